What follows belongs to an exercise in optimizing a design on an open flow for a short achievable clock period and few clock cycles; a production flow would make more cautious choices. In this exercise RTL edits were held to simulation tests only and were not proved equivalent to the original. Runs are listed by start time; runs that overlapped did not see each other's results, and the first one shown may already differ from the original design. Not every run is shown, and edits may drop behaviour that the tests do not exercise. Power figures rest on the tool's default switching activity, not on a simulated workload.

===== flow/run.sh =====
#!/bin/bash
# synth_recipe.tcl (not shown) runs the flow's synth.tcl, then flattens the netlist and writes it again
# the make line also repeats each setting of config.mk as NAME=value (left out here)
make -C /OpenROAD-flow-scripts/flow DESIGN_CONFIG=/design/flow/config.mk WORK_HOME=/design/flow/orfs CLKGATE_MAP_FILE= SYNTH_SCRIPT=/design/flow/synth_recipe.tcl finish

===== flow/config.mk =====
export PLATFORM = sky130hd
export DESIGN_NAME = cpu_add
export DESIGN_NICKNAME = cpu_add
export VERILOG_FILES = /design/flow/design.v
export SDC_FILE = /design/flow/constraint.sdc
export NUM_CORES = 8
export LEC_CHECK = 0
export CAP_MARGIN = 20
export CORE_MARGIN = 2
export CORE_UTILIZATION = 40
export SLEW_MARGIN = 20

===== flow/constraint.sdc =====
create_clock -name core_clock -period 18.0 [get_ports {clk}]
set_input_delay 3.6000 -clock core_clock [delete_from_list [all_inputs] [get_ports {clk}]]
set_output_delay 3.6000 -clock core_clock [all_outputs]
set_load 0.01 [all_outputs]

===== flow/design.v =====
module Banco_reg(
    input  wire        Clk,
    input  wire        Reset,
    input  wire        RegWrite,
    input  wire [4:0]  ReadReg1,
    input  wire [4:0]  ReadReg2,
    input  wire [4:0]  WriteReg,
    input  wire [31:0] WriteData,
    output wire [31:0] ReadData1,
    output wire [31:0] ReadData2
);
    reg [31:0] Cluster [0:31];
    integer i;
    assign ReadData1 = Cluster[ReadReg1];
    assign ReadData2 = Cluster[ReadReg2];
    always @(posedge Clk or posedge Reset) begin
        if (Reset) begin
            for (i = 0; i < 32; i = i + 1)
                Cluster[i] <= 32'd0;
        end else if (RegWrite) begin
            Cluster[WriteReg] <= WriteData;
        end
    end
endmodule
module Instr_Reg(
    input  wire        Clk,
    input  wire        Reset,
    input  wire        Load_ir,
    input  wire [31:0] Entrada,
    output reg  [5:0]  Instr31_26,
    output reg  [4:0]  Instr25_21,
    output reg  [4:0]  Instr20_16,
    output reg  [15:0] Instr15_0
);
    always @(posedge Clk or posedge Reset) begin
        if (Reset) begin
            Instr31_26 <= 6'd0;
            Instr25_21 <= 5'd0;
            Instr20_16 <= 5'd0;
            Instr15_0  <= 16'd0;
        end else if (Load_ir) begin
            Instr31_26 <= Entrada[31:26];
            Instr25_21 <= Entrada[25:21];
            Instr20_16 <= Entrada[20:16];
            Instr15_0  <= Entrada[15:0];
        end
    end
endmodule
module LoadSize(
    input  wire [1:0] LoadSize_Ctrl,
    input  wire [31:0] data_in,
    output reg [31:0] write_data  
);
    always @(*) begin
        case(LoadSize_Ctrl)
            2'b00: write_data = data_in;  
            2'b01: write_data = {16'd0, data_in[15:0]};  
            2'b10: write_data = {24'd0, data_in[7:0]};  
            default: write_data = 32'd0;  
        endcase
    end
endmodule
module Registrador(
    input  wire        Clk,
    input  wire        Reset,
    input  wire        Load,
    input  wire [31:0] Entrada,
    output reg  [31:0] Saida
);
    always @(posedge Clk or posedge Reset) begin
        if (Reset)
            Saida <= 32'd0;
        else if (Load)
            Saida <= Entrada;
    end
endmodule
module StoreSize(
    input  wire [1:0]  StoreSize_Ctrl,
    input  wire [31:0] data_in,
    input  wire [31:0] B,
    output reg [31:0] write_data
);
    always @(*) begin
        case(StoreSize_Ctrl)
            2'b00: write_data = B;  
            2'b01: write_data = {data_in[31:16], B[15:0]};  
            2'b10: write_data = {data_in[31:8], B[7:0]};  
            default: write_data = 32'd0;  
        endcase
    end
endmodule 
module ctrl_unit(
    input wire clk,
    input wire reset,
    input wire Gt,
    input wire Eq,
    input wire Lt,
    input wire Ng,
    input wire Zr,
    input wire Ofw,
    input wire DIVQ,  
    input wire [5:0] OPCODE,
    input wire [5:0] Funct,
    output reg PCWrite,
    output reg PCWriteCond,
    output reg [1:0] ExcptCtrl,
    output reg [2:0] IorD,
    output reg [1:0] SSCtrl,
    output reg mult_ctrl,
    output reg DIVASelect,
    output reg DIVBSelect,
    output reg div_ctrl,
    output reg MDSelect,
    output reg MEM_write_or_read,
    output reg HiCtrl,
    output reg LoCtrl,
    output reg DivQuotCtrl,
    output reg DivRemCtrl,
    output reg MDRCtrl,
    output reg IR_Write,
    output reg [1:0] LSCtrl,
    output reg [1:0] RegDst,
    output reg RegWrite,
    output reg AB_Write,
    output reg [1:0] ALUSrcA,
    output reg [1:0] ALUSrcB,
    output reg [2:0] ALUCtrl,
    output reg ALUOutCtrl,
    output reg EPCCtrl,
    output reg [2:0] PCSource,
    output reg [3:0] DataSrc,
    output reg ShiftSrc,
    output reg ShiftAmt,
    output reg [2:0] ShiftCtrl,
    output reg [1:0] Branch_Ctrl,
    output reg reset_out
);
    reg [5:0] COUNTER;
    reg [5:0] STATE;
    parameter ST_COMMON = 6'd0;
    parameter ST_ADD = 6'd1;
    parameter ST_ADDI = 6'd2;
    parameter ST_RESET = 6'd3;
    parameter ST_AND = 6'd4;
    parameter ST_SUB = 6'd5;
    parameter ST_MULT = 6'd6;
    parameter ST_DIV = 6'd7;
    parameter ST_DIVM = 6'd8;
    parameter ST_MFHI = 6'd9;
    parameter ST_MFLO = 6'd10;
    parameter ST_JR = 6'd11;
    parameter ST_SRL = 6'd12;
    parameter ST_SLL = 6'd13;
    parameter ST_SRA = 6'd14;
    parameter ST_SLLV = 6'd15;
    parameter ST_SRAV = 6'd16;
    parameter ST_SLT = 6'd17;
    parameter ST_RTE = 6'd18;
    parameter ST_ADDIU = 6'd19;
    parameter ST_BEQ = 6'd20;
    parameter ST_BNE = 6'd21;
    parameter ST_BLE = 6'd22;
    parameter ST_BGT = 6'd23;
    parameter ST_LUI = 6'd24;
    parameter ST_ADDM = 6'd25;
    parameter ST_SLTI = 6'd26;
    parameter ST_J = 6'd27;
    parameter ST_JAL = 6'd28;
    parameter ST_BREAK = 6'd29;
    parameter ST_LW = 6'd30;
    parameter ST_LH = 6'd31;
    parameter ST_LB = 6'd32;
    parameter ST_SW = 6'd33;
    parameter ST_SH = 6'd34;
    parameter ST_SB = 6'd35;
    parameter ST_EXCP_OPCODE_INEXISTS = 6'd36;
    parameter ST_EXCP_OVERFLOW = 6'd37;
    parameter ST_EXCP_DIVZERO = 6'd38;
    parameter R_TYPE = 6'b000000;
    parameter RESET = 6'b111111;
    parameter ADDI = 6'h8;
    parameter ADDIU = 6'h9;
    parameter BEQ = 6'h4;
    parameter BNE = 6'h5;
    parameter BLE = 6'h6;
    parameter BGT = 6'h7;
    parameter ADDM = 6'h1;  
    parameter LB = 6'h20;
    parameter LH = 6'h21;
    parameter LUI = 6'hf;
    parameter LW = 6'h23;
    parameter SB = 6'h28;
    parameter SH = 6'h29;
    parameter SLTI = 6'ha;
    parameter SW = 6'h2b;
    parameter J = 6'h2;
    parameter JAL = 6'h3;
    parameter ADD = 6'h20;
    parameter AND = 6'h24;
    parameter DIV = 6'h1a;
    parameter MULT = 6'h18;
    parameter JR = 6'h8;
    parameter MFHI = 6'h10;
    parameter MFLO = 6'h12;
    parameter SLL = 6'h0;
    parameter SLLV = 6'h4;
    parameter SLT = 6'h2a;
    parameter SRA = 6'h3;
    parameter SRAV = 6'h7;
    parameter SRL = 6'h2;
    parameter SUB = 6'h22;
    parameter BREAK = 6'hd;
    parameter RTE = 6'h13;
    parameter DIVM = 6'h5;  
    reg [1:0] exceptionCtrl;
    reg [1:0] branchCtrl;
    reg [1:0] lsCtrl;
    reg [1:0] ssCtrl;
    always @(posedge clk) begin
        if (reset == 1'b1) begin
            if (STATE != ST_RESET) begin
                STATE <= ST_RESET;
                PCWrite <= 1'b0;
                PCWriteCond <= 1'b0;
                ExcptCtrl <= 2'b00;
                IorD <= 3'b000;
                SSCtrl <= 2'b00;
                mult_ctrl <= 1'b0;
                DIVASelect <= 1'b0;
                DIVBSelect <= 1'b0;
                div_ctrl <= 1'b0;
                MDSelect <= 1'b0;
                MEM_write_or_read <= 1'b0;
                HiCtrl <= 1'b0;
                LoCtrl <= 1'b0;
                DivQuotCtrl <= 1'b0;
                DivRemCtrl <= 1'b0;
                MDRCtrl <= 1'b0;
                IR_Write <= 1'b0;
                LSCtrl <= 2'b00;
                RegDst <= 2'b00;
                RegWrite <= 1'b0;
                AB_Write <= 1'b0;
                ALUSrcA <= 2'b00;
                ALUSrcB <= 2'b00;
                ALUCtrl <= 3'b000;
                ALUOutCtrl <= 1'b0;
                EPCCtrl <= 1'b0;
                PCSource <= 3'b000;
                DataSrc <= 4'b0000;
                ShiftSrc <= 1'b0;
                ShiftAmt <= 1'b0;
                ShiftCtrl <= 3'b000;
                Branch_Ctrl <= 2'b00;
                reset_out <= 1'b1;
                COUNTER <= 6'b000000;
            end
            else begin
                STATE <= ST_COMMON;
                PCWrite <= 1'b0;
                PCWriteCond <= 1'b0;
                ExcptCtrl <= 2'b00;
                IorD <= 3'b000;
                SSCtrl <= 2'b00;
                mult_ctrl <= 1'b0;
                DIVASelect <= 1'b0;
                DIVBSelect <= 1'b0;
                div_ctrl <= 1'b0;
                MDSelect <= 1'b0;
                MEM_write_or_read <= 1'b0;
                HiCtrl <= 1'b0;
                LoCtrl <= 1'b0;
                DivQuotCtrl <= 1'b0;
                DivRemCtrl <= 1'b0;
                MDRCtrl <= 1'b0;
                IR_Write <= 1'b0;
                LSCtrl <= 2'b00;
                RegDst <= 2'b10;   
                RegWrite <= 1'b1;  
                AB_Write <= 1'b0;
                ALUSrcA <= 2'b00;
                ALUSrcB <= 2'b00;
                ALUCtrl <= 3'b000;
                ALUOutCtrl <= 1'b0;
                EPCCtrl <= 1'b0;
                PCSource <= 3'b000;
                DataSrc <= 4'b1000;  
                ShiftSrc <= 1'b0;
                ShiftAmt <= 1'b0;
                ShiftCtrl <= 3'b000;
                Branch_Ctrl <= 2'b00;
                reset_out <= 1'b0;  
                COUNTER <= 6'b000000;
            end
        end
        else begin
            case (STATE)
                ST_COMMON: begin
                    if (COUNTER == 6'b000000 || COUNTER == 6'b000001 || COUNTER == 6'b000010) begin
                        STATE <= ST_COMMON;
                        PCWrite <= 1'b0;
                        PCWriteCond <= 1'b0;
                        ExcptCtrl <= 2'b00;
                        IorD <= 3'b000;
                        SSCtrl <= 2'b00;
                        mult_ctrl <= 1'b0;
                        DIVASelect <= 1'b0;
                        DIVBSelect <= 1'b0;
                        div_ctrl <= 1'b0;
                        MDSelect <= 1'b0;
                        MEM_write_or_read <= 1'b0;
                        HiCtrl <= 1'b0;
                        LoCtrl <= 1'b0;
                        DivQuotCtrl <= 1'b0;
                        DivRemCtrl <= 1'b0;
                        MDRCtrl <= 1'b0;
                        IR_Write <= 1'b0;
                        LSCtrl <= 2'b00;
                        RegDst <= 2'b00;
                        RegWrite <= 1'b0;
                        AB_Write <= 1'b0;
                        ALUSrcA <= 2'b00;  
                        ALUSrcB <= 2'b01;  
                        ALUCtrl <= 3'b001;  
                        ALUOutCtrl <= 1'b0;
                        EPCCtrl <= 1'b0;
                        PCSource <= 3'b000;
                        DataSrc <= 4'b0000;
                        ShiftSrc <= 1'b0;
                        ShiftAmt <= 1'b0;
                        ShiftCtrl <= 3'b000;
                        Branch_Ctrl <= 2'b00;
                        reset_out <= 1'b0;
                        COUNTER <= COUNTER + 1;
                    end
                    else if (COUNTER == 6'b000011) begin
                        STATE <= ST_COMMON;
                        PCWrite <= 1'b1;  
                        PCWriteCond <= 1'b0;
                        ExcptCtrl <= 2'b00;
                        IorD <= 3'b000;
                        SSCtrl <= 2'b00;
                        mult_ctrl <= 1'b0;
                        DIVASelect <= 1'b0;
                        DIVBSelect <= 1'b0;
                        div_ctrl <= 1'b0;
                        MDSelect <= 1'b0;
                        MEM_write_or_read <= 1'b0; 
                        HiCtrl <= 1'b0;
                        LoCtrl <= 1'b0;
                        DivQuotCtrl <= 1'b0;
                        DivRemCtrl <= 1'b0;
                        MDRCtrl <= 1'b0;
                        IR_Write <= 1'b1; 
                        LSCtrl <= 2'b00;
                        RegDst <= 2'b00;
                        RegWrite <= 1'b0;
                        AB_Write <= 1'b0;
                        ALUSrcA <= 2'b00;
                        ALUSrcB <= 2'b01; 
                        ALUCtrl <= 3'b001;  
                        ALUOutCtrl <= 1'b1;  
                        EPCCtrl <= 1'b0;
                        PCSource <= 3'b000;
                        DataSrc <= 4'b0000;
                        ShiftSrc <= 1'b0;
                        ShiftAmt <= 1'b0;
                        ShiftCtrl <= 3'b000;
                        Branch_Ctrl <= 2'b00;
                        reset_out <= 1'b0;
                        COUNTER <= COUNTER + 1;
                    end
                    else if (COUNTER == 6'b000100) begin
                        STATE <= ST_COMMON;
                        PCWrite <= 1'b0;
                        PCWriteCond <= 1'b0;
                        ExcptCtrl <= 2'b00;
                        IorD <= 3'b000;
                        SSCtrl <= 2'b00;
                        mult_ctrl <= 1'b0;
                        DIVASelect <= 1'b0;
                        DIVBSelect <= 1'b0;
                        div_ctrl <= 1'b0;
                        MDSelect <= 1'b0;
                        MEM_write_or_read <= 1'b0;
                        HiCtrl <= 1'b0;
                        LoCtrl <= 1'b0;
                        DivQuotCtrl <= 1'b0;
                        DivRemCtrl <= 1'b0;
                        MDRCtrl <= 1'b0;
                        IR_Write <= 1'b0;
                        LSCtrl <= 2'b00;
                        RegDst <= 2'b00;
                        RegWrite <= 1'b0;
                        AB_Write <= 1'b1;  
                        ALUSrcA <= 2'b00;
                        ALUSrcB <= 2'b00;
                        ALUCtrl <= 3'b000;
                        ALUOutCtrl <= 1'b0;
                        EPCCtrl <= 1'b0;
                        PCSource <= 3'b000;
                        DataSrc <= 4'b0000;
                        ShiftSrc <= 1'b0;
                        ShiftAmt <= 1'b0;
                        ShiftCtrl <= 3'b000;
                        Branch_Ctrl <= 2'b00;
                        reset_out <= 1'b0;
                        COUNTER <= COUNTER + 1;
                    end
                    else if (COUNTER == 6'b000101) begin
                        case (OPCODE)
                            R_TYPE: begin
                                case(Funct)
                                ADD: begin
                                    STATE <= ST_ADD;
                                end
                                AND: begin
                                    STATE <= ST_AND;
                                end
                                SUB: begin
                                    STATE <= ST_SUB;
                                end
                                MULT: begin
                                    STATE <= ST_MULT;
                                end
                                DIV: begin
                                    STATE <= ST_DIV;
                                end
                                DIVM: begin
                                    STATE <= ST_DIVM;
                                end
                                MFHI: begin
                                    STATE <= ST_MFHI;
                                end
                                MFLO: begin
                                    STATE <= ST_MFLO;
                                end
                                SRL: begin
                                    STATE <= ST_SRL;
                                end
                                SLL: begin
                                    STATE <= ST_SLL;
                                end
                                SRA: begin
                                    STATE <= ST_SRA;
                                end
                                SLLV: begin
                                    STATE <= ST_SLLV;
                                end
                                SRAV: begin
                                    STATE <= ST_SRAV;
                                end
                                SLT: begin
                                    STATE <= ST_SLT;
                                end
                                JR: begin
                                    STATE <= ST_JR;
                                end
                                RTE: begin
                                    STATE <= ST_RTE;
                                end
                                BREAK:begin
                                    STATE <= ST_BREAK;
                                end
                            endcase
                            end
                            ADDI: begin
                                STATE <= ST_ADDI;
                            end
                            ADDIU: begin
                                STATE <= ST_ADDIU;
                            end
                            BEQ: begin
                                STATE <= ST_BEQ;
                            end
                            BNE: begin
                                STATE <= ST_BNE;
                            end
                            BLE: begin
                                STATE <= ST_BLE;
                            end
                            BGT: begin
                                STATE <= ST_BGT;
                            end
                            ADDM: begin
                                STATE <= ST_ADDM;
                            end
                            LB: begin
                                STATE <= ST_LB;
                            end
                            LH: begin
                                STATE <= ST_LH;
                            end
                            LW: begin
                                STATE <= ST_LW;
                            end
                            LUI: begin
                                STATE <= ST_LUI;
                            end
                            SB: begin
                                STATE <= ST_SB;
                            end
                            SH: begin
                                STATE <= ST_SH;
                            end
                            SW: begin
                                STATE <= ST_SW;
                            end
                            SLTI: begin
                                STATE <= ST_SLTI;
                            end
                            J: begin
                                STATE <= ST_J;
                            end
                            JAL: begin
                                STATE <= ST_JAL;
                            end
                            default: begin
                                STATE <= ST_EXCP_OPCODE_INEXISTS;
                            end
                        endcase
                        PCWrite <= 1'b0;
                        PCWriteCond <= 1'b0;
                        ExcptCtrl <= 2'b00;
                        IorD <= 3'b000;
                        SSCtrl <= 2'b00;
                        mult_ctrl <= 1'b0;
                        DIVASelect <= 1'b0;
                        DIVBSelect <= 1'b0;
                        div_ctrl <= 1'b0;
                        MDSelect <= 1'b0;
                        MEM_write_or_read <= 1'b0;
                        HiCtrl <= 1'b0;
                        LoCtrl <= 1'b0;
                        DivQuotCtrl <= 1'b0;
                        DivRemCtrl <= 1'b0;
                        MDRCtrl <= 1'b0;
                        IR_Write <= 1'b0;
                        LSCtrl <= 2'b00;
                        RegDst <= 2'b00;
                        RegWrite <= 1'b0;
                        AB_Write <= 1'b0;
                        ALUSrcA <= 2'b00;
                        ALUSrcB <= 2'b00;
                        ALUCtrl <= 3'b000;
                        ALUOutCtrl <= 1'b0;
                        EPCCtrl <= 1'b0;
                        PCSource <= 3'b000;
                        DataSrc <= 4'b0000;
                        ShiftSrc <= 1'b0;
                        ShiftAmt <= 1'b0;
                        ShiftCtrl <= 3'b000;
                        Branch_Ctrl <= 2'b00;
                        reset_out <= 1'b0;
                        COUNTER <= 6'b000000;
                    end
                end
                ST_ADD: begin
                    if (COUNTER == 6'b000000) begin
                        STATE <= ST_ADD;
                        PCWrite <= 1'b0;
                        PCWriteCond <= 1'b0;
                        ExcptCtrl <= 2'b00;
                        IorD <= 3'b000;
                        SSCtrl <= 2'b00;
                        mult_ctrl <= 1'b0;
                        DIVASelect <= 1'b0;
                        DIVBSelect <= 1'b0;
                        div_ctrl <= 1'b0;
                        MDSelect <= 1'b0;
                        MEM_write_or_read <= 1'b0;
                        HiCtrl <= 1'b0;
                        LoCtrl <= 1'b0;
                        DivQuotCtrl <= 1'b0;
                        DivRemCtrl <= 1'b0;
                        MDRCtrl <= 1'b0;
                        IR_Write <= 1'b0;
                        LSCtrl <= 2'b00;
                        RegDst <= 2'b00;
                        RegWrite <= 1'b0;
                        AB_Write <= 1'b0;
                        ALUSrcA <= 2'b01;  
                        ALUSrcB <= 2'b00;  
                        ALUCtrl <= 3'b001;  
                        ALUOutCtrl <= 1'b1;  
                        EPCCtrl <= 1'b0;
                        PCSource <= 3'b000;
                        DataSrc <= 4'b0000;
                        ShiftSrc <= 1'b0;
                        ShiftAmt <= 1'b0;
                        ShiftCtrl <= 3'b000;
                        Branch_Ctrl <= 2'b00;
                        reset_out <= 1'b0;
                        COUNTER <= COUNTER + 1;
                    end
                    else if (COUNTER == 6'b000001) begin
                        STATE <= ST_ADD;
                        PCWrite <= 1'b0;
                        PCWriteCond <= 1'b0;
                        ExcptCtrl <= 2'b00;
                        IorD <= 3'b000;
                        SSCtrl <= 2'b00;
                        mult_ctrl <= 1'b0;
                        DIVASelect <= 1'b0;
                        DIVBSelect <= 1'b0;
                        div_ctrl <= 1'b0;
                        MDSelect <= 1'b0;
                        MEM_write_or_read <= 1'b0;
                        HiCtrl <= 1'b0;
                        LoCtrl <= 1'b0;
                        DivQuotCtrl <= 1'b0;
                        DivRemCtrl <= 1'b0;
                        MDRCtrl <= 1'b0;
                        IR_Write <= 1'b0;
                        LSCtrl <= 2'b00;
                        RegDst <= 2'b01;  
                        RegWrite <= 1'b1;  
                        AB_Write <= 1'b0;
                        ALUSrcA <= 2'b01;  
                        ALUSrcB <= 2'b00;  
                        ALUCtrl <= 3'b001;  
                        ALUOutCtrl <= 1'b0;
                        EPCCtrl <= 1'b0;
                        PCSource <= 3'b000;
                        DataSrc <= 4'b0000;  
                        ShiftSrc <= 1'b0;
                        ShiftAmt <= 1'b0;
                        ShiftCtrl <= 3'b000;
                        Branch_Ctrl <= 2'b00;
                        reset_out <= 1'b0;
                        COUNTER <= COUNTER + 1;
                        if (Ofw == 1'b1) 
                        begin
                            RegDst <= 2'b00;  
                            RegWrite <= 1'b0;  
                            ALUSrcA <= 2'b00;  
                            ALUCtrl <= 3'b000;  
                            STATE <= ST_EXCP_OVERFLOW;
                            COUNTER <= 6'b000000;
                        end
                    end
                    else if (COUNTER == 6'b000010) begin
                        PCWrite <= 1'b0;
                        PCWriteCond <= 1'b0;
                        ExcptCtrl <= 2'b00;
                        IorD <= 3'b000;
                        SSCtrl <= 2'b00;
                        mult_ctrl <= 1'b0;
                        DIVASelect <= 1'b0;
                        DIVBSelect <= 1'b0;
                        div_ctrl <= 1'b0;
                        MDSelect <= 1'b0;
                        MEM_write_or_read <= 1'b0;
                        HiCtrl <= 1'b0;
                        LoCtrl <= 1'b0;
                        DivQuotCtrl <= 1'b0;
                        DivRemCtrl <= 1'b0;
                        MDRCtrl <= 1'b0;
                        IR_Write <= 1'b0;
                        LSCtrl <= 2'b00;
                        RegDst <= 2'b01;  
                        RegWrite <= 1'b0;  
                        AB_Write <= 1'b0;
                        ALUSrcA <= 2'b01;  
                        ALUSrcB <= 2'b00;  
                        ALUCtrl <= 3'b001;  
                        ALUOutCtrl <= 1'b0;
                        EPCCtrl <= 1'b0;
                        PCSource <= 3'b000;
                        DataSrc <= 4'b0000; 
                        ShiftSrc <= 1'b0;
                        ShiftAmt <= 1'b0;
                        ShiftCtrl <= 3'b000;
                        Branch_Ctrl <= 2'b00;
                        reset_out <= 1'b0;
                        STATE <= ST_COMMON;
                        COUNTER <= 6'b000000;
                    end
                end
                ST_ADDI: begin
                    if (COUNTER == 6'b000000) begin
                        STATE <= ST_ADDI;
                        PCWrite <= 1'b0;
                        PCWriteCond <= 1'b0;
                        ExcptCtrl <= 2'b00;
                        IorD <= 3'b000;
                        SSCtrl <= 2'b00;
                        mult_ctrl <= 1'b0;
                        DIVASelect <= 1'b0;
                        DIVBSelect <= 1'b0;
                        div_ctrl <= 1'b0;
                        MDSelect <= 1'b0;
                        MEM_write_or_read <= 1'b0;
                        HiCtrl <= 1'b0;
                        LoCtrl <= 1'b0;
                        DivQuotCtrl <= 1'b0;
                        DivRemCtrl <= 1'b0;
                        MDRCtrl <= 1'b0;
                        IR_Write <= 1'b0;
                        LSCtrl <= 2'b00;
                        RegDst <= 2'b00;  
                        RegWrite <= 1'b0;
                        AB_Write <= 1'b0;
                        ALUSrcA <= 2'b01;  
                        ALUSrcB <= 2'b10;  
                        ALUCtrl <= 3'b001;  
                        ALUOutCtrl <= 1'b1;  
                        EPCCtrl <= 1'b0;
                        PCSource <= 3'b000;
                        DataSrc <= 4'b0000;
                        ShiftSrc <= 1'b0;
                        ShiftAmt <= 1'b0;
                        ShiftCtrl <= 3'b000;
                        Branch_Ctrl <= 2'b00;
                        reset_out <= 1'b0;
                        COUNTER <= COUNTER + 1;
                    end
                    else if (COUNTER == 6'b000001) begin
                        STATE <= ST_ADDI;
                        PCWrite <= 1'b0;
                        PCWriteCond <= 1'b0;
                        ExcptCtrl <= 2'b00;
                        IorD <= 3'b000;
                        SSCtrl <= 2'b00;
                        mult_ctrl <= 1'b0;
                        DIVASelect <= 1'b0;
                        DIVBSelect <= 1'b0;
                        div_ctrl <= 1'b0;
                        MDSelect <= 1'b0;
                        MEM_write_or_read <= 1'b0;
                        HiCtrl <= 1'b0;
                        LoCtrl <= 1'b0;
                        DivQuotCtrl <= 1'b0;
                        DivRemCtrl <= 1'b0;
                        MDRCtrl <= 1'b0;
                        IR_Write <= 1'b0;
                        LSCtrl <= 2'b00;
                        RegDst <= 2'b00;
                        RegWrite <= 1'b1;  
                        AB_Write <= 1'b0;
                        ALUSrcA <= 2'b01;  
                        ALUSrcB <= 2'b10;  
                        ALUCtrl <= 3'b001;  
                        ALUOutCtrl <= 1'b1;  
                        EPCCtrl <= 1'b0;
                        PCSource <= 3'b000;
                        DataSrc <= 4'b0000;
                        ShiftSrc <= 1'b0;
                        ShiftAmt <= 1'b0;
                        ShiftCtrl <= 3'b000;
                        Branch_Ctrl <= 2'b00;
                        reset_out <= 1'b0;
                        COUNTER <= COUNTER + 1;
                        if (Ofw == 1'b1) 
                        begin
                            RegDst <= 2'b00;  
                            RegWrite <= 1'b0;  
                            ALUSrcA <= 2'b00;  
                            ALUCtrl <= 3'b000;  
                            ALUSrcB <= 2'b00;
                            ALUOutCtrl <= 1'b0;
                            STATE <= ST_EXCP_OVERFLOW;
                            COUNTER <= 6'b000000;
                        end
                    end
                    else if (COUNTER == 6'b000010) begin
                        PCWrite <= 1'b0;
                        PCWriteCond <= 1'b0;
                        ExcptCtrl <= 2'b00;
                        IorD <= 3'b000;
                        SSCtrl <= 2'b00;
                        mult_ctrl <= 1'b0;
                        DIVASelect <= 1'b0;
                        DIVBSelect <= 1'b0;
                        div_ctrl <= 1'b0;
                        MDSelect <= 1'b0;
                        MEM_write_or_read <= 1'b0;
                        HiCtrl <= 1'b0;
                        LoCtrl <= 1'b0;
                        DivQuotCtrl <= 1'b0;
                        DivRemCtrl <= 1'b0;
                        MDRCtrl <= 1'b0;
                        IR_Write <= 1'b0;
                        LSCtrl <= 2'b00;
                        RegDst <= 2'b00;
                        RegWrite <= 1'b0;
                        AB_Write <= 1'b0;
                        ALUSrcA <= 2'b00;
                        ALUSrcB <= 2'b00;
                        ALUCtrl <= 3'b000;
                        ALUOutCtrl <= 1'b0;
                        EPCCtrl <= 1'b0;
                        PCSource <= 3'b000;
                        DataSrc <= 4'b0000;
                        ShiftSrc <= 1'b0;
                        ShiftAmt <= 1'b0;
                        ShiftCtrl <= 3'b000;
                        Branch_Ctrl <= 2'b00;
                        reset_out <= 1'b0;
                        STATE <= ST_COMMON;
                        COUNTER <= 6'b000000;
                    end
                end
                ST_ADDIU: begin
                    if (COUNTER == 6'b000000) begin
                        STATE <= ST_ADDIU;
                        PCWrite <= 1'b0;
                        PCWriteCond <= 1'b0;
                        ExcptCtrl <= 2'b00;
                        IorD <= 3'b000;
                        SSCtrl <= 2'b00;
                        mult_ctrl <= 1'b0;
                        DIVASelect <= 1'b0;
                        DIVBSelect <= 1'b0;
                        div_ctrl <= 1'b0;
                        MDSelect <= 1'b0;
                        MEM_write_or_read <= 1'b0;
                        HiCtrl <= 1'b0;
                        LoCtrl <= 1'b0;
                        DivQuotCtrl <= 1'b0;
                        DivRemCtrl <= 1'b0;
                        MDRCtrl <= 1'b0;
                        IR_Write <= 1'b0;
                        LSCtrl <= 2'b00;
                        RegDst <= 2'b00;  
                        RegWrite <= 1'b0;
                        AB_Write <= 1'b0;
                        ALUSrcA <= 2'b01;  
                        ALUSrcB <= 2'b10;  
                        ALUCtrl <= 3'b001;  
                        ALUOutCtrl <= 1'b1;  
                        EPCCtrl <= 1'b0;
                        PCSource <= 3'b000;
                        DataSrc <= 4'b0000;
                        ShiftSrc <= 1'b0;
                        ShiftAmt <= 1'b0;
                        ShiftCtrl <= 3'b000;
                        Branch_Ctrl <= 2'b00;
                        reset_out <= 1'b0;
                        COUNTER <= COUNTER + 1;
                    end
                    else if (COUNTER == 6'b000001) begin
                        STATE <= ST_ADDIU;
                        PCWrite <= 1'b0;
                        PCWriteCond <= 1'b0;
                        ExcptCtrl <= 2'b00;
                        IorD <= 3'b000;
                        SSCtrl <= 2'b00;
                        mult_ctrl <= 1'b0;
                        DIVASelect <= 1'b0;
                        DIVBSelect <= 1'b0;
                        div_ctrl <= 1'b0;
                        MDSelect <= 1'b0;
                        MEM_write_or_read <= 1'b0;
                        HiCtrl <= 1'b0;
                        LoCtrl <= 1'b0;
                        DivQuotCtrl <= 1'b0;
                        DivRemCtrl <= 1'b0;
                        MDRCtrl <= 1'b0;
                        IR_Write <= 1'b0;
                        LSCtrl <= 2'b00;
                        RegDst <= 2'b00;
                        RegWrite <= 1'b1;  
                        AB_Write <= 1'b0;
                        ALUSrcA <= 2'b01;  
                        ALUSrcB <= 2'b10;  
                        ALUCtrl <= 3'b001;  
                        ALUOutCtrl <= 1'b1;  
                        EPCCtrl <= 1'b0;
                        PCSource <= 3'b000;
                        DataSrc <= 4'b0000;
                        ShiftSrc <= 1'b0;
                        ShiftAmt <= 1'b0;
                        ShiftCtrl <= 3'b000;
                        Branch_Ctrl <= 2'b00;
                        reset_out <= 1'b0;
                        COUNTER <= COUNTER + 1;
                    end
                    else if (COUNTER == 6'b000010) begin
                        PCWrite <= 1'b0;
                        PCWriteCond <= 1'b0;
                        ExcptCtrl <= 2'b00;
                        IorD <= 3'b000;
                        SSCtrl <= 2'b00;
                        mult_ctrl <= 1'b0;
                        DIVASelect <= 1'b0;
                        DIVBSelect <= 1'b0;
                        div_ctrl <= 1'b0;
                        MDSelect <= 1'b0;
                        MEM_write_or_read <= 1'b0;
                        HiCtrl <= 1'b0;
                        LoCtrl <= 1'b0;
                        DivQuotCtrl <= 1'b0;
                        DivRemCtrl <= 1'b0;
                        MDRCtrl <= 1'b0;
                        IR_Write <= 1'b0;
                        LSCtrl <= 2'b00;
                        RegDst <= 2'b00;
                        RegWrite <= 1'b0;
                        AB_Write <= 1'b0;
                        ALUSrcA <= 2'b00;
                        ALUSrcB <= 2'b00;
                        ALUCtrl <= 3'b000;
                        ALUOutCtrl <= 1'b0;
                        EPCCtrl <= 1'b0;
                        PCSource <= 3'b000;
                        DataSrc <= 4'b0000;
                        ShiftSrc <= 1'b0;
                        ShiftAmt <= 1'b0;
                        ShiftCtrl <= 3'b000;
                        Branch_Ctrl <= 2'b00;
                        reset_out <= 1'b0;
                        STATE <= ST_COMMON;
                        COUNTER <= 6'b000000;
                    end
                end
                ST_RESET: begin
                    if (COUNTER == 6'b000000) begin
                        STATE <= ST_RESET;
                        PCWrite <= 1'b0;
                        PCWriteCond <= 1'b0;
                        ExcptCtrl <= 2'b00;
                        IorD <= 3'b000;
                        SSCtrl <= 2'b00;
                        mult_ctrl <= 1'b0;
                        DIVASelect <= 1'b0;
                        DIVBSelect <= 1'b0;
                        div_ctrl <= 1'b0;
                        MDSelect <= 1'b0;
                        MEM_write_or_read <= 1'b0;
                        HiCtrl <= 1'b0;
                        LoCtrl <= 1'b0;
                        DivQuotCtrl <= 1'b0;
                        DivRemCtrl <= 1'b0;
                        MDRCtrl <= 1'b0;
                        IR_Write <= 1'b0;
                        LSCtrl <= 2'b00;
                        RegDst <= 2'b00;
                        RegWrite <= 1'b0;
                        AB_Write <= 1'b0;
                        ALUSrcA <= 2'b00;
                        ALUSrcB <= 2'b00;
                        ALUCtrl <= 3'b000;
                        ALUOutCtrl <= 1'b0;
                        EPCCtrl <= 1'b0;
                        PCSource <= 3'b000;
                        DataSrc <= 4'b0000;
                        ShiftSrc <= 1'b0;
                        ShiftAmt <= 1'b0;
                        ShiftCtrl <= 3'b000;
                        Branch_Ctrl <= 2'b00;
                        reset_out <= 1'b1;
                        COUNTER <= 6'b000000;
                    end
            	end
                ST_AND: begin
                    if (COUNTER == 6'b000000) begin
                        STATE <= ST_AND;
                        PCWrite <= 1'b0;
                        PCWriteCond <= 1'b0;
                        ExcptCtrl <= 2'b00;
                        IorD <= 3'b000;
                        SSCtrl <= 2'b00;
                        mult_ctrl <= 1'b0;
                        DIVASelect <= 1'b0;
                        DIVBSelect <= 1'b0;
                        div_ctrl <= 1'b0;
                        MDSelect <= 1'b0;
                        MEM_write_or_read <= 1'b0;
                        HiCtrl <= 1'b0;
                        LoCtrl <= 1'b0;
                        DivQuotCtrl <= 1'b0;
                        DivRemCtrl <= 1'b0;
                        MDRCtrl <= 1'b0;
                        IR_Write <= 1'b0;
                        LSCtrl <= 2'b00;
                        RegDst <= 2'b00;
                        RegWrite <= 1'b0;
                        AB_Write <= 1'b0;
                        ALUSrcA <= 2'b01;
                        ALUSrcB <= 2'b00;
                        ALUCtrl <= 3'b011;
                        ALUOutCtrl <= 1'b1;
                        EPCCtrl <= 1'b0;
                        PCSource <= 3'b000;
                        DataSrc <= 4'b0000;
                        ShiftSrc <= 1'b0;
                        ShiftAmt <= 1'b0;
                        ShiftCtrl <= 3'b000;
                        Branch_Ctrl <= 2'b00;
                        reset_out <= 1'b0;
                        COUNTER <= COUNTER + 1;
                    end
                    else if (COUNTER == 6'b000001) begin
                        STATE <= ST_AND;
                        PCWrite <= 1'b0;
                        PCWriteCond <= 1'b0;
                        ExcptCtrl <= 2'b00;
                        IorD <= 3'b000;
                        SSCtrl <= 2'b00;
                        mult_ctrl <= 1'b0;
                        DIVASelect <= 1'b0;
                        DIVBSelect <= 1'b0;
                        div_ctrl <= 1'b0;
                        MDSelect <= 1'b0;
                        MEM_write_or_read <= 1'b0;
                        HiCtrl <= 1'b0;
                        LoCtrl <= 1'b0;
                        DivQuotCtrl <= 1'b0;
                        DivRemCtrl <= 1'b0;
                        MDRCtrl <= 1'b0;
                        IR_Write <= 1'b0;
                        LSCtrl <= 2'b00;
                        RegDst <= 2'b01;  
                        RegWrite <= 1'b1;  
                        AB_Write <= 1'b0;
                        ALUSrcA <= 2'b01;  
                        ALUSrcB <= 2'b00;
                        ALUCtrl <= 3'b011;  
                        ALUOutCtrl <= 1'b0;
                        EPCCtrl <= 1'b0;
                        PCSource <= 3'b000;
                        DataSrc <= 4'b0000;
                        ShiftSrc <= 1'b0;
                        ShiftAmt <= 1'b0;
                        ShiftCtrl <= 3'b000;
                        Branch_Ctrl <= 2'b00;
                        reset_out <= 1'b0;
                        COUNTER <= COUNTER + 1;
                    end
                    else if (COUNTER == 6'b000010) begin
                        PCWrite <= 1'b0;
                        PCWriteCond <= 1'b0;
                        ExcptCtrl <= 2'b00;
                        IorD <= 3'b000;
                        SSCtrl <= 2'b00;
                        mult_ctrl <= 1'b0;
                        DIVASelect <= 1'b0;
                        DIVBSelect <= 1'b0;
                        div_ctrl <= 1'b0;
                        MDSelect <= 1'b0;
                        MEM_write_or_read <= 1'b0;
                        HiCtrl <= 1'b0;
                        LoCtrl <= 1'b0;
                        DivQuotCtrl <= 1'b0;
                        DivRemCtrl <= 1'b0;
                        MDRCtrl <= 1'b0;
                        IR_Write <= 1'b0;
                        LSCtrl <= 2'b00;
                        RegDst <= 2'b01;  
                        RegWrite <= 1'b0;
                        AB_Write <= 1'b0;
                        ALUSrcA <= 2'b01;
                        ALUSrcB <= 2'b00;
                        ALUCtrl <= 3'b011;
                        ALUOutCtrl <= 1'b0;
                        EPCCtrl <= 1'b0;
                        PCSource <= 3'b000;
                        DataSrc <= 4'b0000;
                        ShiftSrc <= 1'b0;
                        ShiftAmt <= 1'b0;
                        ShiftCtrl <= 3'b000;
                        Branch_Ctrl <= 2'b00;
                        reset_out <= 1'b0;
                        STATE <= ST_COMMON;
                        COUNTER <= 6'b000000;
                    end
                end
                ST_SUB: begin
                    if (COUNTER == 6'b000000) begin
                        STATE <= ST_SUB;
                        PCWrite <= 1'b0;
                        PCWriteCond <= 1'b0;
                        ExcptCtrl <= 2'b00;
                        IorD <= 3'b000;
                        SSCtrl <= 2'b00;
                        mult_ctrl <= 1'b0;
                        DIVASelect <= 1'b0;
                        DIVBSelect <= 1'b0;
                        div_ctrl <= 1'b0;
                        MDSelect <= 1'b0;
                        MEM_write_or_read <= 1'b0;
                        HiCtrl <= 1'b0;
                        LoCtrl <= 1'b0;
                        DivQuotCtrl <= 1'b0;
                        DivRemCtrl <= 1'b0;
                        MDRCtrl <= 1'b0;
                        IR_Write <= 1'b0;
                        LSCtrl <= 2'b00;
                        RegDst <= 2'b00;
                        RegWrite <= 1'b0;
                        AB_Write <= 1'b0;
                        ALUSrcA <= 2'b01;  
                        ALUSrcB <= 2'b00;  
                        ALUCtrl <= 3'b010;  
                        ALUOutCtrl <= 1'b1;
                        EPCCtrl <= 1'b0;
                        PCSource <= 3'b000;
                        DataSrc <= 4'b0000;
                        ShiftSrc <= 1'b0;
                        ShiftAmt <= 1'b0;
                        ShiftCtrl <= 3'b000;
                        Branch_Ctrl <= 2'b00;
                        reset_out <= 1'b0;
                        COUNTER <= COUNTER + 1;
                    end
                    else if (COUNTER == 6'b000001) begin
                        STATE <= ST_SUB;
                        PCWrite <= 1'b0;
                        PCWriteCond <= 1'b0;
                        ExcptCtrl <= 2'b00;
                        IorD <= 3'b000;
                        SSCtrl <= 2'b00;
                        mult_ctrl <= 1'b0;
                        DIVASelect <= 1'b0;
                        DIVBSelect <= 1'b0;
                        div_ctrl <= 1'b0;
                        MDSelect <= 1'b0;
                        MEM_write_or_read <= 1'b0;
                        HiCtrl <= 1'b0;
                        LoCtrl <= 1'b0;
                        DivQuotCtrl <= 1'b0;
                        DivRemCtrl <= 1'b0;
                        MDRCtrl <= 1'b0;
                        IR_Write <= 1'b0;
                        LSCtrl <= 2'b00;
                        RegDst <= 2'b01;  
                        RegWrite <= 1'b1;  
                        AB_Write <= 1'b0;
                        ALUSrcA <= 2'b01;  
                        ALUSrcB <= 2'b00;  
                        ALUCtrl <= 3'b010;  
                        ALUOutCtrl <= 1'b0;
                        EPCCtrl <= 1'b0;
                        PCSource <= 3'b000;
                        DataSrc <= 4'b0000;
                        ShiftSrc <= 1'b0;
                        ShiftAmt <= 1'b0;
                        ShiftCtrl <= 3'b000;
                        Branch_Ctrl <= 2'b00;
                        reset_out <= 1'b0;
                        COUNTER <= COUNTER + 1;
                        if (Ofw == 1'b1) 
                        begin
                            RegDst <= 2'b00;  
                            RegWrite <= 1'b0;  
                            ALUSrcA <= 2'b00;  
                            ALUCtrl <= 3'b000;  
                            STATE <= ST_EXCP_OVERFLOW;
                            COUNTER <= 6'b000000;
                        end
                    end
                    else if (COUNTER == 6'b000010) begin
                        PCWrite <= 1'b0;
                        PCWriteCond <= 1'b0;
                        ExcptCtrl <= 2'b00;
                        IorD <= 3'b000;
                        SSCtrl <= 2'b00;
                        mult_ctrl <= 1'b0;
                        DIVASelect <= 1'b0;
                        DIVBSelect <= 1'b0;
                        div_ctrl <= 1'b0;
                        MDSelect <= 1'b0;
                        MEM_write_or_read <= 1'b0;
                        HiCtrl <= 1'b0;
                        LoCtrl <= 1'b0;
                        DivQuotCtrl <= 1'b0;
                        DivRemCtrl <= 1'b0;
                        MDRCtrl <= 1'b0;
                        IR_Write <= 1'b0;
                        LSCtrl <= 2'b00;
                        RegDst <= 2'b01;  
                        RegWrite <= 1'b0;
                        AB_Write <= 1'b0;
                        ALUSrcA <= 2'b01;  
                        ALUSrcB <= 2'b00;
                        ALUCtrl <= 3'b010;
                        ALUOutCtrl <= 1'b0;
                        EPCCtrl <= 1'b0;
                        PCSource <= 3'b000;
                        DataSrc <= 4'b0000;
                        ShiftSrc <= 1'b0;
                        ShiftAmt <= 1'b0;
                        ShiftCtrl <= 3'b000;
                        Branch_Ctrl <= 2'b00;
                        reset_out <= 1'b0;
                        STATE <= ST_COMMON;
                        COUNTER <= 6'b000000;
                    end
                end
                ST_MULT:begin
                    if(COUNTER == 6'b100001) begin  
                        PCWrite <= 1'b0;
                        PCWriteCond <= 1'b0;
                        ExcptCtrl <= 2'b00;
                        IorD <= 3'b000;
                        SSCtrl <= 2'b00;
                        mult_ctrl <= 1'b1;
                        DIVASelect <= 1'b0;
                        DIVBSelect <= 1'b0;
                        div_ctrl <= 1'b0;
                        MDSelect <= 1'b1;
                        MEM_write_or_read <= 1'b0;
                        HiCtrl <= 1'b1;
                        LoCtrl <= 1'b1;
                        DivQuotCtrl <= 1'b0;
                        DivRemCtrl <= 1'b0;
                        MDRCtrl <= 1'b0;
                        IR_Write <= 1'b0;
                        LSCtrl <= 2'b00;
                        RegDst <= 2'b00;
                        RegWrite <= 1'b0;
                        AB_Write <= 1'b0;
                        ALUSrcA <= 2'b00;
                        ALUSrcB <= 2'b00;
                        ALUCtrl <= 3'b000;
                        ALUOutCtrl <= 1'b0;
                        EPCCtrl <= 1'b0;
                        PCSource <= 3'b000;
                        DataSrc <= 4'b0000;
                        ShiftSrc <= 1'b0;
                        ShiftAmt <= 1'b0;
                        ShiftCtrl <= 3'b000;
                        Branch_Ctrl <= 2'b00;
                        reset_out <= 1'b0;
                        COUNTER <= 6'b000000;
                        STATE <= ST_COMMON;
                    end
                    else if(COUNTER < 6'b100001) begin  
                        STATE <= ST_MULT;
                        PCWrite <= 1'b0;
                        PCWriteCond <= 1'b0;
                        ExcptCtrl <= 2'b00;
                        IorD <= 3'b000;
                        SSCtrl <= 2'b00;
                        mult_ctrl <= 1'b1;
                        DIVASelect <= 1'b0;
                        DIVBSelect <= 1'b0;
                        div_ctrl <= 1'b0;
                        MDSelect <= 1'b0;
                        MEM_write_or_read <= 1'b0;
                        HiCtrl <= 1'b0;
                        LoCtrl <= 1'b0;
                        DivQuotCtrl <= 1'b0;
                        DivRemCtrl <= 1'b0;
                        MDRCtrl <= 1'b0;
                        IR_Write <= 1'b0;
                        LSCtrl <= 2'b00;
                        RegDst <= 2'b00;
                        RegWrite <= 1'b0;
                        AB_Write <= 1'b0;
                        ALUSrcA <= 2'b00;
                        ALUSrcB <= 2'b00;
                        ALUCtrl <= 3'b000;
                        ALUOutCtrl <= 1'b0;
                        EPCCtrl <= 1'b0;
                        PCSource <= 3'b000;
                        DataSrc <= 4'b0000;
                        ShiftSrc <= 1'b0;
                        ShiftAmt <= 1'b0;
                        ShiftCtrl <= 3'b000;
                        Branch_Ctrl <= 2'b00;
                        reset_out <= 1'b0;
                        COUNTER <= COUNTER + 1;
                    end
                end
                ST_DIV: begin
                    if(COUNTER == 6'b100001) begin      
                        STATE <= ST_COMMON;
                        PCWrite <= 1'b0;
                        PCWriteCond <= 1'b0;
                        ExcptCtrl <= 2'b00;
                        IorD <= 3'b000;
                        SSCtrl <= 2'b00;
                        mult_ctrl <= 1'b0;
                        DIVASelect <= 1'b0;
                        DIVBSelect <= 1'b0;
                        div_ctrl <= 1'b1;    
                        MDSelect <= 1'b0;
                        MEM_write_or_read <= 1'b0;
                        HiCtrl <= 1'b1; 
                        LoCtrl <= 1'b1; 
                        DivQuotCtrl <= 1'b0;
                        DivRemCtrl <= 1'b0;
                        MDRCtrl <= 1'b0;
                        IR_Write <= 1'b0;
                        LSCtrl <= 2'b00;
                        RegDst <= 2'b00;
                        RegWrite <= 1'b0;
                        AB_Write <= 1'b0;
                        ALUSrcA <= 2'b00;
                        ALUSrcB <= 2'b00;
                        ALUCtrl <= 3'b000;
                        ALUOutCtrl <= 1'b0;
                        EPCCtrl <= 1'b0;
                        PCSource <= 3'b000;
                        DataSrc <= 4'b0000;
                        ShiftSrc <= 1'b0;
                        ShiftAmt <= 1'b0;
                        ShiftCtrl <= 3'b000;
                        Branch_Ctrl <= 2'b00;
                        reset_out <= 1'b0;
                        COUNTER <= 6'b000000;
                        STATE <= ST_COMMON;
                    end
                    else begin       
                        STATE <= ST_DIV;
                        PCWrite <= 1'b0;
                        PCWriteCond <= 1'b0;
                        ExcptCtrl <= 2'b00;
                        IorD <= 3'b000;
                        SSCtrl <= 2'b00;
                        mult_ctrl <= 1'b0;
                        DIVASelect <= 1'b0;
                        DIVBSelect <= 1'b0;
                        div_ctrl <= 1'b1;  
                        MDSelect <= 1'b0;
                        MEM_write_or_read <= 1'b0;
                        HiCtrl <= 1'b0;  
                        LoCtrl <= 1'b0;  
                        DivQuotCtrl <= 1'b0;
                        DivRemCtrl <= 1'b0;
                        MDRCtrl <= 1'b0;
                        IR_Write <= 1'b0;
                        LSCtrl <= 2'b00;
                        RegDst <= 2'b00;
                        RegWrite <= 1'b0;
                        AB_Write <= 1'b0;
                        ALUSrcA <= 2'b00;
                        ALUSrcB <= 2'b00;
                        ALUCtrl <= 3'b000;
                        ALUOutCtrl <= 1'b0;
                        EPCCtrl <= 1'b0;
                        PCSource <= 3'b000;
                        DataSrc <= 4'b0000;
                        ShiftSrc <= 1'b0;
                        ShiftAmt <= 1'b0;
                        ShiftCtrl <= 3'b000;
                        Branch_Ctrl <= 2'b00;
                        reset_out <= 1'b0;
                        COUNTER <= COUNTER + 1;
                        if(DIVQ)begin
                            div_ctrl <= 1'b0;
                            RegDst <= 2'b00;  
                            RegWrite <= 1'b0;  
                            ALUSrcA <= 2'b00;  
                            ALUCtrl <= 3'b000;  
                            ALUSrcB <= 2'b00;
                            ALUOutCtrl <= 1'b0;
                            STATE <= ST_EXCP_DIVZERO;
                            COUNTER <= 6'b000000; 
                        end
                    end
                end    
                ST_EXCP_OPCODE_INEXISTS, ST_EXCP_OVERFLOW, ST_EXCP_DIVZERO: begin
                    if (COUNTER == 6'b000000) begin
                        case (STATE)
                        ST_EXCP_OPCODE_INEXISTS: exceptionCtrl = 2'b00;
                        ST_EXCP_OVERFLOW: exceptionCtrl = 2'b01;
                        ST_EXCP_DIVZERO: exceptionCtrl = 2'b10;
                        endcase
                        PCWrite <= 1'b0;
                        PCWriteCond <= 1'b0;
                        ExcptCtrl <= exceptionCtrl;  
                        IorD <= 3'b011;  
                        SSCtrl <= 2'b00;
                        mult_ctrl <= 1'b0;
                        DIVASelect <= 1'b0;
                        DIVBSelect <= 1'b0;
                        div_ctrl <= 1'b0;
                        MDSelect <= 1'b0;
                        MEM_write_or_read <= 1'b0;  
                        HiCtrl <= 1'b0;
                        LoCtrl <= 1'b0;
                        DivQuotCtrl <= 1'b0;
                        DivRemCtrl <= 1'b0;
                        MDRCtrl <= 1'b0;
                        IR_Write <= 1'b0;
                        LSCtrl <= 2'b00;
                        RegDst <= 2'b00;
                        RegWrite <= 1'b0;
                        AB_Write <= 1'b0;
                        ALUSrcA <= 2'b00;  
                        ALUSrcB <= 2'b01;  
                        ALUCtrl <= 3'b010;  
                        ALUOutCtrl <= 1'b0;
                        EPCCtrl <= 1'b1;  
                        PCSource <= 3'b000;
                        DataSrc <= 4'b0000;
                        ShiftSrc <= 1'b0;
                        ShiftAmt <= 1'b0;
                        ShiftCtrl <= 3'b000;
                        Branch_Ctrl <= 2'b00;
                        COUNTER <= COUNTER + 1;
                    end
                    else if (COUNTER == 6'b000001 || COUNTER == 6'b000010) begin
                        case (STATE)
                        ST_EXCP_OPCODE_INEXISTS: exceptionCtrl = 2'b00;
                        ST_EXCP_OVERFLOW: exceptionCtrl = 2'b01;
                        ST_EXCP_DIVZERO: exceptionCtrl = 2'b10;
                        endcase
                        PCWrite <= 1'b0;
                        PCWriteCond <= 1'b0;
                        ExcptCtrl <= exceptionCtrl;  
                        IorD <= 3'b011;  
                        SSCtrl <= 2'b00;
                        mult_ctrl <= 1'b0;
                        DIVASelect <= 1'b0;
                        DIVBSelect <= 1'b0;
                        div_ctrl <= 1'b0;
                        MDSelect <= 1'b0;
                        MEM_write_or_read <= 1'b0;  
                        HiCtrl <= 1'b0;
                        LoCtrl <= 1'b0;
                        DivQuotCtrl <= 1'b0;
                        DivRemCtrl <= 1'b0;
                        MDRCtrl <= 1'b1;  
                        IR_Write <= 1'b0;
                        LSCtrl <= 2'b00;
                        RegDst <= 2'b00;
                        RegWrite <= 1'b0;
                        AB_Write <= 1'b0;
                        ALUSrcA <= 2'b00;  
                        ALUSrcB <= 2'b00;  
                        ALUCtrl <= 3'b000;  
                        ALUOutCtrl <= 1'b0;
                        EPCCtrl <= 1'b0;  
                        PCSource <= 3'b000;
                        DataSrc <= 4'b0000;
                        ShiftSrc <= 1'b0;
                        ShiftAmt <= 1'b0;
                        ShiftCtrl <= 3'b000;
                        Branch_Ctrl <= 2'b00;
                        COUNTER <= COUNTER + 1;
                    end
                    else if (COUNTER == 6'd3) begin
                        PCWrite <= 1'b1;  
                        PCWriteCond <= 1'b0;
                        ExcptCtrl <= 1'b0;  
                        IorD <= 3'b000;  
                        SSCtrl <= 2'b00;
                        mult_ctrl <= 1'b0;
                        DIVASelect <= 1'b0;
                        DIVBSelect <= 1'b0;
                        div_ctrl <= 1'b0;
                        MDSelect <= 1'b0;
                        MEM_write_or_read <= 1'b0;  
                        HiCtrl <= 1'b0;
                        LoCtrl <= 1'b0;
                        DivQuotCtrl <= 1'b0;
                        DivRemCtrl <= 1'b0;
                        MDRCtrl <= 1'b0;  
                        IR_Write <= 1'b0;
                        LSCtrl <= 2'b00;
                        RegDst <= 2'b00;
                        RegWrite <= 1'b0;
                        AB_Write <= 1'b0;
                        ALUSrcA <= 2'b00;  
                        ALUSrcB <= 2'b00;  
                        ALUCtrl <= 3'b000;  
                        ALUOutCtrl <= 1'b0;
                        EPCCtrl <= 1'b0;  
                        PCSource <= 3'b011;  
                        DataSrc <= 4'b0000;
                        ShiftSrc <= 1'b0;
                        ShiftAmt <= 1'b0;
                        ShiftCtrl <= 3'b000;
                        Branch_Ctrl <= 2'b00;
                        COUNTER <= COUNTER + 1;
                    end
                    else if (COUNTER == 6'd4) begin
                        STATE <= ST_COMMON;
                        COUNTER <= 6'b000000;
                    end
                end
                ST_MFHI: begin
                    if(COUNTER == 6'b000000) begin
                        STATE <= ST_MFHI;
                        PCWrite <= 1'b0;
                        PCWriteCond <= 1'b0;
                        ExcptCtrl <= 2'b00;
                        IorD <= 3'b000;
                        SSCtrl <= 2'b00;
                        mult_ctrl <= 1'b0;
                        DIVASelect <= 1'b0;
                        DIVBSelect <= 1'b0;
                        div_ctrl <= 1'b0;
                        MDSelect <= 1'b0;
                        MEM_write_or_read <= 1'b0;
                        HiCtrl <= 1'b1;
                        LoCtrl <= 1'b0;
                        DivQuotCtrl <= 1'b0;
                        DivRemCtrl <= 1'b0;
                        MDRCtrl <= 1'b0;
                        IR_Write <= 1'b0;
                        LSCtrl <= 2'b00;
                        RegDst <= 2'b01;
                        RegWrite <= 1'b1;
                        AB_Write <= 1'b0;
                        ALUSrcA <= 2'b00;
                        ALUSrcB <= 2'b00;
                        ALUCtrl <= 3'b000;
                        ALUOutCtrl <= 1'b0;
                        EPCCtrl <= 1'b0;
                        PCSource <= 3'b000;
                        DataSrc <= 4'b0010;
                        ShiftSrc <= 1'b0;
                        ShiftAmt <= 1'b0;
                        ShiftCtrl <= 3'b000;
                        Branch_Ctrl <= 2'b00;
                        reset_out <= 1'b0;
                        COUNTER <= COUNTER + 1;
                    end
                    else if(COUNTER == 6'b000001)begin
                        PCWrite <= 1'b0;
                        PCWriteCond <= 1'b0;
                        ExcptCtrl <= 2'b00;
                        IorD <= 3'b000;
                        SSCtrl <= 2'b00;
                        mult_ctrl <= 1'b0;
                        DIVASelect <= 1'b0;
                        DIVBSelect <= 1'b0;
                        div_ctrl <= 1'b0;
                        MDSelect <= 1'b0;
                        MEM_write_or_read <= 1'b0;
                        HiCtrl <= 1'b0;
                        LoCtrl <= 1'b0;
                        DivQuotCtrl <= 1'b0;
                        DivRemCtrl <= 1'b0;
                        MDRCtrl <= 1'b0;
                        IR_Write <= 1'b0;
                        LSCtrl <= 2'b00;
                        RegDst <= 2'b01;
                        RegWrite <= 1'b0;
                        AB_Write <= 1'b0;
                        ALUSrcA <= 2'b00;
                        ALUSrcB <= 2'b00;
                        ALUCtrl <= 3'b000;
                        ALUOutCtrl <= 1'b0;
                        EPCCtrl <= 1'b0;
                        PCSource <= 3'b000;
                        DataSrc <= 4'b0010;
                        ShiftSrc <= 1'b0;
                        ShiftAmt <= 1'b0;
                        ShiftCtrl <= 3'b000;
                        Branch_Ctrl <= 2'b00;
                        reset_out <= 1'b0;
                        STATE <= ST_COMMON;
                        COUNTER <= 6'b000000;
                    end
                end
                ST_MFLO: begin
                    if(COUNTER == 6'b000000) begin
                        STATE <= ST_MFLO;
                        PCWrite <= 1'b0;
                        PCWriteCond <= 1'b0;
                        ExcptCtrl <= 2'b00;
                        IorD <= 3'b000;
                        SSCtrl <= 2'b00;
                        mult_ctrl <= 1'b0;
                        DIVASelect <= 1'b0;
                        DIVBSelect <= 1'b0;
                        div_ctrl <= 1'b0;
                        MDSelect <= 1'b0;
                        MEM_write_or_read <= 1'b0;
                        HiCtrl <= 1'b0;
                        LoCtrl <= 1'b1;
                        DivQuotCtrl <= 1'b0;
                        DivRemCtrl <= 1'b0;
                        MDRCtrl <= 1'b0;
                        IR_Write <= 1'b0;
                        LSCtrl <= 2'b00;
                        RegDst <= 2'b01;
                        RegWrite <= 1'b1;
                        AB_Write <= 1'b0;
                        ALUSrcA <= 2'b00;
                        ALUSrcB <= 2'b00;
                        ALUCtrl <= 3'b000;
                        ALUOutCtrl <= 1'b0;
                        EPCCtrl <= 1'b0;
                        PCSource <= 3'b000;
                        DataSrc <= 4'b0011;
                        ShiftSrc <= 1'b0;
                        ShiftAmt <= 1'b0;
                        ShiftCtrl <= 3'b000;
                        Branch_Ctrl <= 2'b00;
                        reset_out <= 1'b0;
                        COUNTER <= COUNTER + 1;
                    end
                    else if(COUNTER == 6'b000001)begin
                        PCWrite <= 1'b0;
                        PCWriteCond <= 1'b0;
                        ExcptCtrl <= 2'b00;
                        IorD <= 3'b000;
                        SSCtrl <= 2'b00;
                        mult_ctrl <= 1'b0;
                        DIVASelect <= 1'b0;
                        DIVBSelect <= 1'b0;
                        div_ctrl <= 1'b0;
                        MDSelect <= 1'b0;
                        MEM_write_or_read <= 1'b0;
                        HiCtrl <= 1'b0;
                        LoCtrl <= 1'b0;
                        DivQuotCtrl <= 1'b0;
                        DivRemCtrl <= 1'b0;
                        MDRCtrl <= 1'b0;
                        IR_Write <= 1'b0;
                        LSCtrl <= 2'b00;
                        RegDst <= 2'b01;
                        RegWrite <= 1'b0;
                        AB_Write <= 1'b0;
                        ALUSrcA <= 2'b00;
                        ALUSrcB <= 2'b00;
                        ALUCtrl <= 3'b000;
                        ALUOutCtrl <= 1'b0;
                        EPCCtrl <= 1'b0;
                        PCSource <= 3'b000;
                        DataSrc <= 4'b0011;
                        ShiftSrc <= 1'b0;
                        ShiftAmt <= 1'b0;
                        ShiftCtrl <= 3'b000;
                        Branch_Ctrl <= 2'b00;
                        reset_out <= 1'b0;
                        STATE <= ST_COMMON;
                        COUNTER <= 6'b000000;
                    end
                end
                ST_BEQ, ST_BNE, ST_BLE, ST_BGT: begin
                    if (COUNTER == 6'd0) begin
                        PCWrite <= 1'b0;
                        PCWriteCond <= 1'b0;
                        ExcptCtrl <= 2'b00;
                        IorD <= 3'b000;
                        SSCtrl <= 2'b00;
                        mult_ctrl <= 1'b0;
                        DIVASelect <= 1'b0;
                        DIVBSelect <= 1'b0;
                        div_ctrl <= 1'b0;
                        MDSelect <= 1'b0;
                        MEM_write_or_read <= 1'b0;
                        HiCtrl <= 1'b0;
                        LoCtrl <= 1'b0;
                        DivQuotCtrl <= 1'b0;
                        DivRemCtrl <= 1'b0;
                        MDRCtrl <= 1'b0;
                        IR_Write <= 1'b0;
                        LSCtrl <= 2'b00;
                        RegDst <= 2'b00;
                        RegWrite <= 1'b0;
                        AB_Write <= 1'b0;
                        ALUSrcA <= 2'b00;  
                        ALUSrcB <= 2'b11;  
                        ALUCtrl <= 3'b001;  
                        ALUOutCtrl <= 1'b1;  
                        EPCCtrl <= 1'b0;
                        PCSource <= 3'b000;
                        DataSrc <= 4'b0000;
                        ShiftSrc <= 1'b0;
                        ShiftAmt <= 1'b0;
                        ShiftCtrl <= 3'b000;
                        Branch_Ctrl <= 2'b00;
                        reset_out <= 1'b0;
                        COUNTER <= COUNTER +1;
                    end
                    else if (COUNTER == 6'd1) begin
                        case (STATE)
                        ST_BEQ: branchCtrl = 2'b00;
                        ST_BNE: branchCtrl = 2'b01;
                        ST_BLE: branchCtrl = 2'b10;
                        ST_BGT: branchCtrl = 2'b11;
                        endcase
                        PCWrite <= 1'b0;
                        PCWriteCond <= 1'b1;  
                        ExcptCtrl <= 2'b00;
                        IorD <= 3'b000;
                        SSCtrl <= 2'b00;
                        mult_ctrl <= 1'b0;
                        DIVASelect <= 1'b0;
                        DIVBSelect <= 1'b0;
                        div_ctrl <= 1'b0;
                        MDSelect <= 1'b0;
                        MEM_write_or_read <= 1'b0;
                        HiCtrl <= 1'b0;
                        LoCtrl <= 1'b0;
                        DivQuotCtrl <= 1'b0;
                        DivRemCtrl <= 1'b0;
                        MDRCtrl <= 1'b0;
                        IR_Write <= 1'b0;
                        LSCtrl <= 2'b00;
                        RegDst <= 2'b00;
                        RegWrite <= 1'b0;
                        AB_Write <= 1'b0;
                        ALUSrcA <= 2'b01;  
                        ALUSrcB <= 2'b00;  
                        ALUCtrl <= 3'b111;  
                        ALUOutCtrl <= 1'b0;  
                        EPCCtrl <= 1'b0;
                        PCSource <= 3'b001;  
                        DataSrc <= 4'b0000;
                        ShiftSrc <= 1'b0;
                        ShiftAmt <= 1'b0;
                        ShiftCtrl <= 3'b000;
                        Branch_Ctrl <= branchCtrl;
                        reset_out <= 1'b0;
                        COUNTER <= 6'd0;
                        STATE <= ST_COMMON;
                    end
                end
                ST_JR: begin
                    if(COUNTER == 6'b000000) begin
                        STATE <= ST_JR;
                        PCWrite <= 1'b1;
                        PCWriteCond <= 1'b0;
                        ExcptCtrl <= 2'b00;
                        IorD <= 3'b000;
                        SSCtrl <= 2'b00;
                        mult_ctrl <= 1'b0;
                        DIVASelect <= 1'b0;
                        DIVBSelect <= 1'b0;
                        div_ctrl <= 1'b0;
                        MDSelect <= 1'b0;
                        MEM_write_or_read <= 1'b0;
                        HiCtrl <= 1'b0;
                        LoCtrl <= 1'b0;
                        DivQuotCtrl <= 1'b0;
                        DivRemCtrl <= 1'b0;
                        MDRCtrl <= 1'b0;
                        IR_Write <= 1'b0;
                        LSCtrl <= 2'b00;
                        RegDst <= 2'b00;
                        RegWrite <= 1'b0;
                        AB_Write <= 1'b0;
                        ALUSrcA <= 2'b01;
                        ALUSrcB <= 2'b00;
                        ALUCtrl <= 3'b000;
                        ALUOutCtrl <= 1'b0;
                        EPCCtrl <= 1'b0;
                        PCSource <= 3'b000;
                        DataSrc <= 4'b0000;
                        ShiftSrc <= 1'b0;
                        ShiftAmt <= 1'b0;
                        ShiftCtrl <= 3'b000;
                        Branch_Ctrl <= 2'b00;
                        reset_out <= 1'b0;
                        COUNTER <= COUNTER + 1;
                    end
                    else if(COUNTER == 6'b000001) begin
                        STATE <= ST_JR;
                        PCWrite <= 1'b1;
                        PCWriteCond <= 1'b0;
                        ExcptCtrl <= 2'b00;
                        IorD <= 3'b000;
                        SSCtrl <= 2'b00;
                        mult_ctrl <= 1'b0;
                        DIVASelect <= 1'b0;
                        DIVBSelect <= 1'b0;
                        div_ctrl <= 1'b0;
                        MDSelect <= 1'b0;
                        MEM_write_or_read <= 1'b0;
                        HiCtrl <= 1'b0;
                        LoCtrl <= 1'b0;
                        DivQuotCtrl <= 1'b0;
                        DivRemCtrl <= 1'b0;
                        MDRCtrl <= 1'b0;
                        IR_Write <= 1'b0;
                        LSCtrl <= 2'b00;
                        RegDst <= 2'b00;
                        RegWrite <= 1'b0;
                        AB_Write <= 1'b0;
                        ALUSrcA <= 2'b01;
                        ALUSrcB <= 2'b00;
                        ALUCtrl <= 3'b000;
                        ALUOutCtrl <= 1'b0;
                        EPCCtrl <= 1'b0;
                        PCSource <= 3'b000;
                        DataSrc <= 4'b0000;
                        ShiftSrc <= 1'b0;
                        ShiftAmt <= 1'b0;
                        ShiftCtrl <= 3'b000;
                        Branch_Ctrl <= 2'b00;
                        reset_out <= 1'b0;
                        STATE <= ST_COMMON;
                        COUNTER <= 6'b000000;
                    end
                end
                ST_J: begin
                    if (COUNTER == 6'd0) begin
                        PCWrite <= 1'b1;  
                        PCWriteCond <= 1'b0;
                        ExcptCtrl <= 2'b00;
                        IorD <= 3'b000;
                        SSCtrl <= 2'b00;
                        mult_ctrl <= 1'b0;
                        DIVASelect <= 1'b0;
                        DIVBSelect <= 1'b0;
                        div_ctrl <= 1'b0;
                        MDSelect <= 1'b0;
                        MEM_write_or_read <= 1'b0;
                        HiCtrl <= 1'b0;
                        LoCtrl <= 1'b0;
                        DivQuotCtrl <= 1'b0;
                        DivRemCtrl <= 1'b0;
                        MDRCtrl <= 1'b0;
                        IR_Write <= 1'b0;
                        LSCtrl <= 2'b00;
                        RegDst <= 2'b00;
                        RegWrite <= 1'b0;
                        AB_Write <= 1'b0;
                        ALUSrcA <= 2'b00;
                        ALUSrcB <= 2'b00;
                        ALUCtrl <= 3'b000;
                        ALUOutCtrl <= 1'b0;
                        EPCCtrl <= 1'b0;
                        PCSource <= 3'b010;  
                        DataSrc <= 4'b0000;
                        ShiftSrc <= 1'b0;
                        ShiftAmt <= 1'b0;
                        ShiftCtrl <= 3'b000;
                        Branch_Ctrl <= 2'b00;
                        reset_out <= 1'b0;
                        COUNTER <= 6'd0;
                        STATE <= ST_COMMON;
                    end
                end
                ST_SRL: begin
                    if(COUNTER == 6'b000000) begin
                        STATE <= ST_SRL;
                        PCWrite <= 1'b0;
                        PCWriteCond <= 1'b0;
                        ExcptCtrl <= 2'b00;
                        IorD <= 3'b000;
                        SSCtrl <= 2'b00;
                        mult_ctrl <= 1'b0;
                        DIVASelect <= 1'b0;
                        DIVBSelect <= 1'b0;
                        div_ctrl <= 1'b0;
                        MDSelect <= 1'b0;
                        MEM_write_or_read <= 1'b0;
                        HiCtrl <= 1'b0;
                        LoCtrl <= 1'b0;
                        DivQuotCtrl <= 1'b0;
                        DivRemCtrl <= 1'b0;
                        MDRCtrl <= 1'b0;
                        IR_Write <= 1'b0;
                        LSCtrl <= 2'b00;
                        RegDst <= 2'b00;
                        RegWrite <= 1'b0;
                        AB_Write <= 1'b0;
                        ALUSrcA <= 2'b00;
                        ALUSrcB <= 2'b00;
                        ALUCtrl <= 3'b000;
                        ALUOutCtrl <= 1'b0;
                        EPCCtrl <= 1'b0;
                        PCSource <= 3'b000;
                        DataSrc <= 4'b0000;
                        ShiftSrc <= 1'b1; 
                        ShiftAmt <= 1'b1; 
                        ShiftCtrl <= 3'b001; 
                        Branch_Ctrl <= 2'b00;
                        reset_out <= 1'b0;
                        COUNTER <= COUNTER + 1;
                    end
                    else if(COUNTER == 6'b000001) begin
                        STATE <= ST_SRL;
                        PCWrite <= 1'b0;
                        PCWriteCond <= 1'b0;
                        ExcptCtrl <= 2'b00;
                        IorD <= 3'b000;
                        SSCtrl <= 2'b00;
                        mult_ctrl <= 1'b0;
                        DIVASelect <= 1'b0;
                        DIVBSelect <= 1'b0;
                        div_ctrl <= 1'b0;
                        MDSelect <= 1'b0;
                        MEM_write_or_read <= 1'b0;
                        HiCtrl <= 1'b0;
                        LoCtrl <= 1'b0;
                        DivQuotCtrl <= 1'b0;
                        DivRemCtrl <= 1'b0;
                        MDRCtrl <= 1'b0;
                        IR_Write <= 1'b0;
                        LSCtrl <= 2'b00;
                        RegDst <= 2'b00;
                        RegWrite <= 1'b0; 
                        AB_Write <= 1'b0;
                        ALUSrcA <= 2'b00;
                        ALUSrcB <= 2'b00;
                        ALUCtrl <= 3'b000;
                        ALUOutCtrl <= 1'b0;
                        EPCCtrl <= 1'b0;
                        PCSource <= 3'b000;
                        DataSrc <= 4'b0000;
                        ShiftSrc <= 1'b1; 
                        ShiftAmt <= 1'b1; 
                        ShiftCtrl <= 3'b011; 
                        Branch_Ctrl <= 2'b00;
                        reset_out <= 1'b0;
                        COUNTER <= COUNTER + 1;
                    end
                    else if(COUNTER == 6'b000010) begin
                        STATE <= ST_SRL;
                        PCWrite <= 1'b0;
                        PCWriteCond <= 1'b0;
                        ExcptCtrl <= 2'b00;
                        IorD <= 3'b000;
                        SSCtrl <= 2'b00;
                        mult_ctrl <= 1'b0;
                        DIVASelect <= 1'b0;
                        DIVBSelect <= 1'b0;
                        div_ctrl <= 1'b0;
                        MDSelect <= 1'b0;
                        MEM_write_or_read <= 1'b0;
                        HiCtrl <= 1'b0;
                        LoCtrl <= 1'b0;
                        DivQuotCtrl <= 1'b0;
                        DivRemCtrl <= 1'b0;
                        MDRCtrl <= 1'b0;
                        IR_Write <= 1'b0;
                        LSCtrl <= 2'b00;
                        RegDst <= 2'b01;
                        RegWrite <= 1'b1; 
                        AB_Write <= 1'b0;
                        ALUSrcA <= 2'b00;
                        ALUSrcB <= 2'b00;
                        ALUCtrl <= 3'b000;
                        ALUOutCtrl <= 1'b0;
                        EPCCtrl <= 1'b0;
                        PCSource <= 3'b000;
                        DataSrc <= 4'b0111; 
                        ShiftSrc <= 1'b1; 
                        ShiftAmt <= 1'b1; 
                        ShiftCtrl <= 3'b011; 
                        Branch_Ctrl <= 2'b00;
                        reset_out <= 1'b0;
                        COUNTER <= 6'd0;
                        STATE <= ST_COMMON;
                    end
                end
                ST_SLL: begin
                    if(COUNTER == 6'b000000) begin
                        STATE <= ST_SLL;
                        PCWrite <= 1'b0;
                        PCWriteCond <= 1'b0;
                        ExcptCtrl <= 2'b00;
                        IorD <= 3'b000;
                        SSCtrl <= 2'b00;
                        mult_ctrl <= 1'b0;
                        DIVASelect <= 1'b0;
                        DIVBSelect <= 1'b0;
                        div_ctrl <= 1'b0;
                        MDSelect <= 1'b0;
                        MEM_write_or_read <= 1'b0;
                        HiCtrl <= 1'b0;
                        LoCtrl <= 1'b0;
                        DivQuotCtrl <= 1'b0;
                        DivRemCtrl <= 1'b0;
                        MDRCtrl <= 1'b0;
                        IR_Write <= 1'b0;
                        LSCtrl <= 2'b00;
                        RegDst <= 2'b00;
                        RegWrite <= 1'b0; 
                        AB_Write <= 1'b0;
                        ALUSrcA <= 2'b00;
                        ALUSrcB <= 2'b00;
                        ALUCtrl <= 3'b000;
                        ALUOutCtrl <= 1'b0;
                        EPCCtrl <= 1'b0;
                        PCSource <= 3'b000;
                        DataSrc <= 4'b0000;
                        ShiftSrc <= 1'b1; 
                        ShiftAmt <= 1'b1; 
                        ShiftCtrl <= 3'b001; 
                        Branch_Ctrl <= 2'b00;
                        reset_out <= 1'b0;
                        COUNTER <= COUNTER + 1;
                    end
                    else if(COUNTER == 6'b000001) begin
                        STATE <= ST_SLL;
                        PCWrite <= 1'b0;
                        PCWriteCond <= 1'b0;
                        ExcptCtrl <= 2'b00;
                        IorD <= 3'b000;
                        SSCtrl <= 2'b00;
                        mult_ctrl <= 1'b0;
                        DIVASelect <= 1'b0;
                        DIVBSelect <= 1'b0;
                        div_ctrl <= 1'b0;
                        MDSelect <= 1'b0;
                        MEM_write_or_read <= 1'b0;
                        HiCtrl <= 1'b0;
                        LoCtrl <= 1'b0;
                        DivQuotCtrl <= 1'b0;
                        DivRemCtrl <= 1'b0;
                        MDRCtrl <= 1'b0;
                        IR_Write <= 1'b0;
                        LSCtrl <= 2'b00;
                        RegDst <= 2'b00;
                        RegWrite <= 1'b0; 
                        AB_Write <= 1'b0;
                        ALUSrcA <= 2'b00;
                        ALUSrcB <= 2'b00;
                        ALUCtrl <= 3'b000;
                        ALUOutCtrl <= 1'b0;
                        EPCCtrl <= 1'b0;
                        PCSource <= 3'b000;
                        DataSrc <= 4'b0000;
                        ShiftSrc <= 1'b1; 
                        ShiftAmt <= 1'b1; 
                        ShiftCtrl <= 3'b010;
                        Branch_Ctrl <= 2'b00;
                        reset_out <= 1'b0;
                        COUNTER <= COUNTER + 1;
                    end
                    else if(COUNTER == 6'b000010) begin
                        STATE <= ST_SLL;
                        PCWrite <= 1'b0;
                        PCWriteCond <= 1'b0;
                        ExcptCtrl <= 2'b00;
                        IorD <= 3'b000;
                        SSCtrl <= 2'b00;
                        mult_ctrl <= 1'b0;
                        DIVASelect <= 1'b0;
                        DIVBSelect <= 1'b0;
                        div_ctrl <= 1'b0;
                        MDSelect <= 1'b0;
                        MEM_write_or_read <= 1'b0;
                        HiCtrl <= 1'b0;
                        LoCtrl <= 1'b0;
                        DivQuotCtrl <= 1'b0;
                        DivRemCtrl <= 1'b0;
                        MDRCtrl <= 1'b0;
                        IR_Write <= 1'b0;
                        LSCtrl <= 2'b00;
                        RegDst <= 2'b01; 
                        RegWrite <= 1'b1;
                        AB_Write <= 1'b1;
                        ALUSrcA <= 2'b00;
                        ALUSrcB <= 2'b00;
                        ALUCtrl <= 3'b000;
                        ALUOutCtrl <= 1'b0;
                        EPCCtrl <= 1'b0;
                        PCSource <= 3'b000;
                        DataSrc <= 4'b0111; 
                        ShiftSrc <= 1'b1;
                        ShiftAmt <= 1'b1;
                        ShiftCtrl <= 3'b010;
                        Branch_Ctrl <= 2'b00;
                        reset_out <= 1'b0;
                        STATE <= ST_COMMON;
                        COUNTER <= 6'b000000;
                    end
                end
                ST_SRA: begin
                    if(COUNTER == 6'b000000) begin
                        STATE <= ST_SRA;
                        PCWrite <= 1'b0;
                        PCWriteCond <= 1'b0;
                        ExcptCtrl <= 2'b00;
                        IorD <= 3'b000;
                        SSCtrl <= 2'b00;
                        mult_ctrl <= 1'b0;
                        DIVASelect <= 1'b0;
                        DIVBSelect <= 1'b0;
                        div_ctrl <= 1'b0;
                        MDSelect <= 1'b0;
                        MEM_write_or_read <= 1'b0;
                        HiCtrl <= 1'b0;
                        LoCtrl <= 1'b0;
                        DivQuotCtrl <= 1'b0;
                        DivRemCtrl <= 1'b0;
                        MDRCtrl <= 1'b0;
                        IR_Write <= 1'b0;
                        LSCtrl <= 2'b00;
                        RegDst <= 2'b00;
                        RegWrite <= 1'b0;
                        AB_Write <= 1'b0;
                        ALUSrcA <= 2'b00;
                        ALUSrcB <= 2'b00;
                        ALUCtrl <= 3'b000;
                        ALUOutCtrl <= 1'b0;
                        EPCCtrl <= 1'b0;
                        PCSource <= 3'b000;
                        DataSrc <= 4'b0000;
                        ShiftSrc <= 1'b1; 
                        ShiftAmt <= 1'b1; 
                        ShiftCtrl <= 3'b001; 
                        Branch_Ctrl <= 2'b00;
                        reset_out <= 1'b0;
                        COUNTER <= COUNTER + 1;
                    end
                    else if(COUNTER == 6'b000001) begin
                        STATE <= ST_SRA;
                        PCWrite <= 1'b0;
                        PCWriteCond <= 1'b0;
                        ExcptCtrl <= 2'b00;
                        IorD <= 3'b000;
                        SSCtrl <= 2'b00;
                        mult_ctrl <= 1'b0;
                        DIVASelect <= 1'b0;
                        DIVBSelect <= 1'b0;
                        div_ctrl <= 1'b0;
                        MDSelect <= 1'b0;
                        MEM_write_or_read <= 1'b0;
                        HiCtrl <= 1'b0;
                        LoCtrl <= 1'b0;
                        DivQuotCtrl <= 1'b0;
                        DivRemCtrl <= 1'b0;
                        MDRCtrl <= 1'b0;
                        IR_Write <= 1'b0;
                        LSCtrl <= 2'b00;
                        RegDst <= 2'b00;
                        RegWrite <= 1'b0;
                        AB_Write <= 1'b0;
                        ALUSrcA <= 2'b00;
                        ALUSrcB <= 2'b00;
                        ALUCtrl <= 3'b000;
                        ALUOutCtrl <= 1'b0;
                        EPCCtrl <= 1'b0;
                        PCSource <= 3'b000;
                        DataSrc <= 4'b0000;
                        ShiftSrc <= 1'b1; 
                        ShiftAmt <= 1'b1; 
                        ShiftCtrl <= 3'b100; 
                        Branch_Ctrl <= 2'b00;
                        reset_out <= 1'b0;
                        COUNTER <= COUNTER + 1;
                    end
                    else if(COUNTER == 6'b000010) begin
                        STATE <= ST_SRA;
                        PCWrite <= 1'b0;
                        PCWriteCond <= 1'b0;
                        ExcptCtrl <= 2'b00;
                        IorD <= 3'b000;
                        SSCtrl <= 2'b00;
                        mult_ctrl <= 1'b0;
                        DIVASelect <= 1'b0;
                        DIVBSelect <= 1'b0;
                        div_ctrl <= 1'b0;
                        MDSelect <= 1'b0;
                        MEM_write_or_read <= 1'b0;
                        HiCtrl <= 1'b0;
                        LoCtrl <= 1'b0;
                        DivQuotCtrl <= 1'b0;
                        DivRemCtrl <= 1'b0;
                        MDRCtrl <= 1'b0;
                        IR_Write <= 1'b0;
                        LSCtrl <= 2'b00;
                        RegDst <= 2'b01;
                        RegWrite <= 1'b1; 
                        AB_Write <= 1'b0;
                        ALUSrcA <= 2'b00;
                        ALUSrcB <= 2'b00;
                        ALUCtrl <= 3'b000;
                        ALUOutCtrl <= 1'b0;
                        EPCCtrl <= 1'b0;
                        PCSource <= 3'b000;
                        DataSrc <= 4'b0111; 
                        ShiftSrc <= 1'b1; 
                        ShiftAmt <= 1'b1; 
                        ShiftCtrl <= 3'b100; 
                        Branch_Ctrl <= 2'b00;
                        reset_out <= 1'b0;
                        COUNTER <= 6'd0;
                        STATE <= ST_COMMON;
                    end
                end              
                ST_SLLV: begin
                    if(COUNTER == 6'b000000) begin
                        STATE <= ST_SLLV;
                        PCWrite <= 1'b0;
                        PCWriteCond <= 1'b0;
                        ExcptCtrl <= 2'b00;
                        IorD <= 3'b000;
                        SSCtrl <= 2'b00;
                        mult_ctrl <= 1'b0;
                        DIVASelect <= 1'b0;
                        DIVBSelect <= 1'b0;
                        div_ctrl <= 1'b0;
                        MDSelect <= 1'b0;
                        MEM_write_or_read <= 1'b0;
                        HiCtrl <= 1'b0;
                        LoCtrl <= 1'b0;
                        DivQuotCtrl <= 1'b0;
                        DivRemCtrl <= 1'b0;
                        MDRCtrl <= 1'b0;
                        IR_Write <= 1'b0;
                        LSCtrl <= 2'b00;
                        RegDst <= 2'b00;
                        RegWrite <= 1'b0;
                        AB_Write <= 1'b0;
                        ALUSrcA <= 2'b00;
                        ALUSrcB <= 2'b00;
                        ALUCtrl <= 3'b000;
                        ALUOutCtrl <= 1'b0;
                        EPCCtrl <= 1'b0;
                        PCSource <= 3'b000;
                        DataSrc <= 4'b0000;
                        ShiftSrc <= 1'b0; 
                        ShiftAmt <= 1'b0; 
                        ShiftCtrl <= 3'b001; 
                        Branch_Ctrl <= 2'b00;
                        reset_out <= 1'b0;
                        COUNTER <= COUNTER + 1;
                    end
                    else if(COUNTER == 6'b000001) begin
                        STATE <= ST_SLLV;
                        PCWrite <= 1'b0;
                        PCWriteCond <= 1'b0;
                        ExcptCtrl <= 2'b00;
                        IorD <= 3'b000;
                        SSCtrl <= 2'b00;
                        mult_ctrl <= 1'b0;
                        DIVASelect <= 1'b0;
                        DIVBSelect <= 1'b0;
                        div_ctrl <= 1'b0;
                        MDSelect <= 1'b0;
                        MEM_write_or_read <= 1'b0;
                        HiCtrl <= 1'b0;
                        LoCtrl <= 1'b0;
                        DivQuotCtrl <= 1'b0;
                        DivRemCtrl <= 1'b0;
                        MDRCtrl <= 1'b0;
                        IR_Write <= 1'b0;
                        LSCtrl <= 2'b00;
                        RegDst <= 2'b00;
                        RegWrite <= 1'b0;
                        AB_Write <= 1'b0;
                        ALUSrcA <= 2'b00;
                        ALUSrcB <= 2'b00;
                        ALUCtrl <= 3'b000;
                        ALUOutCtrl <= 1'b0;
                        EPCCtrl <= 1'b0;
                        PCSource <= 3'b000;
                        DataSrc <= 4'b0000;
                        ShiftSrc <= 1'b0; 
                        ShiftAmt <= 1'b0; 
                        ShiftCtrl <= 3'b010; 
                        Branch_Ctrl <= 2'b00;
                        reset_out <= 1'b0;
                        COUNTER <= COUNTER + 1;
                    end
                    else if(COUNTER == 6'b000010) begin
                        STATE <= ST_SLLV;
                        PCWrite <= 1'b0;
                        PCWriteCond <= 1'b0;
                        ExcptCtrl <= 2'b00;
                        IorD <= 3'b000;
                        SSCtrl <= 2'b00;
                        mult_ctrl <= 1'b0;
                        DIVASelect <= 1'b0;
                        DIVBSelect <= 1'b0;
                        div_ctrl <= 1'b0;
                        MDSelect <= 1'b0;
                        MEM_write_or_read <= 1'b0;
                        HiCtrl <= 1'b0;
                        LoCtrl <= 1'b0;
                        DivQuotCtrl <= 1'b0;
                        DivRemCtrl <= 1'b0;
                        MDRCtrl <= 1'b0;
                        IR_Write <= 1'b0;
                        LSCtrl <= 2'b00;
                        RegDst <= 2'b01;
                        RegWrite <= 1'b1; 
                        AB_Write <= 1'b0;
                        ALUSrcA <= 2'b00;
                        ALUSrcB <= 2'b00;
                        ALUCtrl <= 3'b000;
                        ALUOutCtrl <= 1'b0;
                        EPCCtrl <= 1'b0;
                        PCSource <= 3'b000;
                        DataSrc <= 4'b0111; 
                        ShiftSrc <= 1'b0; 
                        ShiftAmt <= 1'b0; 
                        ShiftCtrl <= 3'b010; 
                        Branch_Ctrl <= 2'b00;
                        reset_out <= 1'b0;
                        COUNTER <= 6'd0;
                        STATE <= ST_COMMON;
                    end
                end
                ST_SRAV: begin
                    if(COUNTER == 6'b000000) begin
                        STATE <= ST_SRAV;
                        PCWrite <= 1'b0;
                        PCWriteCond <= 1'b0;
                        ExcptCtrl <= 2'b00;
                        IorD <= 3'b000;
                        SSCtrl <= 2'b00;
                        mult_ctrl <= 1'b0;
                        DIVASelect <= 1'b0;
                        DIVBSelect <= 1'b0;
                        div_ctrl <= 1'b0;
                        MDSelect <= 1'b0;
                        MEM_write_or_read <= 1'b0;
                        HiCtrl <= 1'b0;
                        LoCtrl <= 1'b0;
                        DivQuotCtrl <= 1'b0;
                        DivRemCtrl <= 1'b0;
                        MDRCtrl <= 1'b0;
                        IR_Write <= 1'b0;
                        LSCtrl <= 2'b00;
                        RegDst <= 2'b00;
                        RegWrite <= 1'b0;
                        AB_Write <= 1'b0;
                        ALUSrcA <= 2'b00;
                        ALUSrcB <= 2'b00;
                        ALUCtrl <= 3'b000;
                        ALUOutCtrl <= 1'b0;
                        EPCCtrl <= 1'b0;
                        PCSource <= 3'b000;
                        DataSrc <= 4'b0000;
                        ShiftSrc <= 1'b0; 
                        ShiftAmt <= 1'b0; 
                        ShiftCtrl <= 3'b001; 
                        Branch_Ctrl <= 2'b00;
                        reset_out <= 1'b0;
                        COUNTER <= COUNTER + 1;
                    end
                    else if(COUNTER == 6'b000001) begin
                        STATE <= ST_SRAV;
                        PCWrite <= 1'b0;
                        PCWriteCond <= 1'b0;
                        ExcptCtrl <= 2'b00;
                        IorD <= 3'b000;
                        SSCtrl <= 2'b00;
                        mult_ctrl <= 1'b0;
                        DIVASelect <= 1'b0;
                        DIVBSelect <= 1'b0;
                        div_ctrl <= 1'b0;
                        MDSelect <= 1'b0;
                        MEM_write_or_read <= 1'b0;
                        HiCtrl <= 1'b0;
                        LoCtrl <= 1'b0;
                        DivQuotCtrl <= 1'b0;
                        DivRemCtrl <= 1'b0;
                        MDRCtrl <= 1'b0;
                        IR_Write <= 1'b0;
                        LSCtrl <= 2'b00;
                        RegDst <= 2'b00;
                        RegWrite <= 1'b0; 
                        AB_Write <= 1'b0;
                        ALUSrcA <= 2'b00;
                        ALUSrcB <= 2'b00;
                        ALUCtrl <= 3'b000;
                        ALUOutCtrl <= 1'b0;
                        EPCCtrl <= 1'b0;
                        PCSource <= 3'b000;
                        DataSrc <= 4'b0000; 
                        ShiftSrc <= 1'b0; 
                        ShiftAmt <= 1'b0; 
                        ShiftCtrl <= 3'b100; 
                        Branch_Ctrl <= 2'b00;
                        reset_out <= 1'b0;
                        COUNTER <= COUNTER + 1;
                    end
                    else if(COUNTER == 6'b000010) begin
                        STATE <= ST_SRAV;
                        PCWrite <= 1'b0;
                        PCWriteCond <= 1'b0;
                        ExcptCtrl <= 2'b00;
                        IorD <= 3'b000;
                        SSCtrl <= 2'b00;
                        mult_ctrl <= 1'b0;
                        DIVASelect <= 1'b0;
                        DIVBSelect <= 1'b0;
                        div_ctrl <= 1'b0;
                        MDSelect <= 1'b0;
                        MEM_write_or_read <= 1'b0;
                        HiCtrl <= 1'b0;
                        LoCtrl <= 1'b0;
                        DivQuotCtrl <= 1'b0;
                        DivRemCtrl <= 1'b0;
                        MDRCtrl <= 1'b0;
                        IR_Write <= 1'b0;
                        LSCtrl <= 2'b00;
                        RegDst <= 2'b01; 
                        RegWrite <= 1'b1; 
                        AB_Write <= 1'b0; 
                        ALUSrcA <= 2'b00;
                        ALUSrcB <= 2'b00;
                        ALUCtrl <= 3'b000;
                        ALUOutCtrl <= 1'b0;
                        EPCCtrl <= 1'b0;
                        PCSource <= 3'b000;
                        DataSrc <= 4'b0111; 
                        ShiftSrc <= 1'b0; 
                        ShiftAmt <= 1'b0; 
                        ShiftCtrl <= 3'b100; 
                        Branch_Ctrl <= 2'b00;
                        reset_out <= 1'b0;
                        COUNTER <= 6'd0;
                        STATE <= ST_COMMON;
                    end
                end
                ST_SLT: begin
                    if(COUNTER == 6'b000000)begin
                        STATE <= ST_SLT;
                        PCWrite <= 1'b0;
                        PCWriteCond <= 1'b0;
                        ExcptCtrl <= 2'b00;
                        IorD <= 3'b000;
                        SSCtrl <= 2'b00;
                        mult_ctrl <= 1'b0;
                        DIVASelect <= 1'b0;
                        DIVBSelect <= 1'b0;
                        div_ctrl <= 1'b0;
                        MDSelect <= 1'b0;
                        MEM_write_or_read <= 1'b0;
                        HiCtrl <= 1'b0;
                        LoCtrl <= 1'b0;
                        DivQuotCtrl <= 1'b0;
                        DivRemCtrl <= 1'b0;
                        MDRCtrl <= 1'b0;
                        IR_Write <= 1'b0;
                        LSCtrl <= 2'b00;
                        RegDst <= 2'b01;
                        RegWrite <= 1'b1;
                        AB_Write <= 1'b1;
                        ALUSrcA <= 2'b01;
                        ALUSrcB <= 2'b00;
                        ALUCtrl <= 3'b111;
                        ALUOutCtrl <= 1'b0;
                        EPCCtrl <= 1'b0;
                        PCSource <= 3'b000;
                        DataSrc <= 4'b0100;
                        ShiftSrc <= 1'b0;
                        ShiftAmt <= 1'b0;
                        ShiftCtrl <= 3'b000;
                        Branch_Ctrl <= 2'b00;
                        reset_out <= 1'b0;
                        COUNTER <= COUNTER + 1;
                    end
                    else if(COUNTER == 6'b000001) begin
                        STATE <= ST_SLT;
                        PCWrite <= 1'b0;
                        PCWriteCond <= 1'b0;
                        ExcptCtrl <= 2'b00;
                        IorD <= 3'b000;
                        SSCtrl <= 2'b00;
                        mult_ctrl <= 1'b0;
                        DIVASelect <= 1'b0;
                        DIVBSelect <= 1'b0;
                        div_ctrl <= 1'b0;
                        MDSelect <= 1'b0;
                        MEM_write_or_read <= 1'b0;
                        HiCtrl <= 1'b0;
                        LoCtrl <= 1'b0;
                        DivQuotCtrl <= 1'b0;
                        DivRemCtrl <= 1'b0;
                        MDRCtrl <= 1'b0;
                        IR_Write <= 1'b0;
                        LSCtrl <= 2'b00;
                        RegDst <= 2'b01;
                        RegWrite <= 1'b1;
                        AB_Write <= 1'b1;
                        ALUSrcA <= 2'b01;
                        ALUSrcB <= 2'b00;
                        ALUCtrl <= 3'b111;
                        ALUOutCtrl <= 1'b0;
                        EPCCtrl <= 1'b0;
                        PCSource <= 3'b000;
                        DataSrc <= 4'b0100;
                        ShiftSrc <= 1'b0;
                        ShiftAmt <= 1'b0;
                        ShiftCtrl <= 3'b000;
                        Branch_Ctrl <= 2'b00;
                        reset_out <= 1'b0;
                        COUNTER <= COUNTER + 1;
                    end
                    else if(COUNTER == 6'b000010) begin
                        STATE <= ST_SLT;
                        PCWrite <= 1'b0;
                        PCWriteCond <= 1'b0;
                        ExcptCtrl <= 2'b00;
                        IorD <= 3'b000;
                        SSCtrl <= 2'b00;
                        mult_ctrl <= 1'b0;
                        DIVASelect <= 1'b0;
                        DIVBSelect <= 1'b0;
                        div_ctrl <= 1'b0;
                        MDSelect <= 1'b0;
                        MEM_write_or_read <= 1'b0;
                        HiCtrl <= 1'b0;
                        LoCtrl <= 1'b0;
                        DivQuotCtrl <= 1'b0;
                        DivRemCtrl <= 1'b0;
                        MDRCtrl <= 1'b0;
                        IR_Write <= 1'b0;
                        LSCtrl <= 2'b00;
                        RegDst <= 2'b01;
                        RegWrite <= 1'b1;
                        AB_Write <= 1'b1;
                        ALUSrcA <= 2'b01;
                        ALUSrcB <= 2'b00;
                        ALUCtrl <= 3'b111;
                        ALUOutCtrl <= 1'b0;
                        EPCCtrl <= 1'b0;
                        PCSource <= 3'b000;
                        DataSrc <= 4'b0100;
                        ShiftSrc <= 1'b0;
                        ShiftAmt <= 1'b0;
                        ShiftCtrl <= 3'b000;
                        Branch_Ctrl <= 2'b00;
                        reset_out <= 1'b0;
                        STATE <= ST_COMMON;
                        COUNTER <= 6'b000000;
                    end     
                end
                ST_SLTI: begin
                    if(COUNTER == 6'b000000)begin
                        STATE <= ST_SLTI;
                        PCWrite <= 1'b0;
                        PCWriteCond <= 1'b0;
                        ExcptCtrl <= 2'b00;
                        IorD <= 3'b000;
                        SSCtrl <= 2'b00;
                        mult_ctrl <= 1'b0;
                        DIVASelect <= 1'b0;
                        DIVBSelect <= 1'b0;
                        div_ctrl <= 1'b0;
                        MDSelect <= 1'b0;
                        MEM_write_or_read <= 1'b0;
                        HiCtrl <= 1'b0;
                        LoCtrl <= 1'b0;
                        DivQuotCtrl <= 1'b0;
                        DivRemCtrl <= 1'b0;
                        MDRCtrl <= 1'b0;
                        IR_Write <= 1'b0;
                        LSCtrl <= 2'b00;
                        RegDst <= 2'b00;
                        RegWrite <= 1'b1;
                        AB_Write <= 1'b1;
                        ALUSrcA <= 2'b01;
                        ALUSrcB <= 2'b10;
                        ALUCtrl <= 3'b111;
                        ALUOutCtrl <= 1'b0;
                        EPCCtrl <= 1'b0;
                        PCSource <= 3'b000;
                        DataSrc <= 4'b0100;
                        ShiftSrc <= 1'b0;
                        ShiftAmt <= 1'b0;
                        ShiftCtrl <= 3'b000;
                        Branch_Ctrl <= 2'b00;
                        reset_out <= 1'b0;
                        COUNTER <= COUNTER + 1;
                    end
                    else if(COUNTER == 6'b000001) begin
                        STATE <= ST_SLTI;
                        PCWrite <= 1'b0;
                        PCWriteCond <= 1'b0;
                        ExcptCtrl <= 2'b00;
                        IorD <= 3'b000;
                        SSCtrl <= 2'b00;
                        mult_ctrl <= 1'b0;
                        DIVASelect <= 1'b0;
                        DIVBSelect <= 1'b0;
                        div_ctrl <= 1'b0;
                        MDSelect <= 1'b0;
                        MEM_write_or_read <= 1'b0;
                        HiCtrl <= 1'b0;
                        LoCtrl <= 1'b0;
                        DivQuotCtrl <= 1'b0;
                        DivRemCtrl <= 1'b0;
                        MDRCtrl <= 1'b0;
                        IR_Write <= 1'b0;
                        LSCtrl <= 2'b00;
                        RegDst <= 2'b00;
                        RegWrite <= 1'b1;
                        AB_Write <= 1'b1;
                        ALUSrcA <= 2'b01;
                        ALUSrcB <= 2'b10;
                        ALUCtrl <= 3'b111;
                        ALUOutCtrl <= 1'b0;
                        EPCCtrl <= 1'b0;
                        PCSource <= 3'b000;
                        DataSrc <= 4'b0100;
                        ShiftSrc <= 1'b0;
                        ShiftAmt <= 1'b0;
                        ShiftCtrl <= 3'b000;
                        Branch_Ctrl <= 2'b00;
                        reset_out <= 1'b0;
                        COUNTER <= COUNTER + 1;
                    end
                    else if(COUNTER == 6'b000010) begin
                        STATE <= ST_SLTI;
                        PCWrite <= 1'b0;
                        PCWriteCond <= 1'b0;
                        ExcptCtrl <= 2'b00;
                        IorD <= 3'b000;
                        SSCtrl <= 2'b00;
                        mult_ctrl <= 1'b0;
                        DIVASelect <= 1'b0;
                        DIVBSelect <= 1'b0;
                        div_ctrl <= 1'b0;
                        MDSelect <= 1'b0;
                        MEM_write_or_read <= 1'b0;
                        HiCtrl <= 1'b0;
                        LoCtrl <= 1'b0;
                        DivQuotCtrl <= 1'b0;
                        DivRemCtrl <= 1'b0;
                        MDRCtrl <= 1'b0;
                        IR_Write <= 1'b0;
                        LSCtrl <= 2'b00;
                        RegDst <= 2'b00;
                        RegWrite <= 1'b1;
                        AB_Write <= 1'b1;
                        ALUSrcA <= 2'b01;
                        ALUSrcB <= 2'b10;
                        ALUCtrl <= 3'b111;
                        ALUOutCtrl <= 1'b0;
                        EPCCtrl <= 1'b0;
                        PCSource <= 3'b000;
                        DataSrc <= 4'b0100;
                        ShiftSrc <= 1'b0;
                        ShiftAmt <= 1'b0;
                        ShiftCtrl <= 3'b000;
                        Branch_Ctrl <= 2'b00;
                        reset_out <= 1'b0;
                        STATE <= ST_COMMON;
                        COUNTER <= 6'b000000;
                    end  
                end
                ST_RTE: begin
                    STATE <= ST_RTE;
                    PCWrite <= 1'b1;
                    PCWriteCond <= 1'b0;
                    ExcptCtrl <= 2'b00;
                    IorD <= 3'b000;
                    SSCtrl <= 2'b00;
                    mult_ctrl <= 1'b0;
                    DIVASelect <= 1'b0;
                    DIVBSelect <= 1'b0;
                    div_ctrl <= 1'b0;
                    MDSelect <= 1'b0;
                    MEM_write_or_read <= 1'b0;
                    HiCtrl <= 1'b0;
                    LoCtrl <= 1'b0;
                    DivQuotCtrl <= 1'b0;
                    DivRemCtrl <= 1'b0;
                    MDRCtrl <= 1'b0;
                    IR_Write <= 1'b0;
                    LSCtrl <= 2'b00;
                    RegDst <= 2'b00;
                    RegWrite <= 1'b0;
                    AB_Write <= 1'b0;
                    ALUSrcA <= 2'b00;
                    ALUSrcB <= 2'b00;
                    ALUCtrl <= 3'b000;
                    ALUOutCtrl <= 1'b0;
                    EPCCtrl <= 1'b0;
                    PCSource <= 3'b101;
                    DataSrc <= 4'b0000;
                    ShiftSrc <= 1'b0;
                    ShiftAmt <= 1'b0;
                    ShiftCtrl <= 3'b000;
                    Branch_Ctrl <= 2'b00;
                    reset_out <= 1'b0;
                    STATE <= ST_COMMON;
                    COUNTER <= 6'b000000;
                end 
                ST_LUI: begin
                   if(COUNTER == 6'b000000) begin
                        STATE <= ST_LUI;
                        PCWrite <= 1'b0;
                        PCWriteCond <= 1'b0;
                        ExcptCtrl <= 2'b00;
                        IorD <= 3'b000;
                        SSCtrl <= 2'b00;
                        mult_ctrl <= 1'b0;
                        DIVASelect <= 1'b0;
                        DIVBSelect <= 1'b0;
                        div_ctrl <= 1'b0;
                        MDSelect <= 1'b0;
                        MEM_write_or_read <= 1'b0;
                        HiCtrl <= 1'b0;
                        LoCtrl <= 1'b0;
                        DivQuotCtrl <= 1'b0;
                        DivRemCtrl <= 1'b0;
                        MDRCtrl <= 1'b0;
                        IR_Write <= 1'b0;
                        LSCtrl <= 2'b00;
                        RegDst <= 2'b00;
                        RegWrite <= 1'b1;
                        AB_Write <= 1'b0;
                        ALUSrcA <= 2'b00;
                        ALUSrcB <= 2'b00;
                        ALUCtrl <= 3'b000;
                        ALUOutCtrl <= 1'b0;
                        EPCCtrl <= 1'b0;
                        PCSource <= 3'b000;
                        DataSrc <= 4'b0110;
                        ShiftSrc <= 1'b0;
                        ShiftAmt <= 1'b0;
                        ShiftCtrl <= 3'b000;
                        Branch_Ctrl <= 2'b00;
                        reset_out <= 1'b0;
                        COUNTER <= 6'd0;
                        STATE <= ST_COMMON; 
                   end
                end
                ST_ADDM: begin
                    if(COUNTER == 6'b000000) begin
                        STATE <= ST_ADDM;
                        PCWrite <= 1'b0;
                        PCWriteCond <= 1'b0;
                        ExcptCtrl <= 2'b00;
                        IorD <= 3'b000;
                        SSCtrl <= 2'b00;
                        mult_ctrl <= 1'b0;
                        DIVASelect <= 1'b0;
                        DIVBSelect <= 1'b0;
                        div_ctrl <= 1'b0;
                        MDSelect <= 1'b0;
                        MEM_write_or_read <= 1'b0;
                        HiCtrl <= 1'b0;
                        LoCtrl <= 1'b0;
                        MDRCtrl <= 1'b0;
                        IR_Write <= 1'b0;
                        LSCtrl <= 2'b00;
                        RegDst <= 2'b00;
                        RegWrite <= 1'b0;
                        AB_Write <= 1'b0;
                        ALUSrcA <= 2'b01;
                        ALUSrcB <= 2'b10;
                        ALUCtrl <= 3'b001;
                        ALUOutCtrl <= 1'b1;
                        EPCCtrl <= 1'b0;
                        PCSource <= 3'b000;
                        DataSrc <= 4'b0000;
                        ShiftSrc <= 1'b0;
                        ShiftAmt <= 1'b0;
                        ShiftCtrl <= 3'b000;
                        Branch_Ctrl <= 2'b00;
                        reset_out <= 1'b0;
                        COUNTER <= COUNTER + 1;
                    end
                    else if(COUNTER == 6'b000001) begin
                        STATE <= ST_ADDM;
                        PCWrite <= 1'b0;
                        PCWriteCond <= 1'b0;
                        ExcptCtrl <= 2'b00;
                        IorD <= 3'b010;
                        SSCtrl <= 2'b00;
                        mult_ctrl <= 1'b0;
                        DIVASelect <= 1'b0;
                        DIVBSelect <= 1'b0;
                        div_ctrl <= 1'b0;
                        MDSelect <= 1'b0;
                        MEM_write_or_read <= 1'b0;
                        HiCtrl <= 1'b0;
                        LoCtrl <= 1'b0;
                        MDRCtrl <= 1'b1;
                        IR_Write <= 1'b0;
                        LSCtrl <= 2'b00;
                        RegDst <= 2'b00;
                        RegWrite <= 1'b0;
                        AB_Write <= 1'b0;
                        ALUSrcA <= 2'b01;
                        ALUSrcB <= 2'b10;
                        ALUCtrl <= 3'b001;
                        ALUOutCtrl <= 1'b0;
                        EPCCtrl <= 1'b0;
                        PCSource <= 3'b000;
                        DataSrc <= 4'b0000;
                        ShiftSrc <= 1'b0;
                        ShiftAmt <= 1'b0;
                        ShiftCtrl <= 3'b000;
                        Branch_Ctrl <= 2'b00;
                        reset_out <= 1'b0;
                        COUNTER <= COUNTER + 1;
                    end
                    else if(COUNTER == 6'b000010) begin
                        STATE <= ST_ADDM;
                        PCWrite <= 1'b0;
                        PCWriteCond <= 1'b0;
                        ExcptCtrl <= 2'b00;
                        IorD <= 3'b010;
                        SSCtrl <= 2'b00;
                        mult_ctrl <= 1'b0;
                        DIVASelect <= 1'b0;
                        DIVBSelect <= 1'b0;
                        div_ctrl <= 1'b0;
                        MDSelect <= 1'b0;
                        MEM_write_or_read <= 1'b0;
                        HiCtrl <= 1'b0;
                        LoCtrl <= 1'b0;
                        MDRCtrl <= 1'b1;
                        IR_Write <= 1'b0;
                        LSCtrl <= 2'b00;
                        RegDst <= 2'b00;
                        RegWrite <= 1'b0;
                        AB_Write <= 1'b0;
                        ALUSrcA <= 2'b10;
                        ALUSrcB <= 2'b00;
                        ALUCtrl <= 3'b001;
                        ALUOutCtrl <= 1'b1;
                        EPCCtrl <= 1'b0;
                        PCSource <= 3'b000;
                        DataSrc <= 4'b0000;
                        ShiftSrc <= 1'b0;
                        ShiftAmt <= 1'b0;
                        ShiftCtrl <= 3'b000;
                        Branch_Ctrl <= 2'b00;
                        reset_out <= 1'b0;
                        COUNTER <= COUNTER + 1;
                    end
                    else if(COUNTER == 6'b000011) begin
                        STATE <= ST_ADDM;
                        PCWrite <= 1'b0;
                        PCWriteCond <= 1'b0;
                        ExcptCtrl <= 2'b00;
                        IorD <= 3'b010;
                        SSCtrl <= 2'b00;
                        mult_ctrl <= 1'b0;
                        DIVASelect <= 1'b0;
                        DIVBSelect <= 1'b0;
                        div_ctrl <= 1'b0;
                        MDSelect <= 1'b0;
                        MEM_write_or_read <= 1'b0;
                        HiCtrl <= 1'b0;
                        LoCtrl <= 1'b0;
                        MDRCtrl <= 1'b1;
                        IR_Write <= 1'b0;
                        LSCtrl <= 2'b00;
                        RegDst <= 2'b00;
                        RegWrite <= 1'b1;
                        AB_Write <= 1'b0;
                        ALUSrcA <= 2'b01;
                        ALUSrcB <= 2'b10;
                        ALUCtrl <= 3'b001;
                        ALUOutCtrl <= 1'b0;
                        EPCCtrl <= 1'b0;
                        PCSource <= 3'b000;
                        DataSrc <= 4'b0000;
                        ShiftSrc <= 1'b0;
                        ShiftAmt <= 1'b0;
                        ShiftCtrl <= 3'b000;
                        Branch_Ctrl <= 2'b00;
                        reset_out <= 1'b0;
                        COUNTER <= COUNTER + 1;
                    end
                    else if(COUNTER == 6'b000100) begin
                        STATE <= ST_ADDM;
                        PCWrite <= 1'b0;
                        PCWriteCond <= 1'b0;
                        ExcptCtrl <= 2'b00;
                        IorD <= 3'b010;
                        SSCtrl <= 2'b00;
                        mult_ctrl <= 1'b0;
                        DIVASelect <= 1'b0;
                        DIVBSelect <= 1'b0;
                        div_ctrl <= 1'b0;
                        MDSelect <= 1'b0;
                        MEM_write_or_read <= 1'b0;
                        HiCtrl <= 1'b0;
                        LoCtrl <= 1'b0;
                        MDRCtrl <= 1'b1;
                        IR_Write <= 1'b0;
                        LSCtrl <= 2'b00;
                        RegDst <= 2'b00;
                        RegWrite <= 1'b0;
                        AB_Write <= 1'b0;
                        ALUSrcA <= 2'b10;
                        ALUSrcB <= 2'b00;
                        ALUCtrl <= 3'b001;
                        ALUOutCtrl <= 1'b0;
                        EPCCtrl <= 1'b0;
                        PCSource <= 3'b000;
                        DataSrc <= 4'b0000;
                        ShiftSrc <= 1'b0;
                        ShiftAmt <= 1'b0;
                        ShiftCtrl <= 3'b000;
                        Branch_Ctrl <= 2'b00;
                        reset_out <= 1'b0;
                        COUNTER <= COUNTER + 1;
                    end
                    else if(COUNTER == 6'b000101)begin
                        STATE <= ST_ADDM;
                        PCWrite <= 1'b0;
                        PCWriteCond <= 1'b0;
                        ExcptCtrl <= 2'b00;
                        IorD <= 3'b010;
                        SSCtrl <= 2'b00;
                        mult_ctrl <= 1'b0;
                        DIVASelect <= 1'b0;
                        DIVBSelect <= 1'b0;
                        div_ctrl <= 1'b0;
                        MDSelect <= 1'b0;
                        MEM_write_or_read <= 1'b0;
                        HiCtrl <= 1'b0;
                        LoCtrl <= 1'b0;
                        MDRCtrl <= 1'b0;
                        IR_Write <= 1'b0;
                        LSCtrl <= 2'b00;
                        RegDst <= 2'b00;
                        RegWrite <= 1'b0;
                        AB_Write <= 1'b0;
                        ALUSrcA <= 2'b10;
                        ALUSrcB <= 2'b00;
                        ALUCtrl <= 3'b001;
                        ALUOutCtrl <= 1'b1;
                        EPCCtrl <= 1'b0;
                        PCSource <= 3'b000;
                        DataSrc <= 4'b0000;
                        ShiftSrc <= 1'b0;
                        ShiftAmt <= 1'b0;
                        ShiftCtrl <= 3'b000;
                        Branch_Ctrl <= 2'b00;
                        reset_out <= 1'b0;
                        COUNTER <= COUNTER + 1;
                    end
                    else if(COUNTER == 6'b000110) begin
                        STATE <= ST_ADDM;
                        PCWrite <= 1'b0;
                        PCWriteCond <= 1'b0;
                        ExcptCtrl <= 2'b00;
                        IorD <= 3'b010;
                        SSCtrl <= 2'b00;
                        mult_ctrl <= 1'b0;
                        DIVASelect <= 1'b0;
                        DIVBSelect <= 1'b0;
                        div_ctrl <= 1'b0;
                        MDSelect <= 1'b0;
                        MEM_write_or_read <= 1'b0;
                        HiCtrl <= 1'b0;
                        LoCtrl <= 1'b0;
                        MDRCtrl <= 1'b0;
                        IR_Write <= 1'b0;
                        LSCtrl <= 2'b00;
                        RegDst <= 2'b00;
                        RegWrite <= 1'b0;
                        AB_Write <= 1'b0;
                        ALUSrcA <= 2'b10;
                        ALUSrcB <= 2'b00;
                        ALUCtrl <= 3'b001;
                        ALUOutCtrl <= 1'b1;
                        EPCCtrl <= 1'b0;
                        PCSource <= 3'b000;
                        DataSrc <= 4'b0000;
                        ShiftSrc <= 1'b0;
                        ShiftAmt <= 1'b0;
                        ShiftCtrl <= 3'b000;
                        Branch_Ctrl <= 2'b00;
                        reset_out <= 1'b0;
                        COUNTER <= COUNTER + 1;
                    end
                    else if(COUNTER == 6'b000111) begin
                        STATE <= ST_ADDM;
                        PCWrite <= 1'b0;
                        PCWriteCond <= 1'b0;
                        ExcptCtrl <= 2'b00;
                        IorD <= 3'b010;
                        SSCtrl <= 2'b00;
                        mult_ctrl <= 1'b0;
                        DIVASelect <= 1'b0;
                        DIVBSelect <= 1'b0;
                        div_ctrl <= 1'b0;
                        MDSelect <= 1'b0;
                        MEM_write_or_read <= 1'b0;
                        HiCtrl <= 1'b0;
                        LoCtrl <= 1'b0;
                        MDRCtrl <= 1'b0;
                        IR_Write <= 1'b0;
                        LSCtrl <= 2'b00;
                        RegDst <= 2'b00;
                        RegWrite <= 1'b1;
                        AB_Write <= 1'b0;
                        ALUSrcA <= 2'b10;
                        ALUSrcB <= 2'b00;
                        ALUCtrl <= 3'b001;
                        ALUOutCtrl <= 1'b0;
                        EPCCtrl <= 1'b0;
                        PCSource <= 3'b000;
                        DataSrc <= 4'b0000;
                        ShiftSrc <= 1'b0;
                        ShiftAmt <= 1'b0;
                        ShiftCtrl <= 3'b000;
                        Branch_Ctrl <= 2'b00;
                        reset_out <= 1'b0;
                        COUNTER <= COUNTER + 1;
                    end
                    else if(COUNTER == 6'b001000) begin
                        STATE <= ST_ADDM;
                        PCWrite <= 1'b0;
                        PCWriteCond <= 1'b0;
                        ExcptCtrl <= 2'b00;
                        IorD <= 3'b010;
                        SSCtrl <= 2'b00;
                        mult_ctrl <= 1'b0;
                        DIVASelect <= 1'b0;
                        DIVBSelect <= 1'b0;
                        div_ctrl <= 1'b0;
                        MDSelect <= 1'b0;
                        MEM_write_or_read <= 1'b0;
                        HiCtrl <= 1'b0;
                        LoCtrl <= 1'b0;
                        MDRCtrl <= 1'b0;
                        IR_Write <= 1'b0;
                        LSCtrl <= 2'b00;
                        RegDst <= 2'b00;
                        RegWrite <= 1'b1;
                        AB_Write <= 1'b0;
                        ALUSrcA <= 2'b10;
                        ALUSrcB <= 2'b00;
                        ALUCtrl <= 3'b001;
                        ALUOutCtrl <= 1'b0;
                        EPCCtrl <= 1'b0;
                        PCSource <= 3'b000;
                        DataSrc <= 4'b0000;
                        ShiftSrc <= 1'b0;
                        ShiftAmt <= 1'b0;
                        ShiftCtrl <= 3'b000;
                        Branch_Ctrl <= 2'b00;
                        reset_out <= 1'b0;
                        STATE <= ST_COMMON;
                        COUNTER <= 6'b000000;
                    end   
                end
                ST_JAL: begin
                    if (COUNTER == 6'd0) begin
                        STATE <= ST_JAL;
                        PCWrite <= 1'b0;
                        PCWriteCond <= 1'b0;
                        ExcptCtrl <= 2'b00;
                        IorD <= 3'b000;
                        SSCtrl <= 2'b00;
                        mult_ctrl <= 1'b0;
                        DIVASelect <= 1'b0;
                        DIVBSelect <= 1'b0;
                        div_ctrl <= 1'b0;
                        MDSelect <= 1'b0;
                        MEM_write_or_read <= 1'b0;
                        HiCtrl <= 1'b0;
                        LoCtrl <= 1'b0;
                        DivQuotCtrl <= 1'b0;
                        DivRemCtrl <= 1'b0;
                        MDRCtrl <= 1'b0;
                        IR_Write <= 1'b0;
                        LSCtrl <= 2'b00;
                        RegDst <= 2'b00;
                        RegWrite <= 1'b0;
                        AB_Write <= 1'b0;
                        ALUSrcA <= 2'b00;  
                        ALUSrcB <= 2'b00;
                        ALUCtrl <= 3'b000;  
                        ALUOutCtrl <= 1'b1;  
                        EPCCtrl <= 1'b0;
                        PCSource <= 3'b000;
                        DataSrc <= 4'b0000;
                        ShiftSrc <= 1'b0;
                        ShiftAmt <= 1'b0;
                        ShiftCtrl <= 3'b000;
                        Branch_Ctrl <= 2'b00;
                        reset_out <= 1'b0;
                        COUNTER <= COUNTER +1;
                    end
                    else if (COUNTER == 6'd1) begin
                        PCWrite <= 1'b1;  
                        PCWriteCond <= 1'b0;
                        ExcptCtrl <= 2'b00;
                        IorD <= 3'b000;
                        SSCtrl <= 2'b00;
                        mult_ctrl <= 1'b0;
                        DIVASelect <= 1'b0;
                        DIVBSelect <= 1'b0;
                        div_ctrl <= 1'b0;
                        MDSelect <= 1'b0;
                        MEM_write_or_read <= 1'b0;
                        HiCtrl <= 1'b0;
                        LoCtrl <= 1'b0;
                        DivQuotCtrl <= 1'b0;
                        DivRemCtrl <= 1'b0;
                        MDRCtrl <= 1'b0;
                        IR_Write <= 1'b0;
                        LSCtrl <= 2'b00;
                        RegDst <= 2'b11;  
                        RegWrite <= 1'b1;  
                        AB_Write <= 1'b0;
                        ALUSrcA <= 2'b00;
                        ALUSrcB <= 2'b00;
                        ALUCtrl <= 3'b000;
                        ALUOutCtrl <= 1'b0;  
                        EPCCtrl <= 1'b0;
                        PCSource <= 3'b010;  
                        DataSrc <= 4'b0000;  
                        ShiftSrc <= 1'b0;
                        ShiftAmt <= 1'b0;
                        ShiftCtrl <= 3'b000;
                        Branch_Ctrl <= 2'b00;
                        reset_out <= 1'b0;
                        COUNTER <= 6'd0;
                        STATE <= ST_COMMON;
                    end
                end
                ST_BREAK:begin
                    STATE <= ST_COMMON;
                    COUNTER <= 6'd0;
                    PCWrite <= 1'b1;
                    PCWriteCond <= 1'b0;
                    ExcptCtrl <= 2'b00;
                    IorD <= 3'b000; 
                    SSCtrl <= 2'b00;
                    mult_ctrl <= 1'b0;
                    DIVASelect <= 1'b0;
                    DIVBSelect <= 1'b0;
                    div_ctrl <= 1'b0;
                    MDSelect <= 1'b0;
                    MEM_write_or_read <= 1'b0; 
                    HiCtrl <= 1'b0;
                    LoCtrl <= 1'b0;
                    MDRCtrl <= 1'b0;
                    IR_Write <= 1'b0;
                    LSCtrl <= 2'b00;
                    RegDst <= 2'b00;
                    RegWrite <= 1'b0;
                    AB_Write <= 1'b0;
                    ALUSrcA <= 2'b00; 
                    ALUSrcB <= 2'b01; 
                    ALUCtrl <= 3'b010; 
                    ALUOutCtrl <= 1'b0; 
                    EPCCtrl <= 1'b0;
                    PCSource <= 3'b000;
                    DataSrc <= 4'b0000;
                    ShiftSrc <= 1'b0;
                    ShiftAmt <= 1'b0;
                    ShiftCtrl <= 3'b000;
                    Branch_Ctrl <= 2'b00;
                    reset_out <= 1'b0;
                end
                ST_LW, ST_LH, ST_LB, ST_SW, ST_SH, ST_SB: begin
                    if (COUNTER == 6'd0) begin  
                        PCWrite <= 1'b0;
                        PCWriteCond <= 1'b0;
                        ExcptCtrl <= 2'b00;
                        IorD <= 3'b001;  
                        SSCtrl <= 2'b00;
                        mult_ctrl <= 1'b0;
                        DIVASelect <= 1'b0;
                        DIVBSelect <= 1'b0;
                        div_ctrl <= 1'b0;
                        MDSelect <= 1'b0;
                        MEM_write_or_read <= 1'b0;  
                        HiCtrl <= 1'b0;
                        LoCtrl <= 1'b0;
                        MDRCtrl <= 1'b0;
                        IR_Write <= 1'b0;
                        LSCtrl <= 2'b00;
                        RegDst <= 2'b00;
                        RegWrite <= 1'b0;
                        AB_Write <= 1'b0;
                        ALUSrcA <= 2'b01;  
                        ALUSrcB <= 2'b10;  
                        ALUCtrl <= 3'b001;  
                        ALUOutCtrl <= 1'b1;  
                        EPCCtrl <= 1'b0;
                        PCSource <= 3'b000;
                        DataSrc <= 4'b0000;
                        ShiftSrc <= 1'b0;
                        ShiftAmt <= 1'b0;
                        ShiftCtrl <= 3'b000;
                        Branch_Ctrl <= 2'b00;
                        reset_out <= 1'b0;
                        COUNTER <= COUNTER +1;
                    end
                    else if (COUNTER == 6'd1) begin  
                        PCWrite <= 1'b0;
                        PCWriteCond <= 1'b0;
                        ExcptCtrl <= 2'b00;
                        IorD <= 3'b001;  
                        SSCtrl <= 2'b00;
                        mult_ctrl <= 1'b0;
                        DIVASelect <= 1'b0;
                        DIVBSelect <= 1'b0;
                        div_ctrl <= 1'b0;
                        MDSelect <= 1'b0;
                        MEM_write_or_read <= 1'b0;  
                        HiCtrl <= 1'b0;
                        LoCtrl <= 1'b0;
                        MDRCtrl <= 1'b0;
                        IR_Write <= 1'b0;
                        LSCtrl <= 2'b00;
                        RegDst <= 2'b00;
                        RegWrite <= 1'b0;
                        AB_Write <= 1'b0;
                        ALUSrcA <= 2'b01;  
                        ALUSrcB <= 2'b10;  
                        ALUCtrl <= 3'b001;  
                        ALUOutCtrl <= 1'b0;  
                        EPCCtrl <= 1'b0;
                        PCSource <= 3'b000;
                        DataSrc <= 4'b0000;
                        ShiftSrc <= 1'b0;
                        ShiftAmt <= 1'b0;
                        ShiftCtrl <= 3'b000;
                        Branch_Ctrl <= 2'b00;
                        reset_out <= 1'b0;
                        COUNTER <= COUNTER +1;
                    end
                    else if (COUNTER == 6'd2) begin  
                        case(STATE)
                            ST_LW: begin
                                lsCtrl = 2'b00;
                                ssCtrl = 2'b00;
                            end
                            ST_LH: begin
                                lsCtrl = 2'b01;
                                ssCtrl = 2'b00;
                            end
                            ST_LB: begin
                                lsCtrl = 2'b10;
                                ssCtrl = 2'b00;
                            end
                            ST_SW: begin
                                lsCtrl = 2'b00;
                                ssCtrl = 2'b00;
                            end
                            ST_SH: begin
                                lsCtrl = 2'b00;
                                ssCtrl = 2'b01;
                            end
                            ST_SB: begin
                                lsCtrl = 2'b00;
                                ssCtrl = 2'b10;
                            end
                        endcase
                        PCWrite <= 1'b0;
                        PCWriteCond <= 1'b0;
                        ExcptCtrl <= 2'b00;
                        IorD <= 3'b001;
                        SSCtrl <= ssCtrl;
                        mult_ctrl <= 1'b0;
                        DIVASelect <= 1'b0;
                        DIVBSelect <= 1'b0;
                        div_ctrl <= 1'b0;
                        MDSelect <= 1'b0;
                        MEM_write_or_read <= 1'b0;
                        HiCtrl <= 1'b0;
                        LoCtrl <= 1'b0;
                        MDRCtrl <= 1'b1;  
                        IR_Write <= 1'b0;
                        LSCtrl <= lsCtrl;
                        RegDst <= 2'b00;
                        RegWrite <= 1'b0;
                        AB_Write <= 1'b0;
                        ALUSrcA <= 2'b01;  
                        ALUSrcB <= 2'b10;  
                        ALUCtrl <= 3'b001;  
                        ALUOutCtrl <= 1'b0;
                        EPCCtrl <= 1'b0;
                        PCSource <= 3'b000;
                        DataSrc <= 4'b0000;
                        ShiftSrc <= 1'b0;
                        ShiftAmt <= 1'b0;
                        ShiftCtrl <= 3'b000;
                        Branch_Ctrl <= 2'b00;
                        reset_out <= 1'b0;
                        COUNTER <= COUNTER +1;
                    end
                    else if (COUNTER == 6'd3) begin
                        case(STATE)
                        ST_SW, ST_SH, ST_SB: begin
                            PCWrite <= 1'b0;
                            PCWriteCond <= 1'b0;
                            ExcptCtrl <= 2'b00;
                            IorD <= 3'b010;  
                            SSCtrl <= ssCtrl;  
                            mult_ctrl <= 1'b0;
                            DIVASelect <= 1'b0;
                            DIVBSelect <= 1'b0;
                            div_ctrl <= 1'b0;
                            MDSelect <= 1'b0;
                            MEM_write_or_read <= 1'b1;  
                            HiCtrl <= 1'b0;
                            LoCtrl <= 1'b0;
                            MDRCtrl <= 1'b0;  
                            IR_Write <= 1'b0;
                            LSCtrl <= 2'b00;  
                            RegDst <= 2'b00;
                            RegWrite <= 1'b0;
                            AB_Write <= 1'b0;
                            ALUSrcA <= 2'b00;
                            ALUSrcB <= 2'b00;
                            ALUCtrl <= 3'b000;
                            ALUOutCtrl <= 1'b0;
                            EPCCtrl <= 1'b0;
                            PCSource <= 3'b000;
                            DataSrc <= 4'b0000;
                            ShiftSrc <= 1'b0;
                            ShiftAmt <= 1'b0;
                            ShiftCtrl <= 3'b000;
                            Branch_Ctrl <= 2'b00;
                            reset_out <= 1'b0;
                            COUNTER <= 6'd0;
                            STATE <= ST_COMMON;
                        end
                        ST_LW, ST_LH, ST_LB: begin
                            PCWrite <= 1'b0;
                            PCWriteCond <= 1'b0;
                            ExcptCtrl <= 2'b00;
                            IorD <= 3'b000;
                            SSCtrl <= 2'b00;  
                            mult_ctrl <= 1'b0;
                            DIVASelect <= 1'b0;
                            DIVBSelect <= 1'b0;
                            div_ctrl <= 1'b0;
                            MDSelect <= 1'b0;
                            MEM_write_or_read <= 1'b0;
                            HiCtrl <= 1'b0;
                            LoCtrl <= 1'b0;
                            MDRCtrl <= 1'b0;  
                            IR_Write <= 1'b0;
                            LSCtrl <= lsCtrl;  
                            RegDst <= 2'b00;  
                            RegWrite <= 1'b1;   
                            AB_Write <= 1'b0;
                            ALUSrcA <= 2'b00;
                            ALUSrcB <= 2'b00;
                            ALUCtrl <= 3'b000;
                            ALUOutCtrl <= 1'b0;
                            EPCCtrl <= 1'b0;
                            PCSource <= 3'b000;
                            DataSrc <= 4'b0001;  
                            ShiftSrc <= 1'b0;
                            ShiftAmt <= 1'b0;
                            ShiftCtrl <= 3'b000;
                            Branch_Ctrl <= 2'b00;
                            reset_out <= 1'b0;
                            COUNTER <= 6'd0;
                            STATE <= ST_COMMON;
                        end
                        endcase
                    end
                end
	        endcase
        end      
    end
endmodule
module div(
    input wire clk,
    input wire reset,
    input wire div_ctrl,  
    input wire [31:0] a,
    input wire [31:0] b,
    output reg [31:0] resto,
    output reg [31:0] quociente,
    output reg DIVQ  
);
    reg [31:0] aux_a;
    reg [31:0] aux_b;
    reg [31:0] comp_b;
    reg sinal_a;
    reg sinal_b;
    reg div_start;
    reg div_end;
    reg [31:0] aux_quociente;
    reg [31:0] aux_resto;
    reg [32:0] aux_diff;
    integer counter_div;
    always @(posedge clk)begin
        if(div_ctrl == 1'b0)begin
            sinal_a = 1'b0;  
            sinal_b = 1'b0;  
            div_start = 1'b0;
            DIVQ <= 1'b0;
            div_end = 1'b0;
            aux_quociente = 32'b0;
            aux_resto = 32'b0;
            aux_diff = 33'b0;
            counter_div = 31;
            quociente <= 32'b0;
            resto <= 32'b0;
        end
        if (div_ctrl == 1'b1)
            begin
                if (reset)
                begin
                    quociente <= 32'b0;
                    resto <= 32'b0;
                    DIVQ <= 1'b0;
                    div_start = 1'b0;
                    div_end = 1'b1;
                    sinal_a = 1'b0;
                    sinal_b = 1'b0;
                    aux_quociente = 32'b0;
                    aux_resto = 32'b0;
                    aux_diff = 32'b0;
                    counter_div = 0;
                end
                if (!div_end)
                begin
                    if (!div_start)
                    begin
                        if (b == 32'b0)
                        begin
                            DIVQ <= 1'b1;
                            div_end = 1'b1;
                        end
                        else
                        begin 
                            if (a[31])
                            begin
                                aux_a = (~a + 1'b1);
                                sinal_a = 1'b1;
                            end
                            else
                            begin
                                aux_a = a; 
                            end
                            if (b[31])
                            begin
                                aux_b = (~b + 1'b1);
                                sinal_b = 1'b1;
                            end
                            else
                            begin
                                aux_b = b; 
                            end
                        end
                        div_start = 1'b1;
                    end
                    if (div_start)
                    begin
                        aux_resto = aux_resto << 1; 
                        aux_resto[0] = aux_a[counter_div];
                        comp_b = (~aux_b + 1'b1);
                        aux_diff = aux_resto + comp_b; 
                        if (aux_diff[32]) 
                        begin
                            aux_resto = aux_diff[31:0];
                        end
                        aux_quociente[counter_div] = aux_diff[32]; 
                        counter_div = counter_div - 1;
                        if (counter_div == -1)
                        begin
                            if (sinal_a ^ sinal_b)  
                            begin
                                quociente <= (~aux_quociente + 1'b1);
                            end
                            else
                            begin
                                quociente <= aux_quociente;
                            end
                            if (sinal_a)
                            begin
                                resto <= (~aux_resto + 1'b1);
                            end
                            else
                            begin
                                resto <= aux_resto;
                            end
                            div_end = 1'b1;
                        end
                    end
                end
            end
        end
endmodule
module mult(
    input wire clk,
    input wire mult_ctrl,
    input wire reset,
    input wire [31:0] a,
    input wire [31:0] b,
    output reg [31:0] Hi,
    output reg [31:0] Lo
);
    reg [31:0] M; 
    reg [31:0] Q;   
    reg Q1;
    reg [31:0] A;
    reg [5:0] counter;
    always @ (posedge clk)begin
        if(mult_ctrl == 1'b0)begin
            counter = 6'b000000;
            Q = 32'b00000000000000000000000000000000;
            M = 32'b00000000000000000000000000000000;
            Q1 = 1'b0;
            A = 32'b00000000000000000000000000000000;
        end
        else begin
            if(counter == 6'b000000) begin
                Q = a;
                M = b;
                counter = counter + 1;
            end
            else begin 
                if(Q[0] == 1'b1 && Q1 == 1'b0) begin
                    A = A - M;
                end 
                else if(Q[0] == 1'b0 && Q1 == 1'b1) begin
                    A = A + M;
                end 
                {A, Q, Q1} = {A, Q, Q1} >> 1'b1;
                if(A[30] == 1'b1)begin
                    A[31] = 1'b1; 
                end
                counter = counter + 1'b1;
            end
            if(counter == 6'b100001) begin
                Hi <= A;
                Lo <= Q;
            end
        end
    end
endmodule
module mux_2_to_1(
    input wire sel,
    input wire [31:0] a,
    input wire [31:0] b,
    output reg [31:0] out
);
  always@(*) begin
    case (sel)
      1'b0: out = a;
      1'b1: out = b;
    endcase
  end
endmodule
module mux_branch_ctrl(
    input wire [1:0] branch_ctrl,
    input wire gt,
    input wire eq,
    input wire PCWrite,
    input wire PCWriteCond,
    output reg out
);
always@(*) begin
    case (branch_ctrl)
        2'b00: out = (eq & PCWriteCond) | PCWrite ;  
        2'b01: out = (~eq & PCWriteCond) | PCWrite;  
        2'b10: out = (~gt & PCWriteCond) | PCWrite;  
        2'b11: out = (gt & PCWriteCond) | PCWrite ;  
    endcase
  end
endmodule
module mux_datasrc(
    input wire [3:0] sel,
    input wire [31:0] ALUOut,
    input wire [31:0] LS,
    input wire [31:0] Hi,
    input wire [31:0] Lo,
    input wire [31:0] Sign_extend_1_32,
    input wire [31:0] Sign_extend_16_32,
    input wire [31:0] Shift_left,
    input wire [31:0] Reg_shift,
    output reg [31:0] Write_data
);
always@(*) begin
    case (sel)
        4'b0000: Write_data = ALUOut;
        4'b0001: Write_data = LS;
        4'b0010: Write_data = Hi;
        4'b0011: Write_data = Lo;
        4'b0100: Write_data = Sign_extend_1_32;
        4'b0101: Write_data = Sign_extend_16_32;
        4'b0110: Write_data = Shift_left;
        4'b0111: Write_data = Reg_shift;
        4'b1000: Write_data = 32'b11100011;  
        4'b1001: Write_data = 32'b0;
        4'b1010: Write_data = 32'b0;
        4'b1011: Write_data = 32'b0;
        4'b1100: Write_data = 32'b0;
        4'b1101: Write_data = 32'b0;
        4'b1110: Write_data = 32'b0;
        4'b1111: Write_data = 32'b0;
    endcase
  end
endmodule
module mux_excpt_ctrl(
    input wire [1:0]sel,
    output reg [31:0] out
);
    always@(*) begin
        case (sel)
            2'b00: out = 32'b11111101;  
            2'b01: out = 32'b11111110;  
            2'b10: out = 32'b11111111;  
            2'b11: out = 32'b0;
        endcase
    end
endmodule
module mux_iord(
  input wire [2:0] sel,
  input wire [31:0] PC,
  input wire [31:0] RES,
  input wire [31:0] ALUOut,
  input wire [31:0] Excpt,
  input wire [31:0] Reg_A,
  input wire [31:0] Reg_B,
  output reg [31:0] addr
);
  always@(*) begin
    case (sel)
      3'b000: addr = PC;
      3'b001: addr = RES;
      3'b010: addr = ALUOut;
      3'b011: addr = Excpt;
      3'b100: addr = Reg_A;
      3'b101: addr = Reg_B;
      3'b110: addr = 32'b0;
      3'b111: addr = 32'b0;
    endcase
  end
endmodule
module mux_pcsource(
  input wire [2:0] sel,
  input wire [31:0] RES,
  input wire [31:0] ALUOut,
  input wire [31:0] Seila,
  input wire [31:0] Seila2,
  input wire [31:0] MDR,
  input wire [31:0] EPC,
  output reg [31:0] PC_in
);
  always@(*) begin
    case (sel)
      3'b000: PC_in = RES;
      3'b001: PC_in = ALUOut;
      3'b010: PC_in = Seila;  
      3'b011: PC_in = Seila2;  
      3'b100: PC_in = MDR;
      3'b101: PC_in = EPC;
      3'b110: PC_in = 32'b0;
      3'b111: PC_in = 32'b0;
    endcase
  end
endmodule
module mux_regdst(
  input wire [1:0] sel,
  input wire [4:0] instruction_20_16,  
  input wire [4:0] instruction_15_11,  
  output reg [4:0] WriteReg
);
  always@(*) begin
    case (sel)
      2'b00: WriteReg = instruction_20_16;  
      2'b01: WriteReg = instruction_15_11;  
      2'b10: WriteReg = 5'b11101;  
      2'b11: WriteReg = 5'b11111;  
    endcase
  end
endmodule
module mux_shift_amount(
    input wire ShiftAmt,
    input wire [31:0]Reg_B,
    input wire [4:0]instruction_10_6,
    output reg [4:0]out
);
always@(*) begin
    case (ShiftAmt)
        1'b0: out = Reg_B[4:0];
        1'b1: out = instruction_10_6;
    endcase
  end
endmodule
module mux_ulaA(
    input wire [1:0] sel,
    input wire [31:0] PC,
    input wire [31:0] Reg_A,
    input wire [31:0] MDR,
    output reg [31:0] Scr_A
);
    always@(*) begin
        case (sel)
        2'b00: Scr_A = PC;
        2'b01: Scr_A = Reg_A;
        2'b10: Scr_A = MDR;
        default: Scr_A = 32'd0;
        endcase
    end
endmodule
module mux_ulaB(
    input wire [1:0] sel,
    input wire [31:0] Reg_B,
    input wire [31:0] sign_extend_16_32,
    input wire [31:0] sign_extend_shift_left,
    output reg [31:0] Scr_B
);
    always@(*) begin
        case (sel)
        2'b00: Scr_B = Reg_B;
        2'b01: Scr_B = 32'b100;
        2'b10: Scr_B = sign_extend_16_32;
        2'b11: Scr_B = sign_extend_shift_left;
        endcase
    end
endmodule
module reg_shift(
    input wire [2:0] sel,
    input wire [31:0] src,
    input wire [4:0] amt,
    output reg [31:0] out
);
    always @(*) begin
        case (sel)
            3'b011: out <= src >> amt;
            3'b010: out <= src << amt;
            3'b100: out <= src >>> amt;
            default: out <= 32'd0;
        endcase
    end
endmodule
module shift_left_16 (
  input wire [15:0] data_in,  
  output wire [31:0] data_out  
);
  assign data_out = {data_in, 16'b0};  
endmodule
module shift_left_2 (
  input wire [31:0] data_in,  
  output wire [31:0] data_out  
);
  assign data_out = data_in << 2;  
endmodule
module shift_left_2_PC (
  input wire [31:0] pc, 
  input wire [4:0] rs,
  input wire [4:0] rt,
  input wire [15:0] offset,  
  output wire [31:0] data_out  
);
  wire [3:0] pc_4most;
  assign pc_4most = pc[31:28];
  wire [25:0] data_in;
  assign data_in = {rs, rt, offset};
  assign data_out = {pc_4most, data_in, {2{1'b0}}};  
endmodule
module sign_extend_16_32 (
  input wire [15:0] Data_in,
  output wire [31:0] Data_out
);
  assign Data_out = (Data_in[15]) ? {{16{1'b1}}, Data_in} : {{16{1'b0}}, Data_in};
endmodule
module sign_extend_1_32 (
    input wire Data_in,
    output wire [31:0] Data_out
);
    assign Data_out = {31'b0, Data_in};
endmodule
module sign_extend_8_32 (
  input wire [31:0] Data_in,
  output wire [31:0] Data_out
);
  assign Data_out ={{24{1'b0}}, Data_in[7:0]};  
endmodule
module ula32(
    input  wire [31:0] A,
    input  wire [31:0] B,
    input  wire [2:0]  Seletor,
    output wire [31:0] S,
    output wire        Overflow,
    output wire        Negativo,
    output wire        z,
    output wire        Igual,
    output wire        Maior,
    output wire        Menor
);
    reg  [31:0] s_temp;
    reg  [31:0] novo_B;
    wire [31:0] soma_temp;
    wire [31:0] carry_temp;
    wire        overflow_temp;
    wire        igual_temp;
    always @(*) begin
        case (Seletor)
            3'b000:  s_temp = A;             
            3'b001:  s_temp = soma_temp;     
            3'b010:  s_temp = soma_temp;     
            3'b011:  s_temp = A & B;         
            3'b110:  s_temp = A ^ B;         
            3'b101:  s_temp = ~A;            
            3'b100:  s_temp = soma_temp;     
            default: s_temp = 32'd0;
        endcase
    end
    always @(*) begin
        case (Seletor)
            3'b001:  novo_B = B;
            3'b100:  novo_B = 32'd1;
            default: novo_B = ~B;
        endcase
    end
    assign soma_temp[0]  = A[0] ^ novo_B[0] ^ Seletor[1];
    assign carry_temp[0] = (Seletor[1] & (A[0] | novo_B[0])) | (A[0] & novo_B[0]);
    genvar k;
    generate
        for (k = 1; k < 32; k = k + 1) begin : g_add
            assign soma_temp[k]  = A[k] ^ novo_B[k] ^ carry_temp[k-1];
            assign carry_temp[k] = (carry_temp[k-1] & (A[k] | novo_B[k])) | (A[k] & novo_B[k]);
        end
    endgenerate
    assign overflow_temp = carry_temp[31] ^ carry_temp[30];
    assign Overflow = overflow_temp;
    assign S        = s_temp;
    assign Negativo = s_temp[31];
    assign z        = (s_temp == 32'd0);
    assign igual_temp = (soma_temp == 32'd0) ? ~overflow_temp : 1'b0;
    assign Igual    = igual_temp;
    assign Maior    = ((~soma_temp[31] & ~overflow_temp) | (overflow_temp & ~A[31])) & ~igual_temp;
    assign Menor    = (soma_temp[31] & ~overflow_temp) | (overflow_temp & A[31]);
endmodule
module cpu_add(
    input clk,
    input reset,
    output [31:0] mem_addr,
    output mem_wr,
    output [31:0] mem_wdata,
    input  [31:0] mem_rdata
);
    wire reset_out;
    wire rst = reset | reset_out;
    wire Gt;
    wire Eq;
    wire Lt;
    wire Ng;
    wire Zr;
    wire Ofw;
    wire PCWrite;
    wire PCWriteCond;
    wire [1:0] ExcptCtrl;
    wire [2:0] IorD;
    wire [1:0] SSCtrl;
    wire mult_ctrl;
    wire DIVASelect;
    wire DIVBSelect;
    wire div_ctrl;
    wire MDSelect;
    wire MEM_write_or_read;
    wire HiCtrl;
    wire LoCtrl;
    wire DivQuotCtrl;
    wire DivRemCtrl;
    wire MDRCtrl;
    wire IR_Write;
    wire [1:0] LSCtrl;
    wire [1:0] RegDst;
    wire RegWrite;
    wire AB_Write;
    wire [1:0] ALUSrcA;
    wire [1:0] ALUSrcB;
    wire [2:0] ALUCtrl;
    wire ALUOutCtrl;
    wire EPCCtrl;
    wire [2:0] PCSource;
    wire [3:0] DataSrc;
    wire ShiftSrc;
    wire ShiftAmt;
    wire [2:0] ShiftCtrl;
    wire [1:0] Branch_Ctrl;
    wire [31:0] PC_in;
    wire [31:0] PC_out;
    wire PCCtrl;
    wire [31:0] RES;
    wire [31:0] ALUOut;
    wire [31:0] Excpt;
    wire [31:0] addr;
    wire [31:0] Write_data_Reg;
    wire [31:0] Write_data_Mem;
    wire [31:0] Mem_data;
    wire [5:0] OPCODE;
    wire [4:0] RS;
    wire [4:0] RT;
    wire [15:0] OFFSET;  
    wire [4:0] RD = OFFSET[15:11];
    wire [5:0] Funct = OFFSET[5:0];
    wire [4:0] shamt = OFFSET[10:6];
    wire [4:0] Write_Reg;
    wire [31:0] Read_data1;
    wire [31:0] Read_data2;
    wire [31:0] A_Out;
    wire [31:0] B_Out;
    wire [31:0] Src_A;
    wire [31:0] Src_B;
    wire [31:0] SignExtend16to32;  
    wire [31:0] SignExtendShiftLeft;
    wire [31:0] Sign_extend_1_32_out;
    wire [31:0] Shift_left;
    wire [31:0] shift_left_2_pc_out;
    wire [31:0] sign_extend_8_32_out;
    wire [31:0] EPC;
    wire [31:0] RegShift_out;
    wire [31:0] MultHi;
    wire [31:0] MultLo;
    wire [31:0] DIV_A_in;
    wire [31:0] DIV_B_in;
    wire [31:0] DivHi;
    wire [31:0] DivLo;
    wire DIVQ;
    wire [31:0] DivQuot_out;
    wire [31:0] DivRem_out;
    wire [31:0] Hi_in;
    wire [31:0] Hi_out;
    wire [31:0] Lo_in;
    wire [31:0] Lo_out;
    wire [31:0] MDR_out;
    wire [31:0] LS_out;
    wire [31:0] EPC_out;
    wire [31:0] ShiftSrc_in;
    wire[4:0] Shamt_in;
    sign_extend_16_32 signExt16to32(
        OFFSET,
        SignExtend16to32
    );
    sign_extend_8_32 signExt8to32(
        MDR_out,
        sign_extend_8_32_out
    );
    mux_excpt_ctrl MuxExcpt_(
        ExcptCtrl,
        Excpt
    );
    mux_iord MuxIord_(
        IorD,
        PC_out,
        RES,
        ALUOut,
        Excpt,
        A_Out,
        B_Out,
        addr
    );
    mux_2_to_1 MuxDivASelect_(
        DIVASelect,
        A_Out,
        MDR_out,
        DIV_A_in
    );
    mux_2_to_1 MuxDivBSelect_(
        DIVBSelect,
        B_Out,
        MDR_out,
        DIV_B_in
    );
    mux_2_to_1 MuxHi_(
        MDSelect,
        DivHi,
        MultHi,
        Hi_in
    );
    mux_2_to_1 MuxLo_(
        MDSelect,
        DivLo,
        MultLo,
        Lo_in
    );
    mux_regdst MuxRegDst_(
        RegDst,
        RT,
        RD,
        Write_Reg
    );
    mux_datasrc MuxDataSrc_(
        DataSrc,
        ALUOut,
        LS_out,
        Hi_out,
        Lo_out,
        Sign_extend_1_32_out,
        SignExtend16to32,
        Shift_left,
        RegShift_out,
        Write_data_Reg
    );
    mux_ulaA MuxA_(
        ALUSrcA,
        PC_out,
        A_Out,
        MDR_out,
        Src_A
    );
    mux_ulaB MuxB_(
        ALUSrcB,
        B_Out,
        SignExtend16to32,
        SignExtendShiftLeft,
	    Src_B
    );
    mux_pcsource MuxPC_(
        PCSource,
        RES,
        ALUOut,
        shift_left_2_pc_out,
        sign_extend_8_32_out,
        MDR_out,
        EPC_out,
        PC_in
    );
    Registrador PC_(
        clk,
        rst,
        PCCtrl,
        PC_in,
        PC_out
    );
    StoreSize SS_(
        SSCtrl,
        MDR_out,
        B_Out,
        Write_data_Mem
    );
    mult Mult_(
        clk,
        mult_ctrl,
        rst,
        A_Out,
        B_Out,
        MultHi,
        MultLo
    );
    div Div_(
        clk,
        rst,
        div_ctrl,
        DIV_A_in,
        DIV_B_in,
        DivHi,
        DivLo,
        DIVQ
    );
    Registrador DivQuot_(
        clk,
        rst,
        DivQuotCtrl,
        DivHi,
        DivQuot_out
    );
    Registrador DivRem_(
        clk,
        rst,
        DivRemCtrl,
        DivLo,
        DivRem_out
    );
    Registrador Hi_(
        clk,
        rst,
        HiCtrl,
        Hi_in,
        Hi_out
    );
    Registrador Lo_(
        clk,
        rst,
        LoCtrl,
        Lo_in,
        Lo_out
    );
    Registrador MDR_(
        clk,
        rst,
        MDRCtrl,
        Mem_data,
        MDR_out
    );
    Instr_Reg IR_(
        clk,
        rst,
        IR_Write,
        Mem_data,
        OPCODE,
        RS,
        RT,
        OFFSET
    );
    LoadSize LS_(
        LSCtrl,
        MDR_out,
        LS_out
    );
    Banco_reg Regs_(
        clk,
        rst,
        RegWrite,
        RS,
        RT,
        Write_Reg,
        Write_data_Reg,
        Read_data1,
        Read_data2
    );
    Registrador A_(
        clk,
        rst,
        AB_Write,
        Read_data1,
        A_Out
    );
    Registrador B_(
        clk,
        rst,
        AB_Write,
        Read_data2,
        B_Out
    );
    ula32 ULA_(
        Src_A,
        Src_B,
        ALUCtrl,
        RES,
        Ofw,
        Ng,
        Zr,
        Eq,
        Gt,
        Lt
    );
    Registrador ALUOUT(
        clk,
        rst,
        ALUOutCtrl,
        RES,
        ALUOut
    );
    Registrador EPC_(
        clk,
        rst,
        EPCCtrl,
        RES,
        EPC_out
    );
    ctrl_unit Ctrl_(
        clk,
        rst,
        Gt,
        Eq,
        Lt,
        Ng,
        Zr,
        Ofw,
        DIVQ,
        OPCODE,
        Funct,
        PCWrite,
        PCWriteCond,
        ExcptCtrl,
        IorD,
        SSCtrl,
        mult_ctrl,
        DIVASelect,
        DIVBSelect,
        div_ctrl,
        MDSelect,
        MEM_write_or_read,
        HiCtrl,
        LoCtrl,
        DivQuotCtrl,
        DivRemCtrl,
        MDRCtrl,
        IR_Write,
        LSCtrl,
        RegDst,
        RegWrite,
        AB_Write,
        ALUSrcA,
        ALUSrcB,
        ALUCtrl,
        ALUOutCtrl,
        EPCCtrl,
        PCSource,
        DataSrc,
        ShiftSrc,
        ShiftAmt,
        ShiftCtrl,
        Branch_Ctrl,
        reset_out
    );
    mux_2_to_1 mux_shift_src(
        ShiftSrc,
        A_Out,
        B_Out,
        ShiftSrc_in
    );
    mux_shift_amount mux_shift_amt(
        ShiftAmt,
        B_Out,
        shamt,
        Shamt_in
    );
    reg_shift RegShift_(
        ShiftCtrl,
        ShiftSrc_in,
        Shamt_in,
        RegShift_out
    );
    mux_branch_ctrl mux_branch_ctrl (
        Branch_Ctrl,
        Gt,
        Eq,
        PCWrite,
        PCWriteCond,
        PCCtrl
    );
    shift_left_2_PC shift_left_2_PC(
        PC_out,
        RS,
        RT,
        OFFSET,
        shift_left_2_pc_out
    );
    sign_extend_1_32 sign_extend_1_32(
        Lt,
        Sign_extend_1_32_out 
    );
    shift_left_2 shift_left_2(
        SignExtend16to32,
        SignExtendShiftLeft
    );
    shift_left_16 shift_left_16(
        OFFSET,
        Shift_left
    );
    assign mem_addr = addr;
    assign mem_wr = MEM_write_or_read;
    assign mem_wdata = Write_data_Mem;
    assign Mem_data = mem_rdata;
endmodule

==> metrics.cfg, run 1 <==
[run_status]
outcome=no timing/DRC/antenna violations

[clock_tree]
clk_latency_ps=950
cts_tree=yes
clkTransAtPathRegs_ps=70
cts.path.max_buffers=4
numCtsBuffers=202
root_buffer=clkbuf_16
htreeDepth=4
cts.sinks=1771

[synthesis]
synth_ff_type=dfrtp_1
async_flop_share_pct=74.1
synth.area.top_cells=dfrtp_1 (31%), mux2_2 (11%), dfxtp_1 (5.9%)
netlist_area_mm2=0.105
synth_edf_count=146
ys_seq_area_share_pct=41.3
synth_fp_nets=11200
postSynthRegisterBits=1771
yosysTopAreaCellShare_pct=31.2
yosys.area.top_type=dfrtp_1
synth.avg_cell_area_um2=9.58
ys_types=109
synth_warnings=21
netlist_instances=11000

[grt]
grt_first_pass_wirelength_um=734000
grt_overflow=0
grt_use_total_pct=38.3
grt_pass1_vias=94600
grt_max_degree=159
antenna_found_initial=44

[placement]
hpwlAfterDp_um=336000
routabilityCongestion=1.06
io_buffers=98

[route]
routedWlPerCell_um=36.8
met3_length_um=74400
wl_met1_um=190000
wl_met2_um=215000
firstDrtPassIters=10
drtIter0Drc=15700
highest_layer=met5
ant_nets=0
wl_um=529000
viasPerCell=7.03
drc_errors=0
vias=101000

[sta]
skew_ps=107
rsz0062_at_grt=false
finalSetupViolCount=0
worst_hold_slack_ps=455
timing.slew.headroom_pct=7.73
max_freq_ghz=0.0571
final-hold-violation-count=0
final_max_slew_viol_count=0
final.period_utilization_pct=97.3
worst_pin_slew_ps=1380
fin_crit_ps=17510
finalSetupTns_ps=0

[final_layout]
final_nets=10900
top_register=Regs_.Cluster
drive_gt1_share_pct=19.3
largest_reg_flops=1024
finish.utilization_pct=45.0
seqCellArea_mm2=0.0435
fill_cells=25000
multi_input_area_mm2=0.0582
syn_to_final_growth_pct=11.9

[die]
die_y_um=517
rows=188
die-area_mm2=0.267
chipWidth_um=517
core_area_mm2=0.262
start_util_pct=40.2
ios=99

[critical_path]
worstSetupPathType=flop to primary output
max_stage_delay_ps=600
slowest_stage=fa_1
path_max_fanout=9
start_kind=flop
critical_path.most_common_cell=fa_1
endpoint_kind=primary output
rrSetupSlack_ps=3310
critPathArrivalTime_ps=13910
required_ps=14400

[pwr]
cellLeakagePower_nw=48.0
power.total_mw=17.5
peakVddDrop_uv=112
powerDensity_mw_per_mm2=149

[job]
cap_violations=0

[hold_path]
hold_path.class=flop to flop

layout by cell type, fill, tap and decap left out, types with 88 or more instances in the layout:
cell type and count:
a21oi_1 640, a221oi_1 545, a22o_1 481, and2_1 104, buf_4 362, clkbuf_16 208
clkdlybuf4s50_1 98, dfrtp_1 1311, dfxtp_1 291, edfxtp_1 146, ha_1 144, inv_1 252
mux2_2 1053, mux2i_1 361, nand2_1 957, nand3_1 108, nand4_1 189, nor2_1 874
nor3_1 189, o21ai_0 685, xnor2_1 120, xor2_1 88
layer usage:
layer,vias to the layer above,global-route usage [%]
li1,40500,-
met1,49700,46.3
met2,8253,54.5
met3,2709,15.8
met4,40,27.7
met5,-,1.24
stage by stage:
| stage | worst slack [ps] | instances | area, um2 |
|---|---|---|---|
| 6_report | 491 | 14400 | 118000 |
| 2_1_floorplan | 169 | 11000 | 105000 |
| 4_1_cts | 209 | 14300 | 118000 |
| 3_3_place_gp | 1130 | 14000 | 111000 |
| 3_5_place_dp | 1230 | 14000 | 111000 |
| 5_1_grt | 28.8 | 14400 | 118000 |
worst max-delay path: cells and delay by family (launching register included):
family	cells	cell delay, ps
compound gates	6	760
fa+ha+maj	32	9980
buf+inv	5	780
flops	1	460
mux	1	350
simple gates	5	670
path summary, 6_finish.rpt:
kind / startpoint / end / depth (start not counted)
setup / recovery: Ctrl_.ALUSrcB[1] / mem_addr[31] / 49
hold / removal: Div_.resto[21] / Div_.resto[21] / 2
setup reg to reg: Ctrl_.ALUSrcB[1] / PC_.Saida[31] / 51
hold reg to reg: Div_.resto[21] / Div_.resto[21] / 2
max in group asynchronous: reset / Regs_.Cluster[13][29] / 8
min in group asynchronous: Ctrl_.reset_out / Hi_.Saida[17] / 2
report_power, final:
part | internal [mW] | switching (mW) | total [mW]
logic | 2.41 | 4.65 | 7.07
registers | 4.96 | 1.14 | 6.11
clock network | 2.51 | 1.85 | 4.36
cell usage after synthesis, types with 41 or more instances:
| cell | count |
|---|---|
| a21o_1 | 73 |
| mux4_2 | 82 |
| nand2b_1 | 52 |
| nor3_1 | 192 |
| ha_1 | 144 |
| clkbuf_1 | 873 |
| a22oi_1 | 63 |
| edfxtp_1 | 146 |
| xor2_1 | 88 |
| a31oi_1 | 93 |
| nand4_1 | 189 |
| nor4_1 | 60 |
| nand2_1 | 975 |
| mux2i_1 | 364 |
| and2_1 | 104 |
| dfxtp_1 | 313 |
| o211ai_1 | 58 |
| dfrtp_1 | 1312 |
| o221ai_1 | 78 |
| o21ai_0 | 691 |
| nor2_1 | 954 |
| nand3_1 | 109 |
| a22o_1 | 481 |
| a21oi_1 | 646 |
| buf_1 | 99 |
| nor2b_1 | 48 |
| inv_1 | 252 |
| xnor2_1 | 121 |
| a211oi_1 | 41 |
| a221oi_1 | 545 |
| mux2_2 | 1053 |
| o22ai_1 | 76 |
kinds of logic (layout without fill, tap and decap cells):
logic type / count (synthesis) / count (layout) / synth area share, %
and+or+nand+nor: 2890 / 2890 / 12.5
xor gates and xnor gates: 209 / 209 / 1.74
AOI/OAI and AO/OA: 3189 / 3189 / 21.0
adders and majority gates: 181 / 181 / 2.40
buffers and inverters: 1258 / 1093 / 4.53
muxes: 1500 / 1500 / 16.5
other: 0 / 40 / 0
DFF: 1771 / 1771 / 41.3
area by class of cell:
class | count | share of cell area [%]
diodes | 40 | 0.0849
clock buffers | 277 | 4.91
clock inverters | 83 | 0.833
inverters | 257 | 0.828
multi-input cells | 7969 | 49.3
flip-flops and latches | 1771 | 36.9
well taps | 3515 | 3.73
repair buffers | 476 | 3.35
timing repair:
action | 4_1_cts | 5_1_grt
setup endpoints to repair | 0 | 1
gates resized for setup | 0 | 9
endpoints found under the hold margin | 0 | 0
setup buffers | 0 | 1
hold buffers | 0 | 0
Testbench counts, summed over its fixed seeds: cycles 104,955.
==> inputs of run 2 (changes only) <==
==> flow/design.v (replaced) <==
module div (
    input  wire        clk,
    input  wire        reset,
    input  wire        start,
    input  wire [31:0] a,
    input  wire [31:0] b,
    output wire        busy,
    output reg         done,
    output reg  [31:0] quo,
    output reg  [31:0] rem
);
    localparam IDLE = 3'd0, N1 = 3'd1, N2 = 3'd2, ITER = 3'd3, FIX = 3'd4;
    reg [2:0]  st;
    reg [31:0] ua, ud;      
    reg        nq, nr;      
    reg [31:0] r, dd, q;
    reg [5:0]  cnt;         
    reg [5:0]  steps;
    assign busy = (st != IDLE);
    function [5:0] blen(input [31:0] x);
        integer i;
        begin
            blen = 6'd0;
            for (i = 0; i < 32; i = i + 1)
                if (x[i]) blen = i + 1;
        end
    endfunction
    wire [5:0] na = blen(ua);
    wire [5:0] nd = blen(ud);
    wire [63:0] ush = {32'd0, ua} >> steps;
    wire [63:0] dsh = {ua, 32'd0} >> steps;
    wire [32:0] t;
    div_sub u_sub (.a({r, dd[31]}), .b(ud), .d(t));
    always @(posedge clk or posedge reset) begin
        if (reset) begin
            st <= IDLE; done <= 1'b0;
        end else begin
            done <= 1'b0;
            case (st)
            IDLE: if (start) st <= N1;
            N1:   st <= N2;
            N2:   st <= (steps == 6'd0) ? FIX : ITER;
            ITER: if (cnt == 6'd1) st <= FIX;
            FIX:  begin st <= IDLE; done <= 1'b1; end
            default: st <= IDLE;
            endcase
        end
    end
    always @(posedge clk) begin
        case (st)
        IDLE: begin
            ua <= a[31] ? (~a + 32'd1) : a;
            ud <= b[31] ? (~b + 32'd1) : b;
            nq <= a[31] ^ b[31];
            nr <= a[31];
        end
        N1: steps <= (na >= nd) ? (na - nd + 6'd1) : 6'd0;
        N2: begin
            r <= ush[31:0]; dd <= dsh[31:0]; q <= 32'd0; cnt <= steps;
        end
        ITER: begin
            r  <= t[32] ? {r[30:0], dd[31]} : t[31:0];
            q  <= {q[30:0], !t[32]};
            dd <= {dd[30:0], 1'b0};
            cnt <= cnt - 6'd1;
        end
        FIX: begin
            quo <= nq ? (~q + 32'd1) : q;
            rem <= nr ? (~r + 32'd1) : r;
        end
        default: ;
        endcase
    end
endmodule
module div_sub (
    input  wire [32:0] a,
    input  wire [31:0] b,
    output wire [32:0] d
);
    assign d = a - {1'b0, b};
endmodule
module mult(
    input  wire        clk,
    input  wire        reset,
    input  wire        start,
    input  wire [31:0] a,
    input  wire [31:0] b,
    output reg         v1,
    output reg         v2,
    output reg         v3,
    output wire [63:0] p
);
    reg [31:0] ra, rb;
    wire sb = rb[31] & (|rb[30:0]);
    wire [34:0] y = {sb, sb, rb, 1'b0};    
    wire [63:0] xs = {{32{ra[31]}}, ra};
    wire b0_neg = y[2] & ~(y[1] & y[0]);
    wire b0_one = y[1] ^ y[0];
    wire b0_two = (y[2] & ~y[1] & ~y[0]) | (~y[2] & y[1] & y[0]);
    wire [63:0] b0_mag = b0_one ? xs : (b0_two ? {xs[62:0], 1'b0} : 64'd0);
    wire [63:0] b0_t = b0_mag ^ {64{b0_neg}};
    wire [63:0] r0 = b0_t;
    wire b1_neg = y[4] & ~(y[3] & y[2]);
    wire b1_one = y[3] ^ y[2];
    wire b1_two = (y[4] & ~y[3] & ~y[2]) | (~y[4] & y[3] & y[2]);
    wire [63:0] b1_mag = b1_one ? xs : (b1_two ? {xs[62:0], 1'b0} : 64'd0);
    wire [63:0] b1_t = b1_mag ^ {64{b1_neg}};
    wire [63:0] r1 = {b1_t[61:0], 2'd0};
    wire b2_neg = y[6] & ~(y[5] & y[4]);
    wire b2_one = y[5] ^ y[4];
    wire b2_two = (y[6] & ~y[5] & ~y[4]) | (~y[6] & y[5] & y[4]);
    wire [63:0] b2_mag = b2_one ? xs : (b2_two ? {xs[62:0], 1'b0} : 64'd0);
    wire [63:0] b2_t = b2_mag ^ {64{b2_neg}};
    wire [63:0] r2 = {b2_t[59:0], 4'd0};
    wire b3_neg = y[8] & ~(y[7] & y[6]);
    wire b3_one = y[7] ^ y[6];
    wire b3_two = (y[8] & ~y[7] & ~y[6]) | (~y[8] & y[7] & y[6]);
    wire [63:0] b3_mag = b3_one ? xs : (b3_two ? {xs[62:0], 1'b0} : 64'd0);
    wire [63:0] b3_t = b3_mag ^ {64{b3_neg}};
    wire [63:0] r3 = {b3_t[57:0], 6'd0};
    wire b4_neg = y[10] & ~(y[9] & y[8]);
    wire b4_one = y[9] ^ y[8];
    wire b4_two = (y[10] & ~y[9] & ~y[8]) | (~y[10] & y[9] & y[8]);
    wire [63:0] b4_mag = b4_one ? xs : (b4_two ? {xs[62:0], 1'b0} : 64'd0);
    wire [63:0] b4_t = b4_mag ^ {64{b4_neg}};
    wire [63:0] r4 = {b4_t[55:0], 8'd0};
    wire b5_neg = y[12] & ~(y[11] & y[10]);
    wire b5_one = y[11] ^ y[10];
    wire b5_two = (y[12] & ~y[11] & ~y[10]) | (~y[12] & y[11] & y[10]);
    wire [63:0] b5_mag = b5_one ? xs : (b5_two ? {xs[62:0], 1'b0} : 64'd0);
    wire [63:0] b5_t = b5_mag ^ {64{b5_neg}};
    wire [63:0] r5 = {b5_t[53:0], 10'd0};
    wire b6_neg = y[14] & ~(y[13] & y[12]);
    wire b6_one = y[13] ^ y[12];
    wire b6_two = (y[14] & ~y[13] & ~y[12]) | (~y[14] & y[13] & y[12]);
    wire [63:0] b6_mag = b6_one ? xs : (b6_two ? {xs[62:0], 1'b0} : 64'd0);
    wire [63:0] b6_t = b6_mag ^ {64{b6_neg}};
    wire [63:0] r6 = {b6_t[51:0], 12'd0};
    wire b7_neg = y[16] & ~(y[15] & y[14]);
    wire b7_one = y[15] ^ y[14];
    wire b7_two = (y[16] & ~y[15] & ~y[14]) | (~y[16] & y[15] & y[14]);
    wire [63:0] b7_mag = b7_one ? xs : (b7_two ? {xs[62:0], 1'b0} : 64'd0);
    wire [63:0] b7_t = b7_mag ^ {64{b7_neg}};
    wire [63:0] r7 = {b7_t[49:0], 14'd0};
    wire b8_neg = y[18] & ~(y[17] & y[16]);
    wire b8_one = y[17] ^ y[16];
    wire b8_two = (y[18] & ~y[17] & ~y[16]) | (~y[18] & y[17] & y[16]);
    wire [63:0] b8_mag = b8_one ? xs : (b8_two ? {xs[62:0], 1'b0} : 64'd0);
    wire [63:0] b8_t = b8_mag ^ {64{b8_neg}};
    wire [63:0] r8 = {b8_t[47:0], 16'd0};
    wire b9_neg = y[20] & ~(y[19] & y[18]);
    wire b9_one = y[19] ^ y[18];
    wire b9_two = (y[20] & ~y[19] & ~y[18]) | (~y[20] & y[19] & y[18]);
    wire [63:0] b9_mag = b9_one ? xs : (b9_two ? {xs[62:0], 1'b0} : 64'd0);
    wire [63:0] b9_t = b9_mag ^ {64{b9_neg}};
    wire [63:0] r9 = {b9_t[45:0], 18'd0};
    wire b10_neg = y[22] & ~(y[21] & y[20]);
    wire b10_one = y[21] ^ y[20];
    wire b10_two = (y[22] & ~y[21] & ~y[20]) | (~y[22] & y[21] & y[20]);
    wire [63:0] b10_mag = b10_one ? xs : (b10_two ? {xs[62:0], 1'b0} : 64'd0);
    wire [63:0] b10_t = b10_mag ^ {64{b10_neg}};
    wire [63:0] r10 = {b10_t[43:0], 20'd0};
    wire b11_neg = y[24] & ~(y[23] & y[22]);
    wire b11_one = y[23] ^ y[22];
    wire b11_two = (y[24] & ~y[23] & ~y[22]) | (~y[24] & y[23] & y[22]);
    wire [63:0] b11_mag = b11_one ? xs : (b11_two ? {xs[62:0], 1'b0} : 64'd0);
    wire [63:0] b11_t = b11_mag ^ {64{b11_neg}};
    wire [63:0] r11 = {b11_t[41:0], 22'd0};
    wire b12_neg = y[26] & ~(y[25] & y[24]);
    wire b12_one = y[25] ^ y[24];
    wire b12_two = (y[26] & ~y[25] & ~y[24]) | (~y[26] & y[25] & y[24]);
    wire [63:0] b12_mag = b12_one ? xs : (b12_two ? {xs[62:0], 1'b0} : 64'd0);
    wire [63:0] b12_t = b12_mag ^ {64{b12_neg}};
    wire [63:0] r12 = {b12_t[39:0], 24'd0};
    wire b13_neg = y[28] & ~(y[27] & y[26]);
    wire b13_one = y[27] ^ y[26];
    wire b13_two = (y[28] & ~y[27] & ~y[26]) | (~y[28] & y[27] & y[26]);
    wire [63:0] b13_mag = b13_one ? xs : (b13_two ? {xs[62:0], 1'b0} : 64'd0);
    wire [63:0] b13_t = b13_mag ^ {64{b13_neg}};
    wire [63:0] r13 = {b13_t[37:0], 26'd0};
    wire b14_neg = y[30] & ~(y[29] & y[28]);
    wire b14_one = y[29] ^ y[28];
    wire b14_two = (y[30] & ~y[29] & ~y[28]) | (~y[30] & y[29] & y[28]);
    wire [63:0] b14_mag = b14_one ? xs : (b14_two ? {xs[62:0], 1'b0} : 64'd0);
    wire [63:0] b14_t = b14_mag ^ {64{b14_neg}};
    wire [63:0] r14 = {b14_t[35:0], 28'd0};
    wire b15_neg = y[32] & ~(y[31] & y[30]);
    wire b15_one = y[31] ^ y[30];
    wire b15_two = (y[32] & ~y[31] & ~y[30]) | (~y[32] & y[31] & y[30]);
    wire [63:0] b15_mag = b15_one ? xs : (b15_two ? {xs[62:0], 1'b0} : 64'd0);
    wire [63:0] b15_t = b15_mag ^ {64{b15_neg}};
    wire [63:0] r15 = {b15_t[33:0], 30'd0};
    wire b16_neg = y[34] & ~(y[33] & y[32]);
    wire b16_one = y[33] ^ y[32];
    wire b16_two = (y[34] & ~y[33] & ~y[32]) | (~y[34] & y[33] & y[32]);
    wire [63:0] b16_mag = b16_one ? xs : (b16_two ? {xs[62:0], 1'b0} : 64'd0);
    wire [63:0] b16_t = b16_mag ^ {64{b16_neg}};
    wire [63:0] r16 = {b16_t[31:0], 32'd0};
    wire [63:0] rc = ({63'd0, b0_neg} << 0) | ({63'd0, b1_neg} << 2) | ({63'd0, b2_neg} << 4) | ({63'd0, b3_neg} << 6) | ({63'd0, b4_neg} << 8) | ({63'd0, b5_neg} << 10) | ({63'd0, b6_neg} << 12) | ({63'd0, b7_neg} << 14) | ({63'd0, b8_neg} << 16) | ({63'd0, b9_neg} << 18) | ({63'd0, b10_neg} << 20) | ({63'd0, b11_neg} << 22) | ({63'd0, b12_neg} << 24) | ({63'd0, b13_neg} << 26) | ({63'd0, b14_neg} << 28) | ({63'd0, b15_neg} << 30) | ({63'd0, b16_neg} << 32);
    wire [63:0] s0_0 = r0 ^ r1 ^ r2;
    wire [63:0] m0_0 = (r0 & r1) | (r0 & r2) | (r1 & r2);
    wire [63:0] c0_0 = {m0_0[62:0], 1'b0};
    wire [63:0] s0_1 = r3 ^ r4 ^ r5;
    wire [63:0] m0_1 = (r3 & r4) | (r3 & r5) | (r4 & r5);
    wire [63:0] c0_1 = {m0_1[62:0], 1'b0};
    wire [63:0] s0_2 = r6 ^ r7 ^ r8;
    wire [63:0] m0_2 = (r6 & r7) | (r6 & r8) | (r7 & r8);
    wire [63:0] c0_2 = {m0_2[62:0], 1'b0};
    wire [63:0] s0_3 = r9 ^ r10 ^ r11;
    wire [63:0] m0_3 = (r9 & r10) | (r9 & r11) | (r10 & r11);
    wire [63:0] c0_3 = {m0_3[62:0], 1'b0};
    wire [63:0] s0_4 = r12 ^ r13 ^ r14;
    wire [63:0] m0_4 = (r12 & r13) | (r12 & r14) | (r13 & r14);
    wire [63:0] c0_4 = {m0_4[62:0], 1'b0};
    wire [63:0] s0_5 = r15 ^ r16 ^ rc;
    wire [63:0] m0_5 = (r15 & r16) | (r15 & rc) | (r16 & rc);
    wire [63:0] c0_5 = {m0_5[62:0], 1'b0};
    wire [63:0] s1_6 = s0_0 ^ c0_0 ^ s0_1;
    wire [63:0] m1_6 = (s0_0 & c0_0) | (s0_0 & s0_1) | (c0_0 & s0_1);
    wire [63:0] c1_6 = {m1_6[62:0], 1'b0};
    wire [63:0] s1_7 = c0_1 ^ s0_2 ^ c0_2;
    wire [63:0] m1_7 = (c0_1 & s0_2) | (c0_1 & c0_2) | (s0_2 & c0_2);
    wire [63:0] c1_7 = {m1_7[62:0], 1'b0};
    wire [63:0] s1_8 = s0_3 ^ c0_3 ^ s0_4;
    wire [63:0] m1_8 = (s0_3 & c0_3) | (s0_3 & s0_4) | (c0_3 & s0_4);
    wire [63:0] c1_8 = {m1_8[62:0], 1'b0};
    wire [63:0] s1_9 = c0_4 ^ s0_5 ^ c0_5;
    wire [63:0] m1_9 = (c0_4 & s0_5) | (c0_4 & c0_5) | (s0_5 & c0_5);
    wire [63:0] c1_9 = {m1_9[62:0], 1'b0};
    wire [63:0] s2_10 = s1_6 ^ c1_6 ^ s1_7;
    wire [63:0] m2_10 = (s1_6 & c1_6) | (s1_6 & s1_7) | (c1_6 & s1_7);
    wire [63:0] c2_10 = {m2_10[62:0], 1'b0};
    wire [63:0] s2_11 = c1_7 ^ s1_8 ^ c1_8;
    wire [63:0] m2_11 = (c1_7 & s1_8) | (c1_7 & c1_8) | (s1_8 & c1_8);
    wire [63:0] c2_11 = {m2_11[62:0], 1'b0};
    reg [63:0] m0_q;
    reg [63:0] m1_q;
    reg [63:0] m2_q;
    reg [63:0] m3_q;
    reg [63:0] m4_q;
    reg [63:0] m5_q;
    wire [63:0] s3_12 = m0_q ^ m1_q ^ m2_q;
    wire [63:0] m3_12 = (m0_q & m1_q) | (m0_q & m2_q) | (m1_q & m2_q);
    wire [63:0] c3_12 = {m3_12[62:0], 1'b0};
    wire [63:0] s3_13 = m3_q ^ m4_q ^ m5_q;
    wire [63:0] m3_13 = (m3_q & m4_q) | (m3_q & m5_q) | (m4_q & m5_q);
    wire [63:0] c3_13 = {m3_13[62:0], 1'b0};
    wire [63:0] s4_14 = s3_12 ^ c3_12 ^ s3_13;
    wire [63:0] m4_14 = (s3_12 & c3_12) | (s3_12 & s3_13) | (c3_12 & s3_13);
    wire [63:0] c4_14 = {m4_14[62:0], 1'b0};
    wire [63:0] s5_15 = s4_14 ^ c4_14 ^ c3_13;
    wire [63:0] m5_15 = (s4_14 & c4_14) | (s4_14 & c3_13) | (c4_14 & c3_13);
    wire [63:0] c5_15 = {m5_15[62:0], 1'b0};
    reg [63:0] ps, pc;
    always @(posedge clk or posedge reset) begin
        if (reset) begin v1 <= 1'b0; v2 <= 1'b0; v3 <= 1'b0; end
        else begin v1 <= start; v2 <= v1; v3 <= v2; end
    end
    always @(posedge clk) begin
        ra <= a; rb <= b;
        m0_q <= s2_10;
        m1_q <= c2_10;
        m2_q <= s2_11;
        m3_q <= c2_11;
        m4_q <= s1_9;
        m5_q <= c1_9;
        ps <= s5_15; pc <= c5_15;
    end
    assign p = ps + pc;
endmodule
module ula_add(
    input  wire [31:0] a,
    input  wire [31:0] b,
    input  wire        ci,
    output wire [31:0] s
);
    assign s = a + b + {31'd0, ci};
endmodule
module ula_lt(
    input  wire [31:0] a,
    input  wire [31:0] b,
    output wire        lt
);
    assign lt = (a[31] != b[31]) ? a[31] : (a[30:0] < b[30:0]);
endmodule
module ula_eq(
    input  wire [31:0] a,
    input  wire [31:0] b,
    output wire        eq
);
    assign eq = (a == b);
endmodule
module cpu_add(
    input clk,
    input reset,
    output [31:0] mem_addr,
    output mem_wr,
    output [31:0] mem_wdata,
    input  [31:0] mem_rdata
);
    localparam QD = 6;           
    localparam K_NONE = 3'd0, K_LOAD = 3'd1, K_ADDM = 3'd2, K_SHSB = 3'd3, K_TRAP = 3'd4;
    reg  [31:0] ma;
    reg         mwr;
    reg  [31:0] mwd;
    assign mem_addr  = ma;
    assign mem_wr    = mwr;
    assign mem_wdata = mwd;
    reg         s0v, s1v, s2v;
    reg  [31:0] s0pc, s1pc, s2pc;
    reg  [7:0]  s1pg, s1pgm, s1pgp, s2pg, s2pgm, s2pgp;
    reg  [31:0] ras;             
    reg         s1bt, s2bt;      
    reg  [15:0] s1bi, s2bi;      
    localparam NB = 4;
    reg  [NB-1:0] bv;
    reg  [29:0] btag [0:NB-1];
    reg  [15:0] bimm [0:NB-1];
    reg  [31:0] btgt [0:NB-1];
    reg  [1:0]  brr;
    reg  [1:0]  skc;
    reg  [2:0]  d0k, d1k, d2k;
    reg  [4:0]  d0r, d1r, d2r;   
    reg  [1:0]  d0z, d1z, d2z;   
    reg  [31:0] d0b, d1b, d2b;   
    reg  [31:0] d0a, d1a, d2a;   
    reg         amv;
    reg  [4:0]  amr;
    reg  [31:0] amd, amb;
    reg         tfl;
    reg         tpend;
    reg  [1:0]  tk;
    reg  [31:0] xpc_d;           
    reg  [31:0] R [0:31];
    reg  [31:0] rv;
    reg  [31:0] HI_r, LO_r, EPC_r;
    reg         hv, lv, ev;
    wire [31:0] HI  = hv ? HI_r : 32'd0;
    wire [31:0] LO  = lv ? LO_r : 32'd0;
    wire [31:0] EPC = ev ? EPC_r : 32'd0;
    reg  [31:0] q_ir  [0:QD-1];
    reg  [31:0] q_pc  [0:QD-1];
    reg  [31:0] q_jt  [0:QD-1];
    reg         q_pt  [0:QD-1];
    reg  [9:0]  q_pd  [0:QD-1];    
    reg  [31:0] q_rso [0:QD-1];    
    reg  [31:0] q_rto [0:QD-1];
    reg  [7:0]  q_pg  [0:QD-1];    
    reg  [7:0]  q_pgm [0:QD-1];
    reg  [7:0]  q_pgp [0:QD-1];
    reg  [QD-1:0] qv;              
    reg  [QD-1:0] qho, qto;        
    reg         prv;
    reg  [31:0] pr_ir, pr_pc, pr_jt, pr_p8, pr_p12, pr_p16;
    reg         pr_bt;
    reg  [15:0] pr_bi;
    reg         dv;
    reg  [31:0] d_ir, d_pc, d_jt, d_rso, d_rto;
    reg  [7:0]  d_pg, d_pgm, d_pgp;
    reg  [9:0]  d_pd;
    reg         d_pt;
    reg         xv;
    reg  [31:0] xA_r, xB_r, xBx_r, x_pc, x_pc4, x_tgt, x_jt, x_kres, x_sh_r;
    reg  [7:0]  x_pg, x_pgm, x_pgp;
    reg  [15:0] x_imm;
    reg  [4:0]  x_amt_r, x_dst;
    reg         x_fa, x_fb, x_fbx, x_fsh, x_famt;
    reg         x_pt;
    reg         x_wr, x_add, x_addt, x_sub, x_and, x_slt, x_slti, x_shl, x_shr, x_k,
                x_mfhi, x_mflo, x_mult, x_div, x_br, x_jr, x_rte, x_bad,
                x_load, x_sw, x_shsb, x_addm, x_half, x_byte;
    reg  [1:0]  x_bop;
    reg         x_rdrs, x_rdrt, x_rtrs, x_igt1, x_igt0;
    reg         wbv;
    reg  [4:0]  wbr;
    reg  [31:0] wbd;
    wire [31:0] xA  = x_fa  ? wbd : xA_r;
    wire [31:0] xB  = x_fb  ? wbd : xB_r;
    wire [31:0] xBx = x_fbx ? wbd : xBx_r;
    wire [31:0] x_sh = x_fsh ? wbd : x_sh_r;
    wire [4:0]  x_amt = x_famt ? wbd[4:0] : x_amt_r;
    function [31:0] onehot5(input [4:0] r);
        onehot5 = 32'd1 << r;
    endfunction
    function [9:0] pdec(input [31:0] w);
        reg [5:0] o, f;
        reg rt_, jal_, j_, ld_, st_, am_, ali_, hl_, sh_, wrd_, nors_;
        begin
            o = w[31:26]; f = w[5:0];
            rt_  = (o == 6'h00);
            jal_ = (o == 6'h03);
            j_   = (o == 6'h02);
            ld_  = (o == 6'h23) || (o == 6'h21) || (o == 6'h20);
            st_  = (o == 6'h2b) || (o == 6'h29) || (o == 6'h28);
            am_  = (o == 6'h01);
            ali_ = (o == 6'h08) || (o == 6'h09) || (o == 6'h0a) || (o == 6'h0f);
            hl_  = rt_ && (f == 6'h10 || f == 6'h12 || f == 6'h18 || f == 6'h1a);
            sh_  = rt_ && (f == 6'h00 || f == 6'h02 || f == 6'h03);
            wrd_ = rt_ && (f == 6'h20 || f == 6'h22 || f == 6'h24 || f == 6'h2a || f == 6'h00 ||
                           f == 6'h02 || f == 6'h03 || f == 6'h04 || f == 6'h07 || f == 6'h10 || f == 6'h12);
            nors_ = sh_ || (o == 6'h0f) || (rt_ && (f == 6'h10 || f == 6'h12 || f == 6'h13)) || j_ || jal_;
            pdec[9] = !nors_;
            pdec[8] = (rt_ && (f == 6'h20 || f == 6'h22 || f == 6'h24 || f == 6'h2a || f == 6'h00 ||
                               f == 6'h02 || f == 6'h03 || f == 6'h04 || f == 6'h07 || f == 6'h18 || f == 6'h1a)) ||
                      (o[5:2] == 4'b0001) || st_ || am_;
            pdec[7] = wrd_ || ali_ || jal_ || ld_ || am_;
            pdec[6:2] = jal_ ? 5'd31 : (wrd_ ? w[15:11] : w[20:16]);
            pdec[1] = hl_;
            pdec[0] = ld_ || st_ || am_;
        end
    endfunction
    wire [31:0] rdw   = mem_rdata;
    wire a_bpt = (rdw[31:28] == 4'b0001) && ((rdw[31:26] == 6'h05) || rdw[15]);
    wire [5:0]  pr_op  = pr_ir[31:26];
    wire pr_isj   = (pr_op == 6'h02) || (pr_op == 6'h03);
    wire pr_isjal = (pr_op == 6'h03);
    wire pr_isjr  = (pr_op == 6'h00) && (pr_ir[5:0] == 6'h08);
    wire pr_isbrk = (pr_op == 6'h00) && (pr_ir[5:0] == 6'h0d);
    wire pr_bpt   = (pr_op[5:2] == 4'b0001) && ((pr_op == 6'h05) || pr_ir[15]);
    wire [31:0] pr_pc4 = pr_pc + 32'd4;
    wire [31:0] pr_btgt;
    ula_add u_prt (.a(pr_pc4), .b({{14{pr_ir[15]}}, pr_ir[15:0], 2'b00}), .ci(1'b0), .s(pr_btgt));
    wire pr_jmp = pr_isj | pr_isjr | pr_isbrk | pr_bpt;
    wire [25:0] pr_ji = pr_ir[25:0];
    wire pr_j1 = (pr_ji == pr_p8[27:2])  && (pr_p8[31:28]  == pr_pc4[31:28]);
    wire pr_j2 = (pr_ji == pr_p12[27:2]) && (pr_p12[31:28] == pr_pc4[31:28]);
    wire pr_j3 = (pr_ji == pr_p16[27:2]) && (pr_p16[31:28] == pr_pc4[31:28]);
    wire pr_j0 = (pr_ji == pr_pc4[27:2]);
    wire pr_bsh = (pr_ir[15:2] == 14'd0);
    wire pr_short = (pr_bpt & pr_bsh) | (pr_isj & (pr_j0 | pr_j1 | pr_j2 | pr_j3));
    wire [1:0] pr_sk = pr_bpt ? pr_ir[1:0] : (pr_j1 ? 2'd1 : pr_j2 ? 2'd2 : pr_j3 ? 2'd3 : 2'd0);
    wire pr_btok = pr_bpt & pr_ir[15] & (pr_ir[15:0] == pr_bi);
    wire [31:0] pr_tgt = pr_isj ? {pr_pc4[31:28], pr_ir[25:0], 2'b00} :
                         pr_isjr ? pr_jt : pr_isbrk ? pr_pc : pr_btgt;
    wire [5:0]  op  = d_ir[31:26];
    wire [4:0]  rs  = d_ir[25:21];
    wire [4:0]  rt  = d_ir[20:16];
    wire [4:0]  rd  = d_ir[15:11];
    wire [4:0]  sha = d_ir[10:6];
    wire [5:0]  fn  = d_ir[5:0];
    wire [15:0] imm = d_ir[15:0];
    wire [31:0] simm = {{16{imm[15]}}, imm};
    wire rtype   = (op == 6'h00);
    wire i_add   = rtype && fn == 6'h20;
    wire i_sub   = rtype && fn == 6'h22;
    wire i_and   = rtype && fn == 6'h24;
    wire i_slt   = rtype && fn == 6'h2a;
    wire i_sll   = rtype && fn == 6'h00;
    wire i_srl   = rtype && (fn == 6'h02 || fn == 6'h03);
    wire i_sllv  = rtype && fn == 6'h04;
    wire i_srlv  = rtype && fn == 6'h07;
    wire i_mult  = rtype && fn == 6'h18;
    wire i_div   = rtype && fn == 6'h1a;
    wire i_mfhi  = rtype && fn == 6'h10;
    wire i_mflo  = rtype && fn == 6'h12;
    wire i_jr    = rtype && fn == 6'h08;
    wire i_rte   = rtype && fn == 6'h13;
    wire i_addi  = (op == 6'h08);
    wire i_addiu = (op == 6'h09);
    wire i_slti  = (op == 6'h0a);
    wire i_lui   = (op == 6'h0f);
    wire i_br    = (op[5:2] == 4'b0001);
    wire i_lw    = (op == 6'h23);
    wire i_lh    = (op == 6'h21);
    wire i_lb    = (op == 6'h20);
    wire i_sw    = (op == 6'h2b);
    wire i_sh    = (op == 6'h29);
    wire i_sb    = (op == 6'h28);
    wire i_addm  = (op == 6'h01);
    wire i_jal   = (op == 6'h03);
    wire i_j     = (op == 6'h02);
    wire i_load  = i_lw | i_lh | i_lb;
    wire i_shsb  = i_sh | i_sb;
    wire i_mem   = i_load | i_sw | i_shsb | i_addm;
    wire i_bad   = !(rtype | i_addi | i_addiu | i_slti | i_lui | i_br | i_load | i_sw |
                     i_shsb | i_addm | i_jal | i_j);
    wire wr_rd   = i_add | i_sub | i_and | i_slt | i_sll | i_srl | i_sllv | i_srlv | i_mfhi | i_mflo;
    wire wr_rt   = i_addi | i_addiu | i_slti | i_lui;
    wire d_wr    = wr_rd | wr_rt | i_jal;
    wire [4:0] d_dst = i_jal ? 5'd31 : (wr_rd ? rd : rt);
    wire use_rs  = !(i_sll | i_srl | i_lui | i_mfhi | i_mflo | i_j | i_jal | i_rte);
    wire use_rt  = i_add | i_sub | i_and | i_slt | i_sll | i_srl | i_sllv | i_srlv | i_mult | i_div |
                   i_br | i_sw | i_shsb | i_addm;
    wire has_dst = d_wr | i_load | i_addm;
    wire [4:0] h_dst = (i_load | i_addm) ? rt : d_dst;
    wire [31:0] sum, dif;
    wire lt, eq;
    ula_add u_sum (.a(xA), .b(xBx),  .ci(1'b0), .s(sum));
    ula_add u_dif (.a(xA), .b(~xBx), .ci(1'b1), .s(dif));
    ula_lt  u_lt  (.a(xA), .b(xBx), .lt(lt));       
    ula_eq  u_eq  (.a(xA), .b(xB),  .eq(eq));
    wire ovf_add = (xA[31] == xBx[31]) && (sum[31] != xA[31]);
    wire ovf_sub = (xA[31] != xBx[31]) && (dif[31] != xA[31]);
    wire b_gt1 = !xB[31] && (|xB[31:1]);
    wire b_gt0 = !xB[31] && (|xB);
    wire a_le0 = xA[31] || (xA == 32'd0);
    reg slt_res;
    always @(*) begin
        if (x_rdrs && x_rdrt)  slt_res = 1'b0;
        else if (x_rdrs)       slt_res = lt ? b_gt1 : b_gt0;
        else if (x_rdrt)       slt_res = lt ? a_le0 : xA[31];
        else                   slt_res = lt;
    end
    wire slti_res = x_rtrs ? (lt ? x_igt1 : x_igt0) : lt;
    wire [31:0] shl = x_sh << x_amt;
    wire [31:0] shr = x_sh >> x_amt;
    wire [31:0] x_res = ({32{x_add}}  & sum) |
                        ({32{x_sub}}  & dif) |
                        ({32{x_and}}  & (xA & xB)) |
                        ({32{x_slt}}  & {31'd0, slt_res}) |
                        ({32{x_slti}} & {31'd0, slti_res}) |
                        ({32{x_shl}}  & shl) |
                        ({32{x_shr}}  & shr) |
                        ({32{x_k}}    & x_kres) |
                        ({32{x_mfhi}} & HI) |
                        ({32{x_mflo}} & LO);
    reg  [7:0] smc_pgn;           
    reg        smc_act;           
    wire [7:0] bpg = ~smc_pgn;
    function near(input [7:0] p, input [7:0] pm, input [7:0] pp);
        near = (bpg == p) || (bpg == pm) || (bpg == pp);
    endfunction
    reg smc_q;
    integer qi;
    always @(*) begin
        smc_q = 1'b0;
        for (qi = 0; qi < QD; qi = qi + 1)
            if (qv[qi] && near(q_pg[qi], q_pgm[qi], q_pgp[qi])) smc_q = 1'b1;
    end
    wire smc_hit = smc_act && ((xv && near(x_pg, x_pgm, x_pgp)) || (dv && near(d_pg, d_pgm, d_pgp)) ||
                               smc_q || (s2v && near(s2pg, s2pgm, s2pgp)) ||
                               (s1v && near(s1pg, s1pgm, s1pgp)));
    reg [31:0] h_ir, h_pc, h_jt, h_rso, h_rto;
    reg [7:0]  h_pg, h_pgm, h_pgp;
    reg [9:0]  h_pd;
    reg        h_pt;
    integer hi;
    always @(*) begin
        h_ir = 32'd0; h_pc = 32'd0; h_jt = 32'd0; h_rso = 32'd0; h_rto = 32'd0;
        h_pg = 8'd0; h_pgm = 8'd0; h_pgp = 8'd0; h_pt = 1'b0; h_pd = 10'd0;
        for (hi = 0; hi < QD; hi = hi + 1) begin
            h_ir  = h_ir  | ({32{qho[hi]}} & q_ir[hi]);
            h_pc  = h_pc  | ({32{qho[hi]}} & q_pc[hi]);
            h_jt  = h_jt  | ({32{qho[hi]}} & q_jt[hi]);
            h_rso = h_rso | ({32{qho[hi]}} & q_rso[hi]);
            h_rto = h_rto | ({32{qho[hi]}} & q_rto[hi]);
            h_pg  = h_pg  | ({8{qho[hi]}} & q_pg[hi]);
            h_pgm = h_pgm | ({8{qho[hi]}} & q_pgm[hi]);
            h_pgp = h_pgp | ({8{qho[hi]}} & q_pgp[hi]);
            h_pt  = h_pt  | (qho[hi] & q_pt[hi]);
            h_pd  = h_pd  | ({10{qho[hi]}} & q_pd[hi]);
        end
    end
    wire q_ne = |qv;
    wire [31:0] q_head_pc = h_pc;
    reg  [NB-1:0] bhit;
    reg  [31:0] bh_tgt;
    reg  [15:0] bh_imm;
    integer bi;
    always @(*) begin
        bh_tgt = 32'd0; bh_imm = 16'd0;
        for (bi = 0; bi < NB; bi = bi + 1) begin
            bhit[bi] = bv[bi] && (btag[bi] == s0pc[31:2]);
            bh_tgt = bh_tgt | ({32{bhit[bi]}} & btgt[bi]);
            bh_imm = bh_imm | ({16{bhit[bi]}} & bimm[bi]);
        end
    end
    wire b_any = |bhit;
    wire [31:0] seq = s0v ? (b_any ? bh_tgt : s0pc + 32'd4) : s0pc;
    wire [31:0] smc_pc = xv ? x_pc : (dv ? d_pc : (q_ne ? q_head_pc :
                         (s2v ? s2pc : (s1v ? s1pc : seq))));
    wire x_ok   = xv & !smc_hit & !tfl;
    wire t_ovf  = (x_addt & ovf_add) | (x_sub & ovf_sub);
    wire t_dz   = x_div & (xB == 32'd0);
    wire trap   = x_ok & (t_ovf | t_dz | x_bad);
    wire [1:0] trap_k = x_bad ? 2'd0 : (t_ovf ? 2'd1 : 2'd2);
    wire br_tk = (x_bop == 2'b00) ? eq : (x_bop == 2'b01) ? !eq :
                 (x_bop == 2'b10) ? (lt | eq) : !(lt | eq);
    wire mis_br = x_br && (br_tk != x_pt) && (x_imm != 16'd0);    
    wire mis_jr = x_jr && (xA != x_jt);
    wire x_redir = x_ok & (mis_br | mis_jr | x_rte);
    wire [31:0] x_rtgt = x_rte ? EPC : (x_jr ? xA : (br_tk ? x_tgt : x_pc4));
    wire x_memop = x_ok & (x_load | x_sw | x_shsb | x_addm);
    reg x_bhit;
    integer xbi;
    always @(*) begin
        x_bhit = 1'b0;
        for (xbi = 0; xbi < NB; xbi = xbi + 1)
            if (bv[xbi] && btag[xbi] == x_pc[31:2]) x_bhit = 1'b1;
    end
    wire ld0 = (d0k == K_LOAD) || (d0k == K_ADDM);
    wire ld1 = (d1k == K_LOAD) || (d1k == K_ADDM);
    wire am2 = (d2k == K_ADDM);
    wire xld = xv && (x_load || x_addm);
    wire xw  = xv && x_wr;
    function hit5(input u, input [4:0] r, input v, input [4:0] p);
        hit5 = u && v && (r == p);
    endfunction
    wire p_urs = d_pd[9], p_urt = d_pd[8], p_hd = d_pd[7];
    wire [4:0] p_dst = d_pd[6:2];
    wire haz_ld = hit5(p_urs, rs, ld0, d0r) | hit5(p_urs, rs, ld1, d1r) | hit5(p_urs, rs, am2, d2r) |
                  hit5(p_urs, rs, xld, x_dst) | hit5(p_urs, rs, amv, amr) |
                  hit5(p_urt, rt, ld0, d0r) | hit5(p_urt, rt, ld1, d1r) | hit5(p_urt, rt, am2, d2r) |
                  hit5(p_urt, rt, xld, x_dst) | hit5(p_urt, rt, amv, amr) |
                  hit5(p_hd, p_dst, ld0, d0r) | hit5(p_hd, p_dst, ld1, d1r) |
                  hit5(p_hd, p_dst, am2, d2r) | hit5(p_hd, p_dst, xld, x_dst);
    wire haz_ld_old = hit5(use_rs, rs, ld0, d0r) | hit5(use_rs, rs, ld1, d1r) | hit5(use_rs, rs, am2, d2r) |
                  hit5(use_rs, rs, xld, x_dst) | hit5(use_rs, rs, xw, x_dst) | hit5(use_rs, rs, amv, amr) |
                  hit5(use_rt, rt, ld0, d0r) | hit5(use_rt, rt, ld1, d1r) | hit5(use_rt, rt, am2, d2r) |
                  hit5(use_rt, rt, xld, x_dst) | hit5(use_rt, rt, xw, x_dst) | hit5(use_rt, rt, amv, amr) |
                  hit5(has_dst, h_dst, ld0, d0r) | hit5(has_dst, h_dst, ld1, d1r) |
                  hit5(has_dst, h_dst, am2, d2r) | hit5(has_dst, h_dst, xld, x_dst);
    wire shsb_pend = (d0k == K_SHSB) || (d1k == K_SHSB) || (xv && x_shsb);
    wire haz_mem = d_pd[0] && (shsb_pend || tpend);
    wire m_v1, m_v2, m_v3;
    wire dv_busy, dv_done;
    wire [63:0] m_p;
    wire [31:0] dv_q, dv_r;
    wire hilo_busy = m_v1 | m_v2 | m_v3 | dv_busy | dv_done | (xv & (x_mult | x_div));
    wire haz_hl = hilo_busy & d_pd[1];
    wire d_stall = haz_ld | haz_hl | haz_mem;
    wire [31:0] ld_val = (d2z == 2'd1) ? {16'd0, rdw[15:0]} :
                         (d2z == 2'd2) ? {24'd0, rdw[7:0]} : rdw;
    reg [31:0] rf_a, rf_b;
    integer ri;
    always @(*) begin
        rf_a = 32'd0; rf_b = 32'd0;
        for (ri = 0; ri < 32; ri = ri + 1) begin
            rf_a = rf_a | ({32{d_rso[ri]}} & (rv[ri] ? R[ri] : ((ri == 29) ? 32'd227 : 32'd0)));
            rf_b = rf_b | ({32{d_rto[ri]}} & (rv[ri] ? R[ri] : ((ri == 29) ? 32'd227 : 32'd0)));
        end
    end
    wire fw_a = xw && (x_dst == rs);
    wire fw_b = xw && (x_dst == rt);
    wire [31:0] opA = ((d2k == K_LOAD) && d2r == rs) ? ld_val :
                      (wbv && wbr == rs) ? wbd : rf_a;
    wire [31:0] opB = ((d2k == K_LOAD) && d2r == rt) ? ld_val :
                      (wbv && wbr == rt) ? wbd : rf_b;
    wire we_ld   = (d2k == K_LOAD);
    wire shsb_wr = (d2k == K_SHSB);
    wire [31:0] shsb_data = (d2z == 2'd1) ? {rdw[31:16], d2b[15:0]} : {rdw[31:8], d2b[7:0]};
    wire trapv = (d2k == K_TRAP);
    wire [31:0] am_sum = amd + amb;
    wire x_flush  = x_redir | tfl | smc_hit;
    wire pr_redir = prv & !x_flush & (pr_bt ? !pr_btok : (pr_jmp & !pr_short));
    wire [31:0] pr_rtgt = (pr_bt & !pr_jmp) ? pr_pc4 : pr_tgt;
    wire pr_skip  = prv & !x_flush & !pr_bt & pr_jmp & pr_short;
    wire [1:0] skc_e = pr_skip ? pr_sk : skc;
    wire drop = (skc_e != 2'd0);
    wire a_v = s2v & !x_flush & !pr_redir & !drop;
    wire [31:0] nfa = trapv ? {24'd0, rdw[7:0]} :
                      x_redir ? x_rtgt :
                      smc_hit ? smc_pc :
                      pr_redir ? pr_rtgt : seq;
    wire tvec = tpend & !shsb_wr;                 
    wire x_memraw = xv & !tfl & (x_load | x_sw | x_shsb | x_addm);
    wire port_busy = shsb_wr | tvec | x_memraw;
    wire fetch_blk = tpend | (d0k == K_TRAP) | (d1k == K_TRAP);
    reg  [3:0] qn;
    integer ci;
    always @(*) begin
        qn = 4'd0;
        for (ci = 0; ci < QD; ci = ci + 1) qn = qn + {3'd0, qv[ci]};
    end
    wire [4:0] held = {1'b0, qn} + {4'd0, dv} + {4'd0, s2v} + {4'd0, s0v} + {4'd0, s1v};
    wire room = x_flush ? 1'b1 : (held < QD + 1);
    wire issue = !port_busy && !fetch_blk && room;
    wire kill_s = x_flush | pr_redir;            
    wire [31:0] ma_n = x_memraw ? sum :
                       shsb_wr ? d2a :
                       tvec ? {24'd0, 6'b111111, tk[1] ? 2'b11 : (tk[0] ? 2'b10 : 2'b01)} : nfa;
    wire d_go   = dv & !d_stall & !x_flush;       
    wire d_free = !dv | d_go;
    wire q_pop  = d_free & q_ne & !x_flush;
    wire to_d   = d_free & !x_flush & (q_ne | a_v);
    wire q_push = a_v & !(d_free & !q_ne);
    wire d_ld   = !dv | !d_stall;
    mult u_mult (
        .clk(clk), .reset(reset), .start(x_ok & x_mult), .a(xA), .b(xB),
        .v1(m_v1), .v2(m_v2), .v3(m_v3), .p(m_p)
    );
    div u_div (
        .clk(clk), .reset(reset), .start(x_ok & x_div & !t_dz), .a(xA), .b(xB),
        .busy(dv_busy), .done(dv_done), .quo(dv_q), .rem(dv_r)
    );
    always @(posedge clk or posedge reset) begin
        if (reset) begin
            rv <= 32'd0; hv <= 1'b0; lv <= 1'b0; ev <= 1'b0;
            ma <= 32'd0; mwr <= 1'b0;
            s0v <= 1'b1; s1v <= 1'b0; s2v <= 1'b0;
            s0pc <= 32'd0;
            d0k <= K_NONE; d1k <= K_NONE; d2k <= K_NONE;
            amv <= 1'b0; tpend <= 1'b0; tfl <= 1'b0;
            qv <= {QD{1'b0}}; qho <= {{(QD-1){1'b0}}, 1'b1}; qto <= {{(QD-1){1'b0}}, 1'b1};
            smc_act <= 1'b0;
            prv <= 1'b0; dv <= 1'b0; xv <= 1'b0; wbv <= 1'b0;
            bv <= {NB{1'b0}}; brr <= 2'd0; skc <= 2'd0;
        end else begin
            if (wbv) rv[wbr] <= 1'b1;
            if (we_ld) rv[d2r] <= 1'b1;
            if (amv) rv[amr] <= 1'b1;
            if (m_v3 | dv_done) begin hv <= 1'b1; lv <= 1'b1; end
            if (x_ok & x_mfhi) hv <= 1'b0;
            if (x_ok & x_mflo) lv <= 1'b0;
            if (tfl) ev <= 1'b1;
            amv <= (d2k == K_ADDM);
            tfl <= trap;
            if (trap) tpend <= 1'b1;
            else if (tvec) tpend <= 1'b0;
            ma <= ma_n;
            mwr <= shsb_wr | (x_memop & x_sw);
            d1k <= d0k; d2k <= d1k;
            if (tvec) d0k <= K_TRAP;
            else if (x_memop & !x_sw) d0k <= x_load ? K_LOAD : (x_addm ? K_ADDM : K_SHSB);
            else d0k <= K_NONE;
            s0v <= issue;
            s0pc <= nfa;
            s1v <= s0v & !kill_s;
            s2v <= s1v & !kill_s;
            prv <= a_v;
            skc <= x_flush ? 2'd0 : ((s2v & drop) ? skc_e - 2'd1 : skc_e);
            if (x_ok & x_br & br_tk & x_imm[15] & !x_bhit) begin
                bv[brr] <= 1'b1;
                brr <= brr + 2'd1;
            end
            if (x_flush) begin
                qv <= {QD{1'b0}};
                qho <= {{(QD-1){1'b0}}, 1'b1}; qto <= {{(QD-1){1'b0}}, 1'b1};
            end else begin
                qv <= (qv & ~(q_pop ? qho : {QD{1'b0}})) | (q_push ? qto : {QD{1'b0}});
                if (q_pop) qho <= {qho[QD-2:0], qho[QD-1]};
                if (q_push) qto <= {qto[QD-2:0], qto[QD-1]};
            end
            smc_act <= shsb_wr | (x_memop & (x_sw | x_shsb));
            if (d_free | x_flush) dv <= to_d;
            xv <= d_go;
            wbv <= x_ok & x_wr & !trap;
        end
    end
    integer wi;
    always @(posedge clk) begin
        if (wbv) R[wbr] <= wbd;
        if (we_ld) R[d2r] <= ld_val;
        if (amv) R[amr] <= am_sum;
        if (m_v3) begin HI_r <= m_p[63:32]; LO_r <= m_p[31:0]; end
        if (dv_done) begin HI_r <= dv_r; LO_r <= dv_q; end
        xpc_d <= x_pc;
        if (tfl) EPC_r <= xpc_d;
        if (trap) tk <= trap_k;
        amr <= d2r; amd <= rdw; amb <= d2b;
        mwd <= shsb_wr ? shsb_data : xB;
        d1r <= d0r; d1z <= d0z; d1b <= d0b; d1a <= d0a;
        d2r <= d1r; d2z <= d1z; d2b <= d1b; d2a <= d1a;
        d0r <= x_dst;
        d0z <= x_half ? 2'd1 : (x_byte ? 2'd2 : 2'd0);
        d0b <= xB;
        d0a <= sum;
        s1pc <= s0pc;
        s2pc <= s1pc;
        if (prv & pr_isjal) ras <= pr_pc4;
        pr_ir <= rdw; pr_pc <= s2pc; pr_jt <= ras;
        pr_p8 <= s2pc + 32'd8; pr_p12 <= s2pc + 32'd12; pr_p16 <= s2pc + 32'd16;
        pr_bt <= s2bt; pr_bi <= s2bi;
        s1bt <= s0v & b_any; s1bi <= bh_imm;
        s2bt <= s1bt; s2bi <= s1bi;
        if (x_ok & x_br & br_tk & x_imm[15] & !x_bhit) begin
            btag[brr] <= x_pc[31:2]; bimm[brr] <= x_imm; btgt[brr] <= x_tgt;
        end
        smc_pgn <= ~ma_n[15:8];
        s1pg <= s0pc[15:8]; s1pgm <= s0pc[15:8] - 8'd1; s1pgp <= s0pc[15:8] + 8'd1;
        s2pg <= s1pg; s2pgm <= s1pgm; s2pgp <= s1pgp;
        for (wi = 0; wi < QD; wi = wi + 1)
            if (qto[wi] & !qv[wi]) begin
                q_ir[wi] <= rdw; q_pc[wi] <= s2pc; q_jt[wi] <= ras; q_pt[wi] <= a_bpt;
                q_rso[wi] <= onehot5(rdw[25:21]); q_rto[wi] <= onehot5(rdw[20:16]);
                q_pg[wi] <= s2pg; q_pgm[wi] <= s2pgm; q_pgp[wi] <= s2pgp;
                q_pd[wi] <= pdec(rdw);
            end
        if (d_ld) begin
            if (q_ne) begin
                d_ir <= h_ir; d_pc <= h_pc; d_jt <= h_jt; d_pt <= h_pt;
                d_rso <= h_rso; d_rto <= h_rto;
                d_pg <= h_pg; d_pgm <= h_pgm; d_pgp <= h_pgp; d_pd <= h_pd;
            end else begin
                d_ir <= rdw; d_pc <= s2pc; d_jt <= ras; d_pt <= a_bpt;
                d_rso <= onehot5(rdw[25:21]); d_rto <= onehot5(rdw[20:16]);
                d_pg <= s2pg; d_pgm <= s2pgm; d_pgp <= s2pgp; d_pd <= pdec(rdw);
            end
        end
        xA_r <= opA; xB_r <= opB;
        xBx_r <= (i_addi | i_addiu | i_slti | i_mem) ? simm : opB;
        x_fa <= fw_a; x_fb <= fw_b;
        x_fbx <= fw_b & !(i_addi | i_addiu | i_slti | i_mem);
        x_fsh <= (i_sll | i_srl) ? fw_b : fw_a;
        x_famt <= !(i_sll | i_srl) & fw_b;
        x_pc <= d_pc; x_pc4 <= d_pc + 32'd4;
        x_pg <= d_pg; x_pgm <= d_pgm; x_pgp <= d_pgp;
        x_imm <= imm;
        x_tgt <= d_pc + 32'd4 + {simm[29:0], 2'b00};
        x_jt <= d_jt; x_pt <= d_pt;
        x_kres <= i_jal ? d_pc + 32'd4 : {imm, 16'd0};
        x_sh_r <= (i_sll | i_srl) ? opB : opA;
        x_amt_r <= (i_sll | i_srl) ? sha : opB[4:0];
        x_dst <= h_dst;
        x_wr <= d_wr;
        x_add <= i_add | i_addi | i_addiu;
        x_addt <= i_add | i_addi;
        x_sub <= i_sub;
        x_and <= i_and;
        x_slt <= i_slt;
        x_slti <= i_slti;
        x_shl <= i_sll | i_sllv;
        x_shr <= i_srl | i_srlv;
        x_k <= i_lui | i_jal;
        x_mfhi <= i_mfhi; x_mflo <= i_mflo;
        x_mult <= i_mult; x_div <= i_div;
        x_br <= i_br; x_bop <= op[1:0];
        x_jr <= i_jr; x_rte <= i_rte; x_bad <= i_bad;
        x_load <= i_load; x_sw <= i_sw; x_shsb <= i_shsb; x_addm <= i_addm;
        x_half <= i_lh | i_sh; x_byte <= i_lb | i_sb;
        x_rdrs <= (rd == rs); x_rdrt <= (rd == rt); x_rtrs <= (rt == rs);
        x_igt1 <= !imm[15] && (|imm[15:1]);
        x_igt0 <= !imm[15] && (|imm);
        wbr <= x_dst; wbd <= x_res;
    end
endmodule
==> flow/flow/run.sh (new file) <==
#!/bin/bash
# The standard layout, with timing repair asked to leave more setup slack
# than the clock needs (SETUP_SLACK_MARGIN), so it sizes and buffers the
# critical paths. Everything else is the standard flow.
bash standard.sh SETUP_SLACK_MARGIN=12.5 finish > standard.log 2>&1
==> flow/standard.sh (new file) <==
#!/bin/bash
# synth_recipe.tcl (not shown) runs the flow's synth.tcl, then flattens the netlist and writes it again
# the make line also repeats each setting of config.mk as NAME=value (left out here)
make -C /OpenROAD-flow-scripts/flow DESIGN_CONFIG=/design/flow/config.mk WORK_HOME=/design/flow/orfs CLKGATE_MAP_FILE= SYNTH_SCRIPT=/design/flow/synth_recipe.tcl "${@:-finish}"
removed: flow/run.sh
==> run 2 against run 1 <==
Compared with the run above: now fails the layout checks on antenna rules, capacitance limit, slew limit; final cell count up 110%; highest routed layer unchanged; combinational power up 140%; count of clock-buffer cells in the layout up 439; sequential power rose to 2.6 times the previous value; core utilization up 0.19 points; worst hold slack worse by 140 ps; cell area up 130%.
==> metrics.cfg, run 2 <==
[route]
ant_nets=3  ; +3
drtIter0Drc=39200  ; +150%
vias=206000  ; +100%
routedWlPerCell_um=37.4  ; +1.8%
drc_errors=0  ; unchanged
wl_um=1160000  ; +120%
viasPerCell=6.68  ; -5.0%
firstDrtPassIters=15  ; +5

[synthesis]
synth_compound_area_share_pct=16.4  ; -4.6 points
synth_edf_count=3006  ; +2000%
yosys.area.top_type=edfxtp_1
yosysTopAreaCellShare_pct=37.2  ; +6.0 points
async_flop_share_pct=3.30  ; -71 points
synth.area.top_cells=edfxtp_1 (37%), dfxtp_1 (12%), fa_1 (4.7%)
synth_top_family_by_area=compound AO/OA/AOI/OAI gates
synth_fp_nets=23800  ; +110%
ys_seq_area_share_pct=50.9  ; +9.6 points
synth_simple_gate_area_share_pct=10.3  ; -2.2 points
ys_types=113  ; +3.7%
synthTopCellsByCount=edfxtp_1 (3006), nor2_1 (2230), clkbuf_1 (1750), nand2_1 (1499), dfxtp_1 (1472)
postSynthRegisterBits=4631  ; +160%
synth_warnings=13  ; -38%
synthMuxAreaShare_pct=4.81  ; -12 points
netlist_area_mm2=0.243  ; +130%
synth.avg_cell_area_um2=10.7  ; +11%
synth_ff_type=edfxtp_1
yosys.area_share.adder_pct=7.01  ; +4.6 points
yosysMostFrequentCell=edfxtp_1
yosys.area_share.xor_xnor_pct=6.11  ; +4.4 points
netlist_instances=22700  ; +110%

[placement]
dpl-instance-area_mm2=0.254  ; +130%
dp.cells=29600  ; +110%
routabilityCongestion=1.05  ; -0.95%
hpwlAfterDp_um=740000  ; +120%
io_buffers=98  ; unchanged

[die]
ios=99  ; unchanged
chipWidth_um=783  ; +51%
start_util_pct=40.1  ; -0.11 points
core_area_mm2=0.606  ; +130%
die_y_um=783  ; +51%
die-area_mm2=0.613  ; +130%
rows=286  ; +52%

[grt]
grt_pass1_vias=188000  ; +98%
grt_overflow=0  ; unchanged
antenna_found_initial=146  ; +230%
grt_max_degree=136  ; -14%
grt_use_total_pct=36.1  ; -2.2 points
grt_first_pass_wirelength_um=1560000  ; +110%

[sta]
final.period_utilization_pct=31.6  ; -66 points
worst_pin_slew_ps=1980  ; +596 ps
skew_ps=113  ; +6.34 ps
finalSetupTns_ps=0  ; unchanged
timing.slew.headroom_pct=-32.4  ; -40 points
fin_crit_ps=5680  ; -11830 ps
finalSetupViolCount=0  ; unchanged
rsz0062_at_grt=true
final-hold-violation-count=0  ; unchanged
max_freq_ghz=0.176  ; +210%
final_max_slew_viol_count=26  ; +26
worst_hold_slack_ps=319  ; -136 ps

[clock_tree]
cts_hold_buffers=0  ; unchanged
cts.path.max_buffers=4  ; unchanged
cts_tree=yes
htreeDepth=6  ; +2
clkTransAtPathRegs_ps=60  ; about the same
cts.sinks=4631  ; +160%
numCtsBuffers=532  ; +160%
clk_latency_ps=1180  ; +230 ps
root_buffer=clkbuf_16

[critical_path]
rrSetupSlack_ps=12500  ; +9190 ps
critPathArrivalTime_ps=6750  ; -7160 ps
start_kind=primary input
required_ps=19060  ; +4660 ps
endpoint_kind=flop
path_max_fanout=34  ; +25
worstSetupPathType=primary input to flop

[final_layout]
syn_to_final_growth_pct=12.7
top_register=R
final_nets=23200  ; +110%
drive_gt1_share_pct=10.7  ; -8.6 points
finish.utilization_pct=45.2  ; +0.19 points
layoutNonFillerInstCount=30900  ; +110%
final_cell_mix=edfxtp_1 (3006), nor2_1 (2199), nand2_1 (1452)
final_common_cell=edfxtp_1
largest_reg_flops=1024  ; unchanged
fill_cells=55600  ; +120%
fin_area_mm2=0.274  ; +130%

[pwr]
combPwrFrac_pct=39.2  ; -1.1 points
power.internal_mw=25.9  ; +160%
cellLeakagePower_nw=100  ; +110%
power_frac_seq_pct=35.5  ; +0.7 points
peakVddDrop_uv=166  ; +48%
switching_share_pct=41.3  ; -2.3 points
powerDensity_mw_per_mm2=161  ; +8.3%
switchingPower_mw=18.2  ; +140%
clkPwrFrac_pct=25.3  ; +0.4 points

[run_status]
outcome=finished with violations
violations=antenna rules, capacitance limit, slew limit

[job]
cap_violations=2  ; +2

[hold_path]
hold_path.class=flop to flop

-- run 2: layer usage --
metal | wire, um | vias up | part of all wire (%) | global-route usage (%)
met5 | 2320 | - | 0.20 | 4.18
met4 | 118000 | 69 | 10 | 27.0
met3 | 161000 | 5688 | 14 | 14.8
met2 | 461000 | 18100 | 40 | 49.9
met1 | 415000 | 100000 | 36 | 44.6
li1 | - | 82200 | - | -
-- run 2: critical path: stages --
cell and delay (ps):
clkdlybuf4s50_1 1300, nand2_1 100, buf_4 340, o21ai_0 1120, nor2_1 100, a21oi_1 180
-- run 2: final cells by class --
class	count	area, um2	area share [%]
inverters	801	3040	1.11
multi-input cells	15300	111000	40.6
flip-flops and latches	4631	124000	45.2
clock inverters	244	2570	0.938
well taps	8064	10100	3.69
repair buffers	934	7710	2.82
diodes	246	616	0.225
clock buffers	716	14900	5.45
-- run 2: logic make-up after synthesis --
family	count (synthesis)
AO/OA/AOI/OAI	5942
AND/OR/NAND/NOR	5555
flip-flops	4631
buffers and inverters	2854
XOR/XNOR	1685
multiplexers	1063
adder cells (fa/ha/maj)	1017
-- run 2: power groups by stage --
stage | logic, mW | clock network, mW | registers (mW)
finish | 17.3 | 11.2 | 15.7
global route | 18.2 | 11.5 | 15.7
CTS | 16.6 | 11.1 | 15.6
detailed placement | 16.3 | 0 | 15.8
global placement | 16.3 | 0 | 15.7
floorplan | 10.3 | 0 | 14.7
-- run 2: repair_timing --
action | 4_1_cts | 5_1_grt
gates resized for setup | 289 | 86
setup endpoints to repair | 597 | 124
setup buffers | 36 | 25
cloned | 12 | 2
pin swaps | 13 | 17
-- run 2: final timing paths --
check	from	endpoint	depth (start not counted)
max	mem_rdata[14]	x_sh_r[14]	6
min	d1a[19]	d2a[19]	0
max reg2reg	x_fb	ma[27]	17
min reg2reg	d1a[19]	d2a[19]	0
max in group asynchronous	reset	rv[28]	5
min in group asynchronous	reset	bv[2]	3
-- run 2: through the flow --
| step | total power, mW | setup WS, ps |
|---|---|---|
| after floorplan | 25.0 | 12470 |
| after global placement | 32.0 | 10350 |
| after detailed placement | 32.1 | 10220 |
| after CTS | 43.3 | 12500 |
| after global routing | 45.4 | 12460 |
| final | 44.1 | 12320 |
Testbench counts for the RTL of run 2, summed over its fixed seeds: cycles 17,426.
==> inputs of run 3 (changes only) <==
--- a/flow/design.v
+++ b/flow/design.v
@@ -93,110 +93,111 @@
     reg [31:0] ra, rb;
     wire sb = rb[31] & (|rb[30:0]);
     wire [34:0] y = {sb, sb, rb, 1'b0};    
-    wire [63:0] xs = {{32{ra[31]}}, ra};
+    wire [33:0] xs = {{2{ra[31]}}, ra};
     wire b0_neg = y[2] & ~(y[1] & y[0]);
     wire b0_one = y[1] ^ y[0];
     wire b0_two = (y[2] & ~y[1] & ~y[0]) | (~y[2] & y[1] & y[0]);
-    wire [63:0] b0_mag = b0_one ? xs : (b0_two ? {xs[62:0], 1'b0} : 64'd0);
-    wire [63:0] b0_t = b0_mag ^ {64{b0_neg}};
-    wire [63:0] r0 = b0_t;
+    wire [33:0] b0_mag = b0_one ? xs : (b0_two ? {xs[32:0], 1'b0} : 34'd0);
+    wire [33:0] b0_t = (b0_mag ^ {34{b0_neg}}) ^ {1'b1, 33'd0};
+    wire [63:0] r0 = {30'd0, b0_t};
     wire b1_neg = y[4] & ~(y[3] & y[2]);
     wire b1_one = y[3] ^ y[2];
     wire b1_two = (y[4] & ~y[3] & ~y[2]) | (~y[4] & y[3] & y[2]);
-    wire [63:0] b1_mag = b1_one ? xs : (b1_two ? {xs[62:0], 1'b0} : 64'd0);
-    wire [63:0] b1_t = b1_mag ^ {64{b1_neg}};
-    wire [63:0] r1 = {b1_t[61:0], 2'd0};
+    wire [33:0] b1_mag = b1_one ? xs : (b1_two ? {xs[32:0], 1'b0} : 34'd0);
+    wire [33:0] b1_t = (b1_mag ^ {34{b1_neg}}) ^ {1'b1, 33'd0};
+    wire [63:0] r1 = {28'd0, b1_t[33:0], 2'd0};
     wire b2_neg = y[6] & ~(y[5] & y[4]);
     wire b2_one = y[5] ^ y[4];
     wire b2_two = (y[6] & ~y[5] & ~y[4]) | (~y[6] & y[5] & y[4]);
-    wire [63:0] b2_mag = b2_one ? xs : (b2_two ? {xs[62:0], 1'b0} : 64'd0);
-    wire [63:0] b2_t = b2_mag ^ {64{b2_neg}};
-    wire [63:0] r2 = {b2_t[59:0], 4'd0};
+    wire [33:0] b2_mag = b2_one ? xs : (b2_two ? {xs[32:0], 1'b0} : 34'd0);
+    wire [33:0] b2_t = (b2_mag ^ {34{b2_neg}}) ^ {1'b1, 33'd0};
+    wire [63:0] r2 = {26'd0, b2_t[33:0], 4'd0};
     wire b3_neg = y[8] & ~(y[7] & y[6]);
     wire b3_one = y[7] ^ y[6];
     wire b3_two = (y[8] & ~y[7] & ~y[6]) | (~y[8] & y[7] & y[6]);
-    wire [63:0] b3_mag = b3_one ? xs : (b3_two ? {xs[62:0], 1'b0} : 64'd0);
-    wire [63:0] b3_t = b3_mag ^ {64{b3_neg}};
-    wire [63:0] r3 = {b3_t[57:0], 6'd0};
+    wire [33:0] b3_mag = b3_one ? xs : (b3_two ? {xs[32:0], 1'b0} : 34'd0);
+    wire [33:0] b3_t = (b3_mag ^ {34{b3_neg}}) ^ {1'b1, 33'd0};
+    wire [63:0] r3 = {24'd0, b3_t[33:0], 6'd0};
     wire b4_neg = y[10] & ~(y[9] & y[8]);
     wire b4_one = y[9] ^ y[8];
     wire b4_two = (y[10] & ~y[9] & ~y[8]) | (~y[10] & y[9] & y[8]);
-    wire [63:0] b4_mag = b4_one ? xs : (b4_two ? {xs[62:0], 1'b0} : 64'd0);
-    wire [63:0] b4_t = b4_mag ^ {64{b4_neg}};
-    wire [63:0] r4 = {b4_t[55:0], 8'd0};
+    wire [33:0] b4_mag = b4_one ? xs : (b4_two ? {xs[32:0], 1'b0} : 34'd0);
+    wire [33:0] b4_t = (b4_mag ^ {34{b4_neg}}) ^ {1'b1, 33'd0};
+    wire [63:0] r4 = {22'd0, b4_t[33:0], 8'd0};
     wire b5_neg = y[12] & ~(y[11] & y[10]);
     wire b5_one = y[11] ^ y[10];
     wire b5_two = (y[12] & ~y[11] & ~y[10]) | (~y[12] & y[11] & y[10]);
-    wire [63:0] b5_mag = b5_one ? xs : (b5_two ? {xs[62:0], 1'b0} : 64'd0);
-    wire [63:0] b5_t = b5_mag ^ {64{b5_neg}};
-    wire [63:0] r5 = {b5_t[53:0], 10'd0};
+    wire [33:0] b5_mag = b5_one ? xs : (b5_two ? {xs[32:0], 1'b0} : 34'd0);
+    wire [33:0] b5_t = (b5_mag ^ {34{b5_neg}}) ^ {1'b1, 33'd0};
+    wire [63:0] r5 = {20'd0, b5_t[33:0], 10'd0};
     wire b6_neg = y[14] & ~(y[13] & y[12]);
     wire b6_one = y[13] ^ y[12];
     wire b6_two = (y[14] & ~y[13] & ~y[12]) | (~y[14] & y[13] & y[12]);
-    wire [63:0] b6_mag = b6_one ? xs : (b6_two ? {xs[62:0], 1'b0} : 64'd0);
-    wire [63:0] b6_t = b6_mag ^ {64{b6_neg}};
-    wire [63:0] r6 = {b6_t[51:0], 12'd0};
+    wire [33:0] b6_mag = b6_one ? xs : (b6_two ? {xs[32:0], 1'b0} : 34'd0);
+    wire [33:0] b6_t = (b6_mag ^ {34{b6_neg}}) ^ {1'b1, 33'd0};
+    wire [63:0] r6 = {18'd0, b6_t[33:0], 12'd0};
     wire b7_neg = y[16] & ~(y[15] & y[14]);
     wire b7_one = y[15] ^ y[14];
     wire b7_two = (y[16] & ~y[15] & ~y[14]) | (~y[16] & y[15] & y[14]);
-    wire [63:0] b7_mag = b7_one ? xs : (b7_two ? {xs[62:0], 1'b0} : 64'd0);
-    wire [63:0] b7_t = b7_mag ^ {64{b7_neg}};
-    wire [63:0] r7 = {b7_t[49:0], 14'd0};
+    wire [33:0] b7_mag = b7_one ? xs : (b7_two ? {xs[32:0], 1'b0} : 34'd0);
+    wire [33:0] b7_t = (b7_mag ^ {34{b7_neg}}) ^ {1'b1, 33'd0};
+    wire [63:0] r7 = {16'd0, b7_t[33:0], 14'd0};
     wire b8_neg = y[18] & ~(y[17] & y[16]);
     wire b8_one = y[17] ^ y[16];
     wire b8_two = (y[18] & ~y[17] & ~y[16]) | (~y[18] & y[17] & y[16]);
-    wire [63:0] b8_mag = b8_one ? xs : (b8_two ? {xs[62:0], 1'b0} : 64'd0);
-    wire [63:0] b8_t = b8_mag ^ {64{b8_neg}};
-    wire [63:0] r8 = {b8_t[47:0], 16'd0};
+    wire [33:0] b8_mag = b8_one ? xs : (b8_two ? {xs[32:0], 1'b0} : 34'd0);
+    wire [33:0] b8_t = (b8_mag ^ {34{b8_neg}}) ^ {1'b1, 33'd0};
+    wire [63:0] r8 = {14'd0, b8_t[33:0], 16'd0};
     wire b9_neg = y[20] & ~(y[19] & y[18]);
     wire b9_one = y[19] ^ y[18];
     wire b9_two = (y[20] & ~y[19] & ~y[18]) | (~y[20] & y[19] & y[18]);
-    wire [63:0] b9_mag = b9_one ? xs : (b9_two ? {xs[62:0], 1'b0} : 64'd0);
-    wire [63:0] b9_t = b9_mag ^ {64{b9_neg}};
-    wire [63:0] r9 = {b9_t[45:0], 18'd0};
+    wire [33:0] b9_mag = b9_one ? xs : (b9_two ? {xs[32:0], 1'b0} : 34'd0);
+    wire [33:0] b9_t = (b9_mag ^ {34{b9_neg}}) ^ {1'b1, 33'd0};
+    wire [63:0] r9 = {12'd0, b9_t[33:0], 18'd0};
     wire b10_neg = y[22] & ~(y[21] & y[20]);
     wire b10_one = y[21] ^ y[20];
     wire b10_two = (y[22] & ~y[21] & ~y[20]) | (~y[22] & y[21] & y[20]);
-    wire [63:0] b10_mag = b10_one ? xs : (b10_two ? {xs[62:0], 1'b0} : 64'd0);
-    wire [63:0] b10_t = b10_mag ^ {64{b10_neg}};
-    wire [63:0] r10 = {b10_t[43:0], 20'd0};
+    wire [33:0] b10_mag = b10_one ? xs : (b10_two ? {xs[32:0], 1'b0} : 34'd0);
+    wire [33:0] b10_t = (b10_mag ^ {34{b10_neg}}) ^ {1'b1, 33'd0};
+    wire [63:0] r10 = {10'd0, b10_t[33:0], 20'd0};
     wire b11_neg = y[24] & ~(y[23] & y[22]);
     wire b11_one = y[23] ^ y[22];
     wire b11_two = (y[24] & ~y[23] & ~y[22]) | (~y[24] & y[23] & y[22]);
-    wire [63:0] b11_mag = b11_one ? xs : (b11_two ? {xs[62:0], 1'b0} : 64'd0);
-    wire [63:0] b11_t = b11_mag ^ {64{b11_neg}};
-    wire [63:0] r11 = {b11_t[41:0], 22'd0};
+    wire [33:0] b11_mag = b11_one ? xs : (b11_two ? {xs[32:0], 1'b0} : 34'd0);
+    wire [33:0] b11_t = (b11_mag ^ {34{b11_neg}}) ^ {1'b1, 33'd0};
+    wire [63:0] r11 = {8'd0, b11_t[33:0], 22'd0};
     wire b12_neg = y[26] & ~(y[25] & y[24]);
     wire b12_one = y[25] ^ y[24];
     wire b12_two = (y[26] & ~y[25] & ~y[24]) | (~y[26] & y[25] & y[24]);
-    wire [63:0] b12_mag = b12_one ? xs : (b12_two ? {xs[62:0], 1'b0} : 64'd0);
-    wire [63:0] b12_t = b12_mag ^ {64{b12_neg}};
-    wire [63:0] r12 = {b12_t[39:0], 24'd0};
+    wire [33:0] b12_mag = b12_one ? xs : (b12_two ? {xs[32:0], 1'b0} : 34'd0);
+    wire [33:0] b12_t = (b12_mag ^ {34{b12_neg}}) ^ {1'b1, 33'd0};
+    wire [63:0] r12 = {6'd0, b12_t[33:0], 24'd0};
     wire b13_neg = y[28] & ~(y[27] & y[26]);
     wire b13_one = y[27] ^ y[26];
     wire b13_two = (y[28] & ~y[27] & ~y[26]) | (~y[28] & y[27] & y[26]);
-    wire [63:0] b13_mag = b13_one ? xs : (b13_two ? {xs[62:0], 1'b0} : 64'd0);
-    wire [63:0] b13_t = b13_mag ^ {64{b13_neg}};
-    wire [63:0] r13 = {b13_t[37:0], 26'd0};
+    wire [33:0] b13_mag = b13_one ? xs : (b13_two ? {xs[32:0], 1'b0} : 34'd0);
+    wire [33:0] b13_t = (b13_mag ^ {34{b13_neg}}) ^ {1'b1, 33'd0};
+    wire [63:0] r13 = {4'd0, b13_t[33:0], 26'd0};
     wire b14_neg = y[30] & ~(y[29] & y[28]);
     wire b14_one = y[29] ^ y[28];
     wire b14_two = (y[30] & ~y[29] & ~y[28]) | (~y[30] & y[29] & y[28]);
-    wire [63:0] b14_mag = b14_one ? xs : (b14_two ? {xs[62:0], 1'b0} : 64'd0);
-    wire [63:0] b14_t = b14_mag ^ {64{b14_neg}};
-    wire [63:0] r14 = {b14_t[35:0], 28'd0};
+    wire [33:0] b14_mag = b14_one ? xs : (b14_two ? {xs[32:0], 1'b0} : 34'd0);
+    wire [33:0] b14_t = (b14_mag ^ {34{b14_neg}}) ^ {1'b1, 33'd0};
+    wire [63:0] r14 = {2'd0, b14_t[33:0], 28'd0};
     wire b15_neg = y[32] & ~(y[31] & y[30]);
     wire b15_one = y[31] ^ y[30];
     wire b15_two = (y[32] & ~y[31] & ~y[30]) | (~y[32] & y[31] & y[30]);
-    wire [63:0] b15_mag = b15_one ? xs : (b15_two ? {xs[62:0], 1'b0} : 64'd0);
-    wire [63:0] b15_t = b15_mag ^ {64{b15_neg}};
+    wire [33:0] b15_mag = b15_one ? xs : (b15_two ? {xs[32:0], 1'b0} : 34'd0);
+    wire [33:0] b15_t = (b15_mag ^ {34{b15_neg}}) ^ {1'b1, 33'd0};
     wire [63:0] r15 = {b15_t[33:0], 30'd0};
     wire b16_neg = y[34] & ~(y[33] & y[32]);
     wire b16_one = y[33] ^ y[32];
     wire b16_two = (y[34] & ~y[33] & ~y[32]) | (~y[34] & y[33] & y[32]);
-    wire [63:0] b16_mag = b16_one ? xs : (b16_two ? {xs[62:0], 1'b0} : 64'd0);
-    wire [63:0] b16_t = b16_mag ^ {64{b16_neg}};
+    wire [33:0] b16_mag = b16_one ? xs : (b16_two ? {xs[32:0], 1'b0} : 34'd0);
+    wire [33:0] b16_t = (b16_mag ^ {34{b16_neg}}) ^ {1'b1, 33'd0};
     wire [63:0] r16 = {b16_t[31:0], 32'd0};
     wire [63:0] rc = ({63'd0, b0_neg} << 0) | ({63'd0, b1_neg} << 2) | ({63'd0, b2_neg} << 4) | ({63'd0, b3_neg} << 6) | ({63'd0, b4_neg} << 8) | ({63'd0, b5_neg} << 10) | ({63'd0, b6_neg} << 12) | ({63'd0, b7_neg} << 14) | ({63'd0, b8_neg} << 16) | ({63'd0, b9_neg} << 18) | ({63'd0, b10_neg} << 20) | ({63'd0, b11_neg} << 22) | ({63'd0, b12_neg} << 24) | ({63'd0, b13_neg} << 26) | ({63'd0, b14_neg} << 28) | ({63'd0, b15_neg} << 30) | ({63'd0, b16_neg} << 32);
+    wire [63:0] rk = 64'h5555555600000000;    
     wire [63:0] s0_0 = r0 ^ r1 ^ r2;
     wire [63:0] m0_0 = (r0 & r1) | (r0 & r2) | (r1 & r2);
     wire [63:0] c0_0 = {m0_0[62:0], 1'b0};
@@ -233,24 +234,27 @@
     wire [63:0] s2_11 = c1_7 ^ s1_8 ^ c1_8;
     wire [63:0] m2_11 = (c1_7 & s1_8) | (c1_7 & c1_8) | (s1_8 & c1_8);
     wire [63:0] c2_11 = {m2_11[62:0], 1'b0};
+    wire [63:0] s2_12 = s1_9 ^ c1_9 ^ rk;
+    wire [63:0] m2_12 = (s1_9 & c1_9) | (s1_9 & rk) | (c1_9 & rk);
+    wire [63:0] c2_12 = {m2_12[62:0], 1'b0};
     reg [63:0] m0_q;
     reg [63:0] m1_q;
     reg [63:0] m2_q;
     reg [63:0] m3_q;
     reg [63:0] m4_q;
     reg [63:0] m5_q;
-    wire [63:0] s3_12 = m0_q ^ m1_q ^ m2_q;
-    wire [63:0] m3_12 = (m0_q & m1_q) | (m0_q & m2_q) | (m1_q & m2_q);
-    wire [63:0] c3_12 = {m3_12[62:0], 1'b0};
-    wire [63:0] s3_13 = m3_q ^ m4_q ^ m5_q;
-    wire [63:0] m3_13 = (m3_q & m4_q) | (m3_q & m5_q) | (m4_q & m5_q);
+    wire [63:0] s3_13 = m0_q ^ m1_q ^ m2_q;
+    wire [63:0] m3_13 = (m0_q & m1_q) | (m0_q & m2_q) | (m1_q & m2_q);
     wire [63:0] c3_13 = {m3_13[62:0], 1'b0};
-    wire [63:0] s4_14 = s3_12 ^ c3_12 ^ s3_13;
-    wire [63:0] m4_14 = (s3_12 & c3_12) | (s3_12 & s3_13) | (c3_12 & s3_13);
-    wire [63:0] c4_14 = {m4_14[62:0], 1'b0};
-    wire [63:0] s5_15 = s4_14 ^ c4_14 ^ c3_13;
-    wire [63:0] m5_15 = (s4_14 & c4_14) | (s4_14 & c3_13) | (c4_14 & c3_13);
-    wire [63:0] c5_15 = {m5_15[62:0], 1'b0};
+    wire [63:0] s3_14 = m3_q ^ m4_q ^ m5_q;
+    wire [63:0] m3_14 = (m3_q & m4_q) | (m3_q & m5_q) | (m4_q & m5_q);
+    wire [63:0] c3_14 = {m3_14[62:0], 1'b0};
+    wire [63:0] s4_15 = s3_13 ^ c3_13 ^ s3_14;
+    wire [63:0] m4_15 = (s3_13 & c3_13) | (s3_13 & s3_14) | (c3_13 & s3_14);
+    wire [63:0] c4_15 = {m4_15[62:0], 1'b0};
+    wire [63:0] s5_16 = s4_15 ^ c4_15 ^ c3_14;
+    wire [63:0] m5_16 = (s4_15 & c4_15) | (s4_15 & c3_14) | (c4_15 & c3_14);
+    wire [63:0] c5_16 = {m5_16[62:0], 1'b0};
     reg [63:0] ps, pc;
     always @(posedge clk or posedge reset) begin
         if (reset) begin v1 <= 1'b0; v2 <= 1'b0; v3 <= 1'b0; end
@@ -262,9 +266,9 @@
         m1_q <= c2_10;
         m2_q <= s2_11;
         m3_q <= c2_11;
-        m4_q <= s1_9;
-        m5_q <= c1_9;
-        ps <= s5_15; pc <= c5_15;
+        m4_q <= s2_12;
+        m5_q <= c2_12;
+        ps <= s5_16; pc <= c5_16;
     end
     assign p = ps + pc;
 endmodule
@@ -300,10 +304,12 @@
 );
     localparam QD = 6;           
     localparam K_NONE = 3'd0, K_LOAD = 3'd1, K_ADDM = 3'd2, K_SHSB = 3'd3, K_TRAP = 3'd4;
-    reg  [31:0] ma;
+    reg  [15:0] ma_lo;           
+    reg  [15:0] ma_hi;           
+    reg         boot;            
     reg         mwr;
     reg  [31:0] mwd;
-    assign mem_addr  = ma;
+    assign mem_addr  = {ma_hi, ma_lo};
     assign mem_wr    = mwr;
     assign mem_wdata = mwd;
     reg         s0v, s1v, s2v;
@@ -319,6 +325,9 @@
     reg  [31:0] btgt [0:NB-1];
     reg  [1:0]  brr;
     reg  [1:0]  skc;
+    reg         fold_arm, fold_v;
+    reg  [31:0] fold_ra, fold_tgt;
+    reg  [7:0]  fold_pg, fold_pgm, fold_pgp;
     reg  [2:0]  d0k, d1k, d2k;
     reg  [4:0]  d0r, d1r, d2r;   
     reg  [1:0]  d0z, d1z, d2z;   
@@ -342,22 +351,20 @@
     reg  [31:0] q_pc  [0:QD-1];
     reg  [31:0] q_jt  [0:QD-1];
     reg         q_pt  [0:QD-1];
-    reg  [9:0]  q_pd  [0:QD-1];    
-    reg  [31:0] q_rso [0:QD-1];    
-    reg  [31:0] q_rto [0:QD-1];
     reg  [7:0]  q_pg  [0:QD-1];    
     reg  [7:0]  q_pgm [0:QD-1];
     reg  [7:0]  q_pgp [0:QD-1];
     reg  [QD-1:0] qv;              
     reg  [QD-1:0] qho, qto;        
     reg         prv;
-    reg  [31:0] pr_ir, pr_pc, pr_jt, pr_p8, pr_p12, pr_p16;
+    reg  [31:0] pr_ir, pr_pc, pr_jt;
+    reg         pr_j0, pr_j1, pr_j2, pr_j3;    
+    reg  [31:0] s2p4, s2p8, s2p12, s2p16;       
     reg         pr_bt;
     reg  [15:0] pr_bi;
     reg         dv;
     reg  [31:0] d_ir, d_pc, d_jt, d_rso, d_rto;
     reg  [7:0]  d_pg, d_pgm, d_pgp;
-    reg  [9:0]  d_pd;
     reg         d_pt;
     reg         xv;
     reg  [31:0] xA_r, xB_r, xBx_r, x_pc, x_pc4, x_tgt, x_jt, x_kres, x_sh_r;
@@ -411,6 +418,11 @@
     endfunction
     wire [31:0] rdw   = mem_rdata;
     wire a_bpt = (rdw[31:28] == 4'b0001) && ((rdw[31:26] == 6'h05) || rdw[15]);
+    wire [31:0] s2pc4 = s2p4;
+    wire a_j0 = (rdw[25:0] == s2p4[27:2]);
+    wire a_j1 = (rdw[25:0] == s2p8[27:2])  && (s2p8[31:28]  == s2p4[31:28]);
+    wire a_j2 = (rdw[25:0] == s2p12[27:2]) && (s2p12[31:28] == s2p4[31:28]);
+    wire a_j3 = (rdw[25:0] == s2p16[27:2]) && (s2p16[31:28] == s2p4[31:28]);
     wire [5:0]  pr_op  = pr_ir[31:26];
     wire pr_isj   = (pr_op == 6'h02) || (pr_op == 6'h03);
     wire pr_isjal = (pr_op == 6'h03);
@@ -421,17 +433,13 @@
     wire [31:0] pr_btgt;
     ula_add u_prt (.a(pr_pc4), .b({{14{pr_ir[15]}}, pr_ir[15:0], 2'b00}), .ci(1'b0), .s(pr_btgt));
     wire pr_jmp = pr_isj | pr_isjr | pr_isbrk | pr_bpt;
-    wire [25:0] pr_ji = pr_ir[25:0];
-    wire pr_j1 = (pr_ji == pr_p8[27:2])  && (pr_p8[31:28]  == pr_pc4[31:28]);
-    wire pr_j2 = (pr_ji == pr_p12[27:2]) && (pr_p12[31:28] == pr_pc4[31:28]);
-    wire pr_j3 = (pr_ji == pr_p16[27:2]) && (pr_p16[31:28] == pr_pc4[31:28]);
-    wire pr_j0 = (pr_ji == pr_pc4[27:2]);
     wire pr_bsh = (pr_ir[15:2] == 14'd0);
     wire pr_short = (pr_bpt & pr_bsh) | (pr_isj & (pr_j0 | pr_j1 | pr_j2 | pr_j3));
     wire [1:0] pr_sk = pr_bpt ? pr_ir[1:0] : (pr_j1 ? 2'd1 : pr_j2 ? 2'd2 : pr_j3 ? 2'd3 : 2'd0);
     wire pr_btok = pr_bpt & pr_ir[15] & (pr_ir[15:0] == pr_bi);
+    wire pr_fold = fold_v && (pr_jt == fold_ra);
     wire [31:0] pr_tgt = pr_isj ? {pr_pc4[31:28], pr_ir[25:0], 2'b00} :
-                         pr_isjr ? pr_jt : pr_isbrk ? pr_pc : pr_btgt;
+                         pr_isjr ? (pr_fold ? fold_tgt : pr_jt) : pr_isbrk ? pr_pc : pr_btgt;
     wire [5:0]  op  = d_ir[31:26];
     wire [4:0]  rs  = d_ir[25:21];
     wire [4:0]  rt  = d_ir[20:16];
@@ -485,10 +493,24 @@
     wire [4:0] h_dst = (i_load | i_addm) ? rt : d_dst;
     wire [31:0] sum, dif;
     wire lt, eq;
-    ula_add u_sum (.a(xA), .b(xBx),  .ci(1'b0), .s(sum));
-    ula_add u_dif (.a(xA), .b(~xBx), .ci(1'b1), .s(dif));
-    ula_lt  u_lt  (.a(xA), .b(xBx), .lt(lt));       
-    ula_eq  u_eq  (.a(xA), .b(xB),  .eq(eq));
+    wire [31:0] sum0, sum1, sum2, dif0, dif1, dif2;
+    wire lt0, lt1, lt2, eq0, eq1, eq2;
+    ula_add u_sum0 (.a(xA_r), .b(xBx_r), .ci(1'b0), .s(sum0));
+    ula_add u_sum1 (.a(wbd),  .b(xBx_r), .ci(1'b0), .s(sum1));
+    ula_add u_sum2 (.a(xA_r), .b(wbd),   .ci(1'b0), .s(sum2));
+    ula_add u_dif0 (.a(xA_r), .b(~xBx_r), .ci(1'b1), .s(dif0));
+    ula_add u_dif1 (.a(wbd),  .b(~xBx_r), .ci(1'b1), .s(dif1));
+    ula_add u_dif2 (.a(xA_r), .b(~wbd),   .ci(1'b1), .s(dif2));
+    ula_lt  u_lt0  (.a(xA_r), .b(xBx_r), .lt(lt0));       
+    ula_lt  u_lt1  (.a(wbd),  .b(xBx_r), .lt(lt1));
+    ula_lt  u_lt2  (.a(xA_r), .b(wbd),   .lt(lt2));
+    ula_eq  u_eq0  (.a(xA_r), .b(xB_r),  .eq(eq0));       
+    ula_eq  u_eq1  (.a(wbd),  .b(xB_r),  .eq(eq1));
+    ula_eq  u_eq2  (.a(xA_r), .b(wbd),   .eq(eq2));
+    assign sum = x_fa ? sum1 : (x_fbx ? sum2 : sum0);
+    assign dif = x_fa ? dif1 : (x_fbx ? dif2 : dif0);
+    assign lt  = x_fa ? lt1  : (x_fbx ? lt2  : lt0);
+    assign eq  = x_fa ? eq1  : (x_fb  ? eq2  : eq0);
     wire ovf_add = (xA[31] == xBx[31]) && (sum[31] != xA[31]);
     wire ovf_sub = (xA[31] != xBx[31]) && (dif[31] != xA[31]);
     wire b_gt1 = !xB[31] && (|xB[31:1]);
@@ -527,28 +549,26 @@
         for (qi = 0; qi < QD; qi = qi + 1)
             if (qv[qi] && near(q_pg[qi], q_pgm[qi], q_pgp[qi])) smc_q = 1'b1;
     end
-    wire smc_hit = smc_act && ((xv && near(x_pg, x_pgm, x_pgp)) || (dv && near(d_pg, d_pgm, d_pgp)) ||
+    wire smc_fold = smc_act && fold_v && near(fold_pg, fold_pgm, fold_pgp);
+    wire smc_hit = smc_fold ||
+                   smc_act && ((xv && near(x_pg, x_pgm, x_pgp)) || (dv && near(d_pg, d_pgm, d_pgp)) ||
                                smc_q || (s2v && near(s2pg, s2pgm, s2pgp)) ||
                                (s1v && near(s1pg, s1pgm, s1pgp)));
-    reg [31:0] h_ir, h_pc, h_jt, h_rso, h_rto;
+    reg [31:0] h_ir, h_pc, h_jt;
     reg [7:0]  h_pg, h_pgm, h_pgp;
-    reg [9:0]  h_pd;
     reg        h_pt;
     integer hi;
     always @(*) begin
-        h_ir = 32'd0; h_pc = 32'd0; h_jt = 32'd0; h_rso = 32'd0; h_rto = 32'd0;
-        h_pg = 8'd0; h_pgm = 8'd0; h_pgp = 8'd0; h_pt = 1'b0; h_pd = 10'd0;
+        h_ir = 32'd0; h_pc = 32'd0; h_jt = 32'd0;
+        h_pg = 8'd0; h_pgm = 8'd0; h_pgp = 8'd0; h_pt = 1'b0;
         for (hi = 0; hi < QD; hi = hi + 1) begin
             h_ir  = h_ir  | ({32{qho[hi]}} & q_ir[hi]);
             h_pc  = h_pc  | ({32{qho[hi]}} & q_pc[hi]);
             h_jt  = h_jt  | ({32{qho[hi]}} & q_jt[hi]);
-            h_rso = h_rso | ({32{qho[hi]}} & q_rso[hi]);
-            h_rto = h_rto | ({32{qho[hi]}} & q_rto[hi]);
             h_pg  = h_pg  | ({8{qho[hi]}} & q_pg[hi]);
             h_pgm = h_pgm | ({8{qho[hi]}} & q_pgm[hi]);
             h_pgp = h_pgp | ({8{qho[hi]}} & q_pgp[hi]);
             h_pt  = h_pt  | (qho[hi] & q_pt[hi]);
-            h_pd  = h_pd  | ({10{qho[hi]}} & q_pd[hi]);
         end
     end
     wire q_ne = |qv;
@@ -566,7 +586,7 @@
         end
     end
     wire b_any = |bhit;
-    wire [31:0] seq = s0v ? (b_any ? bh_tgt : s0pc + 32'd4) : s0pc;
+    wire [31:0] seq = boot ? 32'd4 : (s0v ? (b_any ? bh_tgt : s0pc + 32'd4) : s0pc);
     wire [31:0] smc_pc = xv ? x_pc : (dv ? d_pc : (q_ne ? q_head_pc :
                          (s2v ? s2pc : (s1v ? s1pc : seq))));
     wire x_ok   = xv & !smc_hit & !tfl;
@@ -596,8 +616,9 @@
     function hit5(input u, input [4:0] r, input v, input [4:0] p);
         hit5 = u && v && (r == p);
     endfunction
-    wire p_urs = d_pd[9], p_urt = d_pd[8], p_hd = d_pd[7];
-    wire [4:0] p_dst = d_pd[6:2];
+    wire [9:0] pd = pdec(d_ir);
+    wire p_urs = pd[9], p_urt = pd[8], p_hd = pd[7];
+    wire [4:0] p_dst = pd[6:2];
     wire haz_ld = hit5(p_urs, rs, ld0, d0r) | hit5(p_urs, rs, ld1, d1r) | hit5(p_urs, rs, am2, d2r) |
                   hit5(p_urs, rs, xld, x_dst) | hit5(p_urs, rs, amv, amr) |
                   hit5(p_urt, rt, ld0, d0r) | hit5(p_urt, rt, ld1, d1r) | hit5(p_urt, rt, am2, d2r) |
@@ -611,14 +632,17 @@
                   hit5(has_dst, h_dst, ld0, d0r) | hit5(has_dst, h_dst, ld1, d1r) |
                   hit5(has_dst, h_dst, am2, d2r) | hit5(has_dst, h_dst, xld, x_dst);
     wire shsb_pend = (d0k == K_SHSB) || (d1k == K_SHSB) || (xv && x_shsb);
-    wire haz_mem = d_pd[0] && (shsb_pend || tpend);
+    wire haz_mem = pd[0] && (shsb_pend || tpend);
     wire m_v1, m_v2, m_v3;
     wire dv_busy, dv_done;
     wire [63:0] m_p;
     wire [31:0] dv_q, dv_r;
-    wire hilo_busy = m_v1 | m_v2 | m_v3 | dv_busy | dv_done | (xv & (x_mult | x_div));
-    wire haz_hl = hilo_busy & d_pd[1];
-    wire d_stall = haz_ld | haz_hl | haz_mem;
+    wire hilo_busy = m_v1 | m_v2 | dv_busy | (xv & (x_mult | x_div));
+    wire haz_hl = hilo_busy & pd[1];
+    wire fw_a = xw && (x_dst == rs);
+    wire fw_b = xw && (x_dst == rt);
+    wire haz_fw2 = fw_a & fw_b & p_urs & p_urt;
+    wire d_stall = haz_ld | haz_hl | haz_mem | haz_fw2;
     wire [31:0] ld_val = (d2z == 2'd1) ? {16'd0, rdw[15:0]} :
                          (d2z == 2'd2) ? {24'd0, rdw[7:0]} : rdw;
     reg [31:0] rf_a, rf_b;
@@ -630,8 +654,6 @@
             rf_b = rf_b | ({32{d_rto[ri]}} & (rv[ri] ? R[ri] : ((ri == 29) ? 32'd227 : 32'd0)));
         end
     end
-    wire fw_a = xw && (x_dst == rs);
-    wire fw_b = xw && (x_dst == rt);
     wire [31:0] opA = ((d2k == K_LOAD) && d2r == rs) ? ld_val :
                       (wbv && wbr == rs) ? wbd : rf_a;
     wire [31:0] opB = ((d2k == K_LOAD) && d2r == rt) ? ld_val :
@@ -642,12 +664,15 @@
     wire trapv = (d2k == K_TRAP);
     wire [31:0] am_sum = amd + amb;
     wire x_flush  = x_redir | tfl | smc_hit;
-    wire pr_redir = prv & !x_flush & (pr_bt ? !pr_btok : (pr_jmp & !pr_short));
+    wire pr_redir_nf = prv & (pr_bt ? !pr_btok : (pr_jmp & !pr_short));
+    wire pr_redir = pr_redir_nf & !x_flush;
     wire [31:0] pr_rtgt = (pr_bt & !pr_jmp) ? pr_pc4 : pr_tgt;
-    wire pr_skip  = prv & !x_flush & !pr_bt & pr_jmp & pr_short;
+    wire pr_skip  = prv & !pr_bt & pr_jmp & pr_short;
     wire [1:0] skc_e = pr_skip ? pr_sk : skc;
     wire drop = (skc_e != 2'd0);
-    wire a_v = s2v & !x_flush & !pr_redir & !drop;
+    wire a_v_nf = s2v & !pr_redir_nf & !drop;
+    wire a_v = a_v_nf & !x_flush;
+    wire fold_now = s2v & drop & (fold_arm | (pr_skip & pr_isjal & (pr_sk == 2'd1)));
     wire [31:0] nfa = trapv ? {24'd0, rdw[7:0]} :
                       x_redir ? x_rtgt :
                       smc_hit ? smc_pc :
@@ -669,11 +694,12 @@
     wire [31:0] ma_n = x_memraw ? sum :
                        shsb_wr ? d2a :
                        tvec ? {24'd0, 6'b111111, tk[1] ? 2'b11 : (tk[0] ? 2'b10 : 2'b01)} : nfa;
-    wire d_go   = dv & !d_stall & !x_flush;       
-    wire d_free = !dv | d_go;
-    wire q_pop  = d_free & q_ne & !x_flush;
-    wire to_d   = d_free & !x_flush & (q_ne | a_v);
-    wire q_push = a_v & !(d_free & !q_ne);
+    wire d_go_nf = dv & !d_stall;
+    wire d_go   = d_go_nf & !x_flush;            
+    wire d_free = !dv | d_go_nf;
+    wire q_pop  = d_free & q_ne;
+    wire to_d   = d_free & (q_ne | a_v_nf);
+    wire q_push = a_v_nf & !(d_free & !q_ne);
     wire d_ld   = !dv | !d_stall;
     mult u_mult (
         .clk(clk), .reset(reset), .start(x_ok & x_mult), .a(xA), .b(xB),
@@ -686,15 +712,15 @@
     always @(posedge clk or posedge reset) begin
         if (reset) begin
             rv <= 32'd0; hv <= 1'b0; lv <= 1'b0; ev <= 1'b0;
-            ma <= 32'd0; mwr <= 1'b0;
+            ma_lo <= 16'd0; mwr <= 1'b0; boot <= 1'b1;
             s0v <= 1'b1; s1v <= 1'b0; s2v <= 1'b0;
-            s0pc <= 32'd0;
             d0k <= K_NONE; d1k <= K_NONE; d2k <= K_NONE;
             amv <= 1'b0; tpend <= 1'b0; tfl <= 1'b0;
             qv <= {QD{1'b0}}; qho <= {{(QD-1){1'b0}}, 1'b1}; qto <= {{(QD-1){1'b0}}, 1'b1};
             smc_act <= 1'b0;
             prv <= 1'b0; dv <= 1'b0; xv <= 1'b0; wbv <= 1'b0;
             bv <= {NB{1'b0}}; brr <= 2'd0; skc <= 2'd0;
+            fold_arm <= 1'b0; fold_v <= 1'b0;
         end else begin
             if (wbv) rv[wbr] <= 1'b1;
             if (we_ld) rv[d2r] <= 1'b1;
@@ -707,32 +733,36 @@
             tfl <= trap;
             if (trap) tpend <= 1'b1;
             else if (tvec) tpend <= 1'b0;
-            ma <= ma_n;
+            ma_lo <= ma_n[15:0];
+            boot <= 1'b0;
             mwr <= shsb_wr | (x_memop & x_sw);
             d1k <= d0k; d2k <= d1k;
             if (tvec) d0k <= K_TRAP;
             else if (x_memop & !x_sw) d0k <= x_load ? K_LOAD : (x_addm ? K_ADDM : K_SHSB);
             else d0k <= K_NONE;
             s0v <= issue;
-            s0pc <= nfa;
             s1v <= s0v & !kill_s;
             s2v <= s1v & !kill_s;
             prv <= a_v;
             skc <= x_flush ? 2'd0 : ((s2v & drop) ? skc_e - 2'd1 : skc_e);
-            if (x_ok & x_br & br_tk & x_imm[15] & !x_bhit) begin
-                bv[brr] <= 1'b1;
-                brr <= brr + 2'd1;
+            if (smc_fold | x_flush) begin
+                fold_v <= 1'b0; fold_arm <= 1'b0;
+            end else if (fold_now) begin
+                fold_arm <= 1'b0;
+                fold_v <= (rdw[31:26] == 6'h02);
+            end else if (prv & pr_isjal) begin
+                fold_v <= 1'b0;
+                fold_arm <= pr_skip & (pr_sk == 2'd1);
             end
-            if (x_flush) begin
-                qv <= {QD{1'b0}};
-                qho <= {{(QD-1){1'b0}}, 1'b1}; qto <= {{(QD-1){1'b0}}, 1'b1};
-            end else begin
-                qv <= (qv & ~(q_pop ? qho : {QD{1'b0}})) | (q_push ? qto : {QD{1'b0}});
-                if (q_pop) qho <= {qho[QD-2:0], qho[QD-1]};
-                if (q_push) qto <= {qto[QD-2:0], qto[QD-1]};
+            if (xv & x_br & x_imm[15] & !x_bhit) begin
+                bv[brr] <= x_ok & br_tk;
+                if (x_ok & br_tk) brr <= brr + 2'd1;
             end
+            qv  <= x_flush ? {QD{1'b0}} : ((qv & ~(q_pop ? qho : {QD{1'b0}})) | (q_push ? qto : {QD{1'b0}}));
+            qho <= x_flush ? {{(QD-1){1'b0}}, 1'b1} : (q_pop ? {qho[QD-2:0], qho[QD-1]} : qho);
+            qto <= x_flush ? {{(QD-1){1'b0}}, 1'b1} : (q_push ? {qto[QD-2:0], qto[QD-1]} : qto);
             smc_act <= shsb_wr | (x_memop & (x_sw | x_shsb));
-            if (d_free | x_flush) dv <= to_d;
+            dv <= x_flush ? 1'b0 : (d_free ? to_d : dv);
             xv <= d_go;
             wbv <= x_ok & x_wr & !trap;
         end
@@ -755,36 +785,43 @@
         d0z <= x_half ? 2'd1 : (x_byte ? 2'd2 : 2'd0);
         d0b <= xB;
         d0a <= sum;
-        s1pc <= s0pc;
+        s1pc <= boot ? 32'd0 : s0pc;
+        s0pc <= nfa;
+        ma_hi <= ma_n[31:16];
         s2pc <= s1pc;
         if (prv & pr_isjal) ras <= pr_pc4;
+        if (fold_now) begin
+            fold_ra <= s2pc; fold_tgt <= {s2pc4[31:28], rdw[25:0], 2'b00};
+            fold_pg <= s2pg; fold_pgm <= s2pgm; fold_pgp <= s2pgp;
+        end
         pr_ir <= rdw; pr_pc <= s2pc; pr_jt <= ras;
-        pr_p8 <= s2pc + 32'd8; pr_p12 <= s2pc + 32'd12; pr_p16 <= s2pc + 32'd16;
+        pr_j0 <= a_j0; pr_j1 <= a_j1; pr_j2 <= a_j2; pr_j3 <= a_j3;
+        s2p4 <= s1pc + 32'd4; s2p8 <= s1pc + 32'd8; s2p12 <= s1pc + 32'd12; s2p16 <= s1pc + 32'd16;
         pr_bt <= s2bt; pr_bi <= s2bi;
         s1bt <= s0v & b_any; s1bi <= bh_imm;
         s2bt <= s1bt; s2bi <= s1bi;
-        if (x_ok & x_br & br_tk & x_imm[15] & !x_bhit) begin
+        if (xv & x_br & x_imm[15] & !x_bhit) begin
             btag[brr] <= x_pc[31:2]; bimm[brr] <= x_imm; btgt[brr] <= x_tgt;
         end
         smc_pgn <= ~ma_n[15:8];
-        s1pg <= s0pc[15:8]; s1pgm <= s0pc[15:8] - 8'd1; s1pgp <= s0pc[15:8] + 8'd1;
+        s1pg <= boot ? 8'd0 : s0pc[15:8];
+        s1pgm <= boot ? 8'hff : s0pc[15:8] - 8'd1;
+        s1pgp <= boot ? 8'd1 : s0pc[15:8] + 8'd1;
         s2pg <= s1pg; s2pgm <= s1pgm; s2pgp <= s1pgp;
         for (wi = 0; wi < QD; wi = wi + 1)
             if (qto[wi] & !qv[wi]) begin
                 q_ir[wi] <= rdw; q_pc[wi] <= s2pc; q_jt[wi] <= ras; q_pt[wi] <= a_bpt;
-                q_rso[wi] <= onehot5(rdw[25:21]); q_rto[wi] <= onehot5(rdw[20:16]);
                 q_pg[wi] <= s2pg; q_pgm[wi] <= s2pgm; q_pgp[wi] <= s2pgp;
-                q_pd[wi] <= pdec(rdw);
             end
         if (d_ld) begin
             if (q_ne) begin
                 d_ir <= h_ir; d_pc <= h_pc; d_jt <= h_jt; d_pt <= h_pt;
-                d_rso <= h_rso; d_rto <= h_rto;
-                d_pg <= h_pg; d_pgm <= h_pgm; d_pgp <= h_pgp; d_pd <= h_pd;
+                d_rso <= onehot5(h_ir[25:21]); d_rto <= onehot5(h_ir[20:16]);
+                d_pg <= h_pg; d_pgm <= h_pgm; d_pgp <= h_pgp; 
             end else begin
                 d_ir <= rdw; d_pc <= s2pc; d_jt <= ras; d_pt <= a_bpt;
                 d_rso <= onehot5(rdw[25:21]); d_rto <= onehot5(rdw[20:16]);
-                d_pg <= s2pg; d_pgm <= s2pgm; d_pgp <= s2pgp; d_pd <= pdec(rdw);
+                d_pg <= s2pg; d_pgm <= s2pgm; d_pgp <= s2pgp;
             end
         end
         xA_r <= opA; xB_r <= opB;
==> flow/flow/run.sh (replaced) <==
#!/bin/bash
# The standard layout, with two settings changed:
#  - timing repair is asked to leave more setup slack than the clock needs
#    (SETUP_SLACK_MARGIN), so that it sizes and buffers the critical paths;
#  - the buffers that the flow puts on every input and output port are
#    sky130_fd_sc_hd__buf_4 instead of the flow's default choice.
bash standard.sh SETUP_SLACK_MARGIN=12.5 "BUFFER_PORTS_ARGS=-buffer_cell sky130_fd_sc_hd__buf_4" finish > standard.log 2>&1
==> flow/config.mk (replaced) <==
export PLATFORM = sky130hd
export DESIGN_NAME = cpu_add
export DESIGN_NICKNAME = cpu_add
export VERILOG_FILES = /design/flow/design.v
export SDC_FILE = /design/flow/constraint.sdc
export NUM_CORES = 8
export LEC_CHECK = 0
export CAP_MARGIN = 50
export CORE_MARGIN = 2
export CORE_UTILIZATION = 45
export SLEW_MARGIN = 50
==> run 3 against run 2 <==
Compared with the run above: the layout fails its checks (antenna rules); sequential power decreased by 15%; cell area fell by 3.7%; fmax grew 3.5%; largest cell class is now multi-input gates; total power fell by 24%; final cell count fell by 3.7%; worst setup slack improved by 190 ps; critical path type is now flop to flop; synthesized area is 3.6% lower; core utilization is 5.7 points higher; global-route usage rose by 6.9 points; first-iteration DRC count shrank 1.3%.
==> metrics.cfg, run 3 <==
[pwr]
switchingPower_mw=12.4  ; -32%
peakVddDrop_uv=122  ; -27%
powerDensity_mw_per_mm2=127  ; -21%
clkPwrFrac_pct=30.3  ; +5.0 points
power_frac_seq_pct=39.7  ; +4.2 points
combPwrFrac_pct=30.1  ; -9.1 points
switching_share_pct=36.9  ; -4.4 points
cellLeakagePower_nw=97.5  ; -2.9%
power.internal_mw=21.1  ; -18%

[run_status]
outcome=finished with violations
violations=antenna rules

[route]
vias=206000  ; -0.28%
wl_um=1180000  ; +1.7%
firstDrtPassIters=17  ; +2
ant_nets=2  ; -1
routedWlPerCell_um=39.5  ; +5.6%
viasPerCell=6.92  ; +3.5%
drtIter0Drc=38700  ; -1.3%
drc_errors=0  ; unchanged

[sta]
final.period_utilization_pct=30.5  ; -1.1 points
rsz0062_at_grt=false
max_freq_ghz=0.182  ; +3.5%
final_max_slew_viol_count=0  ; -100%
finalSetupViolCount=0  ; unchanged
worst_pin_slew_ps=973  ; -1000 ps
finalSetupTns_ps=0  ; unchanged
fin_crit_ps=5490  ; -190 ps
skew_ps=158  ; +44.9 ps
timing.slew.headroom_pct=35.1  ; +67 points
final-hold-violation-count=0  ; unchanged

[final_layout]
drive_gt1_share_pct=11.2  ; +0.51 points
final_cell_mix=edfxtp_1 (2629), nor2_1 (2099), nand2_1 (1529)
final_common_cell=edfxtp_1
top_register=R
fill_cells=46000  ; -17%
finish.utilization_pct=50.9  ; +5.7 points
syn_to_final_growth_pct=12.6  ; about the same
layoutNonFillerInstCount=29800  ; -3.7%
largest_reg_flops=1024  ; unchanged
fin_area_mm2=0.264  ; -3.7%
final_nets=23300  ; +0.46%

[placement]
dpl-instance-area_mm2=0.246  ; -3.0%
io_buffers=98  ; unchanged
hpwlAfterDp_um=781000  ; +5.6%
routabilityCongestion=1.07  ; +2.1%
dp.cells=28600  ; -3.3%

[die]
rows=264  ; -7.7%
die-area_mm2=0.526  ; -14%
start_util_pct=45.2  ; +5.1 points
core_area_mm2=0.518  ; -15%
ios=99  ; unchanged
die_y_um=725  ; -7.4%
chipWidth_um=725  ; -7.4%

[hold_path]
hold_path.class=flop to flop
hp-start=d1a[26]
worst_hold_path.num_cells=0  ; unchanged
holdPathEnd=d2a[26]

[clock_tree]
htreeDepth=5  ; -1
cts.path.max_buffers=4  ; unchanged
clkTransAtPathRegs_ps=70  ; about the same
cts_tree=yes
numCtsBuffers=463  ; -13%
cts_hold_buffers=0  ; unchanged
root_buffer=clkbuf_16
clk_latency_ps=1140  ; -40 ps
cts.sinks=4278  ; -7.6%

[job]
cap_violations=0  ; -2

[critical_path]
path_max_fanout=45  ; +32%
max_stage_delay_ps=630  ; -670 ps
critical_path.top_delay_family=compound AO/OA/AOI/OAI gates
critPathArrivalTime_ps=6570  ; -180 ps
reg2reg_from=wbd[14]
r2r_end=ma_lo[14]
required_ps=19080  ; +20 ps
worstSetupPathType=flop to flop
crit_chain=buf_4, ha_1, nand2_1, o22ai_1, nor3b_1, a21boi_1, or4_1, a31oi_2, a31oi_1, a211oi_2, a211oi_2, buf_4, mux2i_1, a22o_1, a311oi_1, o22a_1
rrSetupSlack_ps=12510  ; about the same
crit_path_start=wbd[14]
endpoint_kind=flop
crit_buf_inv=2  ; unchanged
slowest_stage=or4_1
r2r_cells=16  ; -1
start_kind=flop

[grt]
grt_max_degree=135  ; -0.74%
antenna_found_initial=159  ; +8.9%
grt_pass1_vias=186000  ; -0.77%
grt_overflow=0  ; unchanged
grt_use_total_pct=43.0  ; +6.9 points
grt_first_pass_wirelength_um=1580000  ; +1.4%

[synthesis]
yosysMostFrequentCell=edfxtp_1
synth_fp_nets=23900  ; +0.58%
synth_ff_type=edfxtp_1
ys_seq_area_share_pct=48.1  ; -2.8 points
async_flop_share_pct=2.52  ; -0.78 points
netlist_area_mm2=0.234  ; -3.6%
yosysTopAreaCellShare_pct=33.7  ; -3.4 points
synthTopCellsByCount=edfxtp_1 (2629), nor2_1 (2137), clkbuf_1 (1672), nand2_1 (1579), dfxtp_1 (1541)
ys_types=104  ; -8.0%
netlist_instances=22800  ; +0.36%
synth.area.top_cells=edfxtp_1 (34%), dfxtp_1 (13%), xnor2_1 (4.6%)
yosys.area.top_type=edfxtp_1
postSynthRegisterBits=4278  ; -7.6%
synth_warnings=10  ; -3
synth.avg_cell_area_um2=10.3  ; -4.0%
synth_edf_count=2629  ; -13%

run 3: how the worst max path moves through the flow:
stage | cells past startpoint | to | slack [ps]
2_1_floorplan | 20 | wbd[30] | 12660
3_3_place_gp | 12 | d_rso[28] | 11510
3_5_place_dp | 16 | ma_hi[14] | 11480
4_1_cts | 1 | mem_addr[21] | 12510
5_1_grt | 18 | wbd[30] | 12500
6_report | 16 | ma_lo[14] | 12510
run 3: worst register-to-register path, stage by stage, from the launching register on:
cell	delay (ps)
dfxtp_2	310
buf_4	580
ha_1	480
nand2_1	130
o22ai_1	250
nor3b_1	90
a21boi_1	210
or4_1	630
a31oi_2	510
a31oi_1	130
a211oi_2	600
a211oi_2	180
buf_4	240
mux2i_1	170
a22o_1	330
a311oi_1	450
o22a_1	220
run 3: cell type report:
type / instances / area [um2] / share of cell area (%)
antenna: 218 / 546 / 0.207
clock inverter: 248 / 2910 / 1.10
inverter: 864 / 3260 / 1.24
sequential: 4278 / 113000 / 42.8
timing repair buffer: 926 / 8560 / 3.25
multi-input combinational: 15700 / 114000 / 43.2
clock buffer: 627 / 13000 / 4.93
tap: 6916 / 8650 / 3.28
run 3: stage by stage:
step / worst slack [ps] / power, mW / hold slack (ps)
6_report: 12510 / 33.5 / 293
2_1_floorplan: 12660 / 19.0 / 310
4_1_cts: 12510 / 33.0 / 310
3_5_place_dp: 11480 / 23.1 / 312
3_3_place_gp: 11510 / 22.9 / 310
5_1_grt: 12500 / 34.5 / 316
run 3: cells by family (layout without fill, tap and decap cells):
family                     count (synthesis)  in the layout  synth area share (%)
AOI/OAI and AO/OA                       6017           6017                  17.0
other                                      1            219               0.00160
DFF                                     4278           4278                  48.1
and+or+nand+nor                         5634           5634                  10.9
muxes                                   1025           1025                  4.86
buffers and inverters                   2865           2665                  4.65
xor gates and xnor gates                1935           1935                  7.24
adders and majority gates               1073           1073                  7.28
run 3: timing repair:
action,CTS,global route
pin swaps,0,2
endpoints found under the setup margin,179,123
resized for setup,18,21
setup buffers,2,2
run 3: power groups by stage:
stage | clock (mW) | combinational (mW) | sequential, mW
floorplan | 0 | 6.43 | 12.5
global placement | 0 | 9.52 | 13.4
detailed placement | 0 | 9.68 | 13.4
CTS | 10.1 | 9.74 | 13.2
global route | 10.5 | 10.7 | 13.3
finish | 10.1 | 10.1 | 13.3
run 3: routing by layer:
metal  vias to the layer above  global-route usage (%)  routed length [um]
met5                         -                    3.17                2710
met4                        95                    33.9              120000
met3                      5646                    17.3              170000
met2                     18600                    58.5              463000
met1                     99700                    53.6              420000
li1                      81900                       -                   -
Testbench counts for the RTL of run 3, summed over its fixed seeds: cycles 16,815.
==> inputs of run 4 (changes only) <==
==> flow/flow/run.sh (replaced) <==
#!/bin/bash
# The standard layout (standard.sh), with these settings changed:
#  - timing repair is asked to leave more setup slack than the clock needs
#    (SETUP_SLACK_MARGIN), so that it sizes and buffers the critical paths;
#  - the buffers that the flow puts on every input and output port are
#    sky130_fd_sc_hd__buf_4 instead of the flow's default choice;
#  - after global routing, antennas are repaired once more with a ratio
#    margin (flow/grt_antenna.tcl), and the repair after detailed routing may
#    take up to 10 rounds instead of 5.
here=$(pwd)
bash standard.sh SETUP_SLACK_MARGIN=12.5 \
  "BUFFER_PORTS_ARGS=-buffer_cell sky130_fd_sc_hd__buf_4" \
  POST_GLOBAL_ROUTE_TCL=$here/flow/grt_antenna.tcl \
  MAX_REPAIR_ANTENNAS_ITER_DRT=10 \
  finish > standard.log 2>&1
==> flow/flow/grt_antenna.tcl (new file) <==
# Run after global routing (ORFS POST_GLOBAL_ROUTE_TCL hook): repair antennas
# once more with a ratio margin, so that fewer are left for after detailed
# routing, then write the routing guides again for the added diodes.
repair_antennas -iterations 5 -ratio_margin 30
check_antennas -report_file $::env(REPORTS_DIR)/grt_antennas_margin.log
write_guides $::env(RESULTS_DIR)/route.guide
==> run 4 against run 3 <==
Compared with the run above: synthesized cell count unchanged; final cell count is 0.70% higher; die area unchanged; cell area grew 0.20%; total power barely moved; clock skew grew 0.70 ps; count of clock-buffer cells in the layout unchanged; the run now finishes clean; largest power group unchanged; critical endpoint unchanged; first-iteration DRC count grew 7.1%; fmax decreased by 0.29%.
==> metrics.cfg, run 4 <==
[run_status]
outcome=no timing/DRC/antenna violations

[die]
ios=99  ; unchanged
rows=264  ; unchanged
die-area_mm2=0.526  ; unchanged
die_y_um=725  ; unchanged
start_util_pct=45.2  ; unchanged
core_area_mm2=0.518  ; unchanged
chipWidth_um=725  ; unchanged

[placement]
hpwlAfterDp_um=781000  ; unchanged
io_buffers=98  ; unchanged
routabilityCongestion=1.07  ; unchanged
dpl-instance-area_mm2=0.246  ; unchanged
pre_cts_ws_ps=11480  ; unchanged

[job]
cap_violations=0  ; unchanged

[critical_path]
start_kind=flop
crit_chain=buf_4, ha_1, o2111ai_1, nand3_1, a21boi_1, or4_1, a31oi_2, a31oi_1, a211oi_2, a211oi_2, buf_4, mux2i_1, a22o_1, a311oi_1, o22a_1
worstSetupPathType=flop to flop
max_stage_delay_ps=630  ; about the same
endpoint_kind=flop
crit_buf_inv=2  ; unchanged
slowest_stage=or4_1
critPathArrivalTime_ps=6580  ; about the same
critical_path.top_delay_family=compound AO/OA/AOI/OAI gates
path_max_fanout=45  ; unchanged
required_ps=19070  ; about the same

[final_layout]
drive_gt1_share_pct=11.2  ; unchanged
final_common_cell=edfxtp_1
final_nets=23300  ; unchanged
finish.utilization_pct=51.0  ; +0.10 points
largest_reg_flops=1024  ; unchanged
fill_cells=46000  ; +0.041%
final_cell_mix=edfxtp_1 (2629), nor2_1 (2099), nand2_1 (1529)
seqCellArea_mm2=0.113  ; unchanged
top_register=R
syn_to_final_growth_pct=12.8
multi_input_area_mm2=0.114  ; unchanged
fin_area_mm2=0.264  ; +0.20%

[grt]
grt_pass1_vias=186000  ; unchanged
grt_use_total_pct=43.0  ; unchanged
grt_max_degree=135  ; unchanged
grt_first_pass_wirelength_um=1580000  ; unchanged
grt_overflow=0  ; unchanged
antenna_found_initial=159  ; unchanged

[clock_tree]
postCtsSetupRepairBufs=2  ; unchanged
clkTransAtPathRegs_ps=70  ; about the same
cts_resized=18  ; unchanged
cts.sinks=4278  ; unchanged
cts_tree=yes
htreeDepth=5  ; unchanged
root_buffer=clkbuf_16
numCtsBuffers=463  ; unchanged
cts_hold_buffers=0  ; unchanged
cts.path.max_buffers=4  ; unchanged
clk_latency_ps=1140  ; about the same

[synthesis]
netlist_area_mm2=0.234  ; unchanged
yosysTopAreaCellShare_pct=33.7  ; unchanged
synth.avg_cell_area_um2=10.3  ; unchanged
yosys.area.top_type=edfxtp_1
synth_edf_count=2629  ; unchanged
synthTopCellsByCount=edfxtp_1 (2629), nor2_1 (2137), clkbuf_1 (1672), nand2_1 (1579), dfxtp_1 (1541)
synth.area.top_cells=edfxtp_1 (34%), dfxtp_1 (13%), xnor2_1 (4.6%)
netlist_instances=22800  ; unchanged
ys_types=104  ; unchanged
synth_fp_nets=23900  ; unchanged
synth_ff_type=edfxtp_1
synth_warnings=10  ; unchanged
async_flop_share_pct=2.52  ; unchanged
ys_seq_area_share_pct=48.1  ; unchanged
postSynthRegisterBits=4278  ; unchanged
yosysMostFrequentCell=edfxtp_1

[sta]
max_freq_ghz=0.182  ; -0.29%
finalSetupViolCount=0  ; unchanged
layout_setup_ws_ps=12490  ; -16.0 ps
skew_ps=159  ; +0.702 ps
final.period_utilization_pct=30.6  ; +0.089 points
worst_pin_slew_ps=951  ; -22.2 ps
finalSetupTns_ps=0  ; unchanged
timing.slew.headroom_pct=36.6  ; +1.5 points
final_max_slew_viol_count=0  ; unchanged
final-hold-violation-count=0  ; unchanged
fin_crit_ps=5510  ; +16.0 ps

[route]
vias=206000  ; +0.12%
drc_errors=0  ; unchanged
viasPerCell=6.88  ; -0.58%
drtIter0Drc=41500  ; +7.1%
firstDrtPassIters=22  ; +5
wl_um=1180000  ; about the same
ant_nets=0  ; -2
routedWlPerCell_um=39.2  ; -0.72%

[pwr]
peakVddDrop_uv=121  ; -0.43%
power.total_mw=33.5  ; about the same
cellLeakagePower_nw=97.5  ; about the same
powerDensity_mw_per_mm2=127  ; -0.16%

[hold_path]
hold_path.class=flop to flop

-- run 4: cell counts after synthesis --
No cell type changed its count.
-- run 4: area by class of cell --
cell class	count	share of cell area [%]
Inverter	864	1.23
Multi-Input combinational cell	15700	43.2
Timing Repair Buffer	926	3.24
Clock buffer	627	4.92
Antenna cell	425	0.403
Clock inverter	248	1.10
Sequential cell	4278	42.7
Tap cell	6916	3.28
-- run 4: final timing paths --
check                             start         end  slack, ps  cells past startpoint
worst max-delay path             wbd[4]   ma_lo[14]      12490                     15
worst min-delay path            d2b[18]     amb[18]        310                      0
worst max register to register   wbd[4]   ma_lo[14]      12490                     15
worst min register to register  d2b[18]     amb[18]        310                      0
max in group asynchronous         reset  u_div.done      13690                      5
min in group asynchronous         reset         mwr       2470                      2
-- run 4: per-layer routing --
layer / global-route usage, % / wire length (um) / part of all wire, %
met5: 3.17 / 1680 / 0.14
met4: 33.9 / 117000 / 10
met3: 17.3 / 173000 / 15
met2: 58.5 / 465000 / 40
met1: 53.6 / 418000 / 36
-- run 4: where the power goes --
group / switching [mW] / internal [mW] / leakage [nW]
sequential: 1.45 / 11.8 / 38.9
clock: 4.42 / 5.72 / 7.69
combinational: 6.50 / 3.58 / 50.9
-- run 4: per-stage QoR --
stage                     hold WS (ps)  cells
final                              308  30000
after CTS                          310  29500
after detailed placement           312  28600
after global placement             310  28500
after floorplan                    310  22800
-- run 4: logic make-up (layout without fill, tap and decap cells) --
logic type	Yosys count	count (layout)	share of synthesized area, %
compound gates	6017	6017	17.0
xor+xnor	1935	1935	7.24
fa+ha+maj	1073	1073	7.28
buf+inv	2865	2665	4.65
flops	4278	4278	48.1
mux	1025	1025	4.86
other cells	1	426	0.00160
simple gates	5634	5634	10.9

[static timing again, ports no longer ideal]
The flow's constraints put no driver on any port. The routed layouts listed below were extracted and timed again, unchanged, in two steps.
Step 1: set_driving_cell puts a clkbuf_16 on clk and a buf_2 on each other input, an assumption about the parent block.
Step 2, shift: input delay + t, output delay - t, t = (earliest + latest rising clock arrival at the registers) / 2. This alone moves slack from input paths to output paths.
Three values: ideal, step 1, step 2; two values: the first two.
run | shift t [ns] | setup slack, ns | hold WS [ns] | latest minus earliest clock arrival (ns) | worst data-port slew with drivers (ns)
run 1 | 1.001 | 0.491 / 0.386 / 1.387 | 0.455 / 0.455 / 0.455 | 0.108 / 0.108 | 0.06
run 2 | 1.236 | 12.318 / 12.268 / 11.032 | 0.319 / 0.319 / 0.319 | 0.130 / 0.130 | 0.35
run 3 | 1.212 | 12.508 / 12.380 / 12.025 | 0.293 / 0.293 / 0.293 | 0.191 / 0.191 | 0.23
run 4 | 1.208 | 12.492 / 12.413 / 12.045 | 0.308 / 0.308 / 0.308 | 0.194 / 0.194 | 0.20
For run 2, which loses most, drivers alone change the setup slack by -0.050 ns; drivers and shift together by -1.286 ns.
